Context: an optimization exercise on an open-source flow, tuned for small area, a short achievable clock period and few clock cycles. The choices shown serve that exercise and are no tape-out recipe.
RTL that was checked went through simulation tests only; none was proved equivalent to the original.
The runs stand in the order in which they began. Some may have run side by side, so a run need not build on the results above it, and the first need not be the original design.
Some runs may be left out. An edit can pass the tests and still lose a function that they never use.
Only the layout flow was run in runs 6, 7, 10, 13, 16 and 17; the RTL was not checked for function there.
Power and IR drop assume default switching activity.

===== run.sh =====
#!/bin/bash
# synth_recipe.tcl (not shown) runs the flow's synth.tcl, then flattens the netlist and writes it again
# the make line also repeats each setting of config.mk as NAME=value (left out here)
make -C /OpenROAD-flow-scripts/flow DESIGN_CONFIG=/design/flow/config.mk WORK_HOME=/design/flow/orfs CLKGATE_MAP_FILE= SYNTH_SCRIPT=/design/flow/synth_recipe.tcl finish

===== config.mk =====
export PLATFORM = sky130hd
export DESIGN_NAME = RV32i_top
export DESIGN_NICKNAME = RV32i_top
export VERILOG_FILES = /design/flow/design.v
export SDC_FILE = /design/flow/constraint.sdc
export NUM_CORES = 8
export LEC_CHECK = 0
export CAP_MARGIN = 20
export CORE_MARGIN = 2
export CORE_UTILIZATION = 40
export SLEW_MARGIN = 20

===== constraint.sdc =====
create_clock -name core_clock -period 10.0 [get_ports {clk_i}]
set_input_delay 2.0000 -clock core_clock [delete_from_list [all_inputs] [get_ports {clk_i}]]
set_output_delay 2.0000 -clock core_clock [all_outputs]
set_load 0.01 [all_outputs]

===== design.v =====
package RV32i_pkg;
  localparam logic [6 : 0] RV32I_R_INSTR = 7'b0110011;
  localparam logic [6 : 0] RV32I_I_INSTR_JALR = 7'b1100111;
  localparam logic [6 : 0] RV32I_I_INSTR_LOAD = 7'b0000011;
  localparam logic [6 : 0] RV32I_I_INSTR_OPER = 7'b0010011;
  localparam logic [6 : 0] RV32I_I_INSTR_FENCE = 7'b0001111;
  localparam logic [6 : 0] RV32I_I_INSTR_ENVCSR = 7'b1110011;
  localparam logic [6 : 0] RV32I_S_INSTR = 7'b0100011;
  localparam logic [6 : 0] RV32I_B_INSTR = 7'b1100011;
  localparam logic [6 : 0] RV32I_U_INSTR_LUI = 7'b0110111;
  localparam logic [6 : 0] RV32I_U_INSTR_AUIPC = 7'b0010111;
  localparam logic [6 : 0] RV32I_J_INSTR = 7'b1101111;
  localparam logic [6 : 0] RV32I_FUNCT7_ADD = 7'b0000000;
  localparam logic [6 : 0] RV32I_FUNCT7_SUB = 7'b0100000;
  localparam logic [6 : 0] RV32I_FUNCT7_SLL = 7'b0000000;
  localparam logic [6 : 0] RV32I_FUNCT7_SLT = 7'b0000000;
  localparam logic [6 : 0] RV32I_FUNCT7_SLTU = 7'b0000000;
  localparam logic [6 : 0] RV32I_FUNCT7_XOR = 7'b0000000;
  localparam logic [6 : 0] RV32I_FUNCT7_SRL = 7'b0000000;
  localparam logic [6 : 0] RV32I_FUNCT7_SRA = 7'b0100000;
  localparam logic [6 : 0] RV32I_FUNCT7_OR = 7'b0000000;
  localparam logic [6 : 0] RV32I_FUNCT7_AND = 7'b0000000;
  localparam logic [1 : 0] ALU_OP_COPY = 2'b11;   
  localparam logic [1 : 0] ALU_OP_FUNCT = 2'b10;   
  localparam logic [1 : 0] ALU_OP_SUB = 2'b01;   
  localparam logic [1 : 0] ALU_OP_ADD = 2'b00;   
  localparam logic [2 : 0] IMM12_SIGEXTD_I = 3'b000;
  localparam logic [2 : 0] IMM12_SIGEXTD_S = 3'b001;
  localparam logic [2 : 0] IMM12_SIGEXTD_SB = 3'b010;
  localparam logic [2 : 0] IMM20_UNSIGN_U = 3'b011;
  localparam logic [2 : 0] IMM20_UNSIGN_UJ = 3'b100;
  localparam logic [2 : 0] RV32I_FUNCT3_ADD = 3'b000;
  localparam logic [2 : 0] RV32I_FUNCT3_JALR = 3'b000;
  localparam logic [2 : 0] RV32I_FUNCT3_SUB = 3'b000;
  localparam logic [2 : 0] RV32I_FUNCT3_SLL = 3'b001;
  localparam logic [2 : 0] RV32I_FUNCT3_SLT = 3'b010;
  localparam logic [2 : 0] RV32I_FUNCT3_SLTU = 3'b011;
  localparam logic [2 : 0] RV32I_FUNCT3_XOR = 3'b100;
  localparam logic [2 : 0] RV32I_FUNCT3_SR = 3'b101;
  localparam logic [2 : 0] RV32I_FUNCT3_OR = 3'b110;
  localparam logic [2 : 0] RV32I_FUNCT3_AND = 3'b111;
  localparam logic [2 : 0] RV32I_FUNCT3_BEQ = 3'b000;
  localparam logic [2 : 0] RV32I_FUNCT3_BNE = 3'b001;
  localparam logic [2 : 0] RV32I_FUNCT3_BLT = 3'b100;
  localparam logic [2 : 0] RV32I_FUNCT3_BGE = 3'b101;
  localparam logic [2 : 0] RV32I_FUNCT3_BLTU = 3'b110;
  localparam logic [2 : 0] RV32I_FUNCT3_BGEU = 3'b111;
  localparam logic [2 : 0] RV32I_FUNCT3_LS_BYTE = 3'b000;
  localparam logic [2 : 0] RV32I_FUNCT3_LS_HALFWORD = 3'b001;
  localparam logic [2 : 0] RV32I_FUNCT3_LS_WORD = 3'b010;
  localparam logic [2 : 0] RV32I_FUNCT3_LBU = 3'b100;
  localparam logic [2 : 0] RV32I_FUNCT3_LHU = 3'b101;
  localparam logic [2 : 0] RV32I_FUNCT3_ENV = 3'b000;
  localparam logic [2 : 0] RV32I_FUNCT3_FENCE = 3'b000;
  localparam logic [2 : 0] RV32I_FUNCT3_FENCE_I = 3'b001;
  localparam logic [2 : 0] RV32I_FUNCT3_CSRRW = 3'b001;
  localparam logic [2 : 0] RV32I_FUNCT3_CSRRS = 3'b010;
  localparam logic [2 : 0] RV32I_FUNCT3_CSRRC = 3'b011;
  localparam logic [2 : 0] RV32I_FUNCT3_CSRRWI = 3'b101;
  localparam logic [2 : 0] RV32I_FUNCT3_CSRRSI = 3'b110;
  localparam logic [2 : 0] RV32I_FUNCT3_CSRRCI = 3'b111;
  localparam logic [3 : 0] ALU_ADD = 4'h1;
  localparam logic [3 : 0] ALU_SUB = 4'h2;
  localparam logic [3 : 0] ALU_AND = 4'h3;
  localparam logic [3 : 0] ALU_XOR = 4'h4;
  localparam logic [3 : 0] ALU_OR = 4'h5;
  localparam logic [3 : 0] ALU_SLT = 4'h6;
  localparam logic [3 : 0] ALU_SLTU = 4'h7;
  localparam logic [3 : 0] ALU_SLLV = 4'h8;
  localparam logic [3 : 0] ALU_SRLV = 4'h9;
  localparam logic [3 : 0] ALU_SRAV = 4'hA;
  localparam logic [3 : 0] ALU_COPY_RS1 = 4'hB;
  localparam logic [3 : 0] ALU_X = 4'h0;
  localparam logic [1 : 0] SEL_OP1_RS1 = 2'b00;
  localparam logic [1 : 0] SEL_OP1_IMM = 2'b01;
  localparam logic [1 : 0] SEL_OP1_PC = 2'b10;
  localparam logic [1 : 0] SEL_OP1_X = 2'b11;
  localparam logic SEL_OP2_RS2 = 1'b0;
  localparam logic SEL_OP2_IMM = 1'b1;
  localparam logic [1 : 0] SEL_WB_ALU = 2'b00;
  localparam logic [1 : 0] SEL_WB_MEM = 2'b01;
  localparam logic [1 : 0] SEL_WB_PC_PLUS_4  = 2'b10;
  localparam logic [1 : 0] SEL_ALU_TO_REG = 2'b00;
  localparam logic [1 : 0] SEL_MEM_TO_REG = 2'b01;
  localparam logic [1 : 0] SEL_PC_PLUS4_TO_REG = 2'b10;
  localparam logic [1 : 0] SEL_CSR_TO_REG = 2'b11;
  localparam logic [2 : 0] SEL_PC_PLUS_4 = 3'b000;  
  localparam logic [2 : 0] SEL_PC_JAL = 3'b001;     
  localparam logic [2 : 0] SEL_PC_JALR = 3'b010;    
  localparam logic [2 : 0] SEL_PC_BRANCH = 3'b011;  
  localparam logic [2 : 0] SEL_PC_EXCEPTION = 3'b111;   
  localparam logic WE_0 = 1'b0;
  localparam logic WE_1 = 1'b1;
  localparam logic RE_0 = 1'b0;
  localparam logic RE_1 = 1'b1;
endpackage
module alu (
    input [3:0] func_i,
    input signed [31:0] op1_i,
    input signed [31:0] op2_i,
    output signed [31:0] d_o,
    output zero_o,
    output lt_o
);
  logic [31:0] d_w;
  always_comb begin
    case (func_i)
      1:  d_w = op1_i + op2_i;   
      2:  d_w = op1_i - op2_i;   
      3:  d_w = op1_i & op2_i;   
      4:  d_w = op1_i ^ op2_i;   
      5:  d_w = op1_i | op2_i;   
      6:  d_w = {31'b0, op1_i < op2_i};   
      7:  d_w = {31'b0, $unsigned(op1_i) < $unsigned(op2_i)};   
      8:  d_w = op1_i << op2_i[4:0];   
      9:  d_w = op1_i >> op2_i[4:0];   
      10: d_w = op1_i >>> op2_i[4:0];   
      11: d_w = op1_i;   
      12: d_w = 32'h0;
      default: d_w = 32'h0;
    endcase   
  end
  assign zero_o = (d_w == 32'h0) ? 1'b1 : 1'b0;
  assign lt_o = ($signed(d_w) < $signed(32'h0)) ? 1'b1 : 1'b0;
  assign d_o = d_w;
endmodule
module regfile (
    input logic clk_i,
    input logic we_i,
    input logic [4:0] rd_add_i,
    input logic [4:0] rs1_add_i,
    input logic [4:0] rs2_add_i,
    input logic [31:0] rd_data_i,
    output logic [31:0] rs1_data_o,
    output logic [31:0] rs2_data_o
);
  logic [31:0] register_r[0:31];
  assign rs1_data_o = (rs1_add_i != 5'b0)? register_r[rs1_add_i] :0;
  assign rs2_data_o = (rs2_add_i != 5'b0)? register_r[rs2_add_i] :0;
  always_ff @(posedge clk_i) begin
    if (we_i) begin
      if (rd_add_i != 5'b0) register_r[rd_add_i] <= rd_data_i;
    end
  end
endmodule
import RV32i_pkg::*;
module RV32i_datapath (
    input logic clk_i,
    input logic resetn_i,
    input logic stall_i,
    input logic [2:0] pc_next_sel_i,
    input logic [3:0] alu_control_i,
    input logic reg_we_i,
    input logic [1:0] alu_src1_i,
    input logic alu_src2_i,
    input logic [2:0] imm_gen_sel_i,
    input logic [1:0] wb_sel_i,
    input logic [4:0] rd_add_i,
    input logic fetch_nop_i,  
    input logic dec_nop_i,  
    input logic imem_valid_i,  
    output logic [31:0] instruction_o,
    output logic alu_zero_o,
    output logic alu_lt_o,
    output logic[31:0]imem_add_o,
    input logic[31:0] imem_data_i,
    output logic[31:0]dmem_add_o,
    input logic[31:0] dmem_do_i,
    output logic[31:0] dmem_di_o,
    output logic [3:0] dmem_ble_o
);
  logic [31:0] pc_counter_r, pc_counter_dec_r, pc_next_w, pc_plus4_w;
  logic [31:0] pc_counter_exec_r, pc_counter_mem_r, pc_counter_wb_r;
  logic[31:0] pc_j_target_w,pc_jr_target_w,pc_br_target_w,pc_br_target_r;
  logic [31:0] inst_w;
  logic [ 2:0] func3_w;
  logic [ 4:0] rs1_add_w;
  logic [ 4:0] rs2_add_w;
  logic [ 4:0] rd_add_w;
  logic [6:0] opcode_w,func7_w;
  logic [31:0] rs1_data_w, rs2_data_w;
  logic [31:0] imm_w;
  logic [31:0] wb_data_w;
  logic [31:0] alu_op1_data_w, alu_op2_data_w, alu_do_w;
  logic [3:0] ble_w;
  logic rdu_w;
  logic [31:0] rd_shifter_do_w, wr_shifter_di_w;
  logic [1:0] dmem_add_lsb_w;
  logic [31:0] inst_r,pc_plus4_r;
  logic [4:0] rs1_add_r, rs2_add_r;
  logic [4:0] rd_add_dec_r;
  logic [6:0] opcode_r,func7_dec_r;
  logic [31:0] alu_op1_data_r, alu_op2_data_r, rs2_data_r;
  logic [31:0] dmem_add_r, dmem_di_r, alu_do_r, rd_shifter_do_r;
  logic [3:0] dmem_ble_r;
  logic [2:0] func3_dec_r,func3_exec_r,func3_mem_r;
  assign pc_plus4_w = pc_counter_r + 4;
  assign pc_j_target_w = pc_counter_dec_r + imm_w;
  assign pc_br_target_w = pc_counter_dec_r + imm_w;
  assign pc_jr_target_w = (rs1_data_w + imm_w) & 32'hFFFF_FFFE;
  always_comb begin : pc_next_comb 
    case (pc_next_sel_i)
      SEL_PC_PLUS_4: pc_next_w = pc_plus4_w;
      SEL_PC_JAL: pc_next_w = pc_j_target_w;
      SEL_PC_JALR: pc_next_w = pc_jr_target_w;
      SEL_PC_BRANCH :pc_next_w = pc_br_target_r;
      default: pc_next_w = pc_plus4_w;
    endcase
  end
   always_ff @(posedge clk_i, negedge resetn_i) begin : program_counter
    if (resetn_i == 1'b0) pc_counter_r <= 0;
    else
      begin
        if ((stall_i == 1'b0) && (imem_valid_i == 1'b1))  
          pc_counter_r <= pc_next_w; 
      end 
  end
  assign inst_w = (fetch_nop_i == 1'b0) ? imem_data_i : 32'h00000013;  
  assign opcode_w  = inst_w[6:0];
  assign func3_w =inst_w[14:12];
  assign rs1_add_w = inst_w[19:15];
  assign rs2_add_w = inst_w[24:20];
  assign func7_w =inst_w[31:25];
  always_ff @(posedge clk_i or negedge resetn_i) begin : dec_stage
  if(resetn_i == 1'b0)
    begin
      opcode_r<=0;
      rd_add_dec_r<=0;
      func3_dec_r<=0;
      rs1_add_r<=0;
      rs2_add_r<=0;
      func7_dec_r<=0;
      pc_counter_dec_r <=0;
      pc_plus4_r <=0;
    end
  else
    begin
      if((stall_i == 1'b0) && (imem_valid_i == 1'b1))  
      begin
        opcode_r<= opcode_w;
        rd_add_dec_r<=inst_w[11:7];
        func3_dec_r<=func3_w;
        rs1_add_r<=rs1_add_w;
        rs2_add_r<=rs2_add_w;
        func7_dec_r<=func7_w;
        pc_counter_dec_r <= pc_counter_r;
        pc_plus4_r <=pc_plus4_w;
      end
    end 
  end
  assign inst_r={func7_dec_r, rs2_add_r,rs1_add_r,func3_dec_r,rd_add_dec_r,opcode_r};
  assign rd_add_w=rd_add_i;
  assign instruction_o= inst_r;
  always_comb begin : alu_src1_mux_comb
    case (alu_src1_i)
      SEL_OP1_RS1: alu_op1_data_w = rs1_data_w;
      SEL_OP1_IMM: alu_op1_data_w = imm_w;
      SEL_OP1_PC: alu_op1_data_w = pc_counter_dec_r;
      default: alu_op1_data_w = 0;
    endcase
  end
  always_comb begin : alu_src2_mux_comb
    case (alu_src2_i)
      SEL_OP2_RS2: alu_op2_data_w = rs2_data_w;
      SEL_OP2_IMM: alu_op2_data_w = imm_w;
      default: alu_op2_data_w = 0;
    endcase
  end
  always_comb begin : imm_generator
    case (imm_gen_sel_i)
      IMM20_UNSIGN_U: imm_w = {inst_r[31:12], 12'b0};
      IMM12_SIGEXTD_I: imm_w = {{20{inst_r[31]}}, inst_r[31:20]};
      IMM12_SIGEXTD_S:
      imm_w = {{20{inst_r[31]}}, {inst_r[31:25], inst_r[11:7]}};
      IMM12_SIGEXTD_SB:
      imm_w = {
        {20{inst_r[31]}}, inst_r[7], inst_r[30:25], inst_r[11:8], 1'b0
      };
      IMM20_UNSIGN_UJ:
      imm_w = {
        {12{inst_r[31]}}, inst_r[19:12], inst_r[20], inst_r[30:21], 1'b0
      };
      default: imm_w = 0;
    endcase
  end
always_ff @(posedge clk_i or negedge resetn_i) begin : exec_stage
    if (resetn_i == 1'b0) begin
        alu_op1_data_r <= 0;
        alu_op2_data_r <= 0;
        rs2_data_r <= 0;
        func3_exec_r <= 0;
        pc_br_target_r <= 0;
        pc_counter_exec_r <= 0;
    end else if (imem_valid_i) begin   
        if (dec_nop_i == 1'b1) begin   
            alu_op1_data_r <= 0;
            alu_op2_data_r <= 0;
            rs2_data_r <= 0;
            func3_exec_r <= 0;
            pc_br_target_r <= pc_br_target_w;
            pc_counter_exec_r <= pc_counter_dec_r;
        end else begin
            alu_op1_data_r <= alu_op1_data_w;
            alu_op2_data_r <= alu_op2_data_w;
            rs2_data_r <= rs2_data_w;
            func3_exec_r <= func3_dec_r;
            pc_br_target_r <= pc_br_target_w;
            pc_counter_exec_r <= pc_counter_dec_r;
        end
    end
end
  assign dmem_add_lsb_w = alu_do_w[1:0];
  always_comb begin : byte_enable_comb
    case (func3_exec_r[1:0])
      2'b00: begin
        unique case (dmem_add_lsb_w)
          2'b00: ble_w = 4'b0001;
          2'b01: ble_w = 4'b0010;
          2'b10: ble_w = 4'b0100;
          2'b11: ble_w = 4'b1000;
        endcase
      end
      2'b01: begin
        unique case (dmem_add_lsb_w)
          2'b00: ble_w = 4'b0011;
          2'b01: ble_w = 4'b0011;
          2'b10: ble_w = 4'b1100;
          2'b11: ble_w = 4'b1100;
        endcase
      end
      2'b10:   ble_w = 4'b1111;
      default: ble_w = 4'b1111;
    endcase
  end
  assign rdu_w = func3_mem_r[2];
  always_comb begin : rd_shifter_comb
    case (dmem_ble_r)
      4'b1111: rd_shifter_do_w = dmem_do_i;
      4'b0001: begin
        if (rdu_w == 1'b1) rd_shifter_do_w = {{24{1'b0}}, dmem_do_i[7:0]};
        else rd_shifter_do_w = {{24{dmem_do_i[7]}}, dmem_do_i[7:0]};
      end
      4'b0010: begin
        if (rdu_w == 1'b1) rd_shifter_do_w = {{24{1'b0}}, dmem_do_i[15:8]};
        else rd_shifter_do_w = {{24{dmem_do_i[15]}}, dmem_do_i[15:8]};
      end
      4'b0100: begin
        if (rdu_w == 1'b1) rd_shifter_do_w = {{24{1'b0}}, dmem_do_i[23:16]};
        else rd_shifter_do_w = {{24{dmem_do_i[23]}}, dmem_do_i[23:16]};
      end
      4'b1000: begin
        if (rdu_w == 1'b1) rd_shifter_do_w = {{24{1'b0}}, dmem_do_i[31:24]};
        else rd_shifter_do_w = {{24{dmem_do_i[31]}}, dmem_do_i[31:24]};
      end
      4'b0011: begin
        if (rdu_w == 1'b1) rd_shifter_do_w = {{16{1'b0}}, dmem_do_i[15:0]};
        else rd_shifter_do_w = {{16{dmem_do_i[15]}}, dmem_do_i[15:0]};
      end
      4'b1100: begin
        if (rdu_w == 1'b1) rd_shifter_do_w = {{16{1'b0}}, dmem_do_i[31:16]};
        else rd_shifter_do_w = {{16{dmem_do_i[31]}}, dmem_do_i[31:16]};
      end
      default: rd_shifter_do_w = 32'b0;
    endcase
  end
  always_comb begin : wr_shifter_comb
        case (ble_w)
      4'b1111: wr_shifter_di_w = rs2_data_r;
      4'b0001: begin
        wr_shifter_di_w = {24'b0, rs2_data_r[7:0]};
      end
      4'b0010: begin
        wr_shifter_di_w = {16'b0, rs2_data_r[7:0],8'b0};
      end
      4'b0100: begin
        wr_shifter_di_w = {8'b0, rs2_data_r[7:0],16'b0};
      end
      4'b1000: begin
        wr_shifter_di_w = {rs2_data_r[7:0],24'b0};
      end
      4'b0011: begin
        wr_shifter_di_w = {16'b0, rs2_data_r[15:0]};
      end
      4'b1100: begin
        wr_shifter_di_w ={rs2_data_r[15:0],16'b0};
      end
      default: wr_shifter_di_w = 32'b0;
    endcase
  end
  alu alu_inst (
      .func_i(alu_control_i),
      .op1_i(alu_op1_data_r),
      .op2_i(alu_op2_data_r),
      .d_o(alu_do_w),
      .zero_o(alu_zero_o),
      .lt_o(alu_lt_o)
  );
  regfile regfile_inst (
      .clk_i(clk_i),
      .we_i(reg_we_i),
      .rd_add_i(rd_add_w),
      .rs1_add_i(rs1_add_r),
      .rs2_add_i(rs2_add_r),
      .rd_data_i(wb_data_w),
      .rs1_data_o(rs1_data_w),
      .rs2_data_o(rs2_data_w)
  );
assign imem_add_o={pc_counter_r[13:2],2'b00};
always_ff @(posedge clk_i, negedge resetn_i) begin : mem_stage
    if (resetn_i == 1'b0) begin
        dmem_add_r <= 32'b0;
        dmem_di_r <= 32'b0;
        dmem_ble_r <= 4'b0;
        func3_mem_r <= 3'b0;
        pc_counter_mem_r <= 32'b0;
    end else if (imem_valid_i) begin   
        dmem_add_r <= alu_do_w;
        dmem_di_r <= wr_shifter_di_w;
        dmem_ble_r <= ble_w;
        func3_mem_r <= func3_exec_r;
        pc_counter_mem_r <= pc_counter_exec_r;
    end
end
assign dmem_di_o=dmem_di_r;
assign dmem_ble_o=dmem_ble_r;
assign dmem_add_o=dmem_add_r;
  always_comb begin : wb_mux
    case (wb_sel_i)
      SEL_WB_ALU: wb_data_w = alu_do_r;
      SEL_WB_MEM: wb_data_w = rd_shifter_do_r;
      SEL_WB_PC_PLUS_4: wb_data_w = pc_counter_wb_r + 4;
      default: wb_data_w = 0;
    endcase
  end
always_ff @(posedge clk_i, negedge resetn_i) begin : wb_stage
    if (resetn_i == 1'b0) begin
        rd_shifter_do_r <= 32'b0;
        alu_do_r <= 32'b0;
        pc_counter_wb_r <= 32'h0;
    end else if (imem_valid_i) begin   
        rd_shifter_do_r <= rd_shifter_do_w;
        alu_do_r <= dmem_add_r;
        pc_counter_wb_r <= pc_counter_mem_r;
    end
end
endmodule   
import RV32i_pkg::*;
module RV32i_controlpath (
    input logic clk_i,
    input logic resetn_i,
    input logic [31:0] instruction_i,
    input logic alu_zero_i,
    input logic alu_lt_i,
    input logic imem_valid_i,  
    output logic [2:0] pc_next_sel_o,
    output logic reg_we_o,
    output logic mem_we_o,
    output logic mem_re_o,
    output logic [1:0] alu_src1_o,
    output logic alu_src2_o,
    output logic [2:0] imm_gen_sel_o,
    output logic [3:0] alu_control_o,
    output logic [1:0] wb_sel_o,
    output logic fetch_nop_o,  
    output logic dec_nop_o,  
    output logic [4:0] rd_add_o,
    output logic stall_o
);
  logic branch_taken_w;
  logic stall_w;
  logic [6:0] opcode_dec_w, opcode_exec_w, opcode_mem_w, opcode_wb_w;
  logic [6:0] func7_exec_w;
  logic [2:0] func3_exec_w;
  logic [9:0] func10_exec_w;
  logic [31:0] inst_dec_r, inst_exec_r, inst_mem_r, inst_wb_r;
  logic [4:0] rd_add_dec_w, rd_add_exec_w, rd_add_mem_w, rd_add_wb_w, rs1_dec_w, rs2_dec_w;
  logic uses_rs1_flag, uses_rs2_flag, writes_rd_flag; 
  logic jump_taken_w;  
  assign rs1_dec_w = instruction_i[19:15];
  assign rs2_dec_w = instruction_i[24:20];
  assign rd_add_dec_w = instruction_i[11:7];
  assign inst_dec_r =((stall_w == 1'b1)||(branch_taken_w == 1'b1)) ? 32'h00000013 : instruction_i;  
  assign opcode_dec_w = instruction_i[6:0];
  always_comb begin : pc_next_sel_comb
    if (branch_taken_w == 1'b1) pc_next_sel_o = SEL_PC_BRANCH;
    else begin
      case (opcode_dec_w)
        RV32I_I_INSTR_JALR: pc_next_sel_o = SEL_PC_JALR;
        RV32I_J_INSTR: pc_next_sel_o = SEL_PC_JAL;
        default: pc_next_sel_o = SEL_PC_PLUS_4;
      endcase
    end
  end
  always_comb begin : alu_src1_comb
    case (opcode_dec_w)
      RV32I_U_INSTR_LUI: alu_src1_o = SEL_OP1_IMM;
      RV32I_U_INSTR_AUIPC: alu_src1_o = SEL_OP1_PC;
      default: alu_src1_o = SEL_OP1_RS1;
    endcase
  end
  always_comb begin : alu_src2_comb
    case (opcode_dec_w)
      RV32I_I_INSTR_OPER: alu_src2_o = SEL_OP2_IMM;
      RV32I_I_INSTR_LOAD: alu_src2_o = SEL_OP2_IMM;
      RV32I_U_INSTR_AUIPC: alu_src2_o = SEL_OP2_IMM;
      RV32I_S_INSTR: alu_src2_o = SEL_OP2_IMM;
      default: alu_src2_o = SEL_OP2_RS2;
    endcase
  end
  always_comb begin : imm_gen_sel_comb
    case (opcode_dec_w)
      RV32I_I_INSTR_OPER: imm_gen_sel_o = IMM12_SIGEXTD_I;
      RV32I_I_INSTR_LOAD: imm_gen_sel_o = IMM12_SIGEXTD_I;
      RV32I_I_INSTR_JALR: imm_gen_sel_o = IMM12_SIGEXTD_I;
      RV32I_U_INSTR_LUI: imm_gen_sel_o = IMM20_UNSIGN_U;
      RV32I_U_INSTR_AUIPC: imm_gen_sel_o = IMM20_UNSIGN_U;
      RV32I_B_INSTR: imm_gen_sel_o = IMM12_SIGEXTD_SB;
      RV32I_S_INSTR: imm_gen_sel_o = IMM12_SIGEXTD_S;
      RV32I_J_INSTR: imm_gen_sel_o = IMM20_UNSIGN_UJ;
      default: imm_gen_sel_o = IMM12_SIGEXTD_I;
    endcase
  end
always_ff @(posedge clk_i or negedge resetn_i) begin : exec_stage
    if (resetn_i == 1'b0) begin
        inst_exec_r <= 32'h0;
    end else if (imem_valid_i) begin   
        inst_exec_r <= inst_dec_r;
    end
end
  assign rd_add_exec_w = inst_exec_r[11:7];
  assign opcode_exec_w = inst_exec_r[6:0];
  assign func7_exec_w  = inst_exec_r[31:25];
  assign func3_exec_w  = inst_exec_r[14:12];
  assign func10_exec_w = {func7_exec_w, func3_exec_w};
  always_comb begin : alu_control_comb
    alu_control_o = ALU_X;
    case (opcode_exec_w)
      RV32I_R_INSTR: begin
        case (func10_exec_w)
          {RV32I_FUNCT7_ADD, RV32I_FUNCT3_ADD} : alu_control_o = ALU_ADD;
          {RV32I_FUNCT7_SUB, RV32I_FUNCT3_SUB} : alu_control_o = ALU_SUB;
          {RV32I_FUNCT7_XOR, RV32I_FUNCT3_XOR} : alu_control_o = ALU_XOR;
          {RV32I_FUNCT7_OR, RV32I_FUNCT3_OR} : alu_control_o = ALU_OR;
          {RV32I_FUNCT7_AND, RV32I_FUNCT3_AND} : alu_control_o = ALU_AND;
          {RV32I_FUNCT7_SLL, RV32I_FUNCT3_SLL} : alu_control_o = ALU_SLLV;
          {RV32I_FUNCT7_SRL, RV32I_FUNCT3_SR} : alu_control_o = ALU_SRLV;
          {RV32I_FUNCT7_SRA, RV32I_FUNCT3_SR} : alu_control_o = ALU_SRAV;
          {RV32I_FUNCT7_SLT, RV32I_FUNCT3_SLT} : alu_control_o = ALU_SLT;
          {RV32I_FUNCT7_SLTU, RV32I_FUNCT3_SLTU} : alu_control_o = ALU_SLTU;
          default: alu_control_o = ALU_X;
        endcase
      end
      RV32I_I_INSTR_OPER: begin
        case (func3_exec_w)
          RV32I_FUNCT3_ADD: alu_control_o = ALU_ADD;
          RV32I_FUNCT3_XOR: alu_control_o = ALU_XOR;
          RV32I_FUNCT3_OR: alu_control_o = ALU_OR;
          RV32I_FUNCT3_AND: alu_control_o = ALU_AND;
          RV32I_FUNCT3_SLL: alu_control_o = ALU_SLLV;
          RV32I_FUNCT3_SLT: alu_control_o = ALU_SLT;
          RV32I_FUNCT3_SLTU: alu_control_o = ALU_SLTU;
          RV32I_FUNCT3_SR: begin
            if (func7_exec_w == RV32I_FUNCT7_SRL) alu_control_o = ALU_SRLV;
            else if (func7_exec_w == RV32I_FUNCT7_SRA) alu_control_o = ALU_SRAV;
          end
          RV32I_FUNCT3_SR: alu_control_o = ALU_SRAV;
          default: alu_control_o = ALU_X;
        endcase
      end
      RV32I_U_INSTR_LUI: alu_control_o = ALU_COPY_RS1;
      RV32I_B_INSTR: begin
        case (func3_exec_w)
          RV32I_FUNCT3_BEQ: alu_control_o = ALU_SUB;
          RV32I_FUNCT3_BNE: alu_control_o = ALU_SUB;
          RV32I_FUNCT3_BLT: alu_control_o = ALU_SLT;
          RV32I_FUNCT3_BGE: alu_control_o = ALU_SLT;
          RV32I_FUNCT3_BLTU: alu_control_o = ALU_SLTU;
          RV32I_FUNCT3_BGEU: alu_control_o = ALU_SLTU;
          default: alu_control_o = ALU_SUB;
        endcase
      end
      RV32I_U_INSTR_AUIPC: alu_control_o = ALU_ADD;
      RV32I_I_INSTR_LOAD: alu_control_o = ALU_ADD;
      RV32I_S_INSTR: alu_control_o = ALU_ADD;
      RV32I_I_INSTR_LOAD: alu_control_o = ALU_ADD;
      RV32I_I_INSTR_JALR: alu_control_o = ALU_ADD;
      default: alu_control_o = ALU_X;
    endcase
  end
  always_comb begin : branch_taken_comb
    case (opcode_exec_w)
      RV32I_B_INSTR:
      case (func3_exec_w)
        RV32I_FUNCT3_BEQ: begin
          if (alu_zero_i == 1'b1) branch_taken_w = 1'b1;
          else branch_taken_w = 1'b0;
        end
        RV32I_FUNCT3_BNE: begin
          if (alu_zero_i == 1'b0) branch_taken_w = 1'b1;
          else branch_taken_w = 1'b0;
        end
        RV32I_FUNCT3_BLT: begin
          if (alu_zero_i == 1'b0) branch_taken_w = 1'b1;
          else branch_taken_w = 1'b0;
        end
        RV32I_FUNCT3_BGE: begin
          if (alu_zero_i == 1'b1) branch_taken_w = 1'b1;
          else branch_taken_w = 1'b0;
        end
        RV32I_FUNCT3_BLTU: begin
          if (alu_zero_i == 1'b0) branch_taken_w = 1'b1;
          else branch_taken_w = 1'b0;
        end
        RV32I_FUNCT3_BGEU: begin
          if (alu_zero_i == 1'b1) branch_taken_w = 1'b1;
          else branch_taken_w = 1'b0;
        end
        default: branch_taken_w = 1'b0;
      endcase
      default: branch_taken_w = 1'b0;
    endcase
  end
always_ff @(posedge clk_i or negedge resetn_i) begin : mem_stage
    if (resetn_i == 1'b0) begin
        inst_mem_r <= 32'h0;
    end else if (imem_valid_i) begin   
        inst_mem_r <= inst_exec_r;
    end
end
  assign rd_add_mem_w = inst_mem_r[11:7];
  assign opcode_mem_w = inst_mem_r[6:0];
  always_comb begin : mem_we_comb
    case (opcode_mem_w)
      RV32I_S_INSTR: mem_we_o = WE_1;
      default: mem_we_o = WE_0;
    endcase
  end
  always_comb begin : mem_re_comb
    case (opcode_mem_w)
      RV32I_I_INSTR_LOAD: mem_re_o = RE_1;
      default: mem_re_o = RE_0;
    endcase
  end
always_ff @(posedge clk_i or negedge resetn_i) begin : wb_stage
    if (resetn_i == 1'b0) begin
        inst_wb_r <= 32'h0;
    end else if (imem_valid_i) begin   
        inst_wb_r <= inst_mem_r;
    end
end
  assign rd_add_wb_w = inst_wb_r[11:7];
  assign rd_add_o = rd_add_wb_w;
  assign opcode_wb_w = inst_wb_r[6:0];
  always_comb begin : reg_we_comb
    case (opcode_wb_w)
      RV32I_B_INSTR: reg_we_o = WE_0;
      RV32I_S_INSTR: reg_we_o = WE_0;
      RV32I_I_INSTR_FENCE: reg_we_o = WE_0;
      RV32I_I_INSTR_ENVCSR: reg_we_o = WE_0;
      RV32I_I_INSTR_JALR: reg_we_o = WE_1;
      RV32I_J_INSTR: reg_we_o = WE_1;
      default: reg_we_o = WE_1;
    endcase
  end
  always_comb begin : wb_sel_comb
    case (opcode_wb_w)
      RV32I_I_INSTR_LOAD: wb_sel_o = SEL_WB_MEM;
      RV32I_I_INSTR_JALR: wb_sel_o = SEL_WB_PC_PLUS_4;
      RV32I_J_INSTR: wb_sel_o = SEL_WB_PC_PLUS_4;
      default: wb_sel_o = SEL_WB_ALU;
    endcase
  end
  always_comb begin : jump_taken_comb
  	case (opcode_dec_w)
        	RV32I_J_INSTR: jump_taken_w = 1'b1;   
        	RV32I_I_INSTR_JALR: jump_taken_w = 1'b1;  
        	default: jump_taken_w = 1'b0;
    	endcase
  end
  always_comb begin
	uses_rs1_flag = 1'b0;
	uses_rs2_flag = 1'b0;
	writes_rd_flag = 1'b0;
	case (opcode_dec_w)
    	RV32I_R_INSTR: begin
        	uses_rs1_flag = 1'b1; 
        	uses_rs2_flag = 1'b1; 
        	writes_rd_flag = 1'b1; 
    	end
    	RV32I_I_INSTR_OPER,
    	RV32I_I_INSTR_LOAD,
    	RV32I_I_INSTR_JALR: begin
        	uses_rs1_flag = 1'b1; 
        	writes_rd_flag = 1'b1; 
    	end
    	RV32I_S_INSTR: begin
        	uses_rs1_flag = 1'b1; 
        	uses_rs2_flag = 1'b1;
    	end
    	RV32I_B_INSTR: begin
        	uses_rs1_flag = 1'b1; 
        	uses_rs2_flag = 1'b1; 
    	end
    	RV32I_U_INSTR_LUI,
    	RV32I_U_INSTR_AUIPC: begin
        	writes_rd_flag = 1'b1; 
    	end
    	RV32I_J_INSTR: begin
        	writes_rd_flag = 1'b1; 
    	end
    	RV32I_I_INSTR_FENCE,
    	RV32I_I_INSTR_ENVCSR: begin
    	end
    	default: begin
	uses_rs1_flag = 1'b0; 
        uses_rs2_flag = 1'b0; 
        writes_rd_flag = 1'b0; 
    	end
	endcase
	end
	assign stall_w =(((rs1_dec_w != 5'b00000) && (uses_rs1_flag && ((rs1_dec_w == rd_add_exec_w) || (rs1_dec_w == rd_add_mem_w) || (rs1_dec_w == rd_add_wb_w))))||((rs2_dec_w != 5'b00000) && (uses_rs2_flag && ((rs2_dec_w == rd_add_exec_w) || (rs2_dec_w == rd_add_mem_w) || (rs2_dec_w == rd_add_wb_w)))));
	assign fetch_nop_o = branch_taken_w || (jump_taken_w && !stall_w) ;
	assign dec_nop_o = branch_taken_w;
  assign stall_o = stall_w && !branch_taken_w;
endmodule
module RV32i_top (
    input logic clk_i,
    input logic resetn_i,
    input logic imem_valid_i,  
    output logic [31:0] imem_add_o,
    input logic [31:0] imem_data_i,
    output logic [31:0] dmem_add_o,
    input logic [31:0] dmem_do_i,
    output logic [31:0] dmem_di_o,
    output logic dmem_we_o,
    output logic dmem_re_o,
    output logic [3:0] dmem_ble_o
);
  logic [31:0] instruction_w;
  logic  stall_w;  
  logic [2:0] pc_next_sel_w;
  logic [3:0] alu_control_w;
  logic reg_we_w;
  logic [1:0] alu_src1_w;
  logic alu_src2_w;
  logic [2:0] imm_gen_sel_w;
  logic [1:0] wb_sel_w;
  logic [4:0] rd_add_w;
  logic alu_zero_w;
  logic alu_lt_w;
  logic fetch_nop_w;
  logic dec_nop_w;
  RV32i_datapath dp (   
      .clk_i(clk_i),
      .resetn_i(resetn_i),
      .stall_i(stall_w), 
      .pc_next_sel_i(pc_next_sel_w),
      .alu_control_i(alu_control_w),
      .reg_we_i(reg_we_w),
      .alu_src1_i(alu_src1_w),
      .alu_src2_i(alu_src2_w),
      .imm_gen_sel_i(imm_gen_sel_w),
      .wb_sel_i(wb_sel_w),
      .rd_add_i(rd_add_w),
      .imem_data_i(imem_data_i),
      .dmem_do_i(dmem_do_i),
      .fetch_nop_i(fetch_nop_w),  
      .dec_nop_i(dec_nop_w),  
      .imem_valid_i(imem_valid_i),  
      .instruction_o(instruction_w),
      .alu_zero_o(alu_zero_w),
      .alu_lt_o(alu_lt_w),
      .imem_add_o(imem_add_o),
      .dmem_add_o(dmem_add_o),
      .dmem_di_o(dmem_di_o),
      .dmem_ble_o(dmem_ble_o)
  );
  RV32i_controlpath cp (
      .clk_i(clk_i),
      .resetn_i(resetn_i),
      .instruction_i(instruction_w),
      .alu_zero_i(alu_zero_w),
      .alu_lt_i(alu_lt_w),
      .imem_valid_i(imem_valid_i),  
      .pc_next_sel_o(pc_next_sel_w),
      .reg_we_o(reg_we_w),
      .mem_we_o(dmem_we_o),
      .mem_re_o(dmem_re_o),
      .alu_src1_o(alu_src1_w),
      .alu_src2_o(alu_src2_w),
      .imm_gen_sel_o(imm_gen_sel_w),
      .alu_control_o(alu_control_w),
      .wb_sel_o(wb_sel_w),
      .rd_add_o(rd_add_w),
      .stall_o(stall_w),
      .fetch_nop_o(fetch_nop_w),  
      .dec_nop_o(dec_nop_w)  
  );
endmodule

==> out/metrics.csv, run 1 <==
stage;metric;value;unit
pwr;p_leak;33.7;nW
floorplan;coreArea;209000;um2
sta;slew_headroom;0.192;
sta;fin_hold_ws;0.471;ns
routing;avgViaCountPerCell;6.50;
cts;clkTransAtPathRegs;0.06;ns
global_routing;grt_pass1_wl;452000;um
placed_design;hpwl;214000;um
synth;synth.top_cells.by_count;edfxtp_1 (1,024), mux4_2 (697), nand2_1 (633);
cts;cts_tree;done;
sta;min_period_over_period;0.859;
routing;routed_wl;321000;um
floorplan;dieArea;214000;um2
floorplan;rows;168;
sta;fmax;116;MHz
synth;synth_flop_cell;edfxtp_1;
critical_path;required;10.70;ns
min_path;hp-class;flip-flop to flip-flop;
floorplan;pin_count;169;
global_routing;grt_max_degree;150;
final_layout;fill_cells;18800;
sta;final_hold_viol_count;0;
cts;cts_resized;0;
critical_path;critical_path_class;flip-flop to flip-flop;
synth;yosysUniqueCellTypes;103;
placed_design;gp_congestion;1.01;
placed_design;numPortBuffers;148;
cts;clock_latency;0.87;ns
cts;clockRootBuffer;clkbuf_16;
cts;cts_made_buffers;167;
routing;drt-initial-drc-count;8331;
global_routing;grtUsageTotal;0.294;
cts;clock_sinks;1526;
synth;yosysMostFrequentCell;edfxtp_1;
final_layout;drive_gt1_frac;0.233;
routing;antenna_left;0;
synth;yosys.area.top_type;edfxtp_1;
critical_path;critical_path.top_delay_family;compound AO/OA/AOI/OAI gates;
synth;synthArstFlopShare;0.329;
sta;rsz0062_at_grt;false;
critical_path;end_kind;flip-flop;
routing;first_pass_iters;8;
synth;synth_edf_count;1024;
sta;fin_crit;8.59;ns
final_layout;seqCellArea;43300;um2
sta;tns;0;ns
critical_path;startpoint_type;flip-flop;
pwr;finalPower;23.4;mW
critical_path;cp_num_buf_inv;2;
final_layout;finish.instance_area;94900;um2
critical_path;crit_chain;nand2b_1 > a2111oi_0 > o31ai_2 > a211o_1 > buf_4 > o32ai_1 > a311o_1 > a211oi_1 > nand3_1 > nor4_1 > nand4_1 > nor4_1 > nand3_1 > a2111oi_2 > or2_4 > buf_4 > mux2_1 > and3b_1 > a221o_1;
final_layout;area_growth_syn_to_layout;12.7;%
pwr;vdd_ir_drop_max;0.000190;V
synth;synth_top_area_frac;0.365;
cts;cts_max_path_buffers;3;
synth;ys_seq_area_frac;0.514;
critical_path;cp_max_fo;26;
routing;drt_drc_violations_left;0;
synth;syn_inst;6337;
outcome;status;timing/DRC/antenna clean;
synth;ys_top_cells_by_area;edfxtp_1 (37%), mux4_2 (19%), dfrtp_1 (15%);
global_routing;overflow;0;
global_routing;antenna_found_initial;11;
cts;cts_setup_buffers;0;
sta;drv_slew;0;
sta;finClkSkew;0.0893;ns
synth;ys_seq_elements;1526;
critical_path;slowest_delay;0.80;ns
pwr;powerDensity;246;nW/um2
floorplan;start_util;0.402;
routing;wire_per_inst;34.4;um
routing;vias;60600;
floorplan;die_h;463;um
final_layout;num-nets-final;6603;
cts;h-tree-depth;4;
synth;synth_warnings;4;
final_layout;multi_input_area;38600;um2
synth;syn_area;84200;um2
critical_path;worstPathArrival;9.30;ns
cts;hold_buffers;0;
global_routing;grt_pass1_vias;59000;
sta;tightestPinTransition;1.21;ns
flow_run;cap_viol_max_count;0;
floorplan;die_w;463;um
critical_path;cpMaxStageDelayCell;o31ai_2;
synth;avgSynthCellArea;13.3;um2
sta;setup_viol;0;
placed_design;postPlaceCellArea;89300;um2
==> logic make-up (layout without fill, tap and decap cells) <==
group,after synthesis,count (layout),share of synthesized area
DFF,1526,1526,0.514
AOI/OAI and AO/OA,1359,1359,0.109
and+or+nand+nor,1455,1455,0.0776
adders and majority gates,164,164,0.0247
buffers and inverters,710,830,0.0354
other,1,64,0.0000445
xor gates and xnor gates,122,122,0.0127
muxes,1000,1000,0.226
==> placed cells by master, fill, tap and decap left out, types with 48 or more instances in the layout <==
cell             netlist  routed
clkbuf_16              0     167
nor3_1                81      80
edfxtp_1            1024    1024
xor2_1                53      53
o2bb2ai_1             64      64
a221oi_1              48      48
nand2_1              633     632
nand3_1              116     115
o21ai_0              248     223
dfrtp_1              502     488
xnor2_1               69      69
nor2_1               350     315
a21o_1                56      56
conb_1                 1      52
clkdlybuf4s50_1        0     146
o211ai_1              53      53
a22o_1                50      50
buf_4                 44     173
mux2_2               232     232
inv_1                187     182
a21oi_1              315     305
ha_1                 160     160
mux2i_1               69      69
o22ai_1               80      80
mux4_2               697     697
==> cell type report <==
cell class                 count  area share
clock buffer                 208      0.0469
timing repair buffer         335      0.0323
tap                         2805      0.0370
antenna                       12    0.000316
multi-input combinational   4152       0.407
inverter                     190     0.00759
clock inverter                97      0.0121
sequential                  1526       0.457
==> final timing paths <==
| kind | start | end | slack [ns] | cells after the start |
|---|---|---|---|---|
| worst max-delay path | cp.inst_exec_r[12] | dp.pc_counter_r[13] | 1.41 | 19 |
| worst min-delay path | dp.pc_counter_exec_r[2] | dp.pc_counter_mem_r[2] | 0.47 | 1 |
| worst max register to register | cp.inst_exec_r[12] | dp.pc_counter_r[13] | 1.41 | 19 |
| worst min register to register | dp.pc_counter_exec_r[2] | dp.pc_counter_mem_r[2] | 0.47 | 1 |
| max in group asynchronous | resetn_i | dp.rs1_add_r[0] | 7.27 | 2 |
| min in group asynchronous | resetn_i | dp.dmem_add_r[5] | 1.18 | 1 |
==> sequential cells by signal (all words and copies together), names as in the netlist, 12 cells and up <==
signal and cells:
dp.pc_counter_exec_r 32, dp.regfile_inst.register_r 1024, dp.alu_op1_data_r 32, dp.dmem_add_r 32, dp.alu_op2_data_r 32, dp.pc_counter_wb_r 32, dp.rd_shifter_do_r 32, dp.pc_counter_dec_r 32
dp.rs2_data_r 32, dp.pc_br_target_r 32, dp.alu_do_r 32, cp.inst_mem_r 12, cp.inst_wb_r 12, cp.inst_exec_r 22, dp.pc_counter_r 32, dp.pc_counter_mem_r 32
dp.dmem_di_r 32
==> per-layer routing <==
metal | vias up | routed length [um] | part of all wire | global-route usage
li1 | 24900 | - | - | -
met1 | 31600 | 124000 | 0.39 | 0.387
met2 | 3424 | 148000 | 0.46 | 0.457
met3 | 698 | 29800 | 0.093 | 0.0634
met4 | 2 | 19200 | 0.060 | 0.154
met5 | - | 11 | 0.000034 | 0
==> where the power goes <==
| group | internal, mW | switching (mW) | total (mW) | leakage, nW |
|---|---|---|---|---|
| logic | 2.96 | 5.13 | 8.10 | 15.5 |
| registers | 8.02 | 0.932 | 8.96 | 15.5 |
| clock network | 3.61 | 2.73 | 6.34 | 2.71 |
==> metrics by stage <==
| stage | std cells | setup slack (ns) | utilization |
|---|---|---|---|
| CTS | 9313 | 1.76 | 0.453 |
| finish | 9325 | 1.41 | 0.453 |
| global placement | 9008 | 1.65 | 0.426 |
| detailed placement | 9008 | 1.78 | 0.426 |
| global route | 9317 | 1.35 | 0.453 |
| floorplan | 6388 | 3.55 | - |
Testbench counts, summed over its fixed seeds: cycles 127,585.
==> inputs of run 2 (changes only) <==
==> design.v (replaced) <==
package RV32i_pkg;
  localparam logic [4:0] OPC_LOAD   = 5'b00000;
  localparam logic [4:0] OPC_OPIMM  = 5'b00100;
  localparam logic [4:0] OPC_AUIPC  = 5'b00101;
  localparam logic [4:0] OPC_STORE  = 5'b01000;
  localparam logic [4:0] OPC_OP     = 5'b01100;
  localparam logic [4:0] OPC_LUI    = 5'b01101;
  localparam logic [4:0] OPC_BRANCH = 5'b11000;
  localparam logic [4:0] OPC_JALR   = 5'b11001;
  localparam logic [4:0] OPC_JAL    = 5'b11011;
endpackage
module alu (
    input  logic [31:0] a_i,
    input  logic [31:0] b_i,
    input  logic        sub_i,      
    input  logic        sel_add_i,
    input  logic        sel_slt_i,
    input  logic        sel_sltu_i,
    input  logic        sel_xor_i,
    input  logic        sel_or_i,
    input  logic        sel_and_i,
    input  logic        sel_sll_i,
    input  logic        sel_sr_i,
    input  logic        arith_i,    
    output logic [31:0] res_o,
    output logic [31:0] sum_o,
    output logic        eq_o,
    output logic        lt_o,       
    output logic        ltu_o       
);
  logic [32:0] sum33;
  logic [31:0] bx;
  logic [31:0] sll, sr;
  assign bx    = sub_i ? ~b_i : b_i;
  assign sum33 = {1'b0, a_i} + {1'b0, bx} + {32'd0, sub_i};
  assign sum_o = sum33[31:0];
  assign eq_o  = (a_i == b_i);
  assign ltu_o = ~sum33[32];
  assign lt_o  = (a_i[31] ^ b_i[31]) ? a_i[31] : sum33[31];
  assign sll = a_i << b_i[4:0];
  assign sr  = $signed({arith_i & a_i[31], a_i}) >>> b_i[4:0];
  assign res_o = ({32{sel_add_i}} & sum33[31:0])
               | ({32{sel_xor_i}} & (a_i ^ b_i))
               | ({32{sel_or_i}}  & (a_i | b_i))
               | ({32{sel_and_i}} & (a_i & b_i))
               | ({32{sel_sll_i}} & sll)
               | ({32{sel_sr_i}}  & sr)
               | {31'd0, (sel_slt_i & lt_o) | (sel_sltu_i & ltu_o)};
endmodule
module regfile (
    input  logic        clk_i,
    input  logic        we_i,
    input  logic [ 4:0] rd_add_i,
    input  logic [31:0] rd_data_i,
    input  logic [ 4:0] rs1_add_i,
    input  logic [ 4:0] rs2_add_i,
    output logic [31:0] rs1_data_o,
    output logic [31:0] rs2_data_o
);
  logic [31:0] regs[1:31];
  always_ff @(posedge clk_i) begin
    if (we_i && rd_add_i != 5'd0) regs[rd_add_i] <= rd_data_i;
  end
  always_comb begin
    rs1_data_o = 32'd0;
    rs2_data_o = 32'd0;
    for (int i = 1; i < 32; i++) begin
      if (rs1_add_i == 5'(i)) rs1_data_o = rs1_data_o | regs[i];
      if (rs2_add_i == 5'(i)) rs2_data_o = rs2_data_o | regs[i];
    end
  end
endmodule
module RV32i_store_fmt (
    input  logic [ 2:0] f3_i,
    input  logic [ 1:0] addr_i,
    input  logic [31:0] data_i,
    output logic [ 3:0] ble_o,
    output logic [31:0] data_o
);
  always_comb begin
    case (f3_i[1:0])
      2'b00: begin
        ble_o  = 4'b0001 << addr_i;
        data_o = {4{data_i[7:0]}};
      end
      2'b01: begin
        ble_o  = addr_i[1] ? 4'b1100 : 4'b0011;
        data_o = {2{data_i[15:0]}};
      end
      default: begin
        ble_o  = 4'b1111;
        data_o = data_i;
      end
    endcase
  end
endmodule
module RV32i_load_fmt (
    input  logic [ 2:0] f3_i,
    input  logic [ 1:0] addr_i,
    input  logic [31:0] word_i,
    output logic [31:0] data_o
);
  logic [15:0] h;
  logic [ 7:0] b;
  assign h = addr_i[1] ? word_i[31:16] : word_i[15:0];
  assign b = addr_i[0] ? h[15:8] : h[7:0];
  always_comb begin
    case (f3_i[1:0])
      2'b00:   data_o = {{24{b[7] & ~f3_i[2]}}, b};
      2'b01:   data_o = {{16{h[15] & ~f3_i[2]}}, h};
      default: data_o = word_i;
    endcase
  end
endmodule
import RV32i_pkg::*;
module RV32i_decoder (
    input  logic [31:0] ins_i,
    output logic        uses_rs1_o,    
    output logic        uses_rs2_o,    
    output logic        b_is_rs2_o,    
    output logic        a_is_pc_o,     
    output logic        a_is_zero_o,   
    output logic        wb_o,          
    output logic        load_o,
    output logic        store_o,
    output logic        branch_o,
    output logic        jal_o,
    output logic        jalr_o,
    output logic [31:0] imm_o,         
    output logic        sub_o,
    output logic        sel_add_o,
    output logic        sel_slt_o,
    output logic        sel_sltu_o,
    output logic        sel_xor_o,
    output logic        sel_or_o,
    output logic        sel_and_o,
    output logic        sel_sll_o,
    output logic        sel_sr_o,
    output logic        arith_o
);
  logic [4:0] opc;
  logic [2:0] f3;
  logic is_op, is_opimm, is_alu;
  assign opc = ins_i[6:2];
  assign f3  = ins_i[14:12];
  assign is_op    = (opc == OPC_OP);
  assign is_opimm = (opc == OPC_OPIMM);
  assign is_alu   = is_op | is_opimm;
  assign load_o   = (opc == OPC_LOAD);
  assign store_o  = (opc == OPC_STORE);
  assign branch_o = (opc == OPC_BRANCH);
  assign jal_o    = (opc == OPC_JAL);
  assign jalr_o   = (opc == OPC_JALR);
  assign a_is_pc_o   = (opc == OPC_AUIPC);
  assign a_is_zero_o = (opc == OPC_LUI);
  assign uses_rs1_o = is_alu | load_o | store_o | branch_o | jalr_o;
  assign uses_rs2_o = is_op | store_o | branch_o;
  assign b_is_rs2_o = is_op | branch_o;
  assign wb_o       = ~(store_o | branch_o);
  always_comb begin
    if (store_o) imm_o = {{20{ins_i[31]}}, ins_i[31:25], ins_i[11:7]};
    else if (a_is_pc_o | a_is_zero_o) imm_o = {ins_i[31:12], 12'd0};
    else imm_o = {{20{ins_i[31]}}, ins_i[31:20]};
  end
  assign sub_o      = branch_o | (is_alu & (f3 == 3'b010 || f3 == 3'b011))
                    | (is_op & f3 == 3'b000 & ins_i[30]);
  assign sel_add_o  = ~is_alu | (f3 == 3'b000);
  assign sel_slt_o  = is_alu & (f3 == 3'b010);
  assign sel_sltu_o = is_alu & (f3 == 3'b011);
  assign sel_xor_o  = is_alu & (f3 == 3'b100);
  assign sel_or_o   = is_alu & (f3 == 3'b110);
  assign sel_and_o  = is_alu & (f3 == 3'b111);
  assign sel_sll_o  = is_alu & (f3 == 3'b001);
  assign sel_sr_o   = is_alu & (f3 == 3'b101);
  assign arith_o    = ins_i[30];
endmodule
import RV32i_pkg::*;
module RV32i_top (
    input  logic        clk_i,
    input  logic        resetn_i,
    input  logic        imem_valid_i,
    output logic [31:0] imem_add_o,
    input  logic [31:0] imem_data_i,
    output logic [31:0] dmem_add_o,
    input  logic [31:0] dmem_do_i,
    output logic [31:0] dmem_di_o,
    output logic        dmem_we_o,
    output logic        dmem_re_o,
    output logic [ 3:0] dmem_ble_o
);
  logic [11:0] pc_q;   
  logic        ex_wb_q, ex_load_q, ex_store_q, ex_branch_q, ex_jalr_q, ex_link_q;
  logic        ex_pred_q;   
  logic [ 4:0] ex_rd_q;
  logic [ 2:0] ex_f3_q;
  logic [31:0] ex_a_q, ex_b_q, ex_sd_q;
  logic        ex_fwd_a_q, ex_fwd_b_q, ex_fwd_s_q;
  logic [11:0] ex_alt_q;   
  logic ex_sub_q, ex_add_q, ex_slt_q, ex_sltu_q, ex_xor_q, ex_or_q, ex_and_q;
  logic ex_sll_q, ex_sr_q, ex_arith_q;
  logic        mem_wb_q, mem_load_q, mem_store_q;
  logic [ 4:0] mem_rd_q;
  logic [ 2:0] mem_f3_q;
  logic [31:0] mem_res_q, mem_sd_q;
  logic [ 3:0] mem_ble_q;
  logic [31:0] ld_data, wb_data;
  RV32i_load_fmt u_ldfmt (
      .f3_i  (mem_f3_q),
      .addr_i(mem_res_q[1:0]),
      .word_i(dmem_do_i),
      .data_o(ld_data)
  );
  assign wb_data = mem_load_q ? ld_data : mem_res_q;
  assign dmem_add_o = mem_res_q;
  assign dmem_di_o  = mem_sd_q;
  assign dmem_ble_o = mem_ble_q;
  assign dmem_we_o  = mem_store_q;
  assign dmem_re_o  = mem_load_q;
  logic [31:0] ins;
  logic [ 4:0] rs1, rs2, rd;
  logic uses_rs1, uses_rs2, b_is_rs2, a_is_pc, a_is_zero, d_wb, d_load, d_store;
  logic d_branch, d_jal, d_jalr;
  logic [31:0] imm;
  logic d_sub, d_add, d_slt, d_sltu, d_xor, d_or, d_and, d_sll, d_sr, d_arith;
  assign ins = imem_data_i;
  assign rs1 = ins[19:15];
  assign rs2 = ins[24:20];
  assign rd  = ins[11:7];
  RV32i_decoder u_dec (
      .ins_i      (ins),
      .uses_rs1_o (uses_rs1),
      .uses_rs2_o (uses_rs2),
      .b_is_rs2_o (b_is_rs2),
      .a_is_pc_o  (a_is_pc),
      .a_is_zero_o(a_is_zero),
      .wb_o       (d_wb),
      .load_o     (d_load),
      .store_o    (d_store),
      .branch_o   (d_branch),
      .jal_o      (d_jal),
      .jalr_o     (d_jalr),
      .imm_o      (imm),
      .sub_o      (d_sub),
      .sel_add_o  (d_add),
      .sel_slt_o  (d_slt),
      .sel_sltu_o (d_sltu),
      .sel_xor_o  (d_xor),
      .sel_or_o   (d_or),
      .sel_and_o  (d_and),
      .sel_sll_o  (d_sll),
      .sel_sr_o   (d_sr),
      .arith_o    (d_arith)
  );
  logic [31:0] rf_rs1, rf_rs2, rs1_val, rs2_val;
  regfile u_rf (
      .clk_i     (clk_i),
      .we_i      (mem_wb_q),
      .rd_add_i  (mem_rd_q),
      .rd_data_i (wb_data),
      .rs1_add_i (rs1),
      .rs2_add_i (rs2),
      .rs1_data_o(rf_rs1),
      .rs2_data_o(rf_rs2)
  );
  assign rs1_val = (mem_wb_q && mem_rd_q == rs1) ? wb_data : rf_rs1;
  assign rs2_val = (mem_wb_q && mem_rd_q == rs2) ? wb_data : rf_rs2;
  logic stall;
  assign stall = ex_load_q && ((uses_rs1 && rs1 == ex_rd_q) || (uses_rs2 && rs2 == ex_rd_q));
  logic redirect;
  logic [11:0] redirect_pc;
  logic [11:0] pc_inc, pc_tgt, off;
  logic pred_taken, rd_nz;
  assign pred_taken = d_branch & ins[31];   
  assign off = d_jal ? {ins[13:12], ins[20], ins[30:22]}
                     : {ins[31], ins[31], ins[7], ins[30:25], ins[11:9]};
  assign pc_tgt = pc_q + off;
  assign pc_inc = pc_q + 12'd1;
  logic go;   
  assign go = imem_valid_i & ~stall & ~redirect;
  always_ff @(posedge clk_i or negedge resetn_i) begin
    if (!resetn_i) pc_q <= 12'd0;
    else if (redirect) pc_q <= redirect_pc;
    else if (imem_valid_i && !stall) pc_q <= (d_jal || pred_taken) ? pc_tgt : pc_inc;
  end
  assign imem_add_o = {18'd0, pc_q, 2'b00};
  assign rd_nz = (rd != 5'd0);
  always_ff @(posedge clk_i or negedge resetn_i) begin
    if (!resetn_i) begin
      ex_wb_q     <= 1'b0;
      ex_load_q   <= 1'b0;
      ex_store_q  <= 1'b0;
      ex_branch_q <= 1'b0;
      ex_jalr_q   <= 1'b0;
    end else begin
      ex_wb_q     <= go & d_wb & rd_nz;
      ex_load_q   <= go & d_load & rd_nz;
      ex_store_q  <= go & d_store;
      ex_branch_q <= go & d_branch;
      ex_jalr_q   <= go & d_jalr;
    end
  end
  always_ff @(posedge clk_i) begin
    ex_link_q  <= d_jal | d_jalr;
    ex_pred_q  <= pred_taken;
    ex_rd_q    <= rd;
    ex_f3_q    <= ins[14:12];
    ex_a_q     <= a_is_zero ? 32'd0 : a_is_pc ? {18'd0, pc_q, 2'b00} : rs1_val;
    ex_b_q     <= b_is_rs2 ? rs2_val : imm;
    ex_sd_q    <= rs2_val;
    ex_fwd_a_q <= ex_wb_q && uses_rs1 && rs1 == ex_rd_q;
    ex_fwd_b_q <= ex_wb_q && b_is_rs2 && rs2 == ex_rd_q;
    ex_fwd_s_q <= ex_wb_q && rs2 == ex_rd_q;
    ex_alt_q   <= (pred_taken || d_jal || d_jalr) ? pc_inc : pc_tgt;
    ex_sub_q   <= d_sub;
    ex_add_q   <= d_add;
    ex_slt_q   <= d_slt;
    ex_sltu_q  <= d_sltu;
    ex_xor_q   <= d_xor;
    ex_or_q    <= d_or;
    ex_and_q   <= d_and;
    ex_sll_q   <= d_sll;
    ex_sr_q    <= d_sr;
    ex_arith_q <= d_arith;
  end
  logic [31:0] a, b, sd, alu_res, sum, res;
  logic eq, lt, ltu, cond, taken;
  assign a  = ex_fwd_a_q ? mem_res_q : ex_a_q;
  assign b  = ex_fwd_b_q ? mem_res_q : ex_b_q;
  assign sd = ex_fwd_s_q ? mem_res_q : ex_sd_q;
  alu u_alu (
      .a_i       (a),
      .b_i       (b),
      .sub_i     (ex_sub_q),
      .sel_add_i (ex_add_q),
      .sel_slt_i (ex_slt_q),
      .sel_sltu_i(ex_sltu_q),
      .sel_xor_i (ex_xor_q),
      .sel_or_i  (ex_or_q),
      .sel_and_i (ex_and_q),
      .sel_sll_i (ex_sll_q),
      .sel_sr_i  (ex_sr_q),
      .arith_i   (ex_arith_q),
      .res_o     (alu_res),
      .sum_o     (sum),
      .eq_o      (eq),
      .lt_o      (lt),
      .ltu_o     (ltu)
  );
  assign cond  = ex_f3_q[2] ? (ex_f3_q[1] ? ltu : lt) : eq;
  assign taken = cond ^ ex_f3_q[0];
  assign redirect    = ex_jalr_q | (ex_branch_q & (taken ^ ex_pred_q));
  assign redirect_pc = ex_jalr_q ? sum[13:2] : ex_alt_q;
  assign res = ex_link_q ? {18'd0, ex_alt_q, 2'b00} : alu_res;
  logic [ 3:0] st_ble;
  logic [31:0] st_data;
  RV32i_store_fmt u_stfmt (
      .f3_i  (ex_f3_q),
      .addr_i(sum[1:0]),
      .data_i(sd),
      .ble_o (st_ble),
      .data_o(st_data)
  );
  always_ff @(posedge clk_i or negedge resetn_i) begin
    if (!resetn_i) begin
      mem_wb_q    <= 1'b0;
      mem_load_q  <= 1'b0;
      mem_store_q <= 1'b0;
    end else begin
      mem_wb_q    <= ex_wb_q;
      mem_load_q  <= ex_load_q;
      mem_store_q <= ex_store_q;
    end
  end
  always_ff @(posedge clk_i) begin
    mem_rd_q  <= ex_rd_q;
    mem_f3_q  <= ex_f3_q;
    mem_res_q <= res;
    mem_sd_q  <= st_data;
    mem_ble_q <= st_ble;
  end
endmodule
==> run 2 against run 1 <==
- clock power fell by about 20%
- via count fell by 14%
- die area fell by 30%
- sequential cell count fell by 307
- design area fell by 29%
- sequential power fell by 25%
- first-iteration DRC count rose by 41%
- highest routed layer unchanged
==> out/metrics.csv, run 2 <==
stage;metric;value;unit;change
global_routing;grt-busiest-layer;met2;;
final_layout;layout_commonest_cell;edfxtp_1;;
synth;synth_edf_count;992;;-3.1%
synth;syn_area;58500;um2;-31%
critical_path;cp_max_fo;46;;+77%
sta;fmax;156;MHz;+34%
pwr;powerDensity;225;nW/um2;-8.7%
global_routing;overflow;0;;unchanged
floorplan;rows;140;;-17%
cts;cts_setup_buffers;0;;unchanged
floorplan;dieArea;149000;um2;-30%
final_layout;largest_register_ffs;992;;-3.1%
global_routing;grt_use_met1;0.444;;+0.0570
cts;h-tree-depth;4;;unchanged
floorplan;coreArea;145000;um2;-31%
final_layout;drive_gt1_frac;0.111;;-0.122
final_layout;finish.instance_area;67500;um2;-29%
cts;cts_made_buffers;132;;-21%
sta;final_hold_viol_count;0;;unchanged
synth;avgSynthCellArea;11.9;um2;-11%
global_routing;grt_use_met3;0.179;;+0.115
synth;synth.top_cells.by_count;edfxtp_1 (992), a22oi_1 (614), nor2_1 (366);;
global_routing;gr-usage-met2;0.544;;+0.0875
sta;rsz0062_at_grt;false;;
floorplan;die_w;386;um;-17%
synth;yosysUniqueCellTypes;86;;-17%
min_path;hp-class;flip-flop to flip-flop;;
global_routing;antenna_found_initial;15;;+4
final_layout;seqCellArea;34400;um2;-21%
cts;cts_max_path_buffers;3;;unchanged
cts;clock_latency;0.82;ns;-0.05 ns
pwr;sw_frac_of_total;0.326;;-0.0500
cts;hold_buffers;0;;unchanged
routing;wire_per_inst;41.6;um;+21%
pwr;vdd_ir_drop_max;0.000170;V;-10%
routing;drt-initial-drc-count;11800;;+41%
placed_design;hpwl;175000;um;-18%
final_layout;area_growth_syn_to_layout;15.4;%;
flow_run;cap_viol_max_count;0;;unchanged
pwr;p_leak;22.9;nW;-32%
final_layout;top_register;u_rf.regs;;
sta;fin_crit;6.40;ns;-2.19 ns
cts;clock_sinks;1219;;-20%
sta;setup_viol;0;;unchanged
synth;synth_flop_cell;edfxtp_1;;
min_path;holdPathStages;0;;-1
sta;drv_slew;0;;unchanged
floorplan;pin_count;169;;unchanged
global_routing;grt_pass1_wl;393000;um;-13%
critical_path;critical_path_class;flip-flop to flip-flop;;
synth;yosys.area.top_type;edfxtp_1;;
final_layout;fill_cells;13100;;-30%
sta;tightestPinTransition;1.38;ns;+0.164 ns
floorplan;die_h;386;um;-17%
pwr;seqPwrFrac;0.443;;+0.060
sta;tns;0;ns;unchanged
critical_path;startpoint_type;flip-flop;;
pwr;p_int;10.2;mW;-30%
final_layout;mostFrequentLayoutCells;edfxtp_1 (992), a22oi_1 (614), nor2_1 (267);;
synth;ys_seq_area_frac;0.588;;+0.0743
synth;ys_seq_elements;1219;;-20%
outcome;status;timing/DRC/antenna clean;;
critical_path;end_kind;flip-flop;;
synth;yosysMostFrequentCell;edfxtp_1;;
synth;syn_inst;4921;;-22%
routing;antenna_left;0;;unchanged
critical_path;worstPathArrival;7.08;ns;-2.22 ns
routing;avgViaCountPerCell;7.37;;+13%
routing;drt_drc_violations_left;0;;unchanged
pwr;power.share.clock;0.333;;+0.062
global_routing;grt_pass1_vias;48100;;-19%
floorplan;start_util;0.402;;about the same
placed_design;gp_congestion;1.01;;-0.19%
critical_path;ff2ff_path_depth;17;;-2
synth;synth_top_area_frac;0.509;;+0.144
pwr;pwr-share-comb;0.224;;-0.122
placed_design;postPlaceCellArea;63000;um2;-29%
global_routing;grtUsageTotal;0.377;;+0.0833
routing;first_pass_iters;13;;+5
sta;finClkSkew;0.0656;ns;-0.0238 ns
final_layout;num-nets-final;5186;;-21%
pwr;power.switching;4.95;mW;-44%
cts;clockRootBuffer;clkbuf_16;;
routing;vias;51800;;-14%
placed_design;dp_cells;6784;;-25%
placed_design;numPortBuffers;146;;-1.4%
global_routing;grt_max_degree;60;;-60%
final_layout;fin_cells;7036;;-25%
cts;cts_tree;done;;
sta;min_period_over_period;0.640;;-0.219
synth;synthArstFlopShare;0.0164;;-0.313
routing;routed_wl;293000;um;-8.8%
synth;synth_warnings;5;;+1
cts;clkTransAtPathRegs;0.06;ns;about the same
final_layout;multi_input_area;23100;um2;-40%
cts;cts_resized;0;;unchanged
critical_path;required;10.68;ns;-0.02 ns
sta;slew_headroom;0.0728;;-0.119
synth;ys_top_cells_by_area;edfxtp_1 (51%), a22oi_1 (7.9%), dfxtp_1 (7.1%);;
run 2: cell types whose count changed in the layout (fill, tap and decap cells not counted), sizes merged, moves of 127 or more:
cell / change
mux4: -696
a221oi: +127
dfrtp: -482
nand2: -376
mux2: -188
dfxtp: +207
o21ai: -130
mux2i: +140
a22oi: +570
run 2: final timing paths:
check	from	endpoint	slack, ns
max in group asynchronous	resetn_i	mem_load_q	8.38
worst min register to register	ex_store_q	mem_store_q	0.35
worst min-delay path	ex_store_q	mem_store_q	0.35
worst max register to register	ex_fwd_b_q	pc_q[8]	3.60
worst max-delay path	ex_fwd_b_q	pc_q[8]	3.60
min in group asynchronous	resetn_i	pc_q[10]	1.20
run 2: cell families after synthesis:
| family | after synthesis | share of synthesized area |
|---|---|---|
| buf+inv | 495 | 0.0337 |
| mux | 256 | 0.0453 |
| simple gates | 1131 | 0.0904 |
| compound gates | 1615 | 0.204 |
| fa+ha+maj | 110 | 0.0238 |
| other cells | 1 | 0.0000641 |
| xor+xnor | 94 | 0.0141 |
| flops | 1219 | 0.588 |
run 2: cell type report:
| class | count | share of cell area |
|---|---|---|
| Tap cell | 1917 | 0.0355 |
| Multi-Input combinational cell | 3226 | 0.342 |
| Clock inverter | 73 | 0.0120 |
| Inverter | 108 | 0.00604 |
| Clock buffer | 164 | 0.0526 |
| Antenna cell | 7 | 0.000260 |
| Sequential cell | 1219 | 0.510 |
| Timing Repair Buffer | 322 | 0.0417 |
run 2: routing by layer:
metal	vias to the layer above	part of all wire
met4	20	0.087
li1	19800	-
met3	1490	0.17
met2	5529	0.41
met5	-	0.0011
met1	25000	0.33
run 2: through the flow:
stage | worst slack [ns] | total power, mW | hold slack, ns | utilization
2_1_floorplan | 4.75 | 8.38 | 0.329 | -
3_3_place_gp | 3.31 | 10.0 | 0.342 | 0.433
3_5_place_dp | 3.27 | 10.0 | 0.343 | 0.433
4_1_cts | 3.80 | 15.0 | 0.356 | 0.463
5_1_grt | 3.45 | 15.5 | 0.366 | 0.464
6_report | 3.60 | 15.2 | 0.354 | 0.464
run 2: worst max-delay path, stage by stage, from the launching register on:
cell	delay (ns)
dfxtp_2	0.31
buf_4	0.51
mux2i_4	0.33
buf_4	0.55
inv_4	0.42
mux2i_2	0.39
inv_1	0.13
fa_1	0.49
a211oi_1	0.32
o21ai_0	0.28
a31oi_1	0.49
a31oi_1	0.39
nor2_1	0.57
a2111o_1	0.25
o211ai_2	0.07
buf_4	0.26
mux2_2	0.32
nor3_1	0.16
run 2: power by group through the flow:
stage | clock [mW] | sequential [mW] | combinational (mW)
floorplan | 0 | 6.65 | 1.73
global placement | 0 | 6.82 | 3.19
detailed placement | 0 | 6.81 | 3.22
CTS | 5.04 | 6.71 | 3.23
global route | 5.23 | 6.73 | 3.53
finish | 5.05 | 6.72 | 3.40
Testbench counts for the RTL of run 2, summed over its fixed seeds: cycles 72,984.
==> inputs of run 3 (changes only) <==
--- a/config.mk
+++ b/config.mk
@@ -6,6 +6,8 @@
 export NUM_CORES = 8
 export LEC_CHECK = 0
+export ABC_CLOCK_PERIOD_IN_PS = 3000
 export CAP_MARGIN = 20
 export CORE_MARGIN = 2
 export CORE_UTILIZATION = 40
+export SETUP_SLACK_MARGIN = 5
 export SLEW_MARGIN = 20
==> run 3 against run 2 <==
- critical path depth is 7 lower
- critical path type is now input port to flip-flop
- final cell count is 0.98% higher
- power is 1.2% lower
- area after synthesis unchanged
- via count rose by 0.58%
- setup slack better by 1.2 ns
- combinational power barely moved
- sequential cell count did not move
- global-route usage rose by 0.36 points
- die area stayed put
- clock-buffer cell count fell by 25
- register-to-register slack improved by 1.6 ns
==> out/metrics.csv, run 3 <==
stage;metric;value;unit;change
routing;wire_per_inst;41.8;um;+0.35%
final_layout;top_register;u_rf.regs;;
synth;avgSynthCellArea;11.9;um2;unchanged
synth;synth.top_cells.by_count;edfxtp_1 (992), a22oi_1 (614), nor2_1 (366);;
cts;clockRootBuffer;clkbuf_16;;
sta;min_period_over_period;0.521;;-0.119
sta;tns;0;ns;unchanged
critical_path;end_kind;flip-flop;;
routing;vias;52100;;+0.58%
critical_path;slowest_delay;0.75;ns;+0.18 ns
final_layout;num-nets-final;5251;;+1.3%
cts;cts_made_buffers;120;;-9.1%
pwr;sw_frac_of_total;0.324;;-0.00242
global_routing;grtUsageTotal;0.381;;+0.00358
sta;fin_crit;5.21;ns;-1.19 ns
global_routing;grt_max_degree;57;;-5.0%
pwr;vdd_ir_drop_max;0.000165;V;-3.0%
routing;routed_wl;297000;um;+1.3%
sta;rsz0062_at_grt;true;;
sta;slew_headroom;0.0844;;+0.0116
cts;cts_max_path_buffers;3;;unchanged
critical_path;startpoint_type;input port;;
synth;yosys.area.top_type;edfxtp_1;;
floorplan;die_w;386;um;unchanged
synth;yosysMostFrequentCell;edfxtp_1;;
floorplan;die_h;386;um;unchanged
sta;fin_hold_ws;0.356;ns;+0.00151 ns
min_path;hp-class;flip-flop to flip-flop;;
sta;final_hold_viol_count;0;;unchanged
final_layout;mostFrequentLayoutCells;edfxtp_1 (992), a22oi_1 (614), nor2_1 (267);;
synth;synth_warnings;5;;unchanged
routing;avgViaCountPerCell;7.34;;-0.40%
placed_design;gp_congestion;1.02;;+1.4%
synth;synthArstFlopShare;0.0164;;unchanged
critical_path;r2r_end;mem_res_q[30];;
sta;fmax;192;MHz;+23%
cts;clock_latency;0.81;ns;about the same
synth;synth_edf_count;992;;unchanged
pwr;power.switching;4.85;mW;-2.0%
global_routing;antenna_found_initial;19;;+4
critical_path;ff2ff_path_depth;16;;-1
routing;drt_drc_violations_left;0;;unchanged
critical_path;timing.critical_path.mode_cell;buf_4;;
flow_run;cap_viol_max_count;0;;unchanged
cts;clkTransAtPathRegs;0.06;ns;about the same
routing;drt-initial-drc-count;12100;;+3.2%
critical_path;regToRegStartpoint;ex_fwd_b_q;;
floorplan;coreArea;145000;um2;unchanged
min_path;hp-start;ex_store_q;;
floorplan;rows;140;;unchanged
min_path;holdPathStages;0;;unchanged
floorplan;start_util;0.402;;unchanged
global_routing;grt_pass1_wl;396000;um;+0.69%
critical_path;reg2reg_slack;5.20;ns;+1.60 ns
sta;layout_setup_ws;4.79;ns;+1.19 ns
final_layout;layout_commonest_cell;edfxtp_1;;
cts;hold_buffers;0;;unchanged
synth;ys_top_cells_by_area;edfxtp_1 (51%), a22oi_1 (7.9%), dfxtp_1 (7.1%);;
critical_path;critical_path.top_delay_family;simple AND/OR/NAND/NOR gates;;
cts;h-tree-depth;3;;-1
pwr;p_int;10.1;mW;-0.87%
critical_path;cp_max_fo;13;;-72%
critical_path;critical_path_class;input port to flip-flop;;
global_routing;grt_pass1_vias;48000;;-0.083%
synth;syn_area;58500;um2;unchanged
placed_design;numPortBuffers;146;;unchanged
critical_path;worstPathArrival;5.94;ns;-1.14 ns
synth;ys_seq_elements;1219;;unchanged
routing;antenna_left;0;;unchanged
final_layout;final_util;0.469;;+0.00484
critical_path;cp_num_buf_inv;3;;-2
cts;clock_sinks;1219;;unchanged
floorplan;dieArea;149000;um2;unchanged
pwr;power.share.clock;0.325;;-0.008
min_path;hold-path-endpoint;mem_store_q;;
sta;drv_slew;0;;unchanged
outcome;status;timing/DRC/antenna clean;;
cts;cts_tree;done;;
synth;yosysUniqueCellTypes;86;;unchanged
pwr;powerDensity;220;nW/um2;-2.2%
final_layout;largest_register_ffs;992;;unchanged
pwr;p_leak;23.2;nW;+1.6%
sta;finClkSkew;0.0827;ns;+0.0172 ns
synth;synth_top_area_frac;0.509;;unchanged
final_layout;drive_gt1_frac;0.132;;+0.0210
floorplan;pin_count;169;;unchanged
pwr;pwr-share-comb;0.228;;+0.004
critical_path;crit_chain;clkdlybuf4s50_1 > buf_4 > or3b_2 > nor2_4 > buf_4 > a22oi_1 > nand2_1 > nor3_1 > a31oi_1 > a21o_1;;
final_layout;area_growth_syn_to_layout;16.6;%;
sta;setup_viol;0;;unchanged
global_routing;overflow;0;;unchanged
critical_path;required;10.72;ns;+0.04 ns
routing;first_pass_iters;10;;-3
critical_path;cpMaxStageDelayCell;a31oi_1;;
synth;syn_inst;4921;;unchanged
placed_design;hpwl;176000;um;+0.72%
placed_design;dp_slack;3.43;ns;+0.153 ns
sta;tightestPinTransition;1.36;ns;-0.0172 ns
synth;ys_seq_area_frac;0.588;;unchanged
pwr;seqPwrFrac;0.447;;+0.004
synth;synth_flop_cell;edfxtp_1;;
-- run 3: cell counts after synthesis --
Identical to the previous run, type by type.
-- run 3: worst register-to-register path, cell delays in order (launching register included) --
cell      delay (ns)
dfxtp_2         0.34
buf_12          0.26
mux2i_4         0.31
buf_6           0.27
inv_8           0.19
mux2i_4         0.32
inv_1           0.12
fa_1            0.49
a211oi_1        0.39
o21ai_2         0.19
a31oi_4         0.28
a31oi_2         0.21
a211o_1         0.37
nand3_1         0.09
nand3_1         0.17
o31a_1          0.28
o311ai_0        0.40
-- run 3: worst max-delay path by stage --
stage | startpoint | to | depth (start not counted)
finish | imem_data_i[23] | ex_b_q[5] | 10
CTS | imem_data_i[23] | ex_b_q[5] | 10
floorplan | imem_data_i[5] | pc_q[8] | 16
global route | ex_fwd_b_q | pc_q[8] | 17
global placement | imem_data_i[19] | ex_a_q[25] | 8
detailed placement | imem_data_i[19] | ex_a_q[25] | 8
-- run 3: cell type report --
| class | instances | area (um2) |
|---|---|---|
| well taps | 1917 | 2400 |
| inverters | 108 | 413 |
| clock buffers | 139 | 3120 |
| diodes | 12 | 30.0 |
| fillers | 13100 | 77200 |
| multi-input cells | 3229 | 23300 |
| repair buffers | 396 | 3490 |
| clock inverters | 85 | 1060 |
| flip-flops and latches | 1219 | 34400 |
-- run 3: logic make-up (layout without fill, tap and decap cells) --
group | after synthesis | after routing | synth area share
multiplexers | 256 | 256 | 0.0453
adder cells (fa/ha/maj) | 110 | 110 | 0.0238
flip-flops | 1219 | 1219 | 0.588
AO/OA/AOI/OAI | 1615 | 1615 | 0.204
buffers and inverters | 495 | 728 | 0.0337
other | 1 | 32 | 0.0000641
AND/OR/NAND/NOR | 1131 | 1134 | 0.0904
XOR/XNOR | 94 | 94 | 0.0141
-- run 3: metal layers --
metal | global-route usage | part of all wire
met1 | 0.447 | 0.33
met2 | 0.556 | 0.42
met3 | 0.164 | 0.16
met4 | 0.276 | 0.096
met5 | 0 | 0.00087
-- run 3: power groups by stage --
stage	logic (mW)	registers [mW]	clock network (mW)
2_1_floorplan	1.74	6.65	0
3_3_place_gp	3.18	6.80	0
3_5_place_dp	3.21	6.79	0
4_1_cts	3.24	6.69	4.85
5_1_grt	3.55	6.72	5.05
6_report	3.41	6.71	4.87
-- run 3: through the flow --
stage / instances / area, um2 / power [mW]
2_1_floorplan: 4940 / 58600 / 8.38
3_3_place_gp: 6794 / 63100 / 9.98
3_5_place_dp: 6795 / 63100 / 10.0
4_1_cts: 7065 / 67800 / 14.8
5_1_grt: 7095 / 68200 / 15.3
6_report: 7105 / 68200 / 15.0
-- run 3: repair_timing --
action                                  CTS  global route
pin swaps                                29            13
buffers inserted                         44            24
endpoints found under the setup margin   86            74
resized for setup                        38            23
gates cloned                              2             1
==> inputs of run 4 (changes only) <==
--- a/config.mk
+++ b/config.mk
@@ -6,5 +6,4 @@
 export NUM_CORES = 8
 export LEC_CHECK = 0
-export ABC_CLOCK_PERIOD_IN_PS = 3000
 export CAP_MARGIN = 20
 export CORE_MARGIN = 2
==> run 4 against run 3 <==
- clock-buffer cell count is the same
- final cell count is the same
- design area is the same
- via count is the same
- largest power group unchanged
- synthesized cell count is the same
- highest routed layer unchanged
- power is the same
- area after synthesis is the same
==> out/metrics.csv, run 4 <==
stage;metric;value;unit;change
sta;fin_hold_ws;0.356;ns;unchanged
placed_design;hpwl;176000;um;unchanged
pwr;power.share.clock;0.325;;about the same
critical_path;timing.critical_path.mode_cell;buf_4;;
critical_path;cpMaxStageDelayCell;a31oi_1;;
final_layout;layout_commonest_cell;edfxtp_1;;
floorplan;start_util;0.402;;unchanged
global_routing;grt_max_degree;57;;unchanged
flow_run;cap_viol_max_count;0;;unchanged
final_layout;mostFrequentLayoutCells;edfxtp_1 (992), a22oi_1 (614), nor2_1 (267);;
critical_path;ff2ff_path_depth;16;;unchanged
sta;fin_crit;5.21;ns;unchanged
global_routing;overflow;0;;unchanged
critical_path;regToRegStartpoint;ex_fwd_b_q;;
global_routing;grt_pass1_vias;48000;;unchanged
critical_path;cp-startpoint;imem_data_i[23];;
routing;drt_drc_violations_left;0;;unchanged
routing;routed_wl;297000;um;unchanged
critical_path;path_depth;10;;unchanged
routing;drt-initial-drc-count;12100;;unchanged
critical_path;startpoint_type;input port;;
critical_path;endpoint;ex_b_q[5];;
critical_path;end_kind;flip-flop;;
synth;ys_top_cells_by_area;edfxtp_1 (51%), a22oi_1 (7.9%), dfxtp_1 (7.1%);;
global_routing;antenna_found_initial;19;;unchanged
sta;layout_setup_ws;4.79;ns;unchanged
cts;cts_max_path_buffers;3;;unchanged
final_layout;top_register;u_rf.regs;;
critical_path;cp_max_fo;13;;unchanged
pwr;p_leak;23.2;nW;unchanged
floorplan;die_w;386;um;unchanged
synth;syn_area;58500;um2;unchanged
cts;cts_tree;done;;
critical_path;worstPathArrival;5.94;ns;about the same
min_path;hp-class;flip-flop to flip-flop;;
pwr;powerDensity;220;nW/um2;unchanged
routing;vias;52100;;unchanged
routing;first_pass_iters;10;;unchanged
sta;finClkSkew;0.0827;ns;unchanged
synth;yosysMostFrequentCell;edfxtp_1;;
placed_design;postPlaceCellArea;63100;um2;unchanged
synth;synthArstFlopShare;0.0164;;unchanged
synth;synth_top_area_frac;0.509;;unchanged
sta;tightestPinTransition;1.36;ns;unchanged
placed_design;dp_cells;6795;;unchanged
critical_path;cp_num_buf_inv;3;;unchanged
final_layout;largest_register_ffs;992;;unchanged
cts;clock_sinks;1219;;unchanged
critical_path;critical_path.top_delay_family;simple AND/OR/NAND/NOR gates;;
cts;h-tree-depth;3;;unchanged
routing;wire_per_inst;41.8;um;unchanged
sta;fmax;192;MHz;unchanged
cts;clock_latency;0.81;ns;about the same
pwr;sw_frac_of_total;0.324;;unchanged
global_routing;grt_pass1_wl;396000;um;unchanged
final_layout;fill_cells;13100;;unchanged
pwr;p_int;10.1;mW;unchanged
synth;yosysUniqueCellTypes;86;;unchanged
sta;drv_slew;0;;unchanged
cts;clkTransAtPathRegs;0.06;ns;about the same
sta;slew_headroom;0.0844;;unchanged
final_layout;num-nets-final;5251;;unchanged
floorplan;pin_count;169;;unchanged
routing;antenna_left;0;;unchanged
pwr;seqPwrFrac;0.447;;about the same
critical_path;slowest_delay;0.75;ns;about the same
synth;yosys.area.top_type;edfxtp_1;;
sta;min_period_over_period;0.521;;unchanged
cts;cts_made_buffers;120;;unchanged
cts;clockRootBuffer;clkbuf_16;;
synth;synth_flop_cell;edfxtp_1;;
final_layout;seqCellArea;34400;um2;unchanged
synth;synth.top_cells.by_count;edfxtp_1 (992), a22oi_1 (614), nor2_1 (366);;
sta;final_hold_viol_count;0;;unchanged
pwr;pwr-share-comb;0.228;;about the same
sta;rsz0062_at_grt;true;;
synth;ys_seq_elements;1219;;unchanged
sta;tns;0;ns;unchanged
final_layout;fin_cells;7105;;unchanged
min_path;hp-start;ex_store_q;;
cts;hold_buffers;0;;unchanged
synth;synth_edf_count;992;;unchanged
final_layout;multi_input_area;23300;um2;unchanged
outcome;status;timing/DRC/antenna clean;;
final_layout;drive_gt1_frac;0.132;;unchanged
placed_design;numPortBuffers;146;;unchanged
final_layout;final_util;0.469;;unchanged
placed_design;gp_congestion;1.02;;unchanged
floorplan;die_h;386;um;unchanged
final_layout;area_growth_syn_to_layout;16.6;%;unchanged
routing;avgViaCountPerCell;7.34;;unchanged
critical_path;reg2reg_slack;5.20;ns;about the same
floorplan;dieArea;149000;um2;unchanged
pwr;finalPower;15.0;mW;unchanged
floorplan;rows;140;;unchanged
critical_path;critical_path_class;input port to flip-flop;;
critical_path;crit_chain;clkdlybuf4s50_1 > buf_4 > or3b_2 > nor2_4 > buf_4 > a22oi_1 > nand2_1 > nor3_1 > a31oi_1 > a21o_1;;
sta;setup_viol;0;;unchanged
global_routing;grtUsageTotal;0.381;;unchanged
synth;syn_inst;4921;;unchanged
final_layout;finish.instance_area;68200;um2;unchanged
pwr;power.switching;4.85;mW;unchanged
floorplan;coreArea;145000;um2;unchanged
pwr;vdd_ir_drop_max;0.000165;V;unchanged
synth;synth_warnings;5;;unchanged
synth;ys_seq_area_frac;0.588;;unchanged
critical_path;r2r_end;mem_res_q[30];;
synth;avgSynthCellArea;11.9;um2;unchanged
critical_path;required;10.72;ns;about the same
placed_design;dp_slack;3.43;ns;unchanged
[run 4: worst min-delay path by stage]
stage / to / slack [ns] / cells after the start
2_1_floorplan: mem_f3_q[0] / 0.33 / 0
3_3_place_gp: mem_store_q / 0.34 / 0
3_5_place_dp: mem_store_q / 0.34 / 0
4_1_cts: mem_store_q / 0.36 / 0
5_1_grt: mem_store_q / 0.36 / 0
6_report: mem_store_q / 0.36 / 0
[run 4: routing by layer]
metal / routed length (um) / GRT usage / vias up
met5: 258 / 0 / -
met4: 28500 / 0.276 / 18
met3: 47100 / 0.164 / 1600
met2: 123000 / 0.556 / 5470
met1: 97300 / 0.447 / 25100
li1: - / - / 19900
[run 4: repair_timing]
| action | in CTS | in global routing |
|---|---|---|
| resized for setup | 38 | 23 |
| setup buffers | 44 | 24 |
| endpoints found under the hold margin | 0 | 0 |
| endpoints found under the setup margin | 86 | 74 |
| gates cloned | 2 | 1 |
| pin swaps | 29 | 13 |
[run 4: cell type report]
class / instances / share of cell area
Sequential cell: 1219 / 0.505
Multi-Input combinational cell: 3229 / 0.341
Timing Repair Buffer: 396 / 0.0511
Clock buffer: 139 / 0.0457
Tap cell: 1917 / 0.0352
Clock inverter: 85 / 0.0155
Inverter: 108 / 0.00605
Antenna cell: 12 / 0.000440
[run 4: worst register-to-register path, delay by kind of cell (launching register included)]
kind                     cells  cell delay (ns)
AO/OA/AOI/OAI                7             2.12
buffers and inverters        4             0.84
multiplexers                 2             0.63
adder cells (fa/ha/maj)      1             0.49
flip-flops                   1             0.34
AND/OR/NAND/NOR              2             0.26
[run 4: power by group through the flow]
stage	clock network (mW)	logic [mW]	registers [mW]
2_1_floorplan	0	1.74	6.65
3_3_place_gp	0	3.18	6.80
3_5_place_dp	0	3.21	6.79
4_1_cts	4.85	3.24	6.69
5_1_grt	5.05	3.55	6.72
6_report	4.87	3.41	6.71
[run 4: logic make-up (layout without fill, tap and decap cells)]
| kind of cell | Yosys count | in the layout | share of synthesized area |
|---|---|---|---|
| multiplexers | 256 | 256 | 0.0453 |
| AO/OA/AOI/OAI | 1615 | 1615 | 0.204 |
| buffers and inverters | 495 | 728 | 0.0337 |
| AND/OR/NAND/NOR | 1131 | 1134 | 0.0904 |
| XOR/XNOR | 94 | 94 | 0.0141 |
| flip-flops | 1219 | 1219 | 0.588 |
| adder cells (fa/ha/maj) | 110 | 110 | 0.0238 |
| other | 1 | 32 | 0.0000641 |
==> inputs of run 5 (changes only) <==
==> flow/run.sh (new file) <==
#!/bin/bash
# Layout: the standard flow (standard.sh), with the timing-repair knobs
# from flow/knobs.sh exported to ORFS. Each tool's output is in standard.log
# here and in ORFS's own logs under orfs/logs.
set -euo pipefail
source flow/knobs.sh
bash standard.sh > standard.log 2>&1
==> flow/knobs.sh (new file) <==
export SETUP_SLACK_MARGIN=6.5
export TNS_END_PERCENT=5
==> standard.sh (new file) <==
#!/bin/bash
# synth_recipe.tcl (not shown) runs the flow's synth.tcl, then flattens the netlist and writes it again
# the make line also repeats each setting of config.mk as NAME=value (left out here)
make -C /OpenROAD-flow-scripts/flow DESIGN_CONFIG=/design/flow/config.mk WORK_HOME=/design/flow/orfs CLKGATE_MAP_FILE= SYNTH_SCRIPT=/design/flow/synth_recipe.tcl "${@:-finish}"
--- a/config.mk
+++ b/config.mk
@@ -9,4 +9,3 @@
 export CORE_MARGIN = 2
 export CORE_UTILIZATION = 40
-export SETUP_SLACK_MARGIN = 5
 export SLEW_MARGIN = 20
removed: run.sh
==> run 5 against run 4 <==
- final cell count is 3.0% higher
- non-clock buffer count increased by 215
- global-route usage grew 1.6 points
- sequential cell count unchanged
- register-to-register slack improved by 0.63 ns
- combinational power up about 20%
- worst hold slack improved by 0.0068 ns
- design area rose by 7.2%
- die area is the same
- first-iteration DRC count increased by 6.8%
- via count is 5.4% higher
- critical endpoint is now pc_q[9]
- highest routed layer unchanged
==> out/metrics.csv, run 5 <==
stage;metric;value;unit;change
synth;avgSynthCellArea;11.9;um2;unchanged
final_layout;num-nets-final;5471;;+4.2%
sta;finClkSkew;0.0974;ns;+0.0147 ns
pwr;pwr-share-comb;0.264;;+0.036
floorplan;pin_count;169;;unchanged
sta;tns;0;ns;unchanged
routing;vias;55000;;+5.4%
synth;synth_flop_cell;edfxtp_1;;
sta;min_period_over_period;0.422;;-0.0994
sta;drv_slew;0;;unchanged
pwr;sw_frac_of_total;0.337;;+0.0133
routing;avgViaCountPerCell;7.51;;+2.3%
floorplan;die_h;386;um;unchanged
sta;final_hold_viol_count;0;;unchanged
final_layout;drive_gt1_frac;0.214;;+0.0819
placed_design;numPortBuffers;146;;unchanged
synth;ys_seq_area_frac;0.588;;unchanged
pwr;seqPwrFrac;0.438;;-0.009
cts;clock_sinks;1219;;unchanged
synth;yosys-mux-area-fraction;0.0453;;unchanged
routing;antenna_left;0;;unchanged
pwr;p_leak;25.1;nW;+7.9%
synth;yosysMostFrequentCell;edfxtp_1;;
floorplan;rows;140;;unchanged
routing;met1_length;101000;um;+3.6%
outcome;status;timing/DRC/antenna clean;;
critical_path;regToRegStartpoint;ex_fwd_a_q;;
final_layout;largest_register_ffs;992;;unchanged
sta;rsz0062_at_grt;true;;
final_layout;multi_input_area;25300;um2;+8.8%
routing;drt-initial-drc-count;13000;;+6.8%
critical_path;startpoint_type;input port;;
final_layout;seqCellArea;34500;um2;about the same
cts;clkTransAtPathRegs;0.06;ns;about the same
floorplan;die_w;386;um;unchanged
final_layout;mostFrequentLayoutCells;edfxtp_1 (992), a22oi_1 (608), buf_4 (317);;
sta;tightestPinTransition;1.30;ns;-0.0562 ns
flow_run;cap_viol_max_count;0;;unchanged
routing;routed-wl-met2;125000;um;+1.1%
placed_design;gp_congestion;1.04;;+2.0%
critical_path;required;10.67;ns;-0.05 ns
cts;clockRootBuffer;clkbuf_16;;
critical_path;cp_max_fo;4;;-9
routing;routed_wl;315000;um;+6.2%
final_layout;top_register;u_rf.regs;;
synth;synth_top_area_frac;0.509;;unchanged
critical_path;critical_path_class;input port to flip-flop;;
cts;cts_max_path_buffers;3;;unchanged
global_routing;grt_pass1_vias;49900;;+3.9%
cts;h-tree-depth;3;;unchanged
global_routing;antenna_found_initial;19;;unchanged
sta;fin_crit;4.22;ns;-0.994 ns
synth;synth_xor_area_frac;0.0141;;unchanged
synth;ys_top_cells_by_area;edfxtp_1 (51%), a22oi_1 (7.9%), dfxtp_1 (7.1%);;
routing;drt_drc_violations_left;0;;unchanged
cts;cts_tree;done;;
sta;fmax;237;MHz;+24%
cts;cts_made_buffers;120;;unchanged
critical_path;cp-startpoint;imem_data_i[4];;
sta;setup_viol;0;;unchanged
pwr;power.switching;5.21;mW;+7.4%
synth;yosysUniqueCellTypes;86;;unchanged
floorplan;start_util;0.402;;unchanged
min_path;hp-start;ex_store_q;;
synth;ys_seq_elements;1219;;unchanged
sta;slew_headroom;0.128;;+0.0438
pwr;powerDensity;211;nW/um2;-3.8%
synth;synth_warnings;5;;unchanged
synth;synthArstFlopShare;0.0164;;unchanged
final_layout;fill_cells;12500;;-4.8%
synth;synthAdderAreaFrac;0.0238;;unchanged
synth;synth_edf_count;992;;unchanged
synth;synth_compound_area_frac;0.204;;unchanged
global_routing;grt_pass1_wl;411000;um;+3.8%
final_layout;area_growth_syn_to_layout;25.0;%;
synth;yosys.area.top_type;edfxtp_1;;
global_routing;overflow;0;;unchanged
pwr;power.share.clock;0.298;;-0.027
cts;clock_latency;0.82;ns;about the same
placed_design;hpwl;179000;um;+1.6%
routing;wl_met3;56800;um;+20%
synth;synth.top_cells.by_count;edfxtp_1 (992), a22oi_1 (614), nor2_1 (366);;
synth;syn_inst;4921;;unchanged
synth;synth_top_family_by_area;compound AO/OA/AOI/OAI gates;;
cts;hold_buffers;0;;unchanged
routing;first_pass_iters;15;;+5
min_path;hp-class;flip-flop to flip-flop;;
synth;synthSimpleGateAreaFrac;0.0904;;unchanged
final_layout;layout_commonest_cell;edfxtp_1;;
global_routing;grtUsageTotal;0.396;;+0.0158
routing;top_layer_used;met5;;
global_routing;grt_max_degree;57;;unchanged
pwr;p_int;10.3;mW;+1.1%
final_layout;final_util;0.503;;+0.0340
synth;syn_area;58500;um2;unchanged
floorplan;coreArea;145000;um2;unchanged
critical_path;end_kind;flip-flop;;
pwr;vdd_ir_drop_max;0.000162;V;-1.8%
critical_path;worstPathArrival;4.89;ns;-1.05 ns
routing;wire_per_inst;43.0;um;+3.1%
floorplan;dieArea;149000;um2;unchanged
[run 5: cell counts after synthesis]
No cell type changed its count.
[run 5: worst max-delay path, cell delays in order]
cell      delay (ns)
buf_8           0.10
and3b_2         0.25
and2_4          0.18
nand2_8         0.07
mux2_4          0.34
ha_4            0.21
a21o_1          0.19
a21o_1          0.21
a211oi_2        0.23
buf_4           0.17
o21ai_4         0.05
a21o_1          0.18
mux2i_2         0.18
a211oi_1        0.13
nor3_1          0.25
o22a_1          0.15
[run 5: layout make-up]
type / instances / area share
Antenna cell: 11 / 0.000376
Clock buffer: 151 / 0.0439
Clock inverter: 68 / 0.00939
Inverter: 108 / 0.00614
Multi-Input combinational cell: 3231 / 0.346
Sequential cell: 1219 / 0.471
Tap cell: 1917 / 0.0328
Timing Repair Buffer: 611 / 0.0901
Timing Repair inverter: 3 / 0.000342
[run 5: metrics by stage]
step	cells	hold WS, ns	worst slack, ns	instance area [um2]	total power [mW]
after global routing	7308	0.372	5.68	73100	15.8
after detailed placement	6790	0.363	3.41	63200	10.1
after CTS	7182	0.366	5.76	70900	14.9
after global placement	6789	0.342	3.38	63200	10.0
final	7319	0.362	5.78	73200	15.5
after floorplan	4940	0.329	5.09	59300	8.42
[run 5: repair_timing]
action | in CTS | in global routing
buffers inserted | 149 | 113
endpoints found under the setup margin | 1138 | 619
resized for setup | 537 | 201
pin swaps | 118 | 68
cloned | 24 | 13
[run 5: path summary, 6_finish.rpt]
check	slack [ns]	to	cells past startpoint
hold / removal	0.36	mem_store_q	0
max in group asynchronous	8.35	pc_q[1]	1
setup reg to reg	5.83	pc_q[8]	15
hold reg to reg	0.36	mem_store_q	0
min in group asynchronous	1.21	mem_store_q	1
setup / recovery	5.78	pc_q[9]	16
[run 5: kinds of logic after synthesis]
group / count (synthesis)
AOI/OAI and AO/OA: 1615
xor gates and xnor gates: 94
adders and majority gates: 110
buffers and inverters: 495
DFF: 1219
muxes: 256
other: 1
and+or+nand+nor: 1131
[run 5: layer usage]
metal | vias up | track usage
li1 | 20400 | -
met1 | 26400 | 0.460
met2 | 6178 | 0.558
met3 | 1919 | 0.208
met4 | 20 | 0.283
met5 | - | 0.00682
[run 5: power by group through the flow]
stage	clock, mW	combinational [mW]	sequential (mW)
final	4.60	4.09	6.78
after global routing	4.78	4.20	6.78
after global placement	0	3.21	6.81
after detailed placement	0	3.25	6.81
after floorplan	0	1.77	6.64
after CTS	4.57	3.58	6.74
==> inputs of run 6 (changes only) <==
--- a/design.v
+++ b/design.v
@@ -13,4 +13,5 @@
     input  logic [31:0] a_i,
     input  logic [31:0] b_i,
+    input  logic [ 4:0] shamt_i,    
     input  logic        sub_i,      
     input  logic        sel_add_i,
@@ -31,5 +32,5 @@
   logic [32:0] sum33;
   logic [31:0] bx;
-  logic [31:0] sll, sr;
+  logic [31:0] sh_in, sh_out, sll, sr;
   assign bx    = sub_i ? ~b_i : b_i;
   assign sum33 = {1'b0, a_i} + {1'b0, bx} + {32'd0, sub_i};
@@ -38,6 +39,12 @@
   assign ltu_o = ~sum33[32];
   assign lt_o  = (a_i[31] ^ b_i[31]) ? a_i[31] : sum33[31];
-  assign sll = a_i << b_i[4:0];
-  assign sr  = $signed({arith_i & a_i[31], a_i}) >>> b_i[4:0];
+  always_comb begin
+    for (int i = 0; i < 32; i++) sh_in[i] = sel_sll_i ? a_i[31-i] : a_i[i];
+  end
+  assign sh_out = 32'($signed({arith_i & a_i[31], sh_in}) >>> shamt_i);
+  always_comb begin
+    for (int i = 0; i < 32; i++) sll[i] = sh_out[31-i];
+  end
+  assign sr = sh_out;
   assign res_o = ({32{sel_add_i}} & sum33[31:0])
                | ({32{sel_xor_i}} & (a_i ^ b_i))
@@ -192,4 +199,5 @@
   logic        ex_wb_q, ex_load_q, ex_store_q, ex_branch_q, ex_jalr_q, ex_link_q;
   logic        ex_pred_q;   
+  logic        ex_kill_q;   
   logic [ 4:0] ex_rd_q;
   logic [ 2:0] ex_f3_q;
@@ -199,4 +207,6 @@
   logic ex_sub_q, ex_add_q, ex_slt_q, ex_sltu_q, ex_xor_q, ex_or_q, ex_and_q;
   logic ex_sll_q, ex_sr_q, ex_arith_q;
+  logic [ 4:0] ex_shamt_q;   
+  logic        ex_fwd_sh_q;
   logic        mem_wb_q, mem_load_q, mem_store_q;
   logic [ 4:0] mem_rd_q;
@@ -204,4 +214,10 @@
   logic [31:0] mem_res_q, mem_sd_q;
   logic [ 3:0] mem_ble_q;
+  logic ex_wb, ex_load, ex_store, ex_branch, ex_jalr;
+  assign ex_wb     = ex_wb_q & ~ex_kill_q;
+  assign ex_load   = ex_load_q & ~ex_kill_q;
+  assign ex_store  = ex_store_q & ~ex_kill_q;
+  assign ex_branch = ex_branch_q & ~ex_kill_q;
+  assign ex_jalr   = ex_jalr_q & ~ex_kill_q;
   logic [31:0] ld_data, wb_data;
   RV32i_load_fmt u_ldfmt (
@@ -266,23 +282,24 @@
   assign rs2_val = (mem_wb_q && mem_rd_q == rs2) ? wb_data : rf_rs2;
   logic stall;
-  assign stall = ex_load_q && ((uses_rs1 && rs1 == ex_rd_q) || (uses_rs2 && rs2 == ex_rd_q));
+  assign stall = ex_load && ((uses_rs1 && rs1 == ex_rd_q) || (uses_rs2 && rs2 == ex_rd_q));
   logic redirect;
   logic [11:0] redirect_pc;
-  logic [11:0] pc_inc, pc_tgt, off;
-  logic pred_taken, rd_nz;
+  logic [11:0] pc_inc, tgt_j, tgt_b, pc_fd;
+  logic pred_taken, rd_nz, d_shift;
   assign pred_taken = d_branch & ins[31];   
-  assign off = d_jal ? {ins[13:12], ins[20], ins[30:22]}
-                     : {ins[31], ins[31], ins[7], ins[30:25], ins[11:9]};
-  assign pc_tgt = pc_q + off;
+  assign tgt_j  = pc_q + {ins[13:12], ins[20], ins[30:22]};
+  assign tgt_b  = pc_q + {ins[31], ins[31], ins[7], ins[30:25], ins[11:9]};
   assign pc_inc = pc_q + 12'd1;
+  assign pc_fd  = d_jal ? tgt_j : pred_taken ? tgt_b : pc_inc;
   logic go;   
-  assign go = imem_valid_i & ~stall & ~redirect;
+  assign go = imem_valid_i & ~stall;
   always_ff @(posedge clk_i or negedge resetn_i) begin
     if (!resetn_i) pc_q <= 12'd0;
     else if (redirect) pc_q <= redirect_pc;
-    else if (imem_valid_i && !stall) pc_q <= (d_jal || pred_taken) ? pc_tgt : pc_inc;
+    else if (imem_valid_i && !stall) pc_q <= pc_fd;
   end
   assign imem_add_o = {18'd0, pc_q, 2'b00};
   assign rd_nz = (rd != 5'd0);
+  assign d_shift = d_sll | d_sr;
   always_ff @(posedge clk_i or negedge resetn_i) begin
     if (!resetn_i) begin
@@ -292,5 +309,7 @@
       ex_branch_q <= 1'b0;
       ex_jalr_q   <= 1'b0;
+      ex_kill_q   <= 1'b0;
     end else begin
+      ex_kill_q   <= redirect;
       ex_wb_q     <= go & d_wb & rd_nz;
       ex_load_q   <= go & d_load & rd_nz;
@@ -308,8 +327,10 @@
     ex_b_q     <= b_is_rs2 ? rs2_val : imm;
     ex_sd_q    <= rs2_val;
-    ex_fwd_a_q <= ex_wb_q && uses_rs1 && rs1 == ex_rd_q;
-    ex_fwd_b_q <= ex_wb_q && b_is_rs2 && rs2 == ex_rd_q;
-    ex_fwd_s_q <= ex_wb_q && rs2 == ex_rd_q;
-    ex_alt_q   <= (pred_taken || d_jal || d_jalr) ? pc_inc : pc_tgt;
+    ex_fwd_a_q <= ex_wb && uses_rs1 && rs1 == ex_rd_q;
+    ex_fwd_b_q <= ex_wb && b_is_rs2 && rs2 == ex_rd_q;
+    ex_fwd_s_q <= ex_wb && rs2 == ex_rd_q;
+    ex_fwd_sh_q <= ex_wb && d_shift && b_is_rs2 && rs2 == ex_rd_q;
+    ex_shamt_q <= d_shift ? (b_is_rs2 ? rs2_val[4:0] : ins[24:20]) : 5'd0;
+    ex_alt_q   <= (pred_taken || d_jal || d_jalr) ? pc_inc : tgt_b;
     ex_sub_q   <= d_sub;
     ex_add_q   <= d_add;
@@ -324,11 +345,14 @@
   end
   logic [31:0] a, b, sd, alu_res, sum, res;
+  logic [ 4:0] shamt;
   logic eq, lt, ltu, cond, taken;
   assign a  = ex_fwd_a_q ? mem_res_q : ex_a_q;
   assign b  = ex_fwd_b_q ? mem_res_q : ex_b_q;
   assign sd = ex_fwd_s_q ? mem_res_q : ex_sd_q;
+  assign shamt = ex_fwd_sh_q ? mem_res_q[4:0] : ex_shamt_q;
   alu u_alu (
       .a_i       (a),
       .b_i       (b),
+      .shamt_i   (shamt),
       .sub_i     (ex_sub_q),
       .sel_add_i (ex_add_q),
@@ -349,5 +373,5 @@
   assign cond  = ex_f3_q[2] ? (ex_f3_q[1] ? ltu : lt) : eq;
   assign taken = cond ^ ex_f3_q[0];
-  assign redirect    = ex_jalr_q | (ex_branch_q & (taken ^ ex_pred_q));
+  assign redirect    = ex_jalr | (ex_branch & (taken ^ ex_pred_q));
   assign redirect_pc = ex_jalr_q ? sum[13:2] : ex_alt_q;
   assign res = ex_link_q ? {18'd0, ex_alt_q, 2'b00} : alu_res;
@@ -367,7 +391,7 @@
       mem_store_q <= 1'b0;
     end else begin
-      mem_wb_q    <= ex_wb_q;
-      mem_load_q  <= ex_load_q;
-      mem_store_q <= ex_store_q;
+      mem_wb_q    <= ex_wb;
+      mem_load_q  <= ex_load;
+      mem_store_q <= ex_store;
     end
   end
==> flow/knobs.sh (replaced) <==
export SETUP_SLACK_MARGIN=6.0
export BUFFER_PORTS_ARGS="-buffer_cell sky130_fd_sc_hd__buf_2"
--- a/config.mk
+++ b/config.mk
@@ -8,4 +8,4 @@
 export CAP_MARGIN = 20
 export CORE_MARGIN = 2
-export CORE_UTILIZATION = 40
+export CORE_UTILIZATION = 60
 export SLEW_MARGIN = 20
==> run 6 against run 5 <==
- the layout now fails its checks (max-capacitance violations)
- clock-buffer cell count down 11
- design area decreased by 6.5%
- setup slack gained 0.0040 ns
- sequential cell count grew 7
- sequential share of layout area is 3.5 points higher
- global-route usage rose by 17 points
- utilization is 21 points higher
==> out/metrics.csv, run 6 <==
stage;metric;value;unit;change
cts;clock_sinks;1226;;+0.57%
sta;slew_headroom;0.00114;;-0.127
global_routing;grt_pass1_vias;48300;;-3.2%
synth;synthSimpleGateAreaFrac;0.0812;;-0.00922
final_layout;num-nets-final;5142;;-6.0%
outcome;status;complete, but fails checks;;
floorplan;start_util;0.604;;+0.202
placed_design;gp_congestion;1.08;;+4.1%
synth;synth_xor_area_frac;0.0156;;+0.00157
synth;ys_seq_area_frac;0.594;;+0.00524
routing;drt-initial-drc-count;13100;;+1.2%
final_layout;mostFrequentLayoutCells;edfxtp_1 (992), a22oi_1 (399), a221oi_1 (279);;
pwr;p_int;9.97;mW;-2.7%
sta;rsz0062_at_grt;true;;
placed_design;hpwl;160000;um;-10%
critical_path;reg2reg_slack;5.79;ns;-0.04 ns
synth;yosysMostFrequentCell;edfxtp_1;;
final_layout;layout_commonest_cell;edfxtp_1;;
synth;synthArstFlopShare;0.0171;;+0.000722
pwr;pwr-share-comb;0.216;;-0.048
synth;yosysUniqueCellTypes;87;;+1.2%
critical_path;cp_max_fo;5;;+1
routing;antenna_left;0;;unchanged
routing;avgViaCountPerCell;8.30;;+11%
routing;routed_wl;286000;um;-9.3%
critical_path;startpoint_type;flip-flop;;
synth;synthAdderAreaFrac;0.0251;;+0.00131
sta;min_period_over_period;0.421;;about the same
final_layout;fill_cells;6740;;-46%
critical_path;end_kind;flip-flop;;
cts;cts_tree;done;;
sta;setup_viol;0;;unchanged
sta;fin_crit;4.21;ns;-0.00404 ns
final_layout;multi_input_area;24000;um2;-5.3%
cts;h-tree-depth;3;;unchanged
critical_path;required;10.64;ns;-0.03 ns
min_path;hp-class;flip-flop to flip-flop;;
critical_path;regToRegStartpoint;ex_fwd_b_q;;
synth;yosys-mux-area-fraction;0.0463;;+0.00107
routing;wire_per_inst;44.9;um;+4.4%
cts;cts_max_path_buffers;3;;unchanged
critical_path;r2r_end;pc_q[7];;
cts;clock_latency;0.80;ns;-0.02 ns
pwr;vdd_ir_drop_max;0.000184;V;+13%
pwr;finalPower;14.7;mW;-4.9%
synth;ys_top_cells_by_area;edfxtp_1 (51%), dfxtp_1 (7.3%), a22oi_1 (5.1%);;
cts;hold_buffers;0;;unchanged
sta;drv_slew;0;;unchanged
sta;tns;0;ns;unchanged
floorplan;coreArea;96400;um2;-34%
synth;synth_top_family_by_area;compound AO/OA/AOI/OAI gates;;
flow_run;cap_viol_max_count;1;;+1
synth;synth_compound_area_frac;0.205;;+0.000393
outcome;violations;max-capacitance violations;;
floorplan;rows;114;;-19%
synth;yosys.area.top_type;edfxtp_1;;
final_layout;area_growth_syn_to_layout;17.4;%;
placed_design;numPortBuffers;146;;unchanged
cts;clockRootBuffer;clkbuf_16;;
global_routing;grt_pass1_wl;382000;um;-6.9%
synth;synth_edf_count;992;;unchanged
pwr;seqPwrFrac;0.466;;+0.028
synth;avgSynthCellArea;12.3;um2;+3.6%
sta;tightestPinTransition;1.46;ns;+0.154 ns
cts;cts_made_buffers;118;;-1.7%
final_layout;seqCellArea;34600;um2;+0.42%
critical_path;cp-startpoint;ex_fwd_b_q;;
global_routing;overflow;0;;unchanged
global_routing;grt_max_degree;62;;+8.8%
global_routing;grtUsageTotal;0.564;;+0.168
sta;finClkSkew;0.0731;ns;-0.0243 ns
synth;synth.top_cells.by_count;edfxtp_1 (992), a22oi_1 (399), nor2_1 (307);;
final_layout;top_register;u_rf.regs;;
critical_path;endpoint;pc_q[7];;
pwr;sw_frac_of_total;0.322;;-0.0149
pwr;powerDensity;215;nW/um2;+1.8%
floorplan;die_h;316;um;-18%
routing;drt_drc_violations_left;0;;unchanged
synth;syn_inst;4727;;-3.9%
final_layout;drive_gt1_frac;0.202;;-0.0115
critical_path;worstPathArrival;4.85;ns;-0.04 ns
final_layout;largest_register_ffs;992;;unchanged
floorplan;dieArea;99600;um2;-33%
cts;clkTransAtPathRegs;0.06;ns;about the same
routing;vias;52800;;-4.0%
synth;synth_flop_cell;edfxtp_1;;
critical_path;ff2ff_path_depth;17;;+2
floorplan;die_w;316;um;-18%
synth;synth_warnings;6;;+1
synth;ys_seq_elements;1226;;+0.57%
synth;synth_top_area_frac;0.511;;+0.00237
pwr;power.share.clock;0.319;;+0.021
pwr;p_leak;23.7;nW;-5.5%
synth;syn_area;58200;um2;-0.46%
sta;fmax;237;MHz;about the same
pwr;power.switching;4.73;mW;-9.1%
routing;first_pass_iters;17;;+2
global_routing;antenna_found_initial;23;;+4
sta;final_hold_viol_count;0;;unchanged
floorplan;pin_count;169;;unchanged
critical_path;critical_path_class;flip-flop to flip-flop;;
-- run 6: cell types whose count changed after synthesis, moves of 20 or more --
cell and change:
a22oi_1 -215, mux2i_1 -52, and3_1 -21, a221oi_1 +110
a31oi_1 -20, mux2_2 -22, a22o_1 +109, nand2_1 -22
mux4_2 +32, nor2_1 -59
-- run 6: cells by family after synthesis --
logic type | after synthesis
fa+ha+maj | 115
buf+inv | 477
compound gates | 1582
mux | 220
simple gates | 1002
other cells | 1
xor+xnor | 104
flops | 1226
-- run 6: final cells by class --
type | instances | share of cell area
Timing Repair Buffer | 455 | 0.0540
Clock inverter | 84 | 0.0134
Clock buffer | 140 | 0.0456
Sequential cell | 1226 | 0.506
Antenna cell | 18 | 0.000659
Multi-Input combinational cell | 3046 | 0.351
Tap cell | 1276 | 0.0233
Inverter | 113 | 0.00629
-- run 6: worst min path at each step --
stage | startpoint | end | slack, ns | cells past startpoint
after floorplan | ex_f3_q[0] | mem_f3_q[0] | 0.33 | 0
after global placement | ex_rd_q[0] | mem_rd_q[0] | 0.39 | 0
after detailed placement | ex_rd_q[1] | mem_rd_q[1] | 0.39 | 0
after CTS | ex_rd_q[4] | mem_rd_q[4] | 0.40 | 0
after global routing | ex_rd_q[4] | mem_rd_q[4] | 0.41 | 0
final | ex_rd_q[4] | mem_rd_q[4] | 0.41 | 0
-- run 6: worst max-delay path, stage by stage (launching register included) --
cell and delay, ns:
dfxtp_4 0.40, buf_6 0.15, buf_16 0.15, mux2i_4 0.19, a32oi_2 0.22, nand2_2 0.11
fa_2 0.42, a211oi_2 0.30, o21ai_1 0.13, nand4_1 0.23, o211ai_4 0.16, a21oi_4 0.24
o41a_1 0.22, mux2i_2 0.29, nand3_4 0.19, a21oi_4 0.31, buf_6 0.17, mux2i_2 0.22
-- run 6: what timing repair did --
item,4_1_cts,5_1_grt
endpoints found under the setup margin,147,140
pin swaps,67,48
cloned,9,1
buffers inserted,114,29
resized for setup,267,88
-- run 6: through the flow --
| step | cell area (um2) | setup WS [ns] | utilization | std cells | hold slack, ns |
|---|---|---|---|---|---|
| 6_report | 68400 | 5.79 | 0.709 | 6358 | 0.406 |
| 5_1_grt | 68300 | 5.78 | 0.709 | 6342 | 0.414 |
| 4_1_cts | 67600 | 5.87 | 0.701 | 6309 | 0.403 |
| 3_5_place_dp | 61200 | 4.20 | 0.635 | 5962 | 0.389 |
| 3_3_place_gp | 61200 | 4.19 | 0.634 | 5961 | 0.390 |
| 2_1_floorplan | 58400 | 5.90 | - | 4746 | 0.329 |
-- run 6: per-layer routing --
metal	up-vias	track usage	wire, um
met1	24900	0.633	84600
met3	2152	0.309	52200
met2	6178	0.773	113000
li1	19600	-	-
met5	-	0.0284	713
met4	28	0.487	35000
-- run 6: power by group through the flow --
stage               clock (mW)  combinational [mW]  sequential (mW)
floorplan                    0                1.59             6.69
global placement             0                2.73             6.87
detailed placement           0                2.77             6.87
CTS                       4.64                2.92             6.81
global route              4.83                3.28             6.84
finish                    4.69                3.17             6.85
==> inputs of run 7 (changes only) <==
--- a/config.mk
+++ b/config.mk
@@ -8,4 +8,4 @@
 export CAP_MARGIN = 20
 export CORE_MARGIN = 2
-export CORE_UTILIZATION = 60
+export CORE_UTILIZATION = 40
 export SLEW_MARGIN = 20
==> run 7 against run 6 <==
- the run now finishes clean
- sequential cell count unchanged
- clock power is 5.8% higher
- clock skew down 0.013 ns
- clock-buffer cell count grew 28
- die area increased by 49%
- sequential power hardly changed
- first-iteration DRC count decreased by 16%
- via count is 1.4% lower
- critical path type unchanged
==> out/metrics.csv, run 7 <==
stage;metric;value;unit;change
outcome;status;timing/DRC/antenna clean;;
sta;tns;0;ns;unchanged
cts;h-tree-depth;4;;+1
placed_design;gp_congestion;1.01;;-6.9%
placed_design;postPlaceCellArea;62000;um2;+1.4%
critical_path;worstPathArrival;4.92;ns;+0.07 ns
sta;slew_headroom;0.150;;+0.149
synth;yosysMostFrequentCell;edfxtp_1;;
cts;clockRootBuffer;clkbuf_16;;
synth;avgSynthCellArea;12.3;um2;unchanged
cts;cts_made_buffers;133;;+13%
global_routing;grt_pass1_vias;48400;;+0.21%
critical_path;critical_path.top_delay_family;compound AO/OA/AOI/OAI gates;;
placed_design;hpwl;177000;um;+11%
cts;clkTransAtPathRegs;0.06;ns;about the same
pwr;power.switching;4.96;mW;+4.8%
critical_path;crit_chain;buf_12 > buf_16 > mux2i_4 > xnor2_1 > ha_1 > o211ai_1 > nor3_2 > nand4_1 > o211ai_4 > a21oi_4 > o41a_1 > mux2i_2 > nand3_4 > a21oi_4 > buf_4 > mux2i_1;;
synth;synth_edf_count;992;;unchanged
min_path;hp-class;flip-flop to flip-flop;;
synth;synth.top_cells.by_count;edfxtp_1 (992), a22oi_1 (399), nor2_1 (307);;
sta;tightestPinTransition;1.24;ns;-0.218 ns
final_layout;top_register;u_rf.regs;;
global_routing;overflow;0;;unchanged
floorplan;rows;140;;+23%
floorplan;die_w;386;um;+22%
final_layout;finish.instance_area;69400;um2;+1.5%
sta;rsz0062_at_grt;true;;
cts;cts_max_path_buffers;3;;unchanged
global_routing;grtUsageTotal;0.392;;-0.172
routing;drt_drc_violations_left;0;;unchanged
synth;ys_top_cells_by_area;edfxtp_1 (51%), dfxtp_1 (7.3%), a22oi_1 (5.1%);;
critical_path;slowest_delay;0.42;ns;about the same
synth;yosys.area.top_type;edfxtp_1;;
pwr;pwr-share-comb;0.216;;about the same
sta;drv_slew;0;;unchanged
pwr;vdd_ir_drop_max;0.000159;V;-13%
critical_path;cp-startpoint;ex_fwd_b_q;;
floorplan;start_util;0.402;;-0.202
synth;yosysUniqueCellTypes;87;;unchanged
cts;clock_latency;0.82;ns;+0.02 ns
final_layout;layout_commonest_cell;edfxtp_1;;
placed_design;numPortBuffers;146;;unchanged
sta;setup_viol;0;;unchanged
global_routing;antenna_found_initial;15;;-35%
synth;ys_seq_elements;1226;;unchanged
routing;avgViaCountPerCell;7.41;;-11%
routing;routed_wl;300000;um;+4.9%
critical_path;startpoint_type;flip-flop;;
sta;min_period_over_period;0.420;;-0.00129
cts;clock_sinks;1226;;unchanged
routing;first_pass_iters;15;;-2
critical_path;critical_path_class;flip-flop to flip-flop;;
pwr;p_leak;23.9;nW;+0.87%
routing;wire_per_inst;42.6;um;-5.2%
critical_path;end_kind;flip-flop;;
pwr;sw_frac_of_total;0.330;;+0.00786
sta;fmax;238;MHz;+0.31%
final_layout;num-nets-final;5171;;+0.56%
critical_path;regToRegStartpoint;ex_fwd_b_q;;
sta;finClkSkew;0.0601;ns;-0.0130 ns
synth;syn_inst;4727;;unchanged
critical_path;cpMaxStageDelayCell;dfxtp_4;;
routing;vias;52100;;-1.4%
pwr;p_int;10.1;mW;+1.1%
routing;antenna_left;0;;unchanged
synth;ys_seq_area_frac;0.594;;unchanged
floorplan;pin_count;169;;unchanged
floorplan;dieArea;149000;um2;+49%
final_layout;mostFrequentLayoutCells;edfxtp_1 (992), a22oi_1 (396), a221oi_1 (278);;
final_layout;final_util;0.479;;-0.231
pwr;powerDensity;217;nW/um2;+0.80%
pwr;seqPwrFrac;0.454;;-0.012
final_layout;largest_register_ffs;992;;unchanged
final_layout;drive_gt1_frac;0.207;;+0.00521
min_path;hp-start;ex_rd_q[3];;
floorplan;die_h;386;um;+22%
flow_run;cap_viol_max_count;0;;-1
synth;synthArstFlopShare;0.0171;;unchanged
critical_path;required;10.71;ns;+0.07 ns
pwr;power.share.clock;0.329;;+0.010
global_routing;grt_pass1_wl;399000;um;+4.4%
critical_path;cp_num_buf_inv;3;;unchanged
synth;syn_area;58200;um2;unchanged
critical_path;cp_max_fo;5;;unchanged
final_layout;area_growth_syn_to_layout;19.2;%;
floorplan;coreArea;145000;um2;+50%
global_routing;grt_max_degree;62;;unchanged
sta;fin_crit;4.20;ns;-0.0129 ns
sta;final_hold_viol_count;0;;unchanged
synth;synth_warnings;6;;unchanged
synth;synth_flop_cell;edfxtp_1;;
cts;cts_tree;done;;
routing;drt-initial-drc-count;11000;;-16%
synth;synth_top_area_frac;0.511;;unchanged
critical_path;timing.critical_path.mode_cell;a21oi_4;;
-- run 7: cell counts after synthesis --
No cell type changed its count.
-- run 7: what timing repair did --
action                     4_1_cts  5_1_grt
resized for setup              241       92
setup endpoints to repair      207      120
hold buffers                     0        0
pin swaps                       90       33
cloned                          10        1
setup buffers                  124       28
-- run 7: layout make-up --
class,instances,area [um2]
Multi-Input combinational cell,3047,23900
Inverter,113,428
Fill cell,12800,75600
Clock buffer,168,3490
Antenna cell,17,42.5
Clock inverter,74,813
Timing Repair inverter,2,10.0
Timing Repair Buffer,466,3700
Sequential cell,1226,34600
Tap cell,1917,2400
-- run 7: power by group through the flow --
stage	Clock [mW]	Combinational (mW)	Sequential (mW)
6_report	4.96	3.25	6.84
5_1_grt	5.15	3.40	6.84
4_1_cts	4.95	3.05	6.81
3_5_place_dp	0	2.88	6.88
3_3_place_gp	0	2.85	6.88
2_1_floorplan	0	1.59	6.69
-- run 7: stage by stage --
stage / total power [mW] / hold WS [ns] / setup slack, ns / cells
after floorplan: 8.28 / 0.329 / 5.90 / 4746
after global placement: 9.72 / 0.384 / 4.08 / 6604
after detailed placement: 9.76 / 0.384 / 4.06 / 6605
after CTS: 14.8 / 0.400 / 5.83 / 6981
after global routing: 15.4 / 0.404 / 5.69 / 7015
final: 15.0 / 0.394 / 5.80 / 7030
-- run 7: metal layers --
| layer | vias to the layer above | track usage | part of all wire |
|---|---|---|---|
| li1 | 19600 | - | - |
| met2 | 5515 | 0.567 | 0.41 |
| met3 | 1719 | 0.172 | 0.16 |
| met5 | - | 0.00682 | 0.0012 |
| met4 | 22 | 0.302 | 0.10 |
| met1 | 25200 | 0.453 | 0.33 |
-- run 7: kinds of logic after synthesis --
family                     count (synthesis)  synth area share
adders and majority gates                115            0.0251
muxes                                    220            0.0463
and+or+nand+nor                         1002            0.0812
other                                      1         0.0000644
DFF                                     1226             0.594
AOI/OAI and AO/OA                       1582             0.205
xor gates and xnor gates                 104            0.0156
buffers and inverters                    477            0.0334
-- run 7: worst paths after layout --
path,to,slack (ns),cells after the start
worst max-delay path,pc_q[5],5.80,16
worst min-delay path,mem_rd_q[3],0.39,0
worst min register to register,mem_rd_q[3],0.39,0
min in group asynchronous,mem_store_q,1.19,1
max in group asynchronous,mem_load_q,8.42,1
worst max register to register,pc_q[5],5.80,16
==> inputs of run 8 (changes only) <==
==> design.v: back to that of run 2 <==
==> flow/knobs.sh (replaced) <==
export SETUP_SLACK_MARGIN=6.0
==> run 8 against run 7 <==
- non-clock buffer count is 85 higher
- setup slack worse by 0.024 ns
- critical endpoint is now pc_q[7]
- register-to-register slack better by 0.06 ns
- fmax decreased by 0.57%
- critical path type is now input port to flip-flop
- still clean
==> out/metrics.csv, run 8 <==
stage;metric;value;unit;change
global_routing;antenna_found_initial;13;;-2
critical_path;worstPathArrival;4.91;ns;about the same
synth;synth_top_area_frac;0.509;;-0.00237
routing;routed_wl;308000;um;+2.6%
cts;hold_buffers;0;;unchanged
routing;vias;54000;;+3.7%
sta;fin_crit;4.23;ns;+0.0241 ns
sta;setup_viol;0;;unchanged
routing;first_pass_iters;13;;-2
sta;final_hold_viol_count;0;;unchanged
routing;wire_per_inst;42.2;um;-0.98%
floorplan;dieArea;149000;um2;+0.46%
critical_path;required;10.68;ns;-0.03 ns
critical_path;cp_num_buf_inv;1;;-2
placed_design;numPortBuffers;146;;unchanged
critical_path;critical_path.top_delay_family;compound AO/OA/AOI/OAI gates;;
sta;min_period_over_period;0.423;;+0.00241
synth;yosys.area.top_type;edfxtp_1;;
routing;antenna_left;0;;unchanged
synth;synth_flop_cell;edfxtp_1;;
global_routing;grtUsageTotal;0.394;;+0.00239
critical_path;critical_path_class;input port to flip-flop;;
placed_design;dp_cells;6766;;+2.4%
synth;yosysUniqueCellTypes;86;;-1.1%
final_layout;drive_gt1_frac;0.212;;+0.00440
cts;clockRootBuffer;clkbuf_16;;
critical_path;crit_chain;buf_8 > and3b_2 > and2_4 > nand2_4 > mux2_4 > ha_4 > a21o_1 > a21o_1 > a211oi_4 > o21bai_1 > a21oi_2 > xnor2_2 > o221ai_2 > mux2_4 > mux2i_1;;
synth;synth.top_cells.by_count;edfxtp_1 (992), a22oi_1 (614), nor2_1 (366);;
cts;clock_sinks;1219;;-0.57%
sta;tns;0;ns;unchanged
synth;ys_seq_elements;1219;;-0.57%
synth;syn_inst;4921;;+4.1%
final_layout;fill_cells;12600;;-1.8%
outcome;status;timing/DRC/antenna clean;;
synth;ys_seq_area_frac;0.588;;-0.00524
floorplan;die_h;386;um;+0.23%
pwr;finalPower;15.8;mW;+4.7%
min_path;hp-class;flip-flop to flip-flop;;
global_routing;grt_pass1_wl;408000;um;+2.3%
sta;rsz0062_at_grt;true;;
critical_path;end_kind;flip-flop;;
routing;drt_drc_violations_left;0;;unchanged
flow_run;cap_viol_max_count;0;;unchanged
cts;cts_tree;done;;
synth;synth_warnings;5;;-1
critical_path;cp_max_fo;4;;-1
routing;avgViaCountPerCell;7.41;;about the same
pwr;p_leak;24.8;nW;+4.0%
critical_path;cpMaxStageDelayCell;mux2_4;;
final_layout;largest_register_ffs;992;;unchanged
global_routing;grt_pass1_vias;50000;;+3.2%
placed_design;hpwl;175000;um;-1.5%
synth;yosysMostFrequentCell;edfxtp_1;;
cts;clkTransAtPathRegs;0.07;ns;about the same
pwr;powerDensity;217;nW/um2;+0.28%
critical_path;slowest_delay;0.35;ns;-0.07 ns
global_routing;grt_max_degree;60;;-3.2%
routing;drt-initial-drc-count;11900;;+8.2%
floorplan;rows;140;;unchanged
cts;cts_made_buffers;130;;-2.3%
final_layout;fin_cells;7286;;+3.6%
cts;h-tree-depth;4;;unchanged
synth;ys_top_cells_by_area;edfxtp_1 (51%), a22oi_1 (7.9%), dfxtp_1 (7.1%);;
floorplan;pin_count;169;;unchanged
pwr;vdd_ir_drop_max;0.000182;V;+14%
synth;synthArstFlopShare;0.0164;;-0.000722
floorplan;start_util;0.402;;+0.000900
synth;syn_area;58500;um2;+0.47%
sta;drv_slew;0;;unchanged
sta;finClkSkew;0.0473;ns;-0.0128 ns
cts;cts_max_path_buffers;3;;unchanged
final_layout;top_register;u_rf.regs;;
placed_design;gp_congestion;1.00;;-0.56%
floorplan;coreArea;145000;um2;+0.24%
global_routing;overflow;0;;unchanged
sta;tightestPinTransition;1.27;ns;+0.0328 ns
synth;avgSynthCellArea;11.9;um2;-3.5%
sta;fmax;237;MHz;-0.57%
critical_path;startpoint_type;input port;;
synth;synth_edf_count;992;;unchanged
final_layout;layout_commonest_cell;edfxtp_1;;
final_layout;num-nets-final;5430;;+5.0%
final_layout;mostFrequentLayoutCells;edfxtp_1 (992), a22oi_1 (612), buf_4 (292);;
sta;slew_headroom;0.149;;-0.00134
floorplan;die_w;386;um;+0.23%
cts;clock_latency;0.81;ns;about the same
final_layout;final_util;0.498;;+0.0197
final_layout;area_growth_syn_to_layout;23.8;%;
-- run 8: changes by cell type after synthesis, moves of 15 or more --
cell / before / now
nor3_1: 89 / 104
mux4_2: 33 / 1
mux2_2: 24 / 46
a22oi_1: 399 / 614
mux2i_1: 155 / 207
and3_1: 9 / 30
nor2_1: 307 / 366
a22o_1: 264 / 155
nand2_1: 235 / 257
a221oi_1: 285 / 175
a31oi_1: 23 / 43
-- run 8: what timing repair did --
action,in CTS,in global routing
pin swaps,108,61
resized for setup,494,190
setup endpoints to repair,511,287
gates cloned,29,3
buffers inserted,177,63
-- run 8: area by class of cell --
type	instances	area, um2	share of cell area
multi-input cells	3235	25300	0.349
repair inverters	8	57.6	0.000794
flip-flops and latches	1219	34500	0.476
clock inverters	74	795	0.0110
repair buffers	551	5530	0.0763
diodes	15	37.5	0.000518
clock buffers	159	3440	0.0475
well taps	1917	2400	0.0331
inverters	108	440	0.00608
-- run 8: metrics by stage --
step	hold WS, ns	area (um2)	setup WS, ns
after floorplan	0.329	58800	5.09
after global placement	0.341	63000	3.22
after detailed placement	0.347	63000	3.13
after CTS	0.358	71000	5.80
after global routing	0.378	72400	5.70
final	0.357	72400	5.77
-- run 8: cell families after synthesis --
group / count (synthesis) / share of synthesized area
AOI/OAI and AO/OA: 1615 / 0.204
muxes: 256 / 0.0453
buffers and inverters: 495 / 0.0337
xor gates and xnor gates: 94 / 0.0141
adders and majority gates: 110 / 0.0238
other: 1 / 0.0000641
and+or+nand+nor: 1131 / 0.0904
DFF: 1219 / 0.588
-- run 8: worst paths after layout --
check	cells past startpoint	slack (ns)	to	from
min	0	0.36	mem_store_q	ex_store_q
max	15	5.77	pc_q[7]	imem_data_i[4]
max reg2reg	16	5.86	pc_q[4]	ex_fwd_b_q
max in group asynchronous	1	8.33	pc_q[5]	resetn_i
min reg2reg	0	0.36	mem_store_q	ex_store_q
min in group asynchronous	1	1.21	ex_store_q	resetn_i
-- run 8: per-layer routing --
layer  vias to the layer above  GRT usage  wire length, um  part of all wire
met5                         -    0.00227              426            0.0014
met4                        22      0.285            28900             0.094
met3                      1773      0.194            53700              0.17
met2                      5888      0.562           126000              0.41
met1                     25900      0.457            98900              0.32
li1                      20400          -                -                 -
-- run 8: power by group --
part           internal [mW]  switching, mW  leakage, nW  total, mW
logic                   1.39           2.67         11.9       4.06
registers               6.34          0.451         10.9       6.79
clock network           2.74           2.15         2.07       4.90
total                   10.5           5.27         24.8       15.8
Testbench counts for the RTL of run 8, summed over its fixed seeds: cycles 72,984.
==> inputs of run 9 (changes only) <==
--- a/design.v
+++ b/design.v
@@ -13,4 +13,5 @@
     input  logic [31:0] a_i,
     input  logic [31:0] b_i,
+    input  logic [ 4:0] shamt_i,    
     input  logic        sub_i,      
     input  logic        sel_add_i,
@@ -31,5 +32,5 @@
   logic [32:0] sum33;
   logic [31:0] bx;
-  logic [31:0] sll, sr;
+  logic [31:0] sh_in, sh_out, sll, sr;
   assign bx    = sub_i ? ~b_i : b_i;
   assign sum33 = {1'b0, a_i} + {1'b0, bx} + {32'd0, sub_i};
@@ -38,6 +39,12 @@
   assign ltu_o = ~sum33[32];
   assign lt_o  = (a_i[31] ^ b_i[31]) ? a_i[31] : sum33[31];
-  assign sll = a_i << b_i[4:0];
-  assign sr  = $signed({arith_i & a_i[31], a_i}) >>> b_i[4:0];
+  always_comb begin
+    for (int i = 0; i < 32; i++) sh_in[i] = sel_sll_i ? a_i[31-i] : a_i[i];
+  end
+  assign sh_out = 32'($signed({arith_i & a_i[31], sh_in}) >>> shamt_i);
+  always_comb begin
+    for (int i = 0; i < 32; i++) sll[i] = sh_out[31-i];
+  end
+  assign sr = sh_out;
   assign res_o = ({32{sel_add_i}} & sum33[31:0])
                | ({32{sel_xor_i}} & (a_i ^ b_i))
@@ -192,11 +199,12 @@
   logic        ex_wb_q, ex_load_q, ex_store_q, ex_branch_q, ex_jalr_q, ex_link_q;
   logic        ex_pred_q;   
+  logic        ex_kill_q;   
   logic [ 4:0] ex_rd_q;
   logic [ 2:0] ex_f3_q;
   logic [31:0] ex_a_q, ex_b_q, ex_sd_q;
-  logic        ex_fwd_a_q, ex_fwd_b_q, ex_fwd_s_q;
   logic [11:0] ex_alt_q;   
   logic ex_sub_q, ex_add_q, ex_slt_q, ex_sltu_q, ex_xor_q, ex_or_q, ex_and_q;
   logic ex_sll_q, ex_sr_q, ex_arith_q;
+  logic [ 4:0] ex_shamt_q;   
   logic        mem_wb_q, mem_load_q, mem_store_q;
   logic [ 4:0] mem_rd_q;
@@ -204,4 +212,10 @@
   logic [31:0] mem_res_q, mem_sd_q;
   logic [ 3:0] mem_ble_q;
+  logic ex_wb, ex_load, ex_store, ex_branch, ex_jalr;
+  assign ex_wb     = ex_wb_q & ~ex_kill_q;
+  assign ex_load   = ex_load_q & ~ex_kill_q;
+  assign ex_store  = ex_store_q & ~ex_kill_q;
+  assign ex_branch = ex_branch_q & ~ex_kill_q;
+  assign ex_jalr   = ex_jalr_q & ~ex_kill_q;
   logic [31:0] ld_data, wb_data;
   RV32i_load_fmt u_ldfmt (
@@ -265,24 +279,29 @@
   assign rs1_val = (mem_wb_q && mem_rd_q == rs1) ? wb_data : rf_rs1;
   assign rs2_val = (mem_wb_q && mem_rd_q == rs2) ? wb_data : rf_rs2;
+  logic fwd1, fwd2;
+  logic [31:0] res;
+  assign fwd1 = ex_wb && rs1 == ex_rd_q;
+  assign fwd2 = ex_wb && rs2 == ex_rd_q;
   logic stall;
-  assign stall = ex_load_q && ((uses_rs1 && rs1 == ex_rd_q) || (uses_rs2 && rs2 == ex_rd_q));
+  assign stall = ex_load && ((uses_rs1 && rs1 == ex_rd_q) || (uses_rs2 && rs2 == ex_rd_q));
   logic redirect;
   logic [11:0] redirect_pc;
-  logic [11:0] pc_inc, pc_tgt, off;
-  logic pred_taken, rd_nz;
+  logic [11:0] pc_inc, tgt_j, tgt_b, pc_fd;
+  logic pred_taken, rd_nz, d_shift;
   assign pred_taken = d_branch & ins[31];   
-  assign off = d_jal ? {ins[13:12], ins[20], ins[30:22]}
-                     : {ins[31], ins[31], ins[7], ins[30:25], ins[11:9]};
-  assign pc_tgt = pc_q + off;
+  assign tgt_j  = pc_q + {ins[13:12], ins[20], ins[30:22]};
+  assign tgt_b  = pc_q + {ins[31], ins[31], ins[7], ins[30:25], ins[11:9]};
   assign pc_inc = pc_q + 12'd1;
+  assign pc_fd  = d_jal ? tgt_j : pred_taken ? tgt_b : pc_inc;
   logic go;   
-  assign go = imem_valid_i & ~stall & ~redirect;
+  assign go = imem_valid_i & ~stall;
   always_ff @(posedge clk_i or negedge resetn_i) begin
     if (!resetn_i) pc_q <= 12'd0;
     else if (redirect) pc_q <= redirect_pc;
-    else if (imem_valid_i && !stall) pc_q <= (d_jal || pred_taken) ? pc_tgt : pc_inc;
+    else if (imem_valid_i && !stall) pc_q <= pc_fd;
   end
   assign imem_add_o = {18'd0, pc_q, 2'b00};
   assign rd_nz = (rd != 5'd0);
+  assign d_shift = d_sll | d_sr;
   always_ff @(posedge clk_i or negedge resetn_i) begin
     if (!resetn_i) begin
@@ -292,5 +311,7 @@
       ex_branch_q <= 1'b0;
       ex_jalr_q   <= 1'b0;
+      ex_kill_q   <= 1'b0;
     end else begin
+      ex_kill_q   <= redirect;
       ex_wb_q     <= go & d_wb & rd_nz;
       ex_load_q   <= go & d_load & rd_nz;
@@ -305,11 +326,11 @@
     ex_rd_q    <= rd;
     ex_f3_q    <= ins[14:12];
-    ex_a_q     <= a_is_zero ? 32'd0 : a_is_pc ? {18'd0, pc_q, 2'b00} : rs1_val;
-    ex_b_q     <= b_is_rs2 ? rs2_val : imm;
-    ex_sd_q    <= rs2_val;
-    ex_fwd_a_q <= ex_wb_q && uses_rs1 && rs1 == ex_rd_q;
-    ex_fwd_b_q <= ex_wb_q && b_is_rs2 && rs2 == ex_rd_q;
-    ex_fwd_s_q <= ex_wb_q && rs2 == ex_rd_q;
-    ex_alt_q   <= (pred_taken || d_jal || d_jalr) ? pc_inc : pc_tgt;
+    ex_a_q     <= (fwd1 && uses_rs1) ? res
+                : a_is_zero ? 32'd0 : a_is_pc ? {18'd0, pc_q, 2'b00} : rs1_val;
+    ex_b_q     <= (fwd2 && b_is_rs2) ? res : b_is_rs2 ? rs2_val : imm;
+    ex_sd_q    <= fwd2 ? res : rs2_val;
+    ex_shamt_q <= (fwd2 && d_shift && b_is_rs2) ? res[4:0]
+                : !d_shift ? 5'd0 : b_is_rs2 ? rs2_val[4:0] : ins[24:20];
+    ex_alt_q   <= (pred_taken || d_jal || d_jalr) ? pc_inc : tgt_b;
     ex_sub_q   <= d_sub;
     ex_add_q   <= d_add;
@@ -323,12 +344,15 @@
     ex_arith_q <= d_arith;
   end
-  logic [31:0] a, b, sd, alu_res, sum, res;
+  logic [31:0] a, b, sd, alu_res, sum;
+  logic [ 4:0] shamt;
   logic eq, lt, ltu, cond, taken;
-  assign a  = ex_fwd_a_q ? mem_res_q : ex_a_q;
-  assign b  = ex_fwd_b_q ? mem_res_q : ex_b_q;
-  assign sd = ex_fwd_s_q ? mem_res_q : ex_sd_q;
+  assign a     = ex_a_q;
+  assign b     = ex_b_q;
+  assign sd    = ex_sd_q;
+  assign shamt = ex_shamt_q;
   alu u_alu (
       .a_i       (a),
       .b_i       (b),
+      .shamt_i   (shamt),
       .sub_i     (ex_sub_q),
       .sel_add_i (ex_add_q),
@@ -349,5 +373,5 @@
   assign cond  = ex_f3_q[2] ? (ex_f3_q[1] ? ltu : lt) : eq;
   assign taken = cond ^ ex_f3_q[0];
-  assign redirect    = ex_jalr_q | (ex_branch_q & (taken ^ ex_pred_q));
+  assign redirect    = ex_jalr | (ex_branch & (taken ^ ex_pred_q));
   assign redirect_pc = ex_jalr_q ? sum[13:2] : ex_alt_q;
   assign res = ex_link_q ? {18'd0, ex_alt_q, 2'b00} : alu_res;
@@ -367,7 +391,7 @@
       mem_store_q <= 1'b0;
     end else begin
-      mem_wb_q    <= ex_wb_q;
-      mem_load_q  <= ex_load_q;
-      mem_store_q <= ex_store_q;
+      mem_wb_q    <= ex_wb;
+      mem_load_q  <= ex_load;
+      mem_store_q <= ex_store;
     end
   end
==> flow/knobs.sh (replaced) <==
export SETUP_SLACK_MARGIN=6.0
export BUFFER_PORTS_ARGS="-buffer_cell sky130_fd_sc_hd__buf_2"
==> run 9 against run 8 <==
- die area down 1.3%
- sequential power down 0.6%
- via count down 3.5%
- fmax up 1.3%
- sequential share of layout area up 3.0 points
- first-iteration DRC count down 3.5%
- critical path depth down 3
- clock skew down 0.012 ns
- largest cell class unchanged
- power down 5.6%
- critical endpoint is now ex_a_q[0]
- still clean
==> out/metrics.csv, run 9 <==
stage;metric;value;unit;change
floorplan;coreArea;143000;um2;-1.3%
synth;synth_edf_count;992;;unchanged
floorplan;die_h;384;um;-0.64%
pwr;p_leak;23.7;nW;-4.5%
synth;synth_top_area_frac;0.516;;+0.00661
synth;synth_warnings;6;;+1
global_routing;antenna_found_initial;24;;+11
global_routing;grt_max_degree;59;;-1.7%
critical_path;reg2reg_slack;5.92;ns;+0.06 ns
routing;routed-wl-met2;120000;um;-4.7%
pwr;p_int;10.0;mW;-4.5%
synth;synth_flop_cell;edfxtp_1;;
cts;h-tree-depth;4;;unchanged
sta;finClkSkew;0.0355;ns;-0.0118 ns
min_path;hp-start;ex_sd_q[7];;
sta;fin_hold_ws;0.386;ns;+0.0286 ns
final_layout;top_register;u_rf.regs;;
pwr;pwr-share-comb;0.223;;-0.035
floorplan;pin_count;169;;unchanged
routing;avgViaCountPerCell;7.46;;+0.57%
routing;wl_met3;53100;um;-1.1%
critical_path;r2r_end;ex_sd_q[27];;
critical_path;critical_path_class;input port to flip-flop;;
final_layout;largest_register_ffs;992;;unchanged
routing;drt-initial-drc-count;11500;;-3.5%
cts;cts_made_buffers;131;;+0.77%
min_path;hold-path-endpoint;mem_sd_q[7];;
sta;min_period_over_period;0.417;;-0.00551
critical_path;required;10.62;ns;-0.06 ns
routing;routed_wl;298000;um;-3.2%
synth;syn_inst;4759;;-3.3%
sta;setup_viol;0;;unchanged
pwr;powerDensity;218;nW/um2;+0.23%
global_routing;grt_pass1_vias;47500;;-4.9%
sta;fmax;240;MHz;+1.3%
sta;tns;0;ns;unchanged
global_routing;grt_pass1_wl;392000;um;-4.0%
sta;drv_slew;0;;unchanged
routing;antenna_left;0;;unchanged
cts;clkTransAtPathRegs;0.06;ns;about the same
final_layout;mostFrequentLayoutCells;edfxtp_1 (992), a22oi_1 (662), nand2_1 (310);;
synth;ys_seq_area_frac;0.597;;+0.00876
routing;drt_drc_violations_left;0;;unchanged
pwr;seqPwrFrac;0.454;;+0.023
global_routing;overflow;0;;unchanged
sta;final_hold_viol_count;0;;unchanged
cts;cts_tree;done;;
outcome;status;timing/DRC/antenna clean;;
cts;clock_latency;0.78;ns;-0.03 ns
synth;ys_top_cells_by_area;edfxtp_1 (52%), a22oi_1 (8.7%), dfxtp_1 (7.2%);;
final_layout;layout_commonest_cell;edfxtp_1;;
min_path;hp-class;flip-flop to flip-flop;;
cts;clockRootBuffer;clkbuf_16;;
final_layout;area_growth_syn_to_layout;18.2;%;
floorplan;dieArea;147000;um2;-1.3%
sta;tightestPinTransition;1.30;ns;+0.0320 ns
cts;cts_max_path_buffers;3;;unchanged
final_layout;num-nets-final;5151;;-5.1%
cts;clock_sinks;1222;;+0.25%
routing;top_layer_used;met5;;
placed_design;gp_congestion;0.992;;-1.2%
min_path;holdPathStages;0;;unchanged
critical_path;cp_max_fo;17;;+13
placed_design;hpwl;168000;um;-3.6%
synth;synthArstFlopShare;0.0172;;+0.000778
synth;synth.top_cells.by_count;edfxtp_1 (992), a22oi_1 (666), nand2_1 (317);;
routing;vias;52100;;-3.5%
pwr;power.share.clock;0.323;;+0.012
synth;syn_area;57800;um2;-1.3%
routing;wire_per_inst;42.6;um;+0.98%
synth;avgSynthCellArea;12.1;um2;+2.1%
final_layout;drive_gt1_frac;0.191;;-0.0207
placed_design;numPortBuffers;146;;unchanged
pwr;power.switching;4.87;mW;-7.6%
sta;rsz0062_at_grt;true;;
global_routing;grtUsageTotal;0.386;;-0.00775
pwr;finalPower;14.9;mW;-5.6%
critical_path;ff2ff_path_depth;9;;-7
sta;fin_crit;4.17;ns;-0.0551 ns
pwr;sw_frac_of_total;0.327;;-0.00733
critical_path;worstPathArrival;4.80;ns;-0.11 ns
synth;yosysUniqueCellTypes;81;;-5.8%
critical_path;startpoint_type;input port;;
critical_path;regToRegStartpoint;ex_sll_q;;
floorplan;rows;139;;-0.71%
synth;ys_seq_elements;1222;;+0.25%
synth;yosys.area.top_type;edfxtp_1;;
routing;first_pass_iters;13;;unchanged
routing;met1_length;96600;um;-2.3%
cts;hold_buffers;0;;unchanged
flow_run;cap_viol_max_count;0;;unchanged
floorplan;start_util;0.403;;about the same
critical_path;end_kind;flip-flop;;
synth;yosysMostFrequentCell;edfxtp_1;;
floorplan;die_w;384;um;-0.64%
pwr;vdd_ir_drop_max;0.000183;V;+0.52%
critical_path;cp-startpoint;imem_data_i[16];;
sta;slew_headroom;0.129;;-0.0202
## run 9: layout make-up
cell class / count / area, um2
clock inverter: 72 / 689
tap: 1903 / 2380
sequential: 1222 / 34500
antenna: 16 / 40.0
timing repair buffer: 405 / 3280
fill: 12700 / 75200
multi-input combinational: 3086 / 23400
inverter: 123 / 473
clock buffer: 161 / 3450
## run 9: logic make-up (layout without fill, tap and decap cells)
family / count (synthesis) / after routing / share of synthesized area
AO/OA/AOI/OAI: 1620 / 1631 / 0.206
XOR/XNOR: 99 / 99 / 0.0150
adder cells (fa/ha/maj): 115 / 115 / 0.0253
buffers and inverters: 483 / 761 / 0.0334
flip-flops: 1222 / 1222 / 0.597
multiplexers: 153 / 153 / 0.0369
other: 1 / 36 / 0.0000649
AND/OR/NAND/NOR: 1066 / 1068 / 0.0859
## run 9: power by group through the flow
stage | Combinational, mW | Clock [mW] | Sequential (mW)
final | 3.32 | 4.80 | 6.75
after global routing | 3.43 | 4.98 | 6.76
after CTS | 3.00 | 4.78 | 6.73
after detailed placement | 2.87 | 0 | 6.83
after global placement | 2.83 | 0 | 6.84
after floorplan | 1.63 | 0 | 6.66
## run 9: how the worst max path moves through the flow
stage                  to  slack (ns)  cells after the start
2_1_floorplan  ex_b_q[26]        5.99                     14
3_3_place_gp    ex_a_q[6]        4.03                     11
3_5_place_dp    ex_a_q[6]        3.99                     11
4_1_cts        ex_b_q[16]        5.96                     10
5_1_grt        ex_b_q[16]        5.86                     13
6_report        ex_a_q[0]        5.83                     12
## run 9: timing repair
action	4_1_cts	5_1_grt
gates resized for setup	172	140
pin swaps	36	42
endpoints found under the setup margin	152	158
setup buffers	67	33
cloned	7	9
## run 9: per-layer routing
layer / GRT usage / up-vias
met5: 0.0188 / -
met4: 0.277 / 30
met3: 0.188 / 1660
met1: 0.457 / 25200
met2: 0.542 / 5707
li1: - / 19500
## run 9: metrics by stage
stage / worst slack (ns) / instances / utilization / instance area (um2)
after floorplan: 5.99 / 4778 / - / 58100
after global placement: 4.03 / 6622 / 0.430 / 61600
after detailed placement: 3.99 / 6622 / 0.430 / 61700
after CTS: 5.96 / 6929 / 0.468 / 67200
after global routing: 5.86 / 6973 / 0.475 / 68200
final: 5.83 / 6988 / 0.476 / 68300
## run 9: critical path, cell delays in order
cell and delay (ns):
buf_4 0.24, nand3b_1 0.16, buf_4 0.20, nor2_4 0.04
buf_4 0.31, buf_12 0.27, a22oi_1 0.17, nand3_1 0.09
nor2_1 0.13, nand4_1 0.54, o221ai_4 0.49, a21oi_1 0.12
Testbench counts for the RTL of run 9, summed over its fixed seeds: cycles 72,984.
==> inputs of run 10 (changes only) <==
--- a/design.v
+++ b/design.v
@@ -16,4 +16,5 @@
     input  logic        sub_i,      
     input  logic        sel_add_i,
+    input  logic        sel_b_i,
     input  logic        sel_slt_i,
     input  logic        sel_sltu_i,
@@ -48,4 +49,5 @@
   assign sr = sh_out;
   assign res_o = ({32{sel_add_i}} & sum33[31:0])
+               | ({32{sel_b_i}}   & b_i)
                | ({32{sel_xor_i}} & (a_i ^ b_i))
                | ({32{sel_or_i}}  & (a_i | b_i))
@@ -137,4 +139,5 @@
     output logic        sub_o,
     output logic        sel_add_o,
+    output logic        sel_b_o,       
     output logic        sel_slt_o,
     output logic        sel_sltu_o,
@@ -172,5 +175,6 @@
   assign sub_o      = branch_o | (is_alu & (f3 == 3'b010 || f3 == 3'b011))
                     | (is_op & f3 == 3'b000 & ins_i[30]);
-  assign sel_add_o  = ~is_alu | (f3 == 3'b000);
+  assign sel_add_o  = (~is_alu & ~(a_is_pc_o | a_is_zero_o)) | (is_alu & f3 == 3'b000);
+  assign sel_b_o    = a_is_pc_o | a_is_zero_o;
   assign sel_slt_o  = is_alu & (f3 == 3'b010);
   assign sel_sltu_o = is_alu & (f3 == 3'b011);
@@ -198,4 +202,5 @@
   logic [11:0] pc_q;   
   logic        ex_wb_q, ex_load_q, ex_store_q, ex_branch_q, ex_jalr_q, ex_link_q;
+  logic        ex_re_q;   
   logic        ex_pred_q;   
   logic        ex_kill_q;   
@@ -205,7 +210,7 @@
   logic [11:0] ex_alt_q;   
   logic ex_sub_q, ex_add_q, ex_slt_q, ex_sltu_q, ex_xor_q, ex_or_q, ex_and_q;
-  logic ex_sll_q, ex_sr_q, ex_arith_q;
+  logic ex_sll_q, ex_sr_q, ex_arith_q, ex_sel_b_q;
   logic [ 4:0] ex_shamt_q;   
-  logic        mem_wb_q, mem_load_q, mem_store_q;
+  logic        mem_wb_q, mem_load_q, mem_store_q, mem_re_q;
   logic [ 4:0] mem_rd_q;
   logic [ 2:0] mem_f3_q;
@@ -230,5 +235,5 @@
   assign dmem_ble_o = mem_ble_q;
   assign dmem_we_o  = mem_store_q;
-  assign dmem_re_o  = mem_load_q;
+  assign dmem_re_o  = mem_re_q;
   logic [31:0] ins;
   logic [ 4:0] rs1, rs2, rd;
@@ -236,4 +241,5 @@
   logic d_branch, d_jal, d_jalr;
   logic [31:0] imm;
+  logic d_sel_b;
   logic d_sub, d_add, d_slt, d_sltu, d_xor, d_or, d_and, d_sll, d_sr, d_arith;
   assign ins = imem_data_i;
@@ -257,4 +263,5 @@
       .sub_o      (d_sub),
       .sel_add_o  (d_add),
+      .sel_b_o    (d_sel_b),
       .sel_slt_o  (d_slt),
       .sel_sltu_o (d_sltu),
@@ -303,4 +310,7 @@
   assign imem_add_o = {18'd0, pc_q, 2'b00};
   assign rd_nz = (rd != 5'd0);
+  logic [31:0] u_val;
+  assign u_val = {ins[31:12] + {18'd0, pc_q[11:10] & {2{a_is_pc}}},
+                  a_is_pc ? {pc_q[9:0], 2'b00} : 12'd0};
   assign d_shift = d_sll | d_sr;
   always_ff @(posedge clk_i or negedge resetn_i) begin
@@ -308,4 +318,5 @@
       ex_wb_q     <= 1'b0;
       ex_load_q   <= 1'b0;
+      ex_re_q     <= 1'b0;
       ex_store_q  <= 1'b0;
       ex_branch_q <= 1'b0;
@@ -316,4 +327,5 @@
       ex_wb_q     <= go & d_wb & rd_nz;
       ex_load_q   <= go & d_load & rd_nz;
+      ex_re_q     <= go & d_load;
       ex_store_q  <= go & d_store;
       ex_branch_q <= go & d_branch;
@@ -326,7 +338,6 @@
     ex_rd_q    <= rd;
     ex_f3_q    <= ins[14:12];
-    ex_a_q     <= (fwd1 && uses_rs1) ? res
-                : a_is_zero ? 32'd0 : a_is_pc ? {18'd0, pc_q, 2'b00} : rs1_val;
-    ex_b_q     <= (fwd2 && b_is_rs2) ? res : b_is_rs2 ? rs2_val : imm;
+    ex_a_q     <= fwd1 ? res : rs1_val;
+    ex_b_q     <= (fwd2 && b_is_rs2) ? res : b_is_rs2 ? rs2_val : d_sel_b ? u_val : imm;
     ex_sd_q    <= fwd2 ? res : rs2_val;
     ex_shamt_q <= (fwd2 && d_shift && b_is_rs2) ? res[4:0]
@@ -335,4 +346,5 @@
     ex_sub_q   <= d_sub;
     ex_add_q   <= d_add;
+    ex_sel_b_q <= d_sel_b;
     ex_slt_q   <= d_slt;
     ex_sltu_q  <= d_sltu;
@@ -357,4 +369,5 @@
       .sub_i     (ex_sub_q),
       .sel_add_i (ex_add_q),
+      .sel_b_i   (ex_sel_b_q),
       .sel_slt_i (ex_slt_q),
       .sel_sltu_i(ex_sltu_q),
@@ -390,8 +403,10 @@
       mem_load_q  <= 1'b0;
       mem_store_q <= 1'b0;
+      mem_re_q    <= 1'b0;
     end else begin
       mem_wb_q    <= ex_wb;
       mem_load_q  <= ex_load;
       mem_store_q <= ex_store;
+      mem_re_q    <= ex_re_q & ~ex_kill_q;
     end
   end
==> run 10 against run 9 <==
- combinational power barely moved
- sequential share of layout area is 0.69 points lower
- clock-buffer cell count up 7
- first-iteration DRC count grew 3.0%
- die area rose by 0.99%
- clock power is 4.6% higher
- synthesized cell count up 1.1%
- setup slack improved by 0.095 ns
- via count grew 0.70%
- register-to-register slack improved by 0.07 ns
- routed wire length is 1.1% higher
- non-clock buffer count increased by 46
- largest cell class unchanged
- highest routed layer unchanged
==> out/metrics.csv, run 10 <==
stage;metric;value;unit;change
critical_path;ff2ff_path_depth;11;;+2
floorplan;pin_count;169;;unchanged
pwr;p_leak;24.5;nW;+3.3%
synth;synthArstFlopShare;0.0188;;+0.00159
placed_design;numPortBuffers;146;;unchanged
sta;finClkSkew;0.0302;ns;-0.00522 ns
min_path;holdPathStages;0;;unchanged
critical_path;reg2reg_slack;5.99;ns;+0.07 ns
critical_path;worstPathArrival;4.73;ns;-0.07 ns
cts;h-tree-depth;4;;unchanged
final_layout;drive_gt1_frac;0.199;;+0.00787
global_routing;grt_max_degree;46;;-22%
critical_path;cp-startpoint;imem_data_i[22];;
routing;wire_per_inst;42.4;um;-0.46%
final_layout;mostFrequentLayoutCells;edfxtp_1 (992), a22oi_1 (674), nand2_1 (361);;
pwr;finalPower;15.1;mW;+1.3%
synth;synth.top_cells.by_count;edfxtp_1 (992), a22oi_1 (675), nand2_1 (367);;
synth;ys_seq_elements;1225;;+0.25%
min_path;hp-class;flip-flop to flip-flop;;
sta;rsz0062_at_grt;true;;
sta;tns;0;ns;unchanged
synth;synth_top_area_frac;0.511;;-0.00512
critical_path;cp_max_fo;19;;+2
synth;synth_flop_cell;edfxtp_1;;
sta;final_hold_viol_count;0;;unchanged
final_layout;largest_register_ffs;992;;unchanged
global_routing;antenna_found_initial;16;;-33%
critical_path;regToRegStartpoint;ex_sll_q;;
cts;clockRootBuffer;clkbuf_16;;
sta;fin_hold_ws;0.389;ns;+0.00360 ns
synth;syn_inst;4812;;+1.1%
placed_design;hpwl;173000;um;+2.6%
final_layout;area_growth_syn_to_layout;18.9;%;
synth;yosys.area.top_type;edfxtp_1;;
critical_path;required;10.65;ns;+0.03 ns
routing;drt-initial-drc-count;11800;;+3.0%
sta;min_period_over_period;0.408;;-0.00948
sta;slew_headroom;0.144;;+0.0152
cts;clock_sinks;1225;;+0.25%
routing;drt_drc_violations_left;0;;unchanged
cts;clock_latency;0.80;ns;+0.02 ns
floorplan;die_w;386;um;+0.49%
synth;yosysUniqueCellTypes;87;;+7.4%
global_routing;grtUsageTotal;0.393;;+0.00636
sta;fin_crit;4.08;ns;-0.0948 ns
global_routing;grt_pass1_wl;399000;um;+1.9%
floorplan;coreArea;145000;um2;+1.2%
pwr;vdd_ir_drop_max;0.000188;V;+2.8%
synth;synth_edf_count;992;;unchanged
synth;synth_warnings;6;;unchanged
cts;hold_buffers;0;;unchanged
global_routing;overflow;0;;unchanged
synth;yosysMostFrequentCell;edfxtp_1;;
final_layout;layout_commonest_cell;edfxtp_1;;
floorplan;start_util;0.402;;-0.000815
outcome;status;timing/DRC/antenna clean;;
sta;fmax;245;MHz;+2.3%
sta;drv_slew;0;;unchanged
placed_design;dp_cells;6719;;+1.5%
floorplan;dieArea;149000;um2;+0.99%
critical_path;critical_path_class;input port to flip-flop;;
critical_path;r2r_end;ex_b_q[9];;
synth;avgSynthCellArea;12.1;um2;-0.11%
routing;antenna_left;0;;unchanged
synth;ys_top_cells_by_area;edfxtp_1 (51%), a22oi_1 (8.7%), dfxtp_1 (7.2%);;
sta;tightestPinTransition;1.27;ns;-0.0331 ns
routing;vias;52500;;+0.70%
cts;cts_tree;done;;
routing;routed_wl;301000;um;+1.1%
cts;cts_made_buffers;132;;+0.76%
cts;clkTransAtPathRegs;0.06;ns;about the same
placed_design;gp_congestion;1.02;;+2.9%
critical_path;startpoint_type;input port;;
critical_path;end_kind;flip-flop;;
critical_path;endpoint;ex_b_q[21];;
global_routing;grt_pass1_vias;48700;;+2.5%
synth;ys_seq_area_frac;0.593;;-0.00473
sta;setup_viol;0;;unchanged
floorplan;die_h;386;um;+0.49%
pwr;powerDensity;217;nW/um2;-0.28%
routing;avgViaCountPerCell;7.39;;-0.86%
final_layout;top_register;u_rf.regs;;
floorplan;rows;140;;+0.72%
flow_run;cap_viol_max_count;0;;unchanged
synth;syn_area;58300;um2;+1.0%
cts;cts_max_path_buffers;3;;unchanged
final_layout;fin_cells;7098;;+1.6%
final_layout;num-nets-final;5250;;+1.9%
routing;first_pass_iters;13;;unchanged
run 10: changes by cell type after synthesis, moves of 24 or more:
cell and change:
a21oi_1 -25, o211ai_1 -24, o22ai_1 +30, nand2_1 +50, o21ai_0 -37, clkbuf_1 -25
run 10: how the worst min path moves through the flow:
stage / startpoint / end
floorplan: ex_f3_q[1] / mem_f3_q[1]
global placement: ex_rd_q[2] / mem_rd_q[2]
detailed placement: ex_rd_q[2] / mem_rd_q[2]
CTS: ex_rd_q[4] / mem_rd_q[4]
global route: ex_rd_q[2] / mem_rd_q[2]
finish: ex_rd_q[2] / mem_rd_q[2]
run 10: worst max-delay path, stage by stage:
cell      delay [ns]
buf_6           0.20
nand3b_1        0.25
buf_4           0.19
nor2_4          0.06
buf_4           0.33
a22oi_1         0.26
nand2_1         0.08
nor4_1          0.28
nand4_1         0.33
o221ai_1        0.44
nand2_1         0.10
nand2_1         0.08
o21ai_0         0.08
run 10: metrics by stage:
stage               area, um2  setup WS, ns   util
finish                  69300          5.92  0.478
global route            69300          5.94  0.477
CTS                     68500          5.97  0.472
detailed placement      62400          4.13  0.430
global placement        62400          4.06  0.430
floorplan               58600          5.51      -
run 10: layer usage:
| layer | up-vias | part of all wire | GRT usage |
|---|---|---|---|
| li1 | 19800 | - | - |
| met1 | 25300 | 0.33 | 0.457 |
| met2 | 5686 | 0.40 | 0.558 |
| met3 | 1691 | 0.17 | 0.180 |
| met4 | 16 | 0.10 | 0.306 |
| met5 | - | 0.0010 | 0.0120 |
run 10: cell type report:
cell class / instances / area, um2
fill: 12700 / 75900
sequential: 1225 / 34600
multi-input combinational: 3123 / 23800
clock buffer: 168 / 3670
timing repair buffer: 451 / 3610
tap: 1917 / 2400
clock inverter: 71 / 709
inverter: 131 / 512
antenna: 11 / 27.5
timing repair inverter: 1 / 5.00
run 10: power by group:
part	switching [mW]	internal (mW)	total [mW]	leakage, nW
clock	2.15	2.88	5.02	2.13
combinational	2.33	0.991	3.32	11.4
sequential	0.384	6.34	6.73	11.0
run 10: kinds of logic (layout without fill, tap and decap cells):
family                   Yosys count  in the layout  synth area share
AND/OR/NAND/NOR                 1113           1116            0.0883
flip-flops                      1225           1225             0.593
XOR/XNOR                         117            117            0.0176
other                              1             31         0.0000643
adder cells (fa/ha/maj)          118            118            0.0258
buffers and inverters            487            822            0.0337
AO/OA/AOI/OAI                   1586           1587             0.203
multiplexers                     165            165            0.0394
run 10: timing repair:
action | 4_1_cts | 5_1_grt
endpoints found under the setup margin | 132 | 81
gates resized for setup | 185 | 121
gates cloned | 8 | 1
setup buffers | 87 | 33
pin swaps | 54 | 48
==> inputs of run 11 (changes only) <==
==> design.v: back to that of run 9 <==
--- a/config.mk
+++ b/config.mk
@@ -9,3 +9,4 @@
 export CORE_MARGIN = 2
 export CORE_UTILIZATION = 40
+export CTS_BUF_LIST = sky130_fd_sc_hd__clkbuf_4
 export SLEW_MARGIN = 20
==> run 11 against run 10 <==
- still clean on timing, DRC and antenna
- sequential power barely moved
- fmax fell by 3.7%
- sequential cell count fell by 3
- area after synthesis fell by 0.99%
- worst hold slack got worse by 0.0016 ns
==> out/metrics.csv, run 11 <==
stage;metric;value;unit;change
global_routing;antenna_found_initial;27;;+11
global_routing;grt_pass1_vias;49000;;+0.50%
routing;wire_per_inst;40.6;um;-4.4%
cts;cts_tree;done;;
sta;tns;0;ns;unchanged
final_layout;fin_cells;7270;;+2.4%
sta;fin_hold_ws;0.388;ns;-0.00165 ns
final_layout;num-nets-final;5305;;+1.0%
critical_path;startpoint_type;input port;;
synth;yosysUniqueCellTypes;81;;-6.9%
synth;synth_top_area_frac;0.516;;+0.00512
pwr;powerDensity;215;nW/um2;-1.0%
cts;clockRootBuffer;clkbuf_4;;
pwr;p_leak;23.6;nW;-3.7%
sta;finClkSkew;0.130;ns;+0.0997 ns
cts;clock_sinks;1222;;-0.24%
cts;clock_latency;1.35;ns;+0.55 ns
placed_design;gp_congestion;0.992;;-2.9%
sta;min_period_over_period;0.423;;+0.0158
synth;ys_top_cells_by_area;edfxtp_1 (52%), a22oi_1 (8.7%), dfxtp_1 (7.2%);;
synth;synth.top_cells.by_count;edfxtp_1 (992), a22oi_1 (666), nand2_1 (317);;
routing;routed_wl;295000;um;-2.0%
synth;synthArstFlopShare;0.0172;;-0.00159
critical_path;critical_path_class;input port to flip-flop;;
sta;setup_viol;0;;unchanged
global_routing;grt_pass1_wl;392000;um;-1.8%
final_layout;finish.instance_area;66900;um2;-3.6%
placed_design;numPortBuffers;146;;unchanged
floorplan;coreArea;143000;um2;-1.2%
sta;slew_headroom;0.154;;+0.00974
floorplan;pin_count;169;;unchanged
routing;drt_drc_violations_left;0;;unchanged
critical_path;reg2reg_slack;5.99;ns;about the same
final_layout;area_growth_syn_to_layout;15.8;%;
floorplan;rows;139;;-0.71%
synth;synth_edf_count;992;;unchanged
critical_path;cpMaxStageDelayCell;nor3_1;;
placed_design;dp_cells;6622;;-1.4%
placed_design;postPlaceCellArea;61700;um2;-1.2%
sta;fmax;236;MHz;-3.7%
global_routing;overflow;0;;unchanged
sta;rsz0062_at_grt;true;;
outcome;status;timing/DRC/antenna clean;;
critical_path;crit_chain;buf_2 > or2_4 > nor2_4 > buf_4 > buf_4 > a22o_1 > a221oi_1 > nand4_1 > nor3_1 > a21oi_1 > a211oi_1 > a21oi_1;;
critical_path;worstPathArrival;5.38;ns;+0.65 ns
critical_path;required;11.15;ns;+0.50 ns
cts;hold_buffers;0;;unchanged
critical_path;cp_max_fo;19;;unchanged
floorplan;dieArea;147000;um2;-0.98%
synth;yosys.area.top_type;edfxtp_1;;
synth;avgSynthCellArea;12.1;um2;+0.11%
placed_design;hpwl;168000;um;-2.6%
global_routing;grt_max_degree;59;;+28%
sta;fin_crit;4.23;ns;+0.158 ns
cts;clkTransAtPathRegs;0.07;ns;about the same
synth;synth_warnings;6;;unchanged
floorplan;start_util;0.403;;+0.000815
cts;h-tree-depth;5;;+1
pwr;vdd_ir_drop_max;0.000140;V;-26%
routing;first_pass_iters;14;;+1
routing;avgViaCountPerCell;7.28;;-1.5%
synth;ys_seq_elements;1222;;-0.24%
sta;tightestPinTransition;1.27;ns;-0.00419 ns
final_layout;mostFrequentLayoutCells;edfxtp_1 (992), a22oi_1 (665), clkbuf_4 (461);;
synth;syn_area;57800;um2;-0.99%
cts;cts_made_buffers;337;;+160%
final_layout;top_register;u_rf.regs;;
routing;antenna_left;0;;unchanged
critical_path;slowest_delay;0.47;ns;+0.03 ns
routing;drt-initial-drc-count;12100;;+2.8%
final_layout;layout_commonest_cell;edfxtp_1;;
critical_path;end_kind;flip-flop;;
synth;ys_seq_area_frac;0.597;;+0.00473
cts;cts_max_path_buffers;4;;+1
min_path;hp-class;flip-flop to flip-flop;;
sta;final_hold_viol_count;0;;unchanged
synth;synth_flop_cell;edfxtp_1;;
synth;syn_inst;4759;;-1.1%
routing;vias;52900;;+0.91%
global_routing;grtUsageTotal;0.385;;-0.00726
sta;drv_slew;0;;unchanged
final_layout;largest_register_ffs;992;;unchanged
final_layout;drive_gt1_frac;0.217;;+0.0177
synth;yosysMostFrequentCell;edfxtp_1;;
floorplan;die_h;384;um;-0.49%
floorplan;die_w;384;um;-0.49%
flow_run;cap_viol_max_count;0;;unchanged
[run 11: final timing paths]
path                            startpoint          end  depth (start not counted)
min                             ex_sd_q[7]  mem_sd_q[7]                          0
max reg2reg                       ex_sll_q    ex_b_q[9]                          9
min reg2reg                     ex_sd_q[7]  mem_sd_q[7]                          0
max                        imem_data_i[18]    ex_a_q[4]                         12
min in group asynchronous         resetn_i      ex_wb_q                          1
max in group asynchronous         resetn_i      pc_q[6]                          1
[run 11: power by group]
part | internal [mW] | switching, mW | leakage (nW)
Sequential | 6.36 | 0.344 | 11.0
Combinational | 0.911 | 2.31 | 10.3
Clock | 2.31 | 2.14 | 2.41
[run 11: cells by family after synthesis]
logic type                 count (synthesis)  synth area share
muxes                                    153            0.0369
other                                      1         0.0000649
xor gates and xnor gates                  99            0.0150
buffers and inverters                    483            0.0334
adders and majority gates                115            0.0253
and+or+nand+nor                         1066            0.0859
DFF                                     1222             0.597
AOI/OAI and AO/OA                       1620             0.206
[run 11: routing by layer]
layer	part of all wire	global-route usage	up-vias
li1	-	-	20000
met1	0.32	0.455	25300
met2	0.41	0.549	5939
met3	0.17	0.181	1719
met4	0.093	0.278	22
met5	0.0014	0	-
[run 11: metrics by stage]
stage / utilization / power, mW / setup WS [ns]
detailed placement: 0.430 / 9.70 / 3.99
CTS: 0.462 / 14.1 / 6.00
global placement: 0.430 / 9.67 / 4.03
finish: 0.466 / 14.4 / 5.77
global route: 0.466 / 14.8 / 5.98
floorplan: - / 8.29 / 5.99
[run 11: worst max-delay path: cells and delay by family]
family	cells	cell delay, ns
simple gates	4	1.01
compound gates	5	1.26
buf+inv	3	1.04
[run 11: timing repair]
action | 4_1_cts | 5_1_grt
cloned | 3 | 1
pin swaps | 15 | 8
setup buffers | 40 | 20
setup endpoints to repair | 133 | 96
resized for setup | 73 | 63
[run 11: final cells by class]
cell class	instances	area, um2
clock inverters	107	623
clock buffers	457	3430
diodes	19	47.5
fillers	13100	76600
inverters	123	462
multi-input cells	3076	22800
repair buffers	363	2550
flip-flops and latches	1222	34500
well taps	1903	2380
Testbench counts for the RTL of run 11, summed over its fixed seeds: cycles 72,984.
==> inputs of run 12 (changes only) <==
--- a/config.mk
+++ b/config.mk
@@ -9,4 +9,6 @@
 export CORE_MARGIN = 2
 export CORE_UTILIZATION = 40
-export CTS_BUF_LIST = sky130_fd_sc_hd__clkbuf_4
+export CTS_BUF_LIST = sky130_fd_sc_hd__clkbuf_8
+export CTS_CLUSTER_DIAMETER = 100
+export CTS_CLUSTER_SIZE = 16
 export SLEW_MARGIN = 20
==> run 12 against run 11 <==
- register-to-register slack better by 0.09 ns
- clock power shrank 42%
- clock-buffer cell count is 366 lower
- final cell count decreased by 5.6%
- highest routed layer unchanged
- design area fell by 2.3%
- sequential share of layout area is 1.2 points higher
- power is 12% lower
- setup slack improved by 0.067 ns
- largest cell class unchanged
- sequential power about the same
==> out/metrics.csv, run 12 <==
stage;metric;value;unit;change
sta;fmax;240;MHz;+1.6%
critical_path;slowest_delay;0.57;ns;+0.10 ns
routing;first_pass_iters;14;;unchanged
synth;synth_edf_count;992;;unchanged
critical_path;reg2reg_slack;6.08;ns;+0.09 ns
synth;yosys.area.top_type;edfxtp_1;;
pwr;p_leak;22.5;nW;-4.9%
synth;ys_seq_area_frac;0.597;;unchanged
synth;avgSynthCellArea;12.1;um2;unchanged
synth;synth.top_cells.by_count;edfxtp_1 (992), a22oi_1 (666), nand2_1 (317);;
global_routing;grtUsageTotal;0.382;;-0.00368
sta;tns;0;ns;unchanged
sta;finClkSkew;0.0585;ns;-0.0715 ns
routing;routed_wl;294000;um;-0.36%
critical_path;required;10.69;ns;-0.46 ns
sta;slew_headroom;0.145;;-0.00888
global_routing;grt_pass1_wl;388000;um;-1.1%
synth;ys_seq_elements;1222;;unchanged
synth;yosysMostFrequentCell;edfxtp_1;;
pwr;vdd_ir_drop_max;0.000114;V;-18%
pwr;powerDensity;193;nW/um2;-10%
sta;layout_setup_ws;5.83;ns;+0.0675 ns
routing;vias;51300;;-3.1%
final_layout;area_growth_syn_to_layout;13.1;%;
placed_design;dp_slack;3.99;ns;unchanged
cts;clockRootBuffer;clkbuf_8;;
sta;fin_crit;4.17;ns;-0.0675 ns
routing;wire_per_inst;42.8;um;+5.6%
cts;h-tree-depth;3;;-2
critical_path;startpoint_type;input port;;
cts;cts_tree;done;;
synth;synth_flop_cell;edfxtp_1;;
sta;fin_hold_ws;0.394;ns;+0.00660 ns
outcome;status;timing/DRC/antenna clean;;
synth;yosysUniqueCellTypes;81;;unchanged
global_routing;antenna_found_initial;27;;unchanged
sta;rsz0062_at_grt;true;;
sta;drv_slew;0;;unchanged
flow_run;cap_viol_max_count;0;;unchanged
floorplan;pin_count;169;;unchanged
floorplan;die_h;384;um;unchanged
global_routing;overflow;0;;unchanged
synth;syn_area;57800;um2;unchanged
critical_path;cpMaxStageDelayCell;clkinvlp_4;;
synth;ys_top_cells_by_area;edfxtp_1 (52%), a22oi_1 (8.7%), dfxtp_1 (7.2%);;
synth;synth_top_area_frac;0.516;;unchanged
cts;clock_latency;0.88;ns;-0.47 ns
final_layout;layout_commonest_cell;edfxtp_1;;
placed_design;gp_congestion;0.992;;unchanged
floorplan;dieArea;147000;um2;unchanged
global_routing;grt_pass1_vias;46900;;-4.3%
routing;antenna_left;0;;unchanged
critical_path;critical_path_class;input port to flip-flop;;
global_routing;grt_max_degree;59;;unchanged
floorplan;coreArea;143000;um2;unchanged
sta;setup_viol;0;;unchanged
sta;tightestPinTransition;1.28;ns;+0.0133 ns
routing;avgViaCountPerCell;7.48;;+2.7%
min_path;hp-class;flip-flop to flip-flop;;
critical_path;cp_max_fo;17;;-2
synth;syn_inst;4759;;unchanged
final_layout;num-nets-final;5101;;-3.8%
cts;clock_sinks;1222;;unchanged
final_layout;mostFrequentLayoutCells;edfxtp_1 (992), a22oi_1 (665), nand2_1 (310);;
critical_path;end_kind;flip-flop;;
floorplan;start_util;0.403;;unchanged
placed_design;hpwl;168000;um;unchanged
cts;cts_max_path_buffers;3;;-1
final_layout;drive_gt1_frac;0.173;;-0.0431
final_layout;top_register;u_rf.regs;;
critical_path;worstPathArrival;4.86;ns;-0.52 ns
floorplan;die_w;384;um;unchanged
placed_design;numPortBuffers;146;;unchanged
floorplan;rows;139;;unchanged
cts;clkTransAtPathRegs;0.10;ns;+0.03 ns
routing;drt-initial-drc-count;11800;;-2.6%
sta;min_period_over_period;0.417;;-0.00675
critical_path;crit_chain;clkbuf_4 > mux4_2 > nor2b_4 > nor3b_4 > buf_4 > o22ai_2 > clkinvlp_4 > o211ai_1 > a21o_1 > o21ai_0;;
sta;final_hold_viol_count;0;;unchanged
synth;synth_warnings;6;;unchanged
routing;drt_drc_violations_left;0;;unchanged
synth;synthArstFlopShare;0.0172;;unchanged
final_layout;largest_register_ffs;992;;unchanged
cts;cts_made_buffers;88;;-74%
run 12: logic make-up (layout without fill, tap and decap cells):
group | count (synthesis) | in the layout | synth area share
xor gates and xnor gates | 99 | 99 | 0.0150
muxes | 153 | 153 | 0.0369
and+or+nand+nor | 1066 | 1068 | 0.0859
other | 1 | 27 | 0.0000649
buffers and inverters | 483 | 649 | 0.0334
AOI/OAI and AO/OA | 1620 | 1627 | 0.206
DFF | 1222 | 1222 | 0.597
adders and majority gates | 115 | 115 | 0.0253
run 12: report_power, final:
group / switching [mW] / leakage (nW) / total [mW] / internal (mW)
clock network: 1.70 / 0.840 / 2.60 / 0.896
logic: 2.32 / 10.7 / 3.26 / 0.935
registers: 0.394 / 11.0 / 6.74 / 6.34
run 12: cell type report:
cell class	instances	area, um2
Fill cell	13000	78100
Sequential cell	1222	34500
Multi-Input combinational cell	3082	23300
Antenna cell	7	17.5
Clock buffer	91	1250
Tap cell	1903	2380
Timing Repair Buffer	401	3200
Inverter	123	473
Clock inverter	33	225
Timing Repair inverter	1	5.00
run 12: worst paths after layout:
path	cells after the start	startpoint	end
worst min-delay path	0	ex_sd_q[7]	mem_sd_q[7]
worst max register to register	9	ex_sll_q	ex_b_q[9]
max in group asynchronous	1	resetn_i	mem_load_q
min in group asynchronous	1	resetn_i	pc_q[11]
worst max-delay path	10	dmem_do_i[23]	ex_b_q[15]
worst min register to register	0	ex_sd_q[7]	mem_sd_q[7]
run 12: per-layer routing:
layer  track usage  part of all wire
met2         0.542              0.40
met3         0.178              0.18
met4         0.261             0.094
met1         0.456              0.32
met5        0.0162            0.0028
run 12: per-stage QoR:
step,instances,area (um2),total power [mW],util
global placement,6622,61600,9.67,0.430
floorplan,4778,58100,8.29,-
CTS,6805,64300,12.2,0.448
finish,6863,65300,12.6,0.455
detailed placement,6622,61700,9.70,0.430
global route,6860,65300,12.9,0.455
run 12: what timing repair did:
action	4_1_cts	5_1_grt
buffers inserted	54	43
gates resized for setup	151	121
cloned	5	7
hold buffers	0	0
pin swaps	29	38
endpoints found under the setup margin	153	129
run 12: worst max-delay path: cells and delay by family:
kind,cells,cell delay [ns]
and+or+nand+nor,2,0.34
muxes,1,0.47
buffers and inverters,3,0.92
AOI/OAI and AO/OA,4,1.12
==> inputs of run 13 (changes only) <==
--- a/design.v
+++ b/design.v
@@ -13,4 +13,6 @@
     input  logic [31:0] a_i,
     input  logic [31:0] b_i,
+    input  logic        simm_sel_i,   
+    input  logic [11:0] simm_i,
     input  logic [ 4:0] shamt_i,    
     input  logic        sub_i,      
@@ -33,5 +35,5 @@
   logic [31:0] bx;
   logic [31:0] sh_in, sh_out, sll, sr;
-  assign bx    = sub_i ? ~b_i : b_i;
+  assign bx    = sub_i ? ~b_i : simm_sel_i ? {{20{simm_i[11]}}, simm_i} : b_i;
   assign sum33 = {1'b0, a_i} + {1'b0, bx} + {32'd0, sub_i};
   assign sum_o = sum33[31:0];
@@ -126,4 +128,5 @@
     output logic        uses_rs2_o,    
     output logic        b_is_rs2_o,    
+    output logic [11:0] simm_o,        
     output logic        a_is_pc_o,     
     output logic        a_is_zero_o,   
@@ -163,9 +166,9 @@
   assign uses_rs1_o = is_alu | load_o | store_o | branch_o | jalr_o;
   assign uses_rs2_o = is_op | store_o | branch_o;
-  assign b_is_rs2_o = is_op | branch_o;
+  assign b_is_rs2_o = is_op | branch_o | store_o;
+  assign simm_o     = {ins_i[31:25], ins_i[11:7]};
   assign wb_o       = ~(store_o | branch_o);
   always_comb begin
-    if (store_o) imm_o = {{20{ins_i[31]}}, ins_i[31:25], ins_i[11:7]};
-    else if (a_is_pc_o | a_is_zero_o) imm_o = {ins_i[31:12], 12'd0};
+    if (a_is_pc_o | a_is_zero_o) imm_o = {ins_i[31:12], 12'd0};
     else imm_o = {{20{ins_i[31]}}, ins_i[31:20]};
   end
@@ -198,14 +201,16 @@
   logic [11:0] pc_q;   
   logic        ex_wb_q, ex_load_q, ex_store_q, ex_branch_q, ex_jalr_q, ex_link_q;
+  logic        ex_re_q;   
   logic        ex_pred_q;   
   logic        ex_kill_q;   
   logic [ 4:0] ex_rd_q;
   logic [ 2:0] ex_f3_q;
-  logic [31:0] ex_a_q, ex_b_q, ex_sd_q;
+  logic [31:0] ex_a_q, ex_b_q;
+  logic [11:0] ex_simm_q;   
   logic [11:0] ex_alt_q;   
   logic ex_sub_q, ex_add_q, ex_slt_q, ex_sltu_q, ex_xor_q, ex_or_q, ex_and_q;
   logic ex_sll_q, ex_sr_q, ex_arith_q;
   logic [ 4:0] ex_shamt_q;   
-  logic        mem_wb_q, mem_load_q, mem_store_q;
+  logic        mem_wb_q, mem_load_q, mem_store_q, mem_re_q;
   logic [ 4:0] mem_rd_q;
   logic [ 2:0] mem_f3_q;
@@ -230,7 +235,8 @@
   assign dmem_ble_o = mem_ble_q;
   assign dmem_we_o  = mem_store_q;
-  assign dmem_re_o  = mem_load_q;
+  assign dmem_re_o  = mem_re_q;
   logic [31:0] ins;
   logic [ 4:0] rs1, rs2, rd;
+  logic [11:0] simm;
   logic uses_rs1, uses_rs2, b_is_rs2, a_is_pc, a_is_zero, d_wb, d_load, d_store;
   logic d_branch, d_jal, d_jalr;
@@ -246,4 +252,5 @@
       .uses_rs2_o (uses_rs2),
       .b_is_rs2_o (b_is_rs2),
+      .simm_o     (simm),
       .a_is_pc_o  (a_is_pc),
       .a_is_zero_o(a_is_zero),
@@ -308,4 +315,5 @@
       ex_wb_q     <= 1'b0;
       ex_load_q   <= 1'b0;
+      ex_re_q     <= 1'b0;
       ex_store_q  <= 1'b0;
       ex_branch_q <= 1'b0;
@@ -316,4 +324,5 @@
       ex_wb_q     <= go & d_wb & rd_nz;
       ex_load_q   <= go & d_load & rd_nz;
+      ex_re_q     <= go & d_load;
       ex_store_q  <= go & d_store;
       ex_branch_q <= go & d_branch;
@@ -329,5 +338,5 @@
                 : a_is_zero ? 32'd0 : a_is_pc ? {18'd0, pc_q, 2'b00} : rs1_val;
     ex_b_q     <= (fwd2 && b_is_rs2) ? res : b_is_rs2 ? rs2_val : imm;
-    ex_sd_q    <= fwd2 ? res : rs2_val;
+    ex_simm_q  <= simm;
     ex_shamt_q <= (fwd2 && d_shift && b_is_rs2) ? res[4:0]
                 : !d_shift ? 5'd0 : b_is_rs2 ? rs2_val[4:0] : ins[24:20];
@@ -349,9 +358,11 @@
   assign a     = ex_a_q;
   assign b     = ex_b_q;
-  assign sd    = ex_sd_q;
+  assign sd    = ex_b_q;   
   assign shamt = ex_shamt_q;
   alu u_alu (
       .a_i       (a),
       .b_i       (b),
+      .simm_sel_i(ex_store_q),
+      .simm_i    (ex_simm_q),
       .shamt_i   (shamt),
       .sub_i     (ex_sub_q),
@@ -390,8 +401,10 @@
       mem_load_q  <= 1'b0;
       mem_store_q <= 1'b0;
+      mem_re_q    <= 1'b0;
     end else begin
       mem_wb_q    <= ex_wb;
       mem_load_q  <= ex_load;
       mem_store_q <= ex_store;
+      mem_re_q    <= ex_re_q & ~ex_kill_q;
     end
   end
--- a/config.mk
+++ b/config.mk
@@ -9,6 +9,3 @@
 export CORE_MARGIN = 2
 export CORE_UTILIZATION = 40
-export CTS_BUF_LIST = sky130_fd_sc_hd__clkbuf_8
-export CTS_CLUSTER_DIAMETER = 100
-export CTS_CLUSTER_SIZE = 16
 export SLEW_MARGIN = 20
==> run 13 against run 12 <==
- fmax down 0.91%
- register-to-register slack got worse by 0.16 ns
- via count grew 3.2%
- final cell count grew 4.2%
- clock skew up 0.0029 ns
- non-clock buffer count rose by 29
- worst hold slack improved by 0.041 ns
- die area grew 0.11%
==> out/metrics.csv, run 13 <==
stage;metric;value;unit;change
outcome;status;timing/DRC/antenna clean;;
synth;syn_inst;4932;;+3.6%
routing;met1_length;99200;um;+4.9%
global_routing;grt_pass1_wl;397000;um;+2.3%
pwr;p_leak;24.1;nW;+7.2%
pwr;finalPower;14.2;mW;+13%
cts;hold_buffers;0;;unchanged
routing;routed-wl-met2;121000;um;+2.3%
synth;synthAdderAreaFrac;0.0256;;+0.000317
final_layout;layout_commonest_cell;edfxtp_1;;
pwr;pwr-share-comb;0.230;;-0.029
global_routing;grtUsageTotal;0.391;;+0.00905
synth;synth_edf_count;992;;unchanged
sta;fin_hold_ws;0.435;ns;+0.0409 ns
synth;synthArstFlopShare;0.0192;;+0.00201
final_layout;drive_gt1_frac;0.185;;+0.0114
synth;yosysMostFrequentCell;edfxtp_1;;
sta;tns;0;ns;unchanged
critical_path;required;10.68;ns;about the same
synth;syn_area;57800;um2;+0.12%
sta;drv_slew;0;;unchanged
floorplan;die_h;384;um;about the same
sta;final_hold_viol_count;0;;unchanged
global_routing;antenna_found_initial;21;;-22%
cts;clockRootBuffer;clkbuf_16;;
cts;cts_made_buffers;116;;+32%
flow_run;cap_viol_max_count;0;;unchanged
critical_path;cpMaxStageDelayCell;o211ai_1;;
min_path;hp-class;flip-flop to flip-flop;;
critical_path;end_kind;flip-flop;;
routing;top_layer_used;met5;;
placed_design;gp_congestion;1.02;;+2.6%
critical_path;startpoint_type;input port;;
pwr;power.switching;4.69;mW;+6.0%
synth;ys_top_cells_by_area;edfxtp_1 (52%), a22oi_1 (11%), dfxtp_1 (6.3%);;
pwr;sw_frac_of_total;0.330;;-0.0206
sta;tightestPinTransition;1.26;ns;-0.0175 ns
synth;yosys-mux-area-fraction;0.0359;;-0.000995
synth;yosysUniqueCellTypes;95;;+17%
routing;vias;52900;;+3.2%
floorplan;die_w;384;um;about the same
sta;fin_crit;4.21;ns;+0.0384 ns
synth;synth.top_cells.by_count;edfxtp_1 (992), a22oi_1 (881), nand2_1 (517);;
critical_path;crit_chain;buf_2 > mux4_2 > nor2b_1 > nor2_1 > o31a_4 > buf_4 > a21oi_4 > buf_12 > o211ai_1 > nand2_1 > o21a_1;;
critical_path;cp_max_fo;8;;-9
synth;synth_compound_area_frac;0.203;;-0.00288
routing;drt_drc_violations_left;0;;unchanged
final_layout;top_register;u_rf.regs;;
sta;slew_headroom;0.159;;+0.0137
routing;wl_met3;54200;um;+2.3%
pwr;vdd_ir_drop_max;0.000169;V;+48%
final_layout;mostFrequentLayoutCells;edfxtp_1 (992), a22oi_1 (872), nand2_1 (512);;
routing;routed_wl;304000;um;+3.4%
critical_path;worstPathArrival;4.88;ns;+0.02 ns
sta;finClkSkew;0.0614;ns;+0.00293 ns
pwr;seqPwrFrac;0.465;;-0.070
synth;ys_seq_area_frac;0.588;;-0.00883
synth;synth_xor_area_frac;0.0103;;-0.00471
cts;clkTransAtPathRegs;0.06;ns;-0.04 ns
synth;yosys.area.top_type;edfxtp_1;;
final_layout;area_growth_syn_to_layout;17.6;%;
routing;wire_per_inst;42.5;um;-0.77%
synth;avgSynthCellArea;11.7;um2;-3.4%
sta;rsz0062_at_grt;true;;
global_routing;grt_pass1_vias;47700;;+1.7%
cts;cts_max_path_buffers;3;;unchanged
routing;antenna_left;0;;unchanged
synth;synth_warnings;6;;unchanged
sta;setup_viol;0;;unchanged
cts;cts_tree;done;;
routing;avgViaCountPerCell;7.41;;-0.95%
pwr;powerDensity;209;nW/um2;+8.2%
floorplan;start_util;0.403;;+0.000471
cts;h-tree-depth;3;;unchanged
final_layout;largest_register_ffs;992;;unchanged
sta;layout_setup_ws;5.79;ns;-0.0384 ns
synth;synth_top_family_by_area;compound AO/OA/AOI/OAI gates;;
synth;synthSimpleGateAreaFrac;0.101;;+0.0147
critical_path;critical_path_class;input port to flip-flop;;
placed_design;dp_slack;3.89;ns;-0.104 ns
sta;fmax;238;MHz;-0.91%
pwr;power.share.clock;0.304;;+0.098
cts;clock_sinks;1198;;-2.0%
floorplan;pin_count;169;;unchanged
global_routing;overflow;0;;unchanged
sta;min_period_over_period;0.421;;+0.00384
global_routing;grt_max_degree;53;;-10%
placed_design;numPortBuffers;146;;unchanged
cts;clock_latency;0.79;ns;-0.09 ns
synth;synth_top_area_frac;0.515;;-0.000603
routing;drt-initial-drc-count;12500;;+6.0%
synth;synth_flop_cell;edfxtp_1;;
floorplan;coreArea;143000;um2;unchanged
routing;first_pass_iters;13;;-1
critical_path;slowest_delay;0.76;ns;+0.19 ns
synth;ys_seq_elements;1198;;-2.0%
floorplan;dieArea;148000;um2;+0.11%
floorplan;rows;139;;unchanged
pwr;p_int;9.50;mW;+16%
final_layout;final_util;0.474;;+0.0185
placed_design;hpwl;166000;um;-1.3%
final_layout;num-nets-final;5330;;+4.5%
==> run 13: cell types whose count changed in the layout (fill, tap and decap cells not counted), sizes merged, moves of 36 or more <==
cell	delta
a21oi	+43
a221oi	-113
a22o	-111
a22oi	+215
clkbuf	+76
clkinv	+45
nand2	+200
nand3	-36
nand4	-56
nor4	+37
==> run 13: cells by family (layout without fill, tap and decap cells) <==
family / after synthesis / after routing
buffers and inverters: 490 / 774
adders and majority gates: 116 / 116
DFF: 1198 / 1198
and+or+nand+nor: 1262 / 1267
xor gates and xnor gates: 68 / 68
other: 1 / 23
muxes: 140 / 140
AOI/OAI and AO/OA: 1657 / 1659
==> run 13: timing repair <==
item,4_1_cts,5_1_grt
endpoints found under the hold margin,0,0
resized for setup,232,171
pin swaps,46,49
endpoints found under the setup margin,135,97
cloned,8,12
setup buffers,75,42
==> run 13: layer usage <==
metal / global-route usage / vias to the layer above
li1: - / 19900
met1: 0.472 / 25400
met2: 0.549 / 5875
met3: 0.180 / 1733
met4: 0.275 / 30
met5: 0 / -
==> run 13: metrics by stage <==
step	cell area, um2	std cells
after floorplan	58100	4951
after global placement	61400	6794
after detailed placement	61400	6794
after CTS	66700	7090
after global routing	68000	7146
final	68000	7148
==> run 13: final timing paths <==
check / start / end / slack, ns / cells after the start
max: dmem_do_i[31] / ex_b_q[29] / 5.79 / 11
min: ex_f3_q[1] / mem_f3_q[1] / 0.44 / 0
max reg2reg: ex_sub_q / pc_q[3] / 5.92 / 16
min reg2reg: ex_f3_q[1] / mem_f3_q[1] / 0.44 / 0
max in group asynchronous: resetn_i / mem_load_q / 8.32 / 1
min in group asynchronous: resetn_i / pc_q[4] / 1.24 / 1
==> run 13: worst max-delay path, delay by kind of cell <==
family / cells / cell delay, ns
buf+inv: 3 / 0.47
compound gates: 4 / 1.27
mux: 1 / 0.48
simple gates: 3 / 0.64
==> run 13: area by class of cell <==
class	instances	area, um2
repair buffers	430	3710
clock inverters	57	503
diodes	3	7.51
flip-flops and latches	1198	34000
fillers	12800	75500
inverters	128	495
multi-input cells	3270	23700
well taps	1903	2380
clock buffers	156	3130
repair inverters	3	17.5
==> run 13: power groups by stage <==
stage	combinational (mW)	sequential, mW	clock [mW]
floorplan	1.58	6.51	0
global placement	2.77	6.67	0
detailed placement	2.81	6.67	0
CTS	2.96	6.57	4.30
global route	3.38	6.59	4.49
finish	3.27	6.60	4.32
==> inputs of run 14 (changes only) <==
==> design.v: back to that of run 9 <==
--- a/config.mk
+++ b/config.mk
@@ -9,3 +9,6 @@
 export CORE_MARGIN = 2
 export CORE_UTILIZATION = 40
+export CTS_BUF_LIST = sky130_fd_sc_hd__clkbuf_8
+export CTS_CLUSTER_DIAMETER = 100
+export CTS_CLUSTER_SIZE = 12
 export SLEW_MARGIN = 20
==> run 14 against run 13 <==
- first-iteration DRC count decreased by 4.2%
- final cell count decreased by 3.3%
- worst hold slack got worse by 0.056 ns
- routed wire length decreased by 2.9%
- combinational power about the same
- still clean on timing, DRC and antenna
- global-route usage decreased by 0.85 points
- clock skew decreased by 0.013 ns
- critical endpoint is now ex_a_q[24]
- clock-buffer cell count decreased by 42
- register-to-register slack about the same
- via count decreased by 2.8%
- utilization decreased by 1.5 points
- highest routed layer unchanged
- fmax increased by 2.6%
- largest power group unchanged
==> out/metrics.csv, run 14 <==
stage;metric;value;unit;change
sta;min_period_over_period;0.410;;-0.0105
final_layout;num-nets-final;5141;;-3.5%
synth;synthArstFlopShare;0.0172;;-0.00201
sta;drv_slew;0;;unchanged
final_layout;fill_cells;13000;;+0.81%
cts;clock_sinks;1222;;+2.0%
sta;fmax;244;MHz;+2.6%
floorplan;pin_count;169;;unchanged
sta;tightestPinTransition;1.29;ns;+0.0237 ns
synth;ys_top_cells_by_area;edfxtp_1 (52%), a22oi_1 (8.7%), dfxtp_1 (7.2%);;
placed_design;gp_congestion;0.992;;-2.5%
critical_path;crit_chain;buf_4 > nand2b_4 > buf_4 > nor2_4 > buf_6 > buf_8 > a22o_1 > a221oi_1 > nand3_1 > nor2_1 > nand4_1 > o221ai_2 > o21ai_0;;
pwr;finalPower;12.9;mW;-9.3%
floorplan;coreArea;143000;um2;unchanged
sta;final_hold_viol_count;0;;unchanged
routing;drt_drc_violations_left;0;;unchanged
global_routing;grtUsageTotal;0.382;;-0.00855
routing;drt-initial-drc-count;12000;;-4.2%
synth;yosys.area.top_type;edfxtp_1;;
routing;first_pass_iters;11;;-2
global_routing;grt_use_met3;0.176;;-0.00470
synth;synth_top_area_frac;0.516;;+0.000603
final_layout;seqCellArea;34500;um2;+1.4%
critical_path;timing.critical_path.mode_cell;buf_4;;
critical_path;cp_max_fo;17;;+9
floorplan;die_h;384;um;about the same
routing;vias;51500;;-2.8%
final_layout;mostFrequentLayoutCells;edfxtp_1 (992), a22oi_1 (665), nand2_1 (310);;
flow_run;cap_viol_max_count;0;;unchanged
global_routing;grt_use_met1;0.460;;-0.0126
critical_path;startpoint_type;input port;;
pwr;powerDensity;195;nW/um2;-6.4%
floorplan;die_w;384;um;about the same
min_path;hp-class;flip-flop to flip-flop;;
final_layout;drive_gt1_frac;0.179;;-0.00625
synth;synth.top_cells.by_count;edfxtp_1 (992), a22oi_1 (666), nand2_1 (317);;
pwr;p_leak;22.8;nW;-5.4%
sta;slew_headroom;0.141;;-0.0178
final_layout;area_growth_syn_to_layout;14.1;%;
critical_path;worstPathArrival;4.81;ns;-0.07 ns
critical_path;critical_path_class;input port to flip-flop;;
cts;cts_tree;done;;
pwr;vdd_ir_drop_max;0.000110;V;-35%
synth;ys_seq_area_frac;0.597;;+0.00883
critical_path;end_kind;flip-flop;;
final_layout;largest_register_ffs;992;;unchanged
final_layout;layout_commonest_cell;edfxtp_1;;
synth;syn_area;57800;um2;-0.12%
floorplan;dieArea;147000;um2;-0.11%
routing;wire_per_inst;42.7;um;+0.44%
sta;setup_viol;0;;unchanged
sta;tns;0;ns;unchanged
final_layout;fin_cells;6913;;-3.3%
cts;clockRootBuffer;clkbuf_8;;
critical_path;critical_path.top_delay_family;compound AO/OA/AOI/OAI gates;;
placed_design;dp_slack;3.99;ns;+0.104 ns
synth;yosysUniqueCellTypes;81;;-15%
synth;avgSynthCellArea;12.1;um2;+3.5%
synth;synth_warnings;6;;unchanged
floorplan;start_util;0.403;;-0.000471
synth;yosysMostFrequentCell;edfxtp_1;;
global_routing;grt_pass1_wl;388000;um;-2.1%
outcome;status;timing/DRC/antenna clean;;
critical_path;cp_num_buf_inv;4;;+1
final_layout;top_register;u_rf.regs;;
cts;cts_max_path_buffers;3;;unchanged
routing;antenna_left;0;;unchanged
sta;rsz0062_at_grt;true;;
cts;h-tree-depth;3;;unchanged
cts;cts_made_buffers;113;;-2.6%
synth;synth_flop_cell;edfxtp_1;;
critical_path;required;10.71;ns;+0.03 ns
synth;syn_inst;4759;;-3.5%
cts;clock_latency;0.87;ns;+0.08 ns
synth;synth_edf_count;992;;unchanged
placed_design;hpwl;168000;um;+1.3%
sta;fin_hold_ws;0.379;ns;-0.0561 ns
critical_path;cpMaxStageDelayCell;o221ai_2;;
critical_path;slowest_delay;0.58;ns;-0.18 ns
global_routing;grt_pass1_vias;47100;;-1.3%
global_routing;gr-usage-met2;0.542;;-0.00693
synth;ys_seq_elements;1222;;+2.0%
global_routing;overflow;0;;unchanged
placed_design;dp_cells;6622;;-2.5%
sta;fin_crit;4.10;ns;-0.105 ns
sta;finClkSkew;0.0479;ns;-0.0135 ns
sta;layout_setup_ws;5.90;ns;+0.105 ns
floorplan;rows;139;;unchanged
routing;avgViaCountPerCell;7.45;;+0.56%
placed_design;numPortBuffers;146;;unchanged
final_layout;multi_input_area;23300;um2;-1.6%
routing;routed_wl;295000;um;-2.9%
cts;clkTransAtPathRegs;0.09;ns;+0.03 ns
global_routing;antenna_found_initial;29;;+38%
global_routing;grt-busiest-layer;met2;;
global_routing;grt_max_degree;59;;+11%
run 14: cell types whose count changed after synthesis, sizes merged, moves of 33 or more:
cell | previous run | this run
a22o | 11 | 122
nand3 | 118 | 156
a221oi | 24 | 137
nor4 | 68 | 31
and3 | 49 | 15
a22oi | 881 | 666
buf | 124 | 69
a21oi | 199 | 151
nand4 | 37 | 93
and2 | 41 | 8
clkbuf | 238 | 291
nand2 | 517 | 318
run 14: power breakdown:
group          total [mW]  internal, mW  switching (mW)
clock network        2.83          1.07            1.76
registers            6.74          6.34           0.395
logic                3.30         0.961            2.33
total                12.9          8.37            4.49
run 14: metal layers:
layer  wire length (um)  vias up  share of wire
met2             119000     5601           0.40
met4              27200       32          0.092
li1                   -    19400              -
met3              51500     1624           0.17
met1              97100    24800           0.33
met5                413        -         0.0014
run 14: final cells by class:
| type | count | area share |
|---|---|---|
| clock inverters | 42 | 0.00347 |
| repair buffers | 418 | 0.0515 |
| multi-input cells | 3081 | 0.354 |
| clock buffers | 114 | 0.0238 |
| inverters | 123 | 0.00718 |
| diodes | 10 | 0.000380 |
| well taps | 1903 | 0.0361 |
| flip-flops and latches | 1222 | 0.524 |
run 14: path summary, 6_finish.rpt:
kind,from,to,slack [ns],cells after the start
setup / recovery,imem_data_i[19],ex_a_q[24],5.90,13
hold / removal,ex_sd_q[7],mem_sd_q[7],0.38,0
setup reg to reg,ex_sll_q,ex_sd_q[27],5.91,9
hold reg to reg,ex_sd_q[7],mem_sd_q[7],0.38,0
max in group asynchronous,resetn_i,mem_load_q,8.53,1
min in group asynchronous,resetn_i,pc_q[6],1.12,1
run 14: kinds of logic after synthesis:
kind of cell    synth area share
fa+ha+maj                 0.0253
flops                      0.597
mux                       0.0369
buf+inv                   0.0334
xor+xnor                  0.0150
compound gates             0.206
other cells            0.0000649
simple gates              0.0859
run 14: timing repair:
action | in CTS | in global routing
endpoints found under the setup margin | 153 | 133
buffers inserted | 57 | 55
hold buffers | 0 | 0
pin swaps | 29 | 52
gates cloned | 5 | 7
resized for setup | 132 | 148
run 14: metrics by stage:
step                utilization  instance area [um2]
finish                    0.459                65900
global route              0.459                65900
CTS                       0.450                64600
detailed placement        0.430                61700
global placement          0.430                61600
floorplan                     -                58100
Testbench counts for the RTL of run 14, summed over its fixed seeds: cycles 72,984.
==> inputs of run 15 (changes only) <==
==> flow/knobs.sh (replaced) <==
export SETUP_SLACK_MARGIN=6.0
export BUFFER_PORTS_ARGS="-buffer_cell sky130_fd_sc_hd__buf_2"
export TNS_END_PERCENT=10
==> run 15 against run 14 <==
- critical endpoint is now ex_sd_q[10]
- design area is 1.0% lower
- clock power about the same
- register-to-register slack gained 0.05 ns
- power is essentially flat
- utilization shrank 0.48 points
- largest power group unchanged
- area after synthesis stayed put
- routed wire length rose by 2.2%
- still clean on timing, DRC and antenna
==> out/metrics.csv, run 15 <==
stage;metric;value;unit;change
critical_path;cp_num_buf_inv;2;;-2
synth;synth_top_area_frac;0.516;;unchanged
critical_path;crit_chain;buf_2 > mux4_2 > nor2b_1 > nor3b_4 > a21oi_1 > o211ai_1 > o21ai_0 > buf_4 > nor2b_1 > a31oi_2 > nand2_1 > o21ai_1;;
final_layout;final_util;0.455;;-0.00477
min_path;hp-start;ex_sd_q[7];;
critical_path;regToRegStartpoint;ex_b_q[1];;
min_path;holdPathStages;0;;unchanged
routing;first_pass_iters;13;;+2
global_routing;grt_pass1_vias;47800;;+1.5%
floorplan;start_util;0.403;;unchanged
synth;yosysMostFrequentCell;edfxtp_1;;
sta;min_period_over_period;0.426;;+0.0160
global_routing;grt_pass1_wl;395000;um;+1.7%
synth;synth.top_cells.by_count;edfxtp_1 (992), a22oi_1 (666), nand2_1 (317);;
critical_path;ff2ff_path_depth;14;;+5
floorplan;die_h;384;um;unchanged
pwr;powerDensity;197;nW/um2;+0.98%
synth;syn_inst;4759;;unchanged
critical_path;timing.critical_path.mode_cell;nor2b_1;;
sta;drv_slew;0;;unchanged
synth;ys_top_cells_by_area;edfxtp_1 (52%), a22oi_1 (8.7%), dfxtp_1 (7.2%);;
synth;yosysUniqueCellTypes;81;;unchanged
routing;antenna_left;0;;unchanged
pwr;p_int;8.31;mW;-0.69%
synth;syn_area;57800;um2;unchanged
critical_path;slowest_delay;0.52;ns;-0.06 ns
critical_path;startpoint_type;input port;;
sta;final_hold_viol_count;0;;unchanged
synth;ys_seq_elements;1222;;unchanged
critical_path;critical_path.top_delay_family;compound AO/OA/AOI/OAI gates;;
synth;synth_edf_count;992;;unchanged
pwr;vdd_ir_drop_max;0.000131;V;+20%
critical_path;end_kind;flip-flop;;
pwr;seqPwrFrac;0.525;;about the same
cts;clock_sinks;1222;;unchanged
cts;clkTransAtPathRegs;0.10;ns;about the same
final_layout;mostFrequentLayoutCells;edfxtp_1 (992), a22oi_1 (665), nand2_1 (313);;
placed_design;numPortBuffers;146;;unchanged
critical_path;cp-startpoint;dmem_do_i[31];;
final_layout;fill_cells;13000;;+0.39%
sta;fmax;235;MHz;-3.8%
min_path;hp-class;flip-flop to flip-flop;;
critical_path;r2r_end;ex_sd_q[28];;
floorplan;pin_count;169;;unchanged
placed_design;hpwl;170000;um;+1.2%
final_layout;drive_gt1_frac;0.170;;-0.00881
cts;cts_made_buffers;114;;+0.88%
placed_design;dp_cells;6622;;unchanged
placed_design;gp_congestion;1.00;;+0.85%
synth;synth_warnings;6;;unchanged
routing;vias;51900;;+0.84%
critical_path;required;10.69;ns;-0.02 ns
final_layout;seqCellArea;34500;um2;about the same
critical_path;cp_max_fo;4;;-13
routing;wire_per_inst;43.8;um;+2.6%
final_layout;multi_input_area;23100;um2;-1.1%
synth;avgSynthCellArea;12.1;um2;unchanged
synth;yosys.area.top_type;edfxtp_1;;
critical_path;endpoint;ex_sd_q[10];;
global_routing;grt_max_degree;59;;unchanged
sta;fin_crit;4.26;ns;+0.160 ns
critical_path;cpMaxStageDelayCell;a31oi_2;;
global_routing;overflow;0;;unchanged
pwr;power.switching;4.54;mW;+1.1%
floorplan;die_w;384;um;unchanged
critical_path;reg2reg_slack;5.96;ns;+0.05 ns
pwr;sw_frac_of_total;0.353;;+0.00400
cts;h-tree-depth;3;;unchanged
critical_path;critical_path_class;input port to flip-flop;;
final_layout;num-nets-final;5113;;-0.54%
flow_run;cap_viol_max_count;0;;unchanged
routing;drt-initial-drc-count;12000;;+0.15%
synth;synthArstFlopShare;0.0172;;unchanged
routing;drt_drc_violations_left;0;;unchanged
floorplan;coreArea;143000;um2;unchanged
synth;synth_flop_cell;edfxtp_1;;
sta;tns;0;ns;unchanged
cts;cts_tree;done;;
pwr;p_leak;22.5;nW;-1.3%
final_layout;largest_register_ffs;992;;unchanged
cts;cts_max_path_buffers;3;;unchanged
cts;clockRootBuffer;clkbuf_8;;
global_routing;antenna_found_initial;23;;-21%
outcome;status;timing/DRC/antenna clean;;
final_layout;top_register;u_rf.regs;;
final_layout;area_growth_syn_to_layout;12.9;%;
critical_path;worstPathArrival;4.95;ns;+0.14 ns
critical_path;path_depth;12;;-1
floorplan;dieArea;147000;um2;unchanged
sta;rsz0062_at_grt;true;;
sta;tightestPinTransition;1.17;ns;-0.114 ns
sta;finClkSkew;0.0665;ns;+0.0186 ns
sta;fin_hold_ws;0.383;ns;+0.00409 ns
pwr;power.share.clock;0.221;;about the same
cts;clock_latency;0.89;ns;+0.02 ns
sta;slew_headroom;0.211;;+0.0705
sta;setup_viol;0;;unchanged
global_routing;grtUsageTotal;0.389;;+0.00668
final_layout;fin_cells;6881;;-0.46%
final_layout;layout_commonest_cell;edfxtp_1;;
routing;avgViaCountPerCell;7.54;;+1.3%
routing;routed_wl;301000;um;+2.2%
synth;ys_seq_area_frac;0.597;;unchanged
pwr;pwr-share-comb;0.254;;-0.002
floorplan;rows;139;;unchanged
## run 15: cell count changes in the layout (fill, tap and decap cells not counted), sizes merged, moves of 2 or more
cell / before / now
clkbuf: 119 / 117
buf: 413 / 385
inv: 157 / 155
a21oi: 157 / 160
diode: 10 / 13
clkinv: 3 / 1
## run 15: stage by stage
step                setup WS (ns)  cell area [um2]  power, mW
finish                       5.74            65200       12.9
global route                 5.82            65200       13.1
CTS                          5.83            64400       12.5
detailed placement           3.97            61700       9.71
global placement             4.00            61600       9.67
floorplan                    5.93            58100       8.28
## run 15: metal layers
metal	track usage	wire (um)	up-vias
li1	-	-	19300
met1	0.456	96400	24900
met2	0.551	120000	5836
met3	0.185	53600	1861
met4	0.289	30300	29
met5	0.00422	787	-
## run 15: worst min path at each step
| stage | endpoint |
|---|---|
| after floorplan | mem_f3_q[2] |
| after global placement | mem_sd_q[7] |
| after detailed placement | mem_sd_q[7] |
| after CTS | mem_sd_q[7] |
| after global routing | mem_sd_q[4] |
| final | mem_sd_q[7] |
## run 15: power by group through the flow
stage               clock network, mW  registers (mW)  logic, mW
finish                           2.85            6.75       3.26
global route                     2.98            6.75       3.38
CTS                              2.81            6.72       2.94
detailed placement                  0            6.83       2.87
global placement                    0            6.84       2.83
floorplan                           0            6.66       1.62
## run 15: final cells by class
class / instances / share of cell area
clock inverter: 36 / 0.00345
sequential: 1222 / 0.529
tap: 1903 / 0.0365
antenna: 13 / 0.000499
multi-input combinational: 3082 / 0.354
clock buffer: 114 / 0.0241
inverter: 123 / 0.00714
timing repair buffer: 388 / 0.0455
## run 15: cells by family after synthesis
family	count (synthesis)	share of synthesized area
simple gates	1066	0.0859
xor+xnor	99	0.0150
other cells	1	0.0000649
fa+ha+maj	115	0.0253
flops	1222	0.597
mux	153	0.0369
buf+inv	483	0.0334
compound gates	1620	0.206
## run 15: repair_timing
| action | in CTS | in global routing |
|---|---|---|
| endpoints found under the hold margin | 0 | 0 |
| setup buffers | 48 | 38 |
| hold buffers | 0 | 0 |
| endpoints found under the setup margin | 163 | 173 |
| pin swaps | 29 | 23 |
| gates cloned | 1 | 8 |
| gates resized for setup | 115 | 81 |
==> inputs of run 16 (changes only) <==
--- a/design.v
+++ b/design.v
@@ -198,5 +198,7 @@
   logic [11:0] pc_q;   
   logic        ex_wb_q, ex_load_q, ex_store_q, ex_branch_q, ex_jalr_q, ex_link_q;
+  logic        ex_re_q;   
   logic        ex_pred_q;   
+  logic        ex_addt_q;   
   logic        ex_kill_q;   
   logic [ 4:0] ex_rd_q;
@@ -207,5 +209,5 @@
   logic ex_sll_q, ex_sr_q, ex_arith_q;
   logic [ 4:0] ex_shamt_q;   
-  logic        mem_wb_q, mem_load_q, mem_store_q;
+  logic        mem_wb_q, mem_load_q, mem_store_q, mem_re_q;
   logic [ 4:0] mem_rd_q;
   logic [ 2:0] mem_f3_q;
@@ -230,5 +232,5 @@
   assign dmem_ble_o = mem_ble_q;
   assign dmem_we_o  = mem_store_q;
-  assign dmem_re_o  = mem_load_q;
+  assign dmem_re_o  = mem_re_q;
   logic [31:0] ins;
   logic [ 4:0] rs1, rs2, rd;
@@ -288,10 +290,13 @@
   logic [11:0] redirect_pc;
   logic [11:0] pc_inc, tgt_j, tgt_b, pc_fd;
-  logic pred_taken, rd_nz, d_shift;
+  logic pred_taken, rd_nz, d_shift, jalr_early;
+  logic [13:0] jalr_tgt;
   assign pred_taken = d_branch & ins[31];   
   assign tgt_j  = pc_q + {ins[13:12], ins[20], ins[30:22]};
   assign tgt_b  = pc_q + {ins[31], ins[31], ins[7], ins[30:25], ins[11:9]};
   assign pc_inc = pc_q + 12'd1;
-  assign pc_fd  = d_jal ? tgt_j : pred_taken ? tgt_b : pc_inc;
+  assign jalr_early = d_jalr & ex_wb & ex_addt_q & (rs1 == ex_rd_q);
+  assign jalr_tgt   = ex_a_q[13:0] + ex_b_q[13:0] + {{2{ins[31]}}, ins[31:20]};
+  assign pc_fd  = d_jal ? tgt_j : pred_taken ? tgt_b : jalr_early ? jalr_tgt[13:2] : pc_inc;
   logic go;   
   assign go = imem_valid_i & ~stall;
@@ -308,4 +313,5 @@
       ex_wb_q     <= 1'b0;
       ex_load_q   <= 1'b0;
+      ex_re_q     <= 1'b0;
       ex_store_q  <= 1'b0;
       ex_branch_q <= 1'b0;
@@ -316,7 +322,8 @@
       ex_wb_q     <= go & d_wb & rd_nz;
       ex_load_q   <= go & d_load & rd_nz;
+      ex_re_q     <= go & d_load;
       ex_store_q  <= go & d_store;
       ex_branch_q <= go & d_branch;
-      ex_jalr_q   <= go & d_jalr;
+      ex_jalr_q   <= go & d_jalr & ~jalr_early;
     end
   end
@@ -324,4 +331,5 @@
     ex_link_q  <= d_jal | d_jalr;
     ex_pred_q  <= pred_taken;
+    ex_addt_q  <= d_add & ~d_sub & ~d_load & ~d_jal & ~d_jalr;
     ex_rd_q    <= rd;
     ex_f3_q    <= ins[14:12];
@@ -390,8 +398,10 @@
       mem_load_q  <= 1'b0;
       mem_store_q <= 1'b0;
+      mem_re_q    <= 1'b0;
     end else begin
       mem_wb_q    <= ex_wb;
       mem_load_q  <= ex_load;
       mem_store_q <= ex_store;
+      mem_re_q    <= ex_re_q & ~ex_kill_q;
     end
   end
==> flow/knobs.sh (replaced) <==
export SETUP_SLACK_MARGIN=6.0
export BUFFER_PORTS_ARGS="-buffer_cell sky130_fd_sc_hd__buf_2"
==> run 16 against run 15 <==
- critical path type is now flip-flop to flip-flop
- routed wire length up 0.36%
- register-to-register slack got worse by 0.27 ns
- power increased by 1.8%
- synthesized cell count grew 1.9%
- sequential share of layout area fell by 0.97 points
- area after synthesis rose by 1.6%
- clock power barely moved
- combinational power increased by 7.7%
- final cell count up 1.7%
- non-clock buffer count increased by 19
- utilization grew 0.28 points
- first-iteration DRC count is 0.20% lower
- largest cell class unchanged
==> out/metrics.csv, run 16 <==
stage;metric;value;unit;change
outcome;status;timing/DRC/antenna clean;;
global_routing;grtUsageTotal;0.387;;-0.00201
pwr;p_leak;23.0;nW;+2.2%
synth;syn_inst;4850;;+1.9%
cts;cts_max_path_buffers;3;;unchanged
cts;clock_sinks;1225;;+0.25%
sta;setup_viol;0;;unchanged
routing;routed_wl;303000;um;+0.36%
critical_path;slowest_delay;0.72;ns;+0.20 ns
global_routing;grt_pass1_wl;401000;um;+1.7%
synth;avgSynthCellArea;12.1;um2;-0.35%
sta;min_period_over_period;0.431;;+0.00527
synth;ys_top_cells_by_area;edfxtp_1 (51%), a22oi_1 (8.5%), dfxtp_1 (7.2%);;
cts;clkTransAtPathRegs;0.10;ns;about the same
sta;tightestPinTransition;1.17;ns;+0.00156 ns
critical_path;startpoint_type;flip-flop;;
routing;drt-initial-drc-count;12000;;-0.20%
synth;yosysUniqueCellTypes;79;;-2.5%
sta;drv_slew;0;;unchanged
cts;clock_latency;0.93;ns;+0.04 ns
critical_path;cpMaxStageDelayCell;dfxtp_1;;
floorplan;rows;140;;+0.72%
final_layout;mostFrequentLayoutCells;edfxtp_1 (992), a22oi_1 (666), nand2_1 (305);;
placed_design;gp_congestion;0.982;;-1.8%
pwr;powerDensity;197;nW/um2;-0.28%
global_routing;grt_pass1_vias;48500;;+1.6%
final_layout;top_register;u_rf.regs;;
synth;synth_warnings;6;;unchanged
critical_path;worstPathArrival;5.08;ns;+0.13 ns
routing;wire_per_inst;43.2;um;-1.3%
pwr;power.share.clock;0.218;;-0.003
sta;fin_crit;4.31;ns;+0.0527 ns
final_layout;final_util;0.457;;+0.00280
floorplan;coreArea;146000;um2;+1.5%
cts;h-tree-depth;3;;unchanged
synth;synth.top_cells.by_count;edfxtp_1 (992), a22oi_1 (667), nor2_1 (317);;
routing;antenna_left;0;;unchanged
routing;drt_drc_violations_left;0;;unchanged
cts;clockRootBuffer;clkbuf_8;;
sta;slew_headroom;0.216;;+0.00431
pwr;sw_frac_of_total;0.353;;-0.000386
placed_design;hpwl;174000;um;+2.2%
synth;synth_edf_count;992;;unchanged
critical_path;reg2reg_slack;5.69;ns;-0.27 ns
pwr;finalPower;13.1;mW;+1.8%
synth;synth_top_area_frac;0.508;;-0.00790
global_routing;antenna_found_initial;17;;-26%
final_layout;area_growth_syn_to_layout;13.5;%;
pwr;vdd_ir_drop_max;0.000135;V;+2.7%
cts;hold_buffers;0;;unchanged
pwr;pwr-share-comb;0.268;;+0.014
critical_path;critical_path_class;flip-flop to flip-flop;;
synth;synthArstFlopShare;0.0188;;+0.00159
final_layout;largest_register_ffs;992;;unchanged
routing;vias;52400;;+1.0%
cts;cts_made_buffers;113;;-0.88%
synth;yosys.area.top_type;edfxtp_1;;
sta;tns;0;ns;unchanged
synth;ys_seq_area_frac;0.589;;-0.00795
floorplan;die_h;387;um;+0.77%
placed_design;numPortBuffers;146;;unchanged
floorplan;pin_count;169;;unchanged
synth;ys_seq_elements;1225;;+0.25%
critical_path;cp_max_fo;8;;+4
pwr;p_int;8.47;mW;+1.8%
final_layout;num-nets-final;5244;;+2.6%
critical_path;cp-startpoint;ex_a_q[9];;
sta;finClkSkew;0.0682;ns;+0.00167 ns
pwr;power.switching;4.62;mW;+1.7%
global_routing;overflow;0;;unchanged
critical_path;required;10.77;ns;+0.08 ns
critical_path;regToRegStartpoint;ex_a_q[9];;
floorplan;die_w;387;um;+0.77%
final_layout;layout_commonest_cell;edfxtp_1;;
synth;syn_area;58700;um2;+1.6%
flow_run;cap_viol_max_count;0;;unchanged
pwr;seqPwrFrac;0.514;;-0.011
cts;cts_tree;done;;
sta;final_hold_viol_count;0;;unchanged
sta;fmax;232;MHz;-1.2%
sta;rsz0062_at_grt;true;;
floorplan;dieArea;150000;um2;+1.5%
min_path;hp-class;flip-flop to flip-flop;;
synth;yosysMostFrequentCell;edfxtp_1;;
final_layout;drive_gt1_frac;0.178;;+0.00859
routing;avgViaCountPerCell;7.49;;-0.68%
critical_path;crit_chain;ha_1 > and3_4 > and3_4 > a2111oi_4 > buf_6 > o31ai_4 > buf_6 > a2111o_1 > nand4_1 > buf_4 > a21oi_4 > or4_4 > mux2i_2;;
min_path;hp-start;ex_sd_q[7];;
routing;first_pass_iters;11;;-2
critical_path;end_kind;flip-flop;;
floorplan;start_util;0.403;;+0.000410
synth;synth_flop_cell;edfxtp_1;;
global_routing;grt_max_degree;58;;-1.7%
==> run 16: timing repair <==
action	CTS	global route
gates cloned	6	3
pin swaps	58	31
buffers inserted	69	27
endpoints found under the setup margin	126	81
resized for setup	167	101
==> run 16: routing by layer <==
layer | up-vias | GRT usage | share of wire
li1 | 19600 | - | -
met1 | 25300 | 0.460 | 0.33
met2 | 5806 | 0.551 | 0.41
met3 | 1723 | 0.175 | 0.17
met4 | 24 | 0.282 | 0.095
met5 | - | 0.00255 | 0.0016
==> run 16: cell type report <==
cell class | instances | area, um2
tap | 1917 | 2400
sequential | 1225 | 34600
clock inverter | 31 | 208
multi-input combinational | 3171 | 24200
clock buffer | 115 | 1580
timing repair buffer | 407 | 3120
antenna | 13 | 32.5
inverter | 119 | 452
fill | 13200 | 79000
==> run 16: per-stage QoR <==
step	instances	area, um2	hold WS, ns	setup slack, ns
3_3_place_gp	6734	62700	0.374	3.82
5_1_grt	6987	66500	0.388	5.68
2_1_floorplan	4869	59100	0.357	5.61
6_report	6998	66600	0.385	5.69
3_5_place_dp	6734	62700	0.372	3.81
4_1_cts	6955	65800	0.384	5.78
==> run 16: cells by family (layout without fill, tap and decap cells) <==
| group | count (synthesis) | after routing | synth area share |
|---|---|---|---|
| AND/OR/NAND/NOR | 1111 | 1114 | 0.0880 |
| adder cells (fa/ha/maj) | 140 | 140 | 0.0319 |
| buffers and inverters | 478 | 672 | 0.0322 |
| other | 1 | 33 | 0.0000639 |
| XOR/XNOR | 117 | 117 | 0.0175 |
| flip-flops | 1225 | 1225 | 0.589 |
| AO/OA/AOI/OAI | 1613 | 1615 | 0.202 |
| multiplexers | 165 | 165 | 0.0391 |
==> run 16: worst paths after layout <==
| path | to | depth (start not counted) |
|---|---|---|
| min in group asynchronous | ex_branch_q | 1 |
| worst min register to register | mem_sd_q[7] | 0 |
| worst min-delay path | mem_sd_q[7] | 0 |
| worst max-delay path | pc_q[5] | 13 |
| worst max register to register | pc_q[5] | 13 |
| max in group asynchronous | mem_load_q | 1 |
==> run 16: power groups by stage <==
stage	combinational [mW]	sequential (mW)	clock [mW]
2_1_floorplan	1.76	6.68	0
3_3_place_gp	3.10	6.82	0
3_5_place_dp	3.11	6.82	0
4_1_cts	3.24	6.71	2.83
5_1_grt	3.64	6.74	3.00
6_report	3.51	6.73	2.85
==> run 16: critical path: cells and delay by family, from the launching register on <==
family          cells  cell delay (ns)
simple gates        4             1.29
compound gates      4             1.02
flops               1             0.72
buf+inv             3             0.49
fa+ha+maj           1             0.40
mux                 1             0.20
==> inputs of run 17 (changes only) <==
--- a/design.v
+++ b/design.v
@@ -200,5 +200,4 @@
   logic        ex_re_q;   
   logic        ex_pred_q;   
-  logic        ex_addt_q;   
   logic        ex_kill_q;   
   logic [ 4:0] ex_rd_q;
@@ -268,5 +267,5 @@
       .arith_o    (d_arith)
   );
-  logic [31:0] rf_rs1, rf_rs2, rs1_val, rs2_val;
+  logic [31:0] rf_rs1, rf_rs2, rs2_val;
   regfile u_rf (
       .clk_i     (clk_i),
@@ -279,10 +278,22 @@
       .rs2_data_o(rf_rs2)
   );
-  assign rs1_val = (mem_wb_q && mem_rd_q == rs1) ? wb_data : rf_rs1;
-  assign rs2_val = (mem_wb_q && mem_rd_q == rs2) ? wb_data : rf_rs2;
-  logic fwd1, fwd2;
+  logic fwd1, fwd2, byp1, byp2;
+  logic a_fwd, a_byp, a_rf, a_pc, b_fwd, b_byp, b_rf, b_imm, s_byp, s_rf;
   logic [31:0] res;
-  assign fwd1 = ex_wb && rs1 == ex_rd_q;
-  assign fwd2 = ex_wb && rs2 == ex_rd_q;
+  assign fwd1  = ex_wb && rs1 == ex_rd_q;
+  assign fwd2  = ex_wb && rs2 == ex_rd_q;
+  assign byp1  = mem_wb_q && rs1 == mem_rd_q;
+  assign byp2  = mem_wb_q && rs2 == mem_rd_q;
+  assign a_fwd = uses_rs1 & fwd1;
+  assign a_byp = uses_rs1 & ~fwd1 & byp1;
+  assign a_rf  = uses_rs1 & ~fwd1 & ~byp1;
+  assign a_pc  = a_is_pc;
+  assign b_fwd = b_is_rs2 & fwd2;
+  assign b_byp = b_is_rs2 & ~fwd2 & byp2;
+  assign b_rf  = b_is_rs2 & ~fwd2 & ~byp2;
+  assign b_imm = ~b_is_rs2;
+  assign s_byp = ~fwd2 & byp2;
+  assign s_rf  = ~fwd2 & ~byp2;
+  assign rs2_val = ({32{s_byp}} & wb_data) | ({32{s_rf}} & rf_rs2);
   logic stall;
   assign stall = ex_load && ((uses_rs1 && rs1 == ex_rd_q) || (uses_rs2 && rs2 == ex_rd_q));
@@ -290,13 +301,10 @@
   logic [11:0] redirect_pc;
   logic [11:0] pc_inc, tgt_j, tgt_b, pc_fd;
-  logic pred_taken, rd_nz, d_shift, jalr_early;
-  logic [13:0] jalr_tgt;
+  logic pred_taken, rd_nz, d_shift;
   assign pred_taken = d_branch & ins[31];   
   assign tgt_j  = pc_q + {ins[13:12], ins[20], ins[30:22]};
   assign tgt_b  = pc_q + {ins[31], ins[31], ins[7], ins[30:25], ins[11:9]};
   assign pc_inc = pc_q + 12'd1;
-  assign jalr_early = d_jalr & ex_wb & ex_addt_q & (rs1 == ex_rd_q);
-  assign jalr_tgt   = ex_a_q[13:0] + ex_b_q[13:0] + {{2{ins[31]}}, ins[31:20]};
-  assign pc_fd  = d_jal ? tgt_j : pred_taken ? tgt_b : jalr_early ? jalr_tgt[13:2] : pc_inc;
+  assign pc_fd  = d_jal ? tgt_j : pred_taken ? tgt_b : pc_inc;
   logic go;   
   assign go = imem_valid_i & ~stall;
@@ -325,5 +333,5 @@
       ex_store_q  <= go & d_store;
       ex_branch_q <= go & d_branch;
-      ex_jalr_q   <= go & d_jalr & ~jalr_early;
+      ex_jalr_q   <= go & d_jalr;
     end
   end
@@ -331,11 +339,11 @@
     ex_link_q  <= d_jal | d_jalr;
     ex_pred_q  <= pred_taken;
-    ex_addt_q  <= d_add & ~d_sub & ~d_load & ~d_jal & ~d_jalr;
     ex_rd_q    <= rd;
     ex_f3_q    <= ins[14:12];
-    ex_a_q     <= (fwd1 && uses_rs1) ? res
-                : a_is_zero ? 32'd0 : a_is_pc ? {18'd0, pc_q, 2'b00} : rs1_val;
-    ex_b_q     <= (fwd2 && b_is_rs2) ? res : b_is_rs2 ? rs2_val : imm;
-    ex_sd_q    <= fwd2 ? res : rs2_val;
+    ex_a_q     <= ({32{a_fwd}} & res) | ({32{a_byp}} & wb_data) | ({32{a_rf}} & rf_rs1)
+                | ({32{a_pc}} & {18'd0, pc_q, 2'b00});
+    ex_b_q     <= ({32{b_fwd}} & res) | ({32{b_byp}} & wb_data) | ({32{b_rf}} & rf_rs2)
+                | ({32{b_imm}} & imm);
+    ex_sd_q    <= ({32{fwd2}} & res) | ({32{s_byp}} & wb_data) | ({32{s_rf}} & rf_rs2);
     ex_shamt_q <= (fwd2 && d_shift && b_is_rs2) ? res[4:0]
                 : !d_shift ? 5'd0 : b_is_rs2 ? rs2_val[4:0] : ins[24:20];
==> flow/knobs.sh (replaced) <==
export SETUP_SLACK_MARGIN=6.2
export BUFFER_PORTS_ARGS="-buffer_cell sky130_fd_sc_hd__buf_1"
==> run 17 against run 16 <==
- still clean on timing, DRC and antenna
- combinational power decreased by about 30%
- non-clock buffer count up 123
- global-route usage is 0.19 points higher
- final cell count shrank 0.44%
- via count about the same
- synthesized cell count down 3.2%
- sequential cell count shrank 1
- largest cell class unchanged
- fmax rose by 7.0%
- first-iteration DRC count up 2.3%
- power down 12%
- clock power shrank 2%
==> out/metrics.csv, run 17 <==
stage;metric;value;unit;change
sta;drv_slew;0;;unchanged
synth;yosysMostFrequentCell;edfxtp_1;;
routing;vias;52500;;+0.048%
critical_path;ff2ff_path_depth;15;;+2
synth;synth_top_area_frac;0.515;;+0.00694
global_routing;grt_pass1_wl;395000;um;-1.6%
floorplan;coreArea;144000;um2;-1.3%
cts;cts_tree;done;;
global_routing;overflow;0;;unchanged
placed_design;dp_slack;3.72;ns;-0.0912 ns
floorplan;start_util;0.403;;about the same
routing;routed_wl;301000;um;-0.59%
critical_path;startpoint_type;flip-flop;;
sta;layout_setup_ws;5.97;ns;+0.282 ns
routing;drt-initial-drc-count;12300;;+2.3%
outcome;status;timing/DRC/antenna clean;;
sta;final_hold_viol_count;0;;unchanged
critical_path;required;10.77;ns;about the same
sta;tns;0;ns;unchanged
synth;yosys.area.top_type;edfxtp_1;;
sta;slew_headroom;0.224;;+0.00813
floorplan;die_w;384;um;-0.67%
cts;cts_made_buffers;113;;unchanged
critical_path;regToRegStartpoint;ex_sub_q;;
sta;setup_viol;0;;unchanged
synth;synth.top_cells.by_count;edfxtp_1 (992), a22oi_1 (623), clkbuf_1 (298);;
global_routing;grt_pass1_vias;48200;;-0.64%
pwr;powerDensity;169;nW/um2;-14%
cts;h-tree-depth;3;;unchanged
placed_design;hpwl;169000;um;-2.7%
sta;fmax;248;MHz;+7.0%
cts;clkTransAtPathRegs;0.09;ns;about the same
critical_path;cp_max_fo;8;;unchanged
routing;antenna_left;0;;unchanged
synth;yosysUniqueCellTypes;84;;+6.3%
critical_path;worstPathArrival;4.81;ns;-0.27 ns
synth;synth_edf_count;992;;unchanged
routing;drt_drc_violations_left;0;;unchanged
min_path;hp-start;ex_rd_q[1];;
global_routing;grtUsageTotal;0.389;;+0.00193
critical_path;critical_path_class;flip-flop to flip-flop;;
critical_path;end_kind;flip-flop;;
floorplan;die_h;384;um;-0.67%
synth;avgSynthCellArea;12.3;um2;+1.9%
floorplan;dieArea;148000;um2;-1.3%
critical_path;slowest_delay;0.56;ns;-0.16 ns
min_path;hp-class;flip-flop to flip-flop;;
synth;ys_seq_elements;1224;;-0.082%
final_layout;largest_register_ffs;992;;unchanged
final_layout;area_growth_syn_to_layout;17.7;%;
sta;fin_crit;4.03;ns;-0.282 ns
pwr;vdd_ir_drop_max;0.000109;V;-19%
critical_path;cp-startpoint;ex_sub_q;;
sta;min_period_over_period;0.403;;-0.0282
synth;ys_seq_area_frac;0.597;;+0.00771
routing;wire_per_inst;43.2;um;-0.14%
cts;cts_max_path_buffers;3;;unchanged
cts;hold_buffers;0;;unchanged
placed_design;numPortBuffers;146;;unchanged
routing;first_pass_iters;32;;+21
cts;clockRootBuffer;clkbuf_8;;
synth;synthArstFlopShare;0.0188;;about the same
synth;syn_area;57900;um2;-1.3%
routing;avgViaCountPerCell;7.53;;+0.49%
min_path;holdPathStages;0;;unchanged
final_layout;drive_gt1_frac;0.206;;+0.0281
critical_path;cpMaxStageDelayCell;or4b_4;;
placed_design;gp_congestion;1.05;;+6.6%
flow_run;cap_viol_max_count;0;;unchanged
floorplan;pin_count;169;;unchanged
final_layout;num-nets-final;5190;;-1.0%
final_layout;layout_commonest_cell;edfxtp_1;;
sta;rsz0062_at_grt;true;;
sta;tightestPinTransition;1.16;ns;-0.0137 ns
final_layout;mostFrequentLayoutCells;edfxtp_1 (992), a22oi_1 (617), buf_4 (272);;
sta;finClkSkew;0.0703;ns;+0.00215 ns
synth;synth_flop_cell;edfxtp_1;;
final_layout;fill_cells;12700;;-3.4%
global_routing;antenna_found_initial;19;;+2
cts;clock_latency;0.87;ns;-0.06 ns
cts;clock_sinks;1224;;-0.082%
synth;synth_warnings;6;;unchanged
synth;syn_inst;4694;;-3.2%
synth;ys_top_cells_by_area;edfxtp_1 (51%), a22oi_1 (8.1%), dfxtp_1 (7.2%);;
global_routing;grt_max_degree;49;;-16%
final_layout;top_register;u_rf.regs;;
pwr;p_leak;23.0;nW;about the same
critical_path;crit_chain;buf_12 > buf_16 > xor2_1 > ha_1 > and4_4 > nor4b_4 > a22oi_2 > a21oi_2 > mux2_4 > o211a_4 > or4b_4 > nand2_8 > buf_4 > mux2_4 > a21oi_2;;
floorplan;rows;139;;-0.71%
[run 17: changes by cell type in the layout (fill, tap and decap cells not counted), sizes merged, moves of 26 or more]
cell / before / now
a21oi: 191 / 161
a221oi: 133 / 172
a22o: 119 / 161
a22oi: 667 / 623
buf: 402 / 517
mux2i: 76 / 50
nand2: 311 / 265
nor2: 317 / 280
nor3: 61 / 106
o21ai: 164 / 125
[run 17: where the power goes]
group	switching, mW	leakage [nW]	internal [mW]	total (mW)
registers	0.285	11.0	5.97	6.26
clock network	1.75	1.05	1.06	2.80
logic	1.69	10.9	0.776	2.46
[run 17: metal layers]
layer  GRT usage  part of all wire  wire length, um
met5           0           0.00083              251
met4       0.273             0.099            29700
met3       0.193              0.18            53900
met2       0.549              0.40           120000
met1       0.460              0.32            96800
[run 17: worst max-delay path: cells and delay by family, from the launching register on]
kind	cells	cell delay, ns
AO/OA/AOI/OAI	4	0.80
XOR/XNOR	1	0.15
adder cells (fa/ha/maj)	1	0.37
buffers and inverters	3	0.43
flip-flops	1	0.39
multiplexers	2	0.64
AND/OR/NAND/NOR	4	1.14
[run 17: area by class of cell]
type                       count  area [um2]  share of cell area
sequential                  1224       34600               0.508
multi-input combinational   3016       24300               0.357
timing repair buffer         530        4530              0.0665
tap                         1903        2380              0.0350
clock buffer                 116        1600              0.0234
inverter                     123         475             0.00698
clock inverter                43         204             0.00299
antenna                       12        30.0            0.000441
[run 17: cells by family (layout without fill, tap and decap cells)]
group | count (synthesis) | after routing | share of synthesized area
compound gates | 1586 | 1596 | 0.207
flops | 1224 | 1224 | 0.597
simple gates | 1027 | 1029 | 0.0832
buf+inv | 485 | 812 | 0.0335
mux | 150 | 150 | 0.0382
fa+ha+maj | 115 | 115 | 0.0253
xor+xnor | 106 | 106 | 0.0160
other cells | 1 | 32 | 0.0000648
[run 17: metrics by stage]
stage,cells,area [um2],total power [mW],util,hold slack [ns]
after global placement,6566,61700,8.35,0.430,0.382
after global routing,6958,68100,11.8,0.474,0.415
final,6967,68100,11.5,0.474,0.404
after floorplan,4713,58700,7.38,-,0.351
after detailed placement,6567,61800,8.37,0.430,0.386
after CTS,6877,66300,11.2,0.461,0.403
[run 17: worst paths after layout]
kind                                    end  slack [ns]
worst max-delay path                pc_q[5]        5.97
worst min-delay path            mem_rd_q[1]        0.40
worst max register to register      pc_q[5]        5.97
worst min register to register  mem_rd_q[1]        0.40
max in group asynchronous           pc_q[0]        8.56
min in group asynchronous          mem_wb_q        1.13
[run 17: what timing repair did]
action,4_1_cts,5_1_grt
resized for setup,297,245
buffers inserted,135,69
hold endpoints to repair,0,0
pin swaps,89,95
setup endpoints to repair,170,108
gates cloned,16,8
==> inputs of run 18 (changes only) <==
==> design.v: back to that of run 9 <==
==> run 18 against run 17 <==
- area after synthesis decreased by 0.19%
- die area decreased by 0.18%
- clock power about the same
- largest cell class unchanged
- largest power group unchanged
- highest routed layer unchanged
==> out/metrics.csv, run 18 <==
stage;metric;value;unit;change
sta;slew_headroom;0.164;;-0.0602
min_path;hp-start;ex_sd_q[7];;
pwr;powerDensity;194;nW/um2;+15%
sta;rsz0062_at_grt;true;;
final_layout;num-nets-final;5242;;+1.0%
synth;syn_area;57800;um2;-0.19%
critical_path;regToRegStartpoint;ex_sub_q;;
cts;clock_latency;0.93;ns;+0.06 ns
routing;routed_wl;309000;um;+2.7%
cts;cts_made_buffers;113;;unchanged
synth;synthSimpleGateAreaFrac;0.0859;;+0.00267
critical_path;critical_path.top_delay_family;simple AND/OR/NAND/NOR gates;;
cts;hold_buffers;0;;unchanged
global_routing;grtUsageTotal;0.401;;+0.0126
routing;drt-initial-drc-count;12300;;-0.18%
synth;yosys.area.top_type;edfxtp_1;;
outcome;status;timing/DRC/antenna clean;;
cts;clock_sinks;1222;;-0.16%
critical_path;cp_max_fo;11;;+3
sta;setup_viol;0;;unchanged
final_layout;area_growth_syn_to_layout;16.9;%;
critical_path;cp_num_buf_inv;2;;-1
global_routing;grt_pass1_vias;48500;;+0.51%
final_layout;fill_cells;12800;;+0.83%
final_layout;mostFrequentLayoutCells;edfxtp_1 (992), a22oi_1 (656), nand2_1 (309);;
critical_path;critical_path_class;input port to flip-flop;;
floorplan;rows;139;;unchanged
synth;yosysMostFrequentCell;edfxtp_1;;
final_layout;largest_register_ffs;992;;unchanged
critical_path;startpoint_type;input port;;
synth;yosys-mux-area-fraction;0.0369;;-0.00129
routing;vias;53000;;+1.0%
pwr;sw_frac_of_total;0.359;;+0.0362
floorplan;die_w;384;um;about the same
final_layout;fin_cells;7004;;+0.53%
synth;synth_xor_area_frac;0.0150;;-0.00103
min_path;hp-class;flip-flop to flip-flop;;
critical_path;r2r_end;ex_sd_q[10];;
global_routing;antenna_found_initial;19;;unchanged
pwr;seqPwrFrac;0.515;;-0.028
placed_design;dp_cells;6630;;+0.96%
flow_run;cap_viol_max_count;0;;unchanged
synth;yosysUniqueCellTypes;81;;-3.6%
cts;cts_tree;done;;
synth;syn_inst;4759;;+1.4%
critical_path;worstPathArrival;4.73;ns;-0.08 ns
floorplan;dieArea;147000;um2;-0.18%
routing;antenna_left;0;;unchanged
floorplan;coreArea;143000;um2;-0.12%
pwr;pwr-share-comb;0.271;;+0.057
sta;final_hold_viol_count;0;;unchanged
final_layout;layout_commonest_cell;edfxtp_1;;
critical_path;reg2reg_slack;6.22;ns;+0.25 ns
routing;first_pass_iters;12;;-63%
placed_design;numPortBuffers;146;;unchanged
sta;tightestPinTransition;1.25;ns;+0.0900 ns
synth;ys_top_cells_by_area;edfxtp_1 (52%), a22oi_1 (8.7%), dfxtp_1 (7.2%);;
synth;synthAdderAreaFrac;0.0253;;+0.0000470
critical_path;timing.critical_path.mode_cell;buf_4;;
synth;ys_seq_elements;1222;;-0.16%
floorplan;pin_count;169;;unchanged
critical_path;cpMaxStageDelayCell;nand4_1;;
pwr;p_leak;23.1;nW;+0.56%
routing;avgViaCountPerCell;7.57;;+0.47%
pwr;power.share.clock;0.215;;-0.028
pwr;finalPower;13.1;mW;+14%
synth;synth_flop_cell;edfxtp_1;;
critical_path;required;10.81;ns;+0.04 ns
cts;cts_max_path_buffers;3;;unchanged
sta;drv_slew;0;;unchanged
synth;synth_edf_count;992;;unchanged
min_path;hold-path-endpoint;mem_sd_q[7];;
pwr;vdd_ir_drop_max;0.000134;V;+23%
synth;synth.top_cells.by_count;edfxtp_1 (992), a22oi_1 (666), nand2_1 (317);;
sta;tns;0;ns;unchanged
placed_design;hpwl;173000;um;+2.2%
sta;min_period_over_period;0.393;;-0.0106
critical_path;slowest_delay;0.52;ns;-0.04 ns
sta;fin_crit;3.93;ns;-0.106 ns
synth;synth_top_area_frac;0.516;;+0.000959
final_layout;drive_gt1_frac;0.191;;-0.0159
final_layout;top_register;u_rf.regs;;
placed_design;gp_congestion;1.01;;-3.7%
critical_path;end_kind;flip-flop;;
pwr;p_int;8.42;mW;+7.9%
synth;synth_warnings;6;;unchanged
cts;clkTransAtPathRegs;0.10;ns;about the same
critical_path;ff2ff_path_depth;15;;unchanged
global_routing;overflow;0;;unchanged
pwr;power.switching;4.71;mW;+27%
sta;fmax;255;MHz;+2.7%
synth;synthArstFlopShare;0.0172;;-0.00161
synth;synth_compound_area_frac;0.206;;-0.000590
routing;drt_drc_violations_left;0;;unchanged
global_routing;grt_pass1_wl;405000;um;+2.5%
synth;synth_top_family_by_area;compound AO/OA/AOI/OAI gates;;
floorplan;die_h;384;um;about the same
sta;finClkSkew;0.0947;ns;+0.0244 ns
critical_path;crit_chain;buf_4 > or3_1 > nor2_4 > buf_4 > a22o_1 > a221oi_2 > nand3_1 > nor2_1 > nand4_1 > o221ai_4 > a21oi_1;;
cts;h-tree-depth;3;;unchanged
min_path;holdPathStages;0;;unchanged
synth;ys_seq_area_frac;0.597;;about the same
cts;clockRootBuffer;clkbuf_8;;
synth;avgSynthCellArea;12.1;um2;-1.5%
global_routing;grt_max_degree;59;;+20%
routing;wire_per_inst;44.1;um;+2.2%
floorplan;start_util;0.403;;about the same
run 18: cell count changes in the layout (fill, tap and decap cells not counted), sizes merged, moves of 15 or more:
cell / previous run / this run
a22oi: 623 / 666
o22ai: 22 / 7
a221oi: 172 / 137
o21ai: 125 / 195
nand2: 265 / 318
buf: 517 / 502
mux2i: 50 / 71
nor2b: 8 / 27
a22o: 161 / 122
nor3: 106 / 67
o211ai: 45 / 70
nor4: 15 / 31
a221o: 29 / 11
run 18: how the worst max path moves through the flow:
stage,startpoint,to,slack (ns),cells after the start
2_1_floorplan,dmem_do_i[31],ex_b_q[22],6.01,10
3_3_place_gp,imem_data_i[21],ex_sd_q[10],3.50,10
3_5_place_dp,imem_data_i[21],ex_sd_q[10],3.50,10
4_1_cts,dmem_do_i[15],ex_a_q[25],6.07,8
5_1_grt,imem_data_i[23],ex_b_q[3],6.10,14
6_report,imem_data_i[15],ex_a_q[0],6.07,11
run 18: cell type report:
class / instances / area, um2 / area share
well taps: 1903 / 2380 / 0.0353
clock buffers: 113 / 1560 / 0.0230
flip-flops and latches: 1222 / 34500 / 0.511
diodes: 16 / 40.0 / 0.000593
multi-input cells: 3091 / 24100 / 0.357
inverters: 123 / 462 / 0.00684
repair buffers: 509 / 4240 / 0.0627
clock inverters: 27 / 180 / 0.00267
run 18: what timing repair did:
item                       4_1_cts  5_1_grt
buffers inserted               124       70
gates cloned                    17        7
setup endpoints to repair      411      184
gates resized for setup        259      217
pin swaps                       89       85
run 18: cells by family (layout without fill, tap and decap cells):
logic type | after synthesis | in the layout
buffers and inverters | 483 | 772
muxes | 153 | 153
AOI/OAI and AO/OA | 1620 | 1636
other | 1 | 36
DFF | 1222 | 1222
and+or+nand+nor | 1066 | 1068
adders and majority gates | 115 | 115
xor gates and xnor gates | 99 | 99
run 18: power by group through the flow:
stage	combinational, mW	clock [mW]	sequential [mW]
floorplan	1.68	0	6.66
global placement	2.85	0	6.85
detailed placement	2.88	0	6.84
CTS	3.13	2.77	6.73
global route	3.65	2.94	6.77
finish	3.56	2.82	6.76
run 18: worst reg2reg max path: cells and delay by family, from the launching register on:
family                   cells  cell delay, ns
flip-flops                   1            0.43
buffers and inverters        3            0.40
AO/OA/AOI/OAI                7            1.59
adder cells (fa/ha/maj)      1            0.43
AND/OR/NAND/NOR              2            0.27
XOR/XNOR                     2            0.52
run 18: routing by layer:
metal,share of wire,wire (um),vias to the layer above,track usage
li1,-,-,19600,-
met1,0.31,97200,25300,0.461
met4,0.11,33000,46,0.307
met5,0.0044,1350,-,0.0159
met3,0.18,55900,2037,0.216
met2,0.39,121000,6008,0.555
run 18: stage by stage:
| step | hold slack, ns | setup slack [ns] | utilization | cell area [um2] |
|---|---|---|---|---|
| detailed placement | 0.379 | 3.50 | 0.430 | 61700 |
| finish | 0.388 | 6.07 | 0.471 | 67500 |
| floorplan | 0.346 | 6.01 | - | 58600 |
| global route | 0.406 | 6.10 | 0.470 | 67500 |
| CTS | 0.389 | 6.07 | 0.458 | 65800 |
| global placement | 0.375 | 3.50 | 0.430 | 61700 |
Testbench counts for the RTL of run 18, summed over its fixed seeds: cycles 72,984.
==> inputs of run 19 (changes only) <==
--- a/design.v
+++ b/design.v
@@ -199,4 +199,6 @@
   logic        ex_wb_q, ex_load_q, ex_store_q, ex_branch_q, ex_jalr_q, ex_link_q;
   logic        ex_pred_q;   
+  logic        ex_back_q;   
+  logic [3:0] ex_hidx_q;   
   logic        ex_kill_q;   
   logic [ 4:0] ex_rd_q;
@@ -285,9 +287,14 @@
   logic stall;
   assign stall = ex_load && ((uses_rs1 && rs1 == ex_rd_q) || (uses_rs2 && rs2 == ex_rd_q));
-  logic redirect;
+  logic redirect, taken;
   logic [11:0] redirect_pc;
   logic [11:0] pc_inc, tgt_j, tgt_b, pc_fd;
   logic pred_taken, rd_nz, d_shift;
-  assign pred_taken = d_branch & ins[31];   
+  logic [15:0] bht_q;
+  always_ff @(posedge clk_i or negedge resetn_i) begin
+    if (!resetn_i) bht_q <= '0;
+    else if (ex_branch && !ex_back_q) bht_q[ex_hidx_q] <= taken;
+  end
+  assign pred_taken = d_branch & (ins[31] | bht_q[pc_q[3:0]]);
   assign tgt_j  = pc_q + {ins[13:12], ins[20], ins[30:22]};
   assign tgt_b  = pc_q + {ins[31], ins[31], ins[7], ins[30:25], ins[11:9]};
@@ -324,4 +331,6 @@
     ex_link_q  <= d_jal | d_jalr;
     ex_pred_q  <= pred_taken;
+    ex_back_q  <= ins[31];
+    ex_hidx_q  <= pc_q[3:0];
     ex_rd_q    <= rd;
     ex_f3_q    <= ins[14:12];
@@ -346,5 +355,5 @@
   logic [31:0] a, b, sd, alu_res, sum;
   logic [ 4:0] shamt;
-  logic eq, lt, ltu, cond, taken;
+  logic eq, lt, ltu, cond;
   assign a     = ex_a_q;
   assign b     = ex_b_q;
==> run 19 against run 18 <==
- synthesized cell count grew 5.9%
- first-iteration DRC count increased by 3.4%
- power grew 0.77%
- critical path depth grew 1
- non-clock buffer count decreased by 53
- sequential power rose by 0.7%
- sequential share of layout area barely moved
- largest power group unchanged
- setup slack gained 0.023 ns
- routed wire length shrank 0.12%
- highest routed layer unchanged
- utilization down 0.72 points
==> out/metrics.csv, run 19 <==
stage;metric;value;unit;change
min_path;hp-start;ex_sd_q[3];;
sta;fin_hold_ws;0.391;ns;+0.00383 ns
synth;ys_seq_area_frac;0.589;;-0.00792
routing;routed_wl;309000;um;-0.12%
synth;ys_seq_elements;1243;;+1.7%
cts;cts_max_path_buffers;3;;unchanged
sta;rsz0062_at_grt;true;;
outcome;status;timing/DRC/antenna clean;;
floorplan;dieArea;152000;um2;+2.8%
synth;synth_warnings;6;;unchanged
critical_path;ff2ff_path_depth;16;;+1
sta;min_period_over_period;0.390;;-0.00234
pwr;sw_frac_of_total;0.357;;-0.00175
final_layout;drive_gt1_frac;0.164;;-0.0266
pwr;powerDensity;193;nW/um2;-0.56%
sta;fin_crit;3.90;ns;-0.0234 ns
synth;syn_inst;5041;;+5.9%
placed_design;numPortBuffers;146;;unchanged
routing;drt_drc_violations_left;0;;unchanged
cts;h-tree-depth;3;;unchanged
synth;syn_area;59400;um2;+2.8%
global_routing;overflow;0;;unchanged
final_layout;area_growth_syn_to_layout;15.2;%;
routing;vias;54000;;+1.9%
cts;clkTransAtPathRegs;0.09;ns;about the same
sta;final_hold_viol_count;0;;unchanged
pwr;vdd_ir_drop_max;0.000113;V;-15%
critical_path;required;10.84;ns;+0.03 ns
final_layout;largest_register_ffs;992;;unchanged
min_path;hp-class;flip-flop to flip-flop;;
sta;layout_setup_ws;6.10;ns;+0.0234 ns
final_layout;fin_cells;7276;;+3.9%
critical_path;crit_chain;buf_1 > buf_8 > or3b_4 > nor2_4 > buf_4 > a22oi_1 > nand2_1 > nor4_1 > a31oi_2 > o21ai_1 > a22o_1 > o21ai_0;;
cts;clock_latency;0.92;ns;about the same
placed_design;dp_slack;3.53;ns;+0.0249 ns
floorplan;start_util;0.402;;about the same
synth;synth_flop_cell;edfxtp_1;;
pwr;power.switching;4.73;mW;+0.28%
floorplan;die_h;389;um;+1.4%
placed_design;dp_cells;6929;;+4.5%
routing;antenna_left;0;;unchanged
synth;synthArstFlopShare;0.0298;;+0.0126
floorplan;coreArea;148000;um2;+2.9%
floorplan;die_w;389;um;+1.4%
global_routing;grt_max_degree;57;;-3.4%
synth;synth.top_cells.by_count;edfxtp_1 (992), a22oi_1 (859), nand2_1 (538);;
routing;drt-initial-drc-count;12700;;+3.4%
pwr;pwr-share-comb;0.267;;-0.004
critical_path;end_kind;flip-flop;;
final_layout;layout_commonest_cell;edfxtp_1;;
global_routing;grtUsageTotal;0.389;;-0.0121
critical_path;cpMaxStageDelayCell;or3b_4;;
sta;setup_viol;0;;unchanged
pwr;finalPower;13.2;mW;+0.77%
global_routing;antenna_found_initial;14;;-5
placed_design;postPlaceCellArea;63100;um2;+2.4%
sta;tightestPinTransition;1.17;ns;-0.0765 ns
routing;first_pass_iters;17;;+5
critical_path;reg2reg_slack;6.20;ns;-0.02 ns
cts;cts_made_buffers;114;;+0.88%
pwr;p_int;8.50;mW;+1.0%
sta;tns;0;ns;unchanged
global_routing;grt_pass1_wl;407000;um;+0.43%
pwr;p_leak;24.1;nW;+4.3%
synth;yosys.area.top_type;edfxtp_1;;
critical_path;startpoint_type;input port;;
critical_path;worstPathArrival;4.74;ns;about the same
critical_path;cp_max_fo;14;;+3
placed_design;hpwl;171000;um;-0.92%
synth;yosysMostFrequentCell;edfxtp_1;;
global_routing;grt_pass1_vias;49200;;+1.6%
critical_path;cp-startpoint;imem_data_i[20];;
flow_run;cap_viol_max_count;0;;unchanged
critical_path;r2r_end;pc_q[11];;
synth;avgSynthCellArea;11.8;um2;-2.9%
final_layout;num-nets-final;5470;;+4.3%
final_layout;final_util;0.463;;-0.00719
critical_path;regToRegStartpoint;ex_sub_q;;
routing;avgViaCountPerCell;7.42;;-1.9%
placed_design;gp_congestion;0.998;;-1.0%
critical_path;critical_path_class;input port to flip-flop;;
floorplan;pin_count;169;;unchanged
synth;synth_edf_count;992;;unchanged
synth;yosysUniqueCellTypes;87;;+7.4%
synth;ys_top_cells_by_area;edfxtp_1 (50%), a22oi_1 (11%), dfxtp_1 (7.2%);;
sta;slew_headroom;0.218;;+0.0541
cts;cts_tree;done;;
final_layout;top_register;u_rf.regs;;
sta;finClkSkew;0.0487;ns;-0.0461 ns
floorplan;rows;141;;+1.4%
final_layout;finish.instance_area;68400;um2;+1.3%
cts;clockRootBuffer;clkbuf_8;;
routing;wire_per_inst;42.4;um;-3.9%
pwr;power.share.clock;0.218;;+0.003
final_layout;fill_cells;13200;;+3.3%
critical_path;slowest_delay;0.45;ns;-0.07 ns
critical_path;endpoint;ex_b_q[22];;
synth;synth_top_area_frac;0.502;;-0.0141
final_layout;mostFrequentLayoutCells;edfxtp_1 (992), a22oi_1 (854), nand2_1 (527);;
sta;fmax;256;MHz;+0.60%
pwr;seqPwrFrac;0.515;;about the same
cts;clock_sinks;1243;;+1.7%
sta;drv_slew;0;;unchanged
-- run 19: final cells by class --
cell class | count | area (um2) | share of cell area
antenna | 15 | 37.5 | 0.000549
clock inverter | 45 | 220 | 0.00322
multi-input combinational | 3329 | 24700 | 0.360
timing repair buffer | 456 | 3890 | 0.0569
inverter | 140 | 547 | 0.00799
sequential | 1243 | 35000 | 0.512
tap | 1930 | 2410 | 0.0353
clock buffer | 118 | 1620 | 0.0237
-- run 19: per-layer routing --
layer / GRT usage / share of wire / vias to the layer above
met5: 0.0341 / 0.0048 / -
met4: 0.273 / 0.090 / 39
met3: 0.197 / 0.18 / 1598
met2: 0.534 / 0.39 / 6051
met1: 0.468 / 0.33 / 26000
li1: - / - / 20300
-- run 19: worst min-delay path by stage --
| stage | end | slack [ns] | depth (start not counted) |
|---|---|---|---|
| 2_1_floorplan | mem_f3_q[0] | 0.33 | 0 |
| 3_3_place_gp | mem_sd_q[3] | 0.38 | 0 |
| 3_5_place_dp | mem_rd_q[2] | 0.38 | 0 |
| 4_1_cts | mem_rd_q[4] | 0.40 | 0 |
| 5_1_grt | mem_sd_q[3] | 0.41 | 0 |
| 6_report | mem_sd_q[3] | 0.39 | 0 |
-- run 19: cells by family (layout without fill, tap and decap cells) --
family          Yosys count  after routing  share of synthesized area
fa+ha+maj               119            119                     0.0255
simple gates           1227           1228                     0.0924
xor+xnor                100            101                     0.0147
buf+inv                 510            759                     0.0369
flops                  1243           1243                      0.589
mux                     163            163                     0.0385
other cells               1             35                  0.0000631
compound gates         1678           1698                      0.203
-- run 19: timing repair --
item	CTS	global route
endpoints found under the setup margin	301	126
cloned	19	8
gates resized for setup	263	180
setup buffers	96	46
hold buffers	0	0
pin swaps	75	54
-- run 19: critical path, delay by kind of cell --
family          cells  cell delay [ns]
buf+inv             3             0.67
simple gates        4             0.95
compound gates      5             1.08
-- run 19: power groups by stage --
stage	clock (mW)	combinational, mW	sequential [mW]
global route	3.03	3.63	6.83
finish	2.88	3.53	6.81
detailed placement	0	2.91	6.92
floorplan	0	1.72	6.76
global placement	0	2.88	6.92
CTS	2.85	3.17	6.80
Testbench counts for the RTL of run 19, summed over its fixed seeds: cycles 70,366.
==> inputs of run 20 (changes only) <==
==> run.sh (new file) <==
#!/bin/bash
# synth_recipe.tcl (not shown) runs the flow's synth.tcl, then flattens the netlist and writes it again
# the make line also repeats each setting of config.mk as NAME=value (left out here)
make -C /OpenROAD-flow-scripts/flow DESIGN_CONFIG=/design/flow/config.mk WORK_HOME=/design/flow/orfs CLKGATE_MAP_FILE= SYNTH_SCRIPT=/design/flow/synth_recipe.tcl finish
--- a/config.mk
+++ b/config.mk
@@ -12,3 +12,4 @@
 export CTS_CLUSTER_DIAMETER = 100
 export CTS_CLUSTER_SIZE = 12
+export SETUP_SLACK_MARGIN = 5
 export SLEW_MARGIN = 20
removed: flow/run.sh
removed: flow/knobs.sh
removed: standard.sh
==> run 20 against run 19 <==
- still clean
- critical path type unchanged
- sequential cell count is the same
- final cell count is 1.6% lower
- fmax down 25%
- sequential share of layout area rose by 1.6 points
- synthesized cell count unchanged
- power fell by 2.1%
- non-clock buffer count fell by 88
- highest routed layer unchanged
- clock skew rose by 0.052 ns
- combinational power decreased by 7.6%
- clock power about the same
- clock-buffer cell count decreased by 1
- via count down 3.4%
==> out/metrics.csv, run 20 <==
stage;metric;value;unit;change
synth;yosysUniqueCellTypes;87;;unchanged
placed_design;hpwl;172000;um;+0.23%
routing;first_pass_iters;9;;-8
flow_run;cap_viol_max_count;0;;unchanged
critical_path;slowest_delay;0.64;ns;+0.19 ns
placed_design;postPlaceCellArea;64000;um2;+1.3%
synth;synth_top_area_frac;0.502;;unchanged
global_routing;grt_pass1_wl;397000;um;-2.4%
cts;hold_buffers;0;;unchanged
cts;clockRootBuffer;clkbuf_8;;
sta;setup_viol;0;;unchanged
synth;synth_flop_cell;edfxtp_1;;
global_routing;antenna_found_initial;21;;+7
final_layout;top_register;u_rf.regs;;
floorplan;die_h;389;um;unchanged
final_layout;area_growth_syn_to_layout;11.7;%;
global_routing;overflow;0;;unchanged
floorplan;coreArea;148000;um2;unchanged
routing;antenna_left;0;;unchanged
final_layout;drive_gt1_frac;0.116;;-0.0477
critical_path;crit_chain;dlygate4sd2_1 > nand2_2 > nor2_4 > buf_4 > buf_4 > a22oi_1 > nand2_1 > nor4_1 > nand3_1 > o21ai_0 > mux2i_2;;
critical_path;cp_max_fo;17;;+3
synth;avgSynthCellArea;11.8;um2;unchanged
synth;synthArstFlopShare;0.0298;;unchanged
synth;synth_warnings;6;;unchanged
floorplan;rows;141;;unchanged
floorplan;die_w;389;um;unchanged
cts;cts_max_path_buffers;3;;unchanged
global_routing;grtUsageTotal;0.377;;-0.0122
routing;wire_per_inst;41.2;um;-2.9%
synth;synth.top_cells.by_count;edfxtp_1 (992), a22oi_1 (859), nand2_1 (538);;
critical_path;worstPathArrival;5.90;ns;+1.16 ns
sta;slew_headroom;0.189;;-0.0281
critical_path;cpMaxStageDelayCell;dlygate4sd2_1;;
final_layout;finish.instance_area;66300;um2;-3.0%
sta;drv_slew;0;;unchanged
sta;fin_crit;5.23;ns;+1.32 ns
pwr;vdd_ir_drop_max;0.000116;V;+1.9%
sta;finClkSkew;0.101;ns;+0.0525 ns
routing;drt_drc_violations_left;0;;unchanged
routing;vias;52200;;-3.4%
routing;avgViaCountPerCell;7.29;;-1.8%
synth;synth_edf_count;992;;unchanged
outcome;status;timing/DRC/antenna clean;;
synth;yosys.area.top_type;edfxtp_1;;
cts;h-tree-depth;3;;unchanged
floorplan;pin_count;169;;unchanged
sta;final_hold_viol_count;0;;unchanged
critical_path;required;10.67;ns;-0.17 ns
placed_design;gp_congestion;1.00;;+0.35%
global_routing;grt_max_degree;48;;-16%
sta;tightestPinTransition;1.21;ns;+0.0368 ns
placed_design;numPortBuffers;146;;unchanged
cts;cts_made_buffers;114;;unchanged
synth;ys_seq_area_frac;0.589;;unchanged
sta;tns;0;ns;unchanged
synth;syn_inst;5041;;unchanged
global_routing;grt_pass1_vias;48100;;-2.3%
final_layout;num-nets-final;5362;;-2.0%
routing;routed_wl;295000;um;-4.5%
critical_path;startpoint_type;input port;;
cts;clock_sinks;1243;;unchanged
cts;clkTransAtPathRegs;0.10;ns;about the same
pwr;powerDensity;195;nW/um2;+0.93%
pwr;p_leak;23.4;nW;-3.0%
critical_path;timing.critical_path.mode_cell;buf_4;;
critical_path;critical_path_class;input port to flip-flop;;
final_layout;mostFrequentLayoutCells;edfxtp_1 (992), a22oi_1 (858), nand2_1 (535);;
min_path;hp-class;flip-flop to flip-flop;;
sta;rsz0062_at_grt;true;;
critical_path;end_kind;flip-flop;;
synth;ys_top_cells_by_area;edfxtp_1 (50%), a22oi_1 (11%), dfxtp_1 (7.2%);;
floorplan;start_util;0.402;;unchanged
cts;clock_latency;0.93;ns;about the same
synth;ys_seq_elements;1243;;unchanged
synth;yosysMostFrequentCell;edfxtp_1;;
final_layout;largest_register_ffs;992;;unchanged
floorplan;dieArea;152000;um2;unchanged
routing;drt-initial-drc-count;12100;;-4.6%
final_layout;final_util;0.449;;-0.0140
synth;syn_area;59400;um2;unchanged
sta;fmax;191;MHz;-25%
final_layout;layout_commonest_cell;edfxtp_1;;
cts;cts_tree;done;;
sta;min_period_over_period;0.523;;+0.132
pwr;finalPower;13.0;mW;-2.1%
[run 20: changes by cell type in the layout (fill, tap and decap cells not counted), sizes merged, moves of 2 or more]
cell and change:
o31a -2, a21oi -18, clkdlybuf4s15 +2, clkinvlp -3, buf -228, inv -4, clkdlybuf4s50 +139, clkbuf -3
[run 20: kinds of logic after synthesis]
kind of cell	after synthesis	synth area share
and+or+nand+nor	1227	0.0924
muxes	163	0.0385
other	1	0.0000631
DFF	1243	0.589
adders and majority gates	119	0.0255
buffers and inverters	510	0.0369
xor gates and xnor gates	100	0.0147
AOI/OAI and AO/OA	1678	0.203
[run 20: critical path: cells and delay by family]
kind                   cells  cell delay (ns)
muxes                      1             0.62
and+or+nand+nor            5             1.14
buffers and inverters      3             1.63
AOI/OAI and AO/OA          2             0.47
[run 20: report_power, final]
part / switching, mW / internal (mW)
Clock: 1.81 / 1.06
Sequential: 0.383 / 6.43
Combinational: 2.25 / 1.01
Total: 4.44 / 8.51
[run 20: worst paths after layout]
kind                                 start           to  slack [ns]  cells after the start
min in group asynchronous         resetn_i     bht_q[4]        1.21                      1
min reg2reg                     ex_rd_q[0]  mem_rd_q[0]        0.35                      0
min                             ex_rd_q[0]  mem_rd_q[0]        0.35                      0
max in group asynchronous         resetn_i   mem_load_q        8.10                      1
max reg2reg                       ex_sub_q     bht_q[6]        5.15                     13
max                        imem_data_i[21]   ex_sd_q[7]        4.77                     11
[run 20: metal layers]
| layer | up-vias | track usage | share of wire |
|---|---|---|---|
| met1 | 25100 | 0.455 | 0.33 |
| met3 | 1410 | 0.176 | 0.17 |
| met4 | 36 | 0.252 | 0.086 |
| met2 | 5608 | 0.534 | 0.41 |
| li1 | 20000 | - | - |
| met5 | - | 0.0188 | 0.0022 |
[run 20: metrics by stage]
| stage | hold slack (ns) | instances | setup slack, ns |
|---|---|---|---|
| after global routing | 0.366 | 7148 | 5.00 |
| after global placement | 0.377 | 6950 | 3.32 |
| after detailed placement | 0.380 | 6950 | 3.27 |
| final | 0.349 | 7160 | 4.77 |
| after floorplan | 0.329 | 5060 | 5.26 |
| after CTS | 0.351 | 7136 | 5.00 |
[run 20: final cells by class]
type	count	area, um2
inverter	140	526
tap	1930	2410
fill	13400	81300
timing repair buffer	368	3260
antenna	15	37.5
sequential	1243	35000
clock inverter	38	195
clock buffer	117	1610
multi-input combinational	3309	23300
[run 20: what timing repair did]
item / 4_1_cts / 5_1_grt
endpoints found under the hold margin: 0 / 0
pin swaps: 16 / 5
gates cloned: 2 / 0
resized for setup: 30 / 23
buffers inserted: 29 / 9
setup endpoints to repair: 92 / 37

-- static timing again, ports no longer ideal --
How much do the figures lean on ideal ports? The routed layouts below were timed once more, with nothing changed but the port constraints.
Step 1: set_driving_cell puts a clkbuf_16 on clk_i and a buf_2 on each other input, an assumption about the parent block.
Step 2 moves the port delays by t, midway between the first and last clock arrival at a register: inputs arrive t later, outputs are due t later. That takes back most of the time a late clock gives input paths.
Slacks: ideal / step 1 / step 2; pairs: ideal / step 1.
| run | shift t [ns] | setup slack, ns | pins driven straight from the clock port |
|---|---|---|---|
| run 1 | 0.912 | 1.406 / 1.406 / 1.406 | 1 |
| run 2 | 0.866 | 3.598 / 3.598 / 2.816 | 1 |
| run 3 | 0.847 | 4.787 / 4.840 / 3.993 | 1 |
| run 4 | 0.847 | 4.787 / 4.840 / 3.993 | 1 |
| run 5 | 0.852 | 5.781 / 5.782 / 4.932 | 1 |
| run 6 | 0.835 | 5.785 / 5.782 / 4.947 | 1 |
| run 7 | 0.865 | 5.798 / 5.798 / 4.993 | 1 |
| run 8 | 0.865 | 5.774 / 5.771 / 4.906 | 1 |
| run 9 | 0.843 | 5.829 / 5.819 / 4.976 | 1 |
| run 10 | 0.866 | 5.924 / 5.852 / 4.986 | 1 |
| run 11 | 1.346 | 5.766 / 5.787 / 4.441 | 1 |
| run 12 | 0.920 | 5.833 / 5.860 / 4.940 | 1 |
| run 13 | 0.849 | 5.795 / 5.836 / 4.987 | 1 |
| run 14 | 0.912 | 5.899 / 5.904 / 4.992 | 1 |
| run 15 | 0.931 | 5.739 / 5.766 / 4.834 | 1 |
| run 16 | 0.966 | 5.686 / 5.686 / 4.849 | 1 |
| run 17 | 0.913 | 5.968 / 5.947 / 5.034 | 1 |
| run 18 | 0.959 | 6.074 / 6.081 / 5.122 | 1 |
| run 19 | 0.969 | 6.098 / 6.121 / 5.152 | 1 |
| run 20 | 0.958 | 4.773 / 4.795 / 3.837 | 1 |
The setup slack of run 11, which loses most, moves by +0.021 ns with the drivers and by -1.325 ns with both steps.
